This is an optimization exercise on Yosys and OpenROAD, whose aim is small area, not a production implementation.
RTL that was checked went through simulation tests only; none was proved equivalent to the original.
Runs are listed by start time; runs that overlapped did not see each other's results, and the first one shown may already differ from the original design.
Some runs may be left out. An edit can pass the tests and still lose a function that they never use.
The RTL of runs 4 to 8, 14 and 22 was laid out without a check of its function.
No activity file was given, so power comes from the tool's default toggle rates.

<file path="flow/config.mk">
export PLATFORM = sky130hd
export DESIGN_NAME = PicosOmpSsManager
export DESIGN_NICKNAME = PicosOmpSsManager
export VERILOG_FILES = /design/flow/design.v
export SDC_FILE = /design/flow/constraint.sdc
export NUM_CORES = 4
export LEC_CHECK = 0
export CAP_MARGIN = 20
export CORE_MARGIN = 2
export CORE_UTILIZATION = 40
export PLACE_DENSITY = 0.6
export SLEW_MARGIN = 20
</file>
<file path="flow/constraint.sdc">
create_clock -name core_clock -period 6.0 [get_ports {clk}]
set_input_delay 1.2000 -clock core_clock [delete_from_list [all_inputs] [get_ports {clk}]]
set_output_delay 1.2000 -clock core_clock [all_outputs]
set_load 0.01 [all_outputs]
</file>
<file path="flow/design.v">
package OmpSsManager;
    localparam ENTRY_VALID_OFFSET = 63;
    localparam ENTRY_VALID_BYTE_OFFSET = 56;
    localparam DESTID_L = 40;
    localparam DESTID_H = 47;
    localparam COMPF_L = 32;
    localparam COMPF_H = 39;
    localparam CMD_TYPE_L = 0;
    localparam CMD_TYPE_H = 7;
    localparam NUM_ARGS_OFFSET = 8;
    localparam NUM_DEPS_OFFSET = 16;
    localparam NUM_COPS_OFFSET = 24;
    localparam TASK_SEQ_ID_L = 32;
    localparam TASK_SEQ_ID_H = 63;
    localparam EXEC_TASK_CODE_BYTE = 8'h1;
    localparam EXEC_TASK_CODE = 4'h1;
    localparam SETUP_HW_INST_CODE = 4'h2;
    localparam EXEC_PERI_TASK_CODE = 4'h5;
    localparam CMD_LOCK_CODE = 8'h04;
    localparam CMD_UNLOCK_CODE = 8'h06;
    localparam ARG_FLAG_L = 0;
    localparam ARG_FLAG_H = 7;
    localparam ARG_IDX_L = 32;
    localparam ARG_IDX_H = 35;
    localparam DEFAULT_ARG_FLAGS = 2'b11;
    localparam INSTREAM_COMPONENTS_L = 0;
    localparam INSTREAM_COMPONENTS_H = 31;
    localparam TYPE_B = 32;
    localparam ACK_REJECT_CODE = 8'h00;
    localparam ACK_OK_CODE = 8'h01;
    localparam ACK_FINAL_CODE = 8'h02;
    localparam HWR_CMDOUT_ID_BYTE = 8'h0;
    localparam HWR_CMDOUT_ID = 2'h0;
    localparam HWR_LOCK_ID = 2'h1;
    localparam HWR_NEWTASK_ID = 2'h2;
    localparam HWR_TASKWAIT_ID = 2'h3;
    localparam CMD_NEWTASK_ARCHBITS_FPGA_B = 32;  
    localparam CMD_NEWTASK_ARCHBITS_SMP_B = 33;  
    localparam SCHED_ARCHBITS_BITS = 2;
    localparam CMD_NEWTASK_ARCHBITS_L = 32;  
    localparam CMD_NEWTASK_ARCHBITS_H = 33;  
    localparam SCHED_TASKTYPE_BITS = 32;
    localparam CMD_NEWTASK_TASKTYPE_L = 0;  
    localparam CMD_NEWTASK_TASKTYPE_H = 31;  
    localparam SCHED_INSNUM_BITS = 8;
    localparam SCHED_INSNUM_ANY = 8'hFF;  
    localparam CMD_NEWTASK_INSNUM_L = 40;  
    localparam CMD_NEWTASK_INSNUM_H = 47;  
    localparam LOCK_ID_BITS = 8;
    localparam LOCK_ID_L = 8;
    localparam LOCK_ID_H = 15;
    localparam NDBGREGS = 2;
    typedef struct packed {
        logic [31:0] copy_in_opt;
        logic [31:0] copy_out_opt;
    } DbgRegs_t;
endpackage
module Command_In_copy_opt #(
    parameter SUBQUEUE_BITS = 6
) (
    input  clk,
    input  rstn,
    output logic [SUBQUEUE_BITS-1:0] cmdin_queue_addr,
    output logic cmdin_queue_en,
    output logic [7:0] cmdin_queue_we,
    output logic [63:0] cmdin_queue_din,
    input  [63:0] cmdin_queue_dout,
    output logic [SUBQUEUE_BITS-1:0] intcmdin_queue_addr,
    output logic intCmdInQueue_en,
    output logic intCmdInQueue_we,
    output logic [63:0] intCmdInQueue_din,
    input  [63:0] intCmdInQueue_dout,
    input [3:0] num_args,
    input start,
    output reg finished,
    input [SUBQUEUE_BITS-1:0] first_idx,
    input [SUBQUEUE_BITS-1:0] first_next_idx,
    input queue_select,  
    input [1:0] cmd_type  
);
    localparam COPY_IN_B = 4;
    localparam COPY_OUT_B = 5;
    localparam COPY_IN_CHAIN_B = 7;
    localparam FLAG_COPY_IN_B = 0;
    localparam FLAG_COPY_OUT_B = 1;
    localparam FLAG_COPY_IN_CHAIN_B = 2;
    typedef enum bit [2:0] {
        IDLE,
        READ_ARG_0,
        READ_ARG_1,
        READ_FLAG_0,
        READ_FLAG_1,
        WRITE_FLAG_0,
        WRITE_FLAG_1
    } State_t;
    (* fsm_encoding = "one_hot" *)
    State_t state;
    reg [SUBQUEUE_BITS-1:0] idx;  
    reg [SUBQUEUE_BITS-1:0] cmd_next_idx;  
    wire [SUBQUEUE_BITS-1:0] next_arg_idx;
    reg [63:0] arg;
    reg [2:0] flag;
    reg [2:0] flag_d;
    reg [63:0] intCmdInQueue_buf;
    reg [7:0] cmdin_flags_buf;
    wire copyflag_bit;
    wire [SUBQUEUE_BITS-1:0] idx_prev;
    assign next_arg_idx = idx + 2;
    assign copyflag_bit = flag[FLAG_COPY_IN_B] & !flag_d[FLAG_COPY_IN_CHAIN_B] & !flag_d[FLAG_COPY_IN_B];
    assign idx_prev = idx-1;
    always_comb begin
        cmdin_queue_en = !queue_select;
        cmdin_queue_we = 0;
        cmdin_queue_addr = idx;
        cmdin_queue_din = {56'd0, cmdin_flags_buf};
        cmdin_queue_din[COPY_IN_CHAIN_B] = flag[FLAG_COPY_IN_CHAIN_B];
        cmdin_queue_din[COPY_OUT_B] = flag[FLAG_COPY_OUT_B] & !cmdin_queue_dout[COPY_OUT_B];
        cmdin_queue_din[COPY_IN_B] = flag[FLAG_COPY_IN_B];
        intCmdInQueue_en = queue_select;
        intCmdInQueue_we = 0;
        intcmdin_queue_addr = idx;
        intCmdInQueue_din = intCmdInQueue_buf;
        intCmdInQueue_din[COPY_IN_CHAIN_B] = flag[FLAG_COPY_IN_CHAIN_B];
        intCmdInQueue_din[COPY_OUT_B] = flag[FLAG_COPY_OUT_B] & !intCmdInQueue_dout[COPY_OUT_B];
        intCmdInQueue_din[COPY_IN_B] = flag[FLAG_COPY_IN_B];
        case (state)
            IDLE: begin
                cmdin_queue_en = 0;
                intCmdInQueue_en = 0;
            end
            READ_ARG_1: begin
                cmdin_queue_addr = cmd_next_idx;
                intcmdin_queue_addr = cmd_next_idx;
            end
            READ_FLAG_1: begin
                cmdin_queue_addr = cmd_next_idx;
                intcmdin_queue_addr = cmd_next_idx;
            end
            WRITE_FLAG_0: begin
                cmdin_queue_we = 8'h01;
                intCmdInQueue_we = 1;
            end
            WRITE_FLAG_1: begin
                cmdin_queue_we = 8'h01;
                intCmdInQueue_we = 1;
                cmdin_queue_addr = cmd_next_idx;
                cmdin_queue_din[COPY_IN_CHAIN_B] = !copyflag_bit & flag[FLAG_COPY_IN_B];
                cmdin_queue_din[COPY_OUT_B] = flag[FLAG_COPY_OUT_B];
                cmdin_queue_din[COPY_IN_B] = copyflag_bit;
                intcmdin_queue_addr = cmd_next_idx;
                intCmdInQueue_din[COPY_IN_CHAIN_B] = !copyflag_bit & flag[FLAG_COPY_IN_B];
                intCmdInQueue_din[COPY_OUT_B] = flag[FLAG_COPY_OUT_B];
                intCmdInQueue_din[COPY_IN_B] = copyflag_bit;
            end
            default: begin
            end
        endcase
    end
    always_ff @(posedge clk) begin
        finished <= 0;
        arg <= queue_select ? intCmdInQueue_dout : cmdin_queue_dout;
        flag <= queue_select ? {intCmdInQueue_dout[7], intCmdInQueue_dout[5], intCmdInQueue_dout[4]} : {cmdin_queue_dout[7], cmdin_queue_dout[5], cmdin_queue_dout[4]};
        flag_d <= flag;
        intCmdInQueue_buf <= intCmdInQueue_dout;
        cmdin_flags_buf <= cmdin_queue_dout[7:0];
        case (state)
            IDLE: begin
                idx <= first_idx + (cmd_type == 0 ? 4 : 5);
                cmd_next_idx <= first_next_idx + (cmd_type == 0 ? 4 : 5);
                if (start) begin
                    if (num_args > 0) begin
                        state <= READ_ARG_0;
                    end else begin
                        finished <= 1;
                    end
                end
            end
            READ_ARG_0: begin
                idx <= idx - 1;
                state <= READ_ARG_1;
            end
            READ_ARG_1: begin
                cmd_next_idx <= cmd_next_idx - 1;
                state <= READ_FLAG_0;
            end
            READ_FLAG_0: begin
                if ((queue_select && arg == intCmdInQueue_dout) || (!queue_select && arg == cmdin_queue_dout)) begin
                    state <= READ_FLAG_1;
                end else if (next_arg_idx == first_next_idx) begin
                    state <= IDLE;
                    finished <= 1;
                end else begin
                    state <= READ_ARG_0;
                    idx <= idx + 3;
                    cmd_next_idx <= cmd_next_idx + 3;
                end
            end
            READ_FLAG_1: begin
                state <= WRITE_FLAG_0;
            end
            WRITE_FLAG_0: begin
                idx <= idx + 3;
                state <= WRITE_FLAG_1;
            end
            WRITE_FLAG_1: begin
                cmd_next_idx <= cmd_next_idx + 3;
                if (idx_prev == first_next_idx) begin
                    state <= IDLE;
                    finished <= 1;
                end else begin
                    state <= READ_ARG_0;
                end
            end
        endcase
        if (!rstn) begin
            state <= IDLE;
        end
    end
endmodule
import OmpSsManager::*;
module Command_In #(
    parameter MAX_ACCS = 16,
    parameter ACC_BITS = $clog2(MAX_ACCS),
    parameter SUBQUEUE_BITS = 6
) (
    input clk,
    input rstn,
    output logic [31:0] cmdin_queue_addr,
    output logic cmdin_queue_en,
    output logic [7:0] cmdin_queue_we,
    output logic [63:0] cmdin_queue_din,
    input  [63:0] cmdin_queue_dout,
    output cmdin_queue_clk,
    output cmdin_queue_rst,
    output logic [SUBQUEUE_BITS+ACC_BITS-1:0] intCmdInQueue_addr,
    output logic intCmdInQueue_en,
    output logic intCmdInQueue_we,
    output logic [63:0] intCmdInQueue_din,
    input  [63:0] intCmdInQueue_dout,
    output [63:0] outStream_TDATA,
    output logic outStream_TVALID,
    input  outStream_TREADY,
    output [ACC_BITS-1:0] outStream_TDEST,
    output outStream_TLAST,
    input [ACC_BITS-1:0] sched_queue_nempty_address,
    input sched_queue_nempty_write,
    input [ACC_BITS-1:0] acc_avail_wr_address,
    input acc_avail_wr
);
    typedef enum bit [3:0] {
        IDLE,
        GET_QUEUE_IDX,
        ISSUE_CMD_READ,
        CHECK_CMD_QUEUE,
        READ_NEXT_CMD,
        CHECK_NEXT_CMD,
        WAIT_COPY_OPT,
        SEND_CMD,
        CLEAR_HEADER,
        UPDATE_QUEUE_NEMPTY
    } State_t;
    (* fsm_encoding = "one_hot" *)
    State_t state;
    reg [SUBQUEUE_BITS-1:0] subqueue_idx_cmd_in[MAX_ACCS];
    reg [SUBQUEUE_BITS-1:0] subqueue_idx_int_cmd_in[MAX_ACCS];
    reg [MAX_ACCS-1:0] acc_avail;
    reg [MAX_ACCS-1:0] queue_nempty;
    reg [MAX_ACCS-1:0] front_sent;  
    reg [MAX_ACCS-1:0] copy_optimized;  
    reg [MAX_ACCS-1:0] in_flight_queue_sel;  
    reg acc_avail_reg;
    reg front_sent_reg;
    reg copy_optimized_reg;
    reg [ACC_BITS-1:0] cmd_in_acc_id;
    reg [ACC_BITS-1:0] acc_id;
    reg [3:0] num_args;
    reg [5:0] cmd_length;  
    reg [1:0] cmd_type;  
    reg [SUBQUEUE_BITS-1:0] first_idx;
    reg [SUBQUEUE_BITS-1:0] first_next_idx;
    reg [SUBQUEUE_BITS-1:0] first_cmd_in_idx;
    reg [SUBQUEUE_BITS-1:0] first_int_cmd_in_idx;
    reg [SUBQUEUE_BITS-1:0] cmd_in_idx;
    reg [SUBQUEUE_BITS-1:0] int_cmd_in_idx;
    wire [5:0] cmdin_task_num_slots;
    wire [5:0] intcmdin_task_num_slots;
    reg queue_select;  
    wire [SUBQUEUE_BITS-1:0] copy_opt_intCmdInQueue_addr;
    wire copy_opt_intCmdInQueue_en;
    wire copy_opt_intCmdInQueue_we;
    wire [63:0] copy_opt_intCmdInQueue_din;
    wire [SUBQUEUE_BITS-1:0] copy_opt_cmdin_queue_addr;
    wire copy_opt_cmdin_queue_en;
    wire [7:0] copy_opt_cmdin_queue_we;
    wire [63:0] copy_opt_cmdin_queue_din;
    reg copy_opt_start;
    reg copy_opt_finished;
    Command_In_copy_opt #(
        .SUBQUEUE_BITS(SUBQUEUE_BITS)
    ) copy_opt (
        .clk(clk),
        .rstn(rstn),
        .cmdin_queue_addr(copy_opt_cmdin_queue_addr),
        .cmdin_queue_en(copy_opt_cmdin_queue_en),
        .cmdin_queue_we(copy_opt_cmdin_queue_we),
        .cmdin_queue_din(copy_opt_cmdin_queue_din),
        .cmdin_queue_dout(cmdin_queue_dout),
        .intcmdin_queue_addr(copy_opt_intCmdInQueue_addr),
        .intCmdInQueue_en(copy_opt_intCmdInQueue_en),
        .intCmdInQueue_we(copy_opt_intCmdInQueue_we),
        .intCmdInQueue_dout(intCmdInQueue_dout),
        .intCmdInQueue_din(copy_opt_intCmdInQueue_din),
        .num_args(num_args),
        .start(copy_opt_start),
        .finished(copy_opt_finished),
        .first_idx(first_idx),
        .first_next_idx(first_next_idx),
        .queue_select(queue_select),
        .cmd_type(cmd_type)
    );
    assign cmdin_queue_clk = clk;
    assign cmdin_queue_rst = 0;
    assign cmdin_queue_addr[31:3 + SUBQUEUE_BITS+ACC_BITS] = 0;
    assign cmdin_queue_addr[2:0] = 0;
    assign cmdin_queue_addr[3 + SUBQUEUE_BITS+ACC_BITS-1:3 + SUBQUEUE_BITS] = acc_id;
    assign intCmdInQueue_addr[SUBQUEUE_BITS+ACC_BITS-1:SUBQUEUE_BITS] = acc_id;
    assign outStream_TDEST = acc_id;
    assign outStream_TDATA = queue_select ? intCmdInQueue_dout : cmdin_queue_dout;
    assign outStream_TLAST = cmd_length == 0;
    assign cmdin_task_num_slots = (cmdin_queue_dout[CMD_TYPE_L+3:CMD_TYPE_L] == EXEC_TASK_CODE ? 6'd3 : 6'd4) + {1'b0, cmdin_queue_dout[NUM_ARGS_OFFSET+3:NUM_ARGS_OFFSET], 1'b0};
    assign intcmdin_task_num_slots = (intCmdInQueue_dout[CMD_TYPE_L+3:CMD_TYPE_L] == EXEC_TASK_CODE ? 6'd3 : 6'd4) + {1'b0, intCmdInQueue_dout[NUM_ARGS_OFFSET+3:NUM_ARGS_OFFSET], 1'b0};
    always_comb begin
        cmdin_queue_en = 0;
        cmdin_queue_we = 0;
        cmdin_queue_addr[3 + SUBQUEUE_BITS-1:3] = cmd_in_idx;
        cmdin_queue_din = 64'd0;
        cmdin_queue_din[ENTRY_VALID_BYTE_OFFSET+7:ENTRY_VALID_BYTE_OFFSET] = 0;
        intCmdInQueue_en = 0;
        intCmdInQueue_we = 0;
        intCmdInQueue_addr[SUBQUEUE_BITS-1:0] = int_cmd_in_idx;
        intCmdInQueue_din = 64'dX;
        intCmdInQueue_din[ENTRY_VALID_OFFSET] = 0;
        intCmdInQueue_din[NUM_ARGS_OFFSET+3:NUM_ARGS_OFFSET] = num_args;
        outStream_TVALID = 0;
        case (state)
            ISSUE_CMD_READ: begin
                cmdin_queue_en = 1;
                intCmdInQueue_en = 1;
            end
            SEND_CMD: begin
                outStream_TVALID = 1;
                if (outStream_TREADY) begin
                    cmdin_queue_en = 1;
                    intCmdInQueue_en = 1;
                    if (!outStream_TLAST) begin
                        cmdin_queue_we = !queue_select ? 8'h80 : 0;
                        intCmdInQueue_we = queue_select;
                    end
                end
            end
            READ_NEXT_CMD: begin
                intCmdInQueue_addr[SUBQUEUE_BITS-1:0] = first_next_idx;
                cmdin_queue_addr[3 + SUBQUEUE_BITS-1:3] = first_next_idx;
                intCmdInQueue_en = 1;
                cmdin_queue_en = 1;
            end
            CHECK_NEXT_CMD: begin
                cmdin_queue_en = 1;
                intCmdInQueue_en = 1;
            end
            WAIT_COPY_OPT: begin
                if (copy_opt_finished) begin
                    cmdin_queue_en = 1;
                    intCmdInQueue_en = 1;
                end else begin
                    cmdin_queue_en = copy_opt_cmdin_queue_en;
                    intCmdInQueue_en = copy_opt_intCmdInQueue_en;
                    cmdin_queue_addr[3 + SUBQUEUE_BITS-1:3] = copy_opt_cmdin_queue_addr;
                    intCmdInQueue_addr[SUBQUEUE_BITS-1:0] = copy_opt_intCmdInQueue_addr;
                    cmdin_queue_we = copy_opt_cmdin_queue_we;
                    intCmdInQueue_we = copy_opt_intCmdInQueue_we;
                    cmdin_queue_din = copy_opt_cmdin_queue_din;
                    intCmdInQueue_din = copy_opt_intCmdInQueue_din;
                end
            end
            CLEAR_HEADER: begin
                cmdin_queue_addr[3 + SUBQUEUE_BITS-1:3] = first_cmd_in_idx;
                intCmdInQueue_addr[SUBQUEUE_BITS-1:0] = first_int_cmd_in_idx;
                intCmdInQueue_en = 1;
                cmdin_queue_en = 1;
                if (queue_select) begin
                    intCmdInQueue_we = 1;
                end else begin
                    cmdin_queue_we = 8'h80;
                end
            end
            default: begin
            end
        endcase
    end
    always_ff @(posedge clk) begin
        copy_opt_start <= 0;
        case (state)
            IDLE: begin
                acc_id <= cmd_in_acc_id;
                queue_select <= 0;
                for (int i = MAX_ACCS-1; i >= 0; i = i-1) begin
                    if (((queue_nempty[i] || (front_sent[i] && in_flight_queue_sel[i])) && acc_avail[i]) ||
                        (front_sent[i] && queue_nempty[i] && !copy_optimized[i])) begin
                        queue_select <= 1;
                        acc_id <= i[ACC_BITS-1:0];
                    end
                end
                state <= GET_QUEUE_IDX;
            end
            GET_QUEUE_IDX: begin
                if (MAX_ACCS & (MAX_ACCS-1) == 0) begin  
                    cmd_in_acc_id <= cmd_in_acc_id+1;
                end else begin
                    if (cmd_in_acc_id == MAX_ACCS-1) begin
                        cmd_in_acc_id <= 0;
                    end else begin
                        cmd_in_acc_id <= cmd_in_acc_id+1;
                    end
                end
                front_sent_reg <= front_sent[acc_id];
                copy_optimized_reg <= copy_optimized[acc_id];
                acc_avail_reg <= acc_avail[acc_id];
                cmd_in_idx <= subqueue_idx_cmd_in[acc_id];
                int_cmd_in_idx <= subqueue_idx_int_cmd_in[acc_id];
                if ((!front_sent[acc_id] && !acc_avail[acc_id]) || (!queue_select && copy_optimized[acc_id] && !acc_avail[acc_id])) begin
                    state <= IDLE;
                end else begin
                    state <= ISSUE_CMD_READ;
                end
            end
            ISSUE_CMD_READ: begin
                first_cmd_in_idx <= cmd_in_idx;
                first_int_cmd_in_idx <= int_cmd_in_idx;
                state <= CHECK_CMD_QUEUE;
            end
            CHECK_CMD_QUEUE: begin
                if (cmdin_queue_dout[CMD_TYPE_L+3:CMD_TYPE_L] == SETUP_HW_INST_CODE) begin
                    cmd_length <= 1;
                    cmd_type <= 1;
                end else if (cmdin_queue_dout[CMD_TYPE_L+3:CMD_TYPE_L] == EXEC_TASK_CODE) begin
                    cmd_length <= 6'd2 + {1'b0, cmdin_queue_dout[NUM_ARGS_OFFSET+3:NUM_ARGS_OFFSET], 1'b0};
                    cmd_type <= 0;
                end else begin  
                    cmd_length <= 6'd3 + {1'b0, cmdin_queue_dout[NUM_ARGS_OFFSET+3:NUM_ARGS_OFFSET], 1'b0};
                    cmd_type <= 2;
                end
                num_args <= cmdin_queue_dout[NUM_ARGS_OFFSET+3:NUM_ARGS_OFFSET];
                first_idx <= queue_select ? int_cmd_in_idx : cmd_in_idx;
                first_next_idx <= cmd_in_idx + cmdin_task_num_slots;
                if (queue_select) begin
                    first_next_idx <= int_cmd_in_idx + intcmdin_task_num_slots;
                    num_args <= intCmdInQueue_dout[NUM_ARGS_OFFSET+3:NUM_ARGS_OFFSET];
                    if (intCmdInQueue_dout[CMD_TYPE_L+3:CMD_TYPE_L] == EXEC_TASK_CODE) begin
                        cmd_length <= 6'd2 + {1'b0, intCmdInQueue_dout[NUM_ARGS_OFFSET+3:NUM_ARGS_OFFSET], 1'b0};
                        cmd_type <= 0;
                    end else begin  
                        cmd_length <= 6'd3 + {1'b0, intCmdInQueue_dout[NUM_ARGS_OFFSET+3:NUM_ARGS_OFFSET], 1'b0};
                        cmd_type <= 2;
                    end
                    state <= READ_NEXT_CMD;
                end else if (cmdin_queue_dout[ENTRY_VALID_OFFSET]) begin
                    state <= READ_NEXT_CMD;
                end else begin
                    state <= IDLE;
                end
            end
            READ_NEXT_CMD: begin
                if (front_sent_reg) begin
                    if (queue_select) begin
                        int_cmd_in_idx <= first_next_idx;
                    end else begin
                        cmd_in_idx <= first_next_idx;
                    end
                end
                state <= CHECK_NEXT_CMD;
            end
            CHECK_NEXT_CMD: begin
                if (!copy_optimized_reg && cmd_type != 2'd1 && ((!queue_select && cmdin_queue_dout[ENTRY_VALID_OFFSET] && cmdin_queue_dout[CMD_TYPE_L] != 0)
                                       || (queue_select && intCmdInQueue_dout[ENTRY_VALID_OFFSET] && intCmdInQueue_dout[CMD_TYPE_L] != 0))) begin
                    copy_opt_start <= 1;
                    state <= WAIT_COPY_OPT;
                end else begin
                    if (!front_sent_reg) begin
                        if (queue_select) begin
                            int_cmd_in_idx <= int_cmd_in_idx+1;
                        end else begin
                            cmd_in_idx <= cmd_in_idx+1;
                        end
                    end
                    if (!front_sent_reg) begin
                        state <= SEND_CMD;
                    end else if (acc_avail_reg) begin
                        state <= CLEAR_HEADER;
                    end else begin
                        state <= IDLE;
                    end
                end
            end
            WAIT_COPY_OPT: begin
                copy_optimized[acc_id] <= 1'b1;
                if (copy_opt_finished) begin
                    if (!front_sent_reg) begin
                        if (queue_select) begin
                            int_cmd_in_idx <= int_cmd_in_idx+1;
                        end else begin
                            cmd_in_idx <= cmd_in_idx+1;
                        end
                    end
                    if (!front_sent_reg) begin
                        state <= SEND_CMD;
                    end else if (acc_avail_reg) begin
                        state <= CLEAR_HEADER;
                    end else begin
                        state <= IDLE;
                    end
                end
            end
            SEND_CMD: begin
                if (outStream_TREADY) begin
                    cmd_length <= cmd_length - 1;
                    if (outStream_TLAST) begin
                        if (cmd_type == 2'd1) begin
                            state <= CLEAR_HEADER;
                        end else begin
                            state <= UPDATE_QUEUE_NEMPTY;
                        end
                    end else begin
                        if (queue_select) begin
                            int_cmd_in_idx <= int_cmd_in_idx+1;
                        end else begin
                            cmd_in_idx <= cmd_in_idx+1;
                        end
                    end
                end
            end
            CLEAR_HEADER: begin
                copy_optimized[acc_id] <= 1'b0;
                front_sent[acc_id] <= 1'b0;
                subqueue_idx_cmd_in[acc_id] <= cmd_in_idx;
                subqueue_idx_int_cmd_in[acc_id] <= int_cmd_in_idx;
                state <= IDLE;
            end
            UPDATE_QUEUE_NEMPTY: begin
                front_sent[acc_id] <= 1'b1;
                in_flight_queue_sel[acc_id] <= queue_select;
                acc_avail[acc_id] <= 0;
                if (queue_select && !intCmdInQueue_dout[ENTRY_VALID_OFFSET]) begin
                    queue_nempty[acc_id] <= 0;
                end
                state <= IDLE;
            end
        endcase
        if (sched_queue_nempty_write) begin
            queue_nempty[sched_queue_nempty_address] <= 1;
        end
        if (acc_avail_wr) begin
            acc_avail[acc_avail_wr_address] <= 1;
        end
        if (!rstn) begin
            for (int i = 0; i < MAX_ACCS; i = i+1) begin
                subqueue_idx_cmd_in[i] <= 0;
                subqueue_idx_int_cmd_in[i] <= 0;
            end
            state <= IDLE;
            queue_nempty <= 0;
            acc_avail <= {MAX_ACCS{1'b1}};
            front_sent <= {MAX_ACCS{1'b0}};
            copy_optimized <= {MAX_ACCS{1'b0}};
            cmd_in_acc_id <= 0;
        end
    end
endmodule
import OmpSsManager::*;
module Command_Out #(
    parameter MAX_ACCS = 16,
    parameter ACC_BITS = $clog2(MAX_ACCS),
    parameter SUBQUEUE_BITS = 6,
    parameter PTID_WIDTH = 0
) (
    input clk,
    input rstn,
    output [31:0] cmdout_queue_addr,
    output logic cmdout_queue_en,
    output logic [7:0] cmdout_queue_we,
    output logic [63:0] cmdout_queue_din,
    input  [63:0] cmdout_queue_dout,
    output cmdout_queue_clk,
    output cmdout_queue_rst,
    input  [63:0] inStream_TDATA,
    input  inStream_TVALID,
    output logic inStream_TREADY,
    input  [ACC_BITS-1:0] inStream_TID,
    output logic [63:0] outStream_TDATA,
    output logic outStream_TVALID,
    input  outStream_TREADY,
    output outStream_TLAST,
    output [31:0] picosFinishTask_TDATA,
    output logic picosFinishTask_TVALID,
    input  picosFinishTask_TREADY,
    output reg [ACC_BITS-1:0] acc_avail_wr_address,
    output reg acc_avail_wr
);
    reg r_READ_HEADER;
    reg r_READ_TID;
    reg r_READ_PTID;
    reg r_CMD_OUT_WAIT;
    reg r_WRITE_TID;
    reg r_WRITE_HEADER;
    reg r_NOTIFY_PICOS;
    reg r_NOTIFY_TW_1;
    reg r_NOTIFY_TW_2;
    reg [SUBQUEUE_BITS-1:0] wIdx_mem[MAX_ACCS];
    reg [SUBQUEUE_BITS-1:0] wIdx;
    reg [SUBQUEUE_BITS-1:0] wIdx_first;
    wire [SUBQUEUE_BITS-1:0] next_wIdx;
    reg [ACC_BITS-1:0] acc_id;
    reg [63:0] task_id;
    reg [PTID_WIDTH-1:0] parent_task_id;
    assign cmdout_queue_clk = clk;
    assign cmdout_queue_rst = 0;
    assign cmdout_queue_addr[31:3 + SUBQUEUE_BITS+ACC_BITS] = 0;
    assign cmdout_queue_addr[3 + SUBQUEUE_BITS+ACC_BITS-1:3 + SUBQUEUE_BITS] = acc_id;
    assign cmdout_queue_addr[3 + SUBQUEUE_BITS-1:3] = wIdx;
    assign cmdout_queue_addr[2:0] = 0;
    assign outStream_TLAST = r_NOTIFY_TW_2;
    assign picosFinishTask_TDATA = task_id[31:0];
    assign next_wIdx = wIdx + 1;
    always_comb begin
        cmdout_queue_en = r_READ_PTID | r_CMD_OUT_WAIT | r_WRITE_TID | r_WRITE_HEADER;
        cmdout_queue_we = (r_WRITE_TID | r_WRITE_HEADER) ? 8'hFF : 0;
        cmdout_queue_din = task_id;
        inStream_TREADY = r_READ_HEADER | r_READ_TID | r_READ_PTID;
        outStream_TVALID = r_NOTIFY_TW_1 | r_NOTIFY_TW_2;
        picosFinishTask_TVALID = r_NOTIFY_PICOS && !task_id[62];
        outStream_TDATA = 64'h8000001000000001;
        if (r_WRITE_HEADER) begin
            cmdout_queue_din[ENTRY_VALID_BYTE_OFFSET+7:ENTRY_VALID_BYTE_OFFSET] = 8'h80;
            cmdout_queue_din[7:0] = 8'h03;
        end
        if (r_NOTIFY_TW_2) begin
            outStream_TDATA[PTID_WIDTH-1:0] = parent_task_id;
        end
    end
    always_ff @(posedge clk) begin
        acc_avail_wr_address <= inStream_TID;
        acc_avail_wr <= 0;
        if (r_READ_HEADER) begin
            acc_id <= inStream_TID;
            acc_avail_wr <= inStream_TVALID;
            r_READ_TID <= inStream_TVALID;
            r_READ_HEADER <= !inStream_TVALID;
        end
        if (r_READ_TID) begin
            wIdx <= wIdx_mem[acc_id];
            task_id <= inStream_TDATA;
            r_READ_PTID <= inStream_TVALID;
            r_READ_TID <= !inStream_TVALID;
        end
        if (r_READ_PTID) begin
            wIdx_first <= wIdx;
            parent_task_id <= inStream_TDATA[PTID_WIDTH-1:0];
            if (inStream_TVALID) begin
                if (!task_id[63]) begin
                    r_CMD_OUT_WAIT <= 1;
                    r_READ_PTID <= 0;
                end else begin
                    r_NOTIFY_PICOS <= 1;
                    r_READ_PTID <= 0;
                end
            end
        end
        r_WRITE_TID <= 0;
        if (r_CMD_OUT_WAIT) begin
            if (!cmdout_queue_dout[ENTRY_VALID_OFFSET]) begin
                wIdx <= next_wIdx;
                r_WRITE_TID <= 1;
                r_CMD_OUT_WAIT <= 0;
            end
        end
        if (r_WRITE_TID) begin
            wIdx <= wIdx_first;
            wIdx_first <= next_wIdx;
        end
        r_WRITE_HEADER <= r_WRITE_TID;
        if (r_WRITE_HEADER) begin
            r_READ_HEADER <= 1;
            wIdx_mem[acc_id] <= wIdx_first;
        end
        if (r_NOTIFY_PICOS) begin
            if (task_id[62] || picosFinishTask_TREADY) begin
                r_NOTIFY_TW_1 <= 1;
                r_NOTIFY_PICOS <= 0;
            end
        end
        if (r_NOTIFY_TW_1) begin
            if (outStream_TREADY) begin
                r_NOTIFY_TW_2 <= 1;
                r_NOTIFY_TW_1 <= 0;
            end
        end
        if (r_NOTIFY_TW_2) begin
            if (outStream_TREADY) begin
                r_READ_HEADER <= 1;
                r_NOTIFY_TW_2 <= 0;
            end
        end
        if (!rstn) begin
            for (int i = 0; i < MAX_ACCS; i = i+1) begin
                wIdx_mem[i] <= 0;
            end
            r_READ_HEADER <= 1;
            r_READ_TID <= 0;
            r_READ_PTID <= 0;
            r_CMD_OUT_WAIT <= 0;
            r_WRITE_TID <= 0;
            r_WRITE_HEADER <= 0;
            r_NOTIFY_PICOS <= 0;
            r_NOTIFY_TW_1 <= 0;
            r_NOTIFY_TW_2 <= 0;
        end
    end
endmodule
module PicosOmpSsManager #(
    parameter MAX_ACCS = 16,
    parameter MAX_ACC_CREATORS = 16,
    parameter MAX_ACC_TYPES = 16,
    parameter CMDIN_SUBQUEUE_LEN = 64,
    parameter CMDOUT_SUBQUEUE_LEN = 64,
    parameter SPAWNIN_QUEUE_LEN = 1024,
    parameter SPAWNOUT_QUEUE_LEN = 1024,
    parameter LOCK_SUPPORT = 0,
    parameter ENABLE_SPAWN_QUEUES = 0,
    parameter AXILITE_INTF = 0,
    parameter ENABLE_TASK_CREATION = 0,
    parameter DBG_AVAIL_COUNT_EN = 0,
    parameter DBG_AVAIL_COUNT_W = 1,
    parameter [MAX_ACC_TYPES*8-1:0]  SCHED_COUNT = 0,
    parameter [MAX_ACC_TYPES*8-1:0]  SCHED_ACCID = 0,
    parameter [MAX_ACC_TYPES*32-1:0] SCHED_TTYPE = 0,
    parameter MAX_ARGS_PER_TASK = 15,
    parameter MAX_DEPS_PER_TASK = 8,
    parameter MAX_COPS_PER_TASK = 15,
    localparam ACC_BITS = $clog2(MAX_ACCS)
) (
    input  clk,
    input  rstn,
    input  cmdout_in_tvalid,
    output cmdout_in_tready,
    input  [ACC_BITS-1:0] cmdout_in_tid,
    input  [63:0] cmdout_in_tdata,
    output cmdin_out_tvalid,
    input  cmdin_out_tready,
    output [ACC_BITS-1:0] cmdin_out_tdest,
    output [63:0] cmdin_out_tdata,
    output cmdin_out_tlast,
    output cmdin_queue_en,
    output [7:0] cmdin_queue_we,
    output [31:0] cmdin_queue_addr,
    output [63:0] cmdin_queue_din,
    input  [63:0] cmdin_queue_dout,
    output cmdout_queue_en,
    output [7:0] cmdout_queue_we,
    output [31:0] cmdout_queue_addr,
    output [63:0] cmdout_queue_din,
    input  [63:0] cmdout_queue_dout
);
    localparam TW_MEM_BITS = $clog2(MAX_ACC_CREATORS);
    localparam CMDIN_SUBQUEUE_BITS = $clog2(CMDIN_SUBQUEUE_LEN);
    localparam CMDOUT_SUBQUEUE_BITS = $clog2(CMDOUT_SUBQUEUE_LEN);
    localparam CMDIN_QUEUE_BITS = CMDIN_SUBQUEUE_BITS+ACC_BITS;
    wire Command_Out_acc_avail_wr;
    wire [ACC_BITS-1:0] Command_Out_acc_avail_wr_address;
    wire [63:0] Command_Out_outStream_tdata;
    wire Command_Out_outStream_tlast;
    wire Command_Out_outStream_tready;
    wire Command_Out_outStream_tvalid;
    wire [31:0] Command_out_Picos_finish_task_tdata;
    wire Command_out_Picos_finish_task_tready;
    wire Command_out_Picos_finish_task_tvalid;
    wire [CMDIN_QUEUE_BITS-1:0] Command_In_intCmdInQueue_addr;
    wire [63:0] Command_In_intCmdInQueue_din;
    wire [63:0] Command_In_intCmdInQueue_dout;
    wire Command_In_intCmdInQueue_en;
    wire Command_In_intCmdInQueue_we;
    wire [ACC_BITS-1:0] Scheduler_sched_queue_nempty_address;
    wire Scheduler_sched_queue_nempty_write;
    Command_In #(
        .MAX_ACCS(MAX_ACCS),
        .SUBQUEUE_BITS(CMDIN_SUBQUEUE_BITS)
    ) Command_In_I (
        .acc_avail_wr(Command_Out_acc_avail_wr),
        .acc_avail_wr_address(Command_Out_acc_avail_wr_address),
        .clk(clk),
        .cmdin_queue_addr(cmdin_queue_addr),
        .cmdin_queue_clk(),
        .cmdin_queue_din(cmdin_queue_din),
        .cmdin_queue_dout(cmdin_queue_dout),
        .cmdin_queue_en(cmdin_queue_en),
        .cmdin_queue_rst(),
        .cmdin_queue_we(cmdin_queue_we),
        .intCmdInQueue_addr(Command_In_intCmdInQueue_addr),
        .intCmdInQueue_din(Command_In_intCmdInQueue_din),
        .intCmdInQueue_dout(Command_In_intCmdInQueue_dout),
        .intCmdInQueue_en(Command_In_intCmdInQueue_en),
        .intCmdInQueue_we(Command_In_intCmdInQueue_we),
        .outStream_TDATA(cmdin_out_tdata),
        .outStream_TDEST(cmdin_out_tdest),
        .outStream_TLAST(cmdin_out_tlast),
        .outStream_TREADY(cmdin_out_tready),
        .outStream_TVALID(cmdin_out_tvalid),
        .rstn(rstn),
        .sched_queue_nempty_address(Scheduler_sched_queue_nempty_address),
        .sched_queue_nempty_write(Scheduler_sched_queue_nempty_write)
    );
    Command_Out #(
        .MAX_ACCS(MAX_ACCS),
        .SUBQUEUE_BITS(CMDOUT_SUBQUEUE_BITS),
        .PTID_WIDTH(TW_MEM_BITS)
    ) Command_Out_I (
        .acc_avail_wr(Command_Out_acc_avail_wr),
        .acc_avail_wr_address(Command_Out_acc_avail_wr_address),
        .clk(clk),
        .cmdout_queue_addr(cmdout_queue_addr),
        .cmdout_queue_clk(),
        .cmdout_queue_din(cmdout_queue_din),
        .cmdout_queue_dout(cmdout_queue_dout),
        .cmdout_queue_en(cmdout_queue_en),
        .cmdout_queue_rst(),
        .cmdout_queue_we(cmdout_queue_we),
        .inStream_TDATA(cmdout_in_tdata),
        .inStream_TID(cmdout_in_tid),
        .inStream_TREADY(cmdout_in_tready),
        .inStream_TVALID(cmdout_in_tvalid),
        .outStream_TDATA(Command_Out_outStream_tdata),
        .outStream_TLAST(Command_Out_outStream_tlast),
        .outStream_TREADY(Command_Out_outStream_tready),
        .outStream_TVALID(Command_Out_outStream_tvalid),
        .picosFinishTask_TDATA(Command_out_Picos_finish_task_tdata),
        .picosFinishTask_TREADY(Command_out_Picos_finish_task_tready),
        .picosFinishTask_TVALID(Command_out_Picos_finish_task_tvalid),
        .rstn(rstn)
    );
    assign Command_In_intCmdInQueue_dout = '0;
    assign Scheduler_sched_queue_nempty_address = '0;
    assign Scheduler_sched_queue_nempty_write = 1'b0;
    assign Command_Out_outStream_tready = 1'b0;
    assign Command_out_Picos_finish_task_tready = 1'b0;
endmodule
</file>
<file path="flow/run.sh">
#!/bin/bash
# synth_recipe.tcl (not shown) runs the flow's synth.tcl, then flattens the netlist and writes it again
# the make line also repeats each setting of config.mk as NAME=value (left out here)
make -C /OpenROAD-flow-scripts/flow DESIGN_CONFIG=/design/flow/config.mk WORK_HOME=/design/flow/orfs CLKGATE_MAP_FILE= SYNTH_SCRIPT=/design/flow/synth_recipe.tcl finish
</file>
==> impl_metrics.env, run 1 <==
export IMPL_internal_power_mw=7.45
export IMPL_startpoint="Command_In_I.state[1]"
export IMPL_antenna_found_initial=1
export IMPL_ys_ff_latch=612
export IMPL_tns_ns=0
export IMPL_critPathKind="reg -> out"
export IMPL_diodes=0
export IMPL_clockBufferDepth=3
export IMPL_fin_crit_sh_pct=80.3
export IMPL_ys_warn_count=3
export IMPL_portBuffers=311
export IMPL_final_util_pct=47.2
export IMPL_dieHeight_um=278
export IMPL_clock_skew_final_ns=0.0219
export IMPL_critPathMaxFanout=20
export IMPL_timing_fmax_mhz=208
export IMPL_power_frac_comb_pct=14.1
export IMPL_drc=0
export IMPL_reg_top3="Command_In_I.subqueue_idx_cmd_in: 96 flops, Command_In_I.subqueue_idx_int_cmd_in: 96 flops, Command_Out_I.wIdx_mem: 96 flops"
export IMPL_swShare_pct=27.3
export IMPL_ios=481
export IMPL_powerDensity_mw_per_mm2=292
export IMPL_setup_viol=0
export IMPL_ys_types=78
export IMPL_syn_area_mm2=0.0300
export IMPL_p_clk_share_pct=41.2
export IMPL_cap_violations=0
export IMPL_drt_total_wl_um=83900
export IMPL_worst_pin_slew_ns=1.14
export IMPL_power_switching_mw=2.80
export IMPL_timing_rr_start="Command_In_I.state[3]"
export IMPL_cts_hold_buf=0
export IMPL_drt_first_pass_iters=5
export IMPL_synth_cells=3050
export IMPL_holdWs_ns=0.351
export IMPL_clk_latency_ns=0.62
export IMPL_slew_violations=0
export IMPL_ys_seq_area_share_pct=45.9
export IMPL_min_path_type="reg -> reg"
export IMPL_drive_above_1_share_pct=8.84
export IMPL_post_cts_resized=0
export IMPL_via_per_inst=5.38
export IMPL_dp_hpwl_um=57900
export IMPL_clock_sinks=612
export IMPL_arrival_ns=3.62
export IMPL_die_area_mm2=0.0772
export IMPL_final_cell_mix="459 x dfxtp_1, 392 x nand2_1, 310 x clkdlybuf4s50_1"
export IMPL_peakVddDrop_mv=0.203
export IMPL_slew_headroom_pct=23.5
export IMPL_required_ns=4.80
export IMPL_drt_wirelength_per_cell_um=20.0
export IMPL_status="no timing/DRC/antenna violations"
export IMPL_drt_iter0_drc=1452
export IMPL_vias=22630
export IMPL_fin_nets=3420
export IMPL_synth_ff_type="dfxtp_1"
export IMPL_cts_tree="yes"
export IMPL_post_cts_repair_setup_buffers=0
export IMPL_cts_root_buffer="clkbuf_16"
export IMPL_track_usage_pct=21.1
export IMPL_gp_congestion=0.912
export IMPL_area_delta_synth_final_pct=16.9
export IMPL_antenna_left=0
export IMPL_grt_max_degree=192
export IMPL_synth_edf_count=152
export IMPL_grt_pass1_vias=22538
export IMPL_async_flop_share_pct=0
export IMPL_hold_viol=0
export IMPL_final_cells=4205
export IMPL_grt_pass1_wl_um=130000
export IMPL_clk_pin_slew_ns=0.06
export IMPL_start_util_pct=40.4
export IMPL_power_leakage_nw=12.4
export IMPL_rows=100
export IMPL_grt_ovfl_total=0
export IMPL_layout_min_cycle_time_ns=4.82
export IMPL_coreArea_mm2=0.0743
export IMPL_cp_start_kind="flip-flop"
export IMPL_end_kind="primary output"
export IMPL_final_common_cell="dfxtp_1"
export IMPL_synth_area_per_cell_um2=9.84
export IMPL_dp_cells=4078
export IMPL_die_x_um=278
export IMPL_htree_levels=3
export IMPL_cts_buffers=69
export IMPL_seqPwrFrac_pct=44.8
export IMPL_min_delay_start="Command_In_I.copy_opt.flag[2]"
export IMPL_rsz0062_at_grt="false"
## cells in the mapped netlist, types with 23 or more instances
cell	number	share of area [%]
ha_1	37	1.5
nor2b_1	192	4.0
mux4_2	104	7.8
nand2_1	392	4.9
xnor2_1	70	2.0
xor2_1	30	0.88
a21oi_1	76	1.3
nand2b_1	23	0.48
nor4_1	24	0.50
dfxtp_1	460	31
buf_2	25	0.42
mux2i_1	98	3.3
clkbuf_1	165	2.1
a21boi_0	187	4.7
edfxtp_1	152	15
buf_4	175	4.4
o21ai_0	101	1.7
inv_1	67	0.84
nor2_1	137	1.7
nand3_1	220	3.7
## critical path, stage by stage, from the launching register on
cell	delay [ns]
dfxtp_1	0.73
nand2b_1	0.27
or2_2	0.40
nor2_1	0.60
a222oi_1	0.17
o21ai_0	0.21
clkdlybuf4s50_1	0.62
## power by group through the flow
stage	logic (mW)	registers (mW)	clock network, mW
finish	1.44	4.59	4.22
global route	1.55	4.61	4.46
CTS	1.44	4.59	4.30
detailed placement	1.43	4.68	0
global placement	1.42	4.67	0
floorplan	0.998	4.56	0
## cell type report
cell class,instances,area (um2)
multi-input combinational,2090,14200
fill,6901,39200
timing repair buffer,338,3360
tap,969,1210
clock buffer,104,2120
clock inverter,23,150
sequential,612,13800
inverter,69,259
## cells by family (layout without fill, tap and decap cells)
| logic type | Yosys count | count (layout) | synth area share, % |
|---|---|---|---|
| DFF | 612 | 612 | 45.9 |
| buffers and inverters | 453 | 534 | 8.14 |
| adders and majority gates | 40 | 40 | 1.74 |
| xor gates and xnor gates | 101 | 101 | 2.97 |
| AOI/OAI and AO/OA | 510 | 510 | 11.5 |
| other | 1 | 106 | 0.0125 |
| and+or+nand+nor | 1119 | 1119 | 18.2 |
| muxes | 214 | 214 | 11.5 |
## layer usage
layer | vias up | share of wire [%] | GRT usage [%]
met5 | - | 0 | 0
met4 | 0 | 2.6 | 6.39
met3 | 128 | 6.5 | 4.10
met2 | 798 | 49 | 36.1
met1 | 11050 | 42 | 27.0
li1 | 10654 | - | -
## worst paths after layout
kind                            slack (ns)  cells after the start                                endpoint
worst max-delay path                  1.18                      6                     cmdin_queue_addr[5]
worst max register to register        2.12                      7  Command_In_I.subqueue_idx_cmd_in[9][3]
worst min register to register        0.35                      0         Command_In_I.copy_opt.flag_d[2]
worst min-delay path                  0.35                      0         Command_In_I.copy_opt.flag_d[2]
## metrics by stage
stage / total power, mW / instance area [um2] / worst slack, ns
4_1_cts: 10.3 / 35100 / 1.21
5_1_grt: 10.6 / 35100 / 0.926
6_report: 10.2 / 35100 / 1.18
3_3_place_gp: 6.10 / 32800 / 1.64
3_5_place_dp: 6.11 / 32800 / 1.81
2_1_floorplan: 5.55 / 30400 / 2.23
==> run 2, diff against run 1 <==
==> flow/design.v (replaced) <==
package OmpSsManager;
    localparam ENTRY_VALID_OFFSET = 63;
    localparam ENTRY_VALID_BYTE_OFFSET = 56;
    localparam DESTID_L = 40;
    localparam DESTID_H = 47;
    localparam COMPF_L = 32;
    localparam COMPF_H = 39;
    localparam CMD_TYPE_L = 0;
    localparam CMD_TYPE_H = 7;
    localparam NUM_ARGS_OFFSET = 8;
    localparam NUM_DEPS_OFFSET = 16;
    localparam NUM_COPS_OFFSET = 24;
    localparam TASK_SEQ_ID_L = 32;
    localparam TASK_SEQ_ID_H = 63;
    localparam EXEC_TASK_CODE_BYTE = 8'h1;
    localparam EXEC_TASK_CODE = 4'h1;
    localparam SETUP_HW_INST_CODE = 4'h2;
    localparam EXEC_PERI_TASK_CODE = 4'h5;
    localparam CMD_LOCK_CODE = 8'h04;
    localparam CMD_UNLOCK_CODE = 8'h06;
    localparam ARG_FLAG_L = 0;
    localparam ARG_FLAG_H = 7;
    localparam ARG_IDX_L = 32;
    localparam ARG_IDX_H = 35;
    localparam DEFAULT_ARG_FLAGS = 2'b11;
    localparam INSTREAM_COMPONENTS_L = 0;
    localparam INSTREAM_COMPONENTS_H = 31;
    localparam TYPE_B = 32;
    localparam ACK_REJECT_CODE = 8'h00;
    localparam ACK_OK_CODE = 8'h01;
    localparam ACK_FINAL_CODE = 8'h02;
    localparam HWR_CMDOUT_ID_BYTE = 8'h0;
    localparam HWR_CMDOUT_ID = 2'h0;
    localparam HWR_LOCK_ID = 2'h1;
    localparam HWR_NEWTASK_ID = 2'h2;
    localparam HWR_TASKWAIT_ID = 2'h3;
    localparam CMD_NEWTASK_ARCHBITS_FPGA_B = 32;  
    localparam CMD_NEWTASK_ARCHBITS_SMP_B = 33;  
    localparam SCHED_ARCHBITS_BITS = 2;
    localparam CMD_NEWTASK_ARCHBITS_L = 32;  
    localparam CMD_NEWTASK_ARCHBITS_H = 33;  
    localparam SCHED_TASKTYPE_BITS = 32;
    localparam CMD_NEWTASK_TASKTYPE_L = 0;  
    localparam CMD_NEWTASK_TASKTYPE_H = 31;  
    localparam SCHED_INSNUM_BITS = 8;
    localparam SCHED_INSNUM_ANY = 8'hFF;  
    localparam CMD_NEWTASK_INSNUM_L = 40;  
    localparam CMD_NEWTASK_INSNUM_H = 47;  
    localparam LOCK_ID_BITS = 8;
    localparam LOCK_ID_L = 8;
    localparam LOCK_ID_H = 15;
    localparam NDBGREGS = 2;
    typedef struct packed {
        logic [31:0] copy_in_opt;
        logic [31:0] copy_out_opt;
    } DbgRegs_t;
endpackage
module Command_In_copy_opt #(
    parameter SUBQUEUE_BITS = 6
) (
    input  clk,
    input  rstn,
    output logic [SUBQUEUE_BITS-1:0] cmdin_queue_addr,
    output logic cmdin_queue_en,
    output logic cmdin_queue_we,
    output logic [7:0] cmdin_queue_din,
    input  [63:0] cmdin_queue_dout,
    input  nz_args,
    input  start,
    output reg finished,
    input  [SUBQUEUE_BITS-1:0] first_idx,
    input  [SUBQUEUE_BITS-1:0] first_next_idx,
    input  exec_task
);
    typedef enum bit [2:0] {
        IDLE,
        READ_ARG_0,
        READ_ARG_1,
        READ_FLAG_0,
        READ_FLAG_1,
        WRITE_FLAG_0,
        WRITE_FLAG_1
    } State_t;
    State_t state;
    reg [SUBQUEUE_BITS-1:0] idx;
    reg [SUBQUEUE_BITS-1:0] cmd_next_idx;
    reg [63:0] arg;         
    reg [1:0] flag_d;       
    wire [2:0] flag = {arg[7], arg[5], arg[4]};
    wire copyflag_bit = flag[0] & !flag_d[1] & !flag_d[0];
    always_comb begin
        cmdin_queue_en = state != IDLE;
        cmdin_queue_we = state == WRITE_FLAG_0 || state == WRITE_FLAG_1;
        cmdin_queue_addr = (state == READ_ARG_1 || state == READ_FLAG_1 || state == WRITE_FLAG_1) ? cmd_next_idx : idx;
        cmdin_queue_din = arg[7:0];
        if (state == WRITE_FLAG_1) begin
            cmdin_queue_din[7] = !copyflag_bit & flag[0];
            cmdin_queue_din[5] = flag[1];
            cmdin_queue_din[4] = copyflag_bit;
        end else begin
            cmdin_queue_din[5] = flag[1] & !cmdin_queue_dout[5];
        end
    end
    always_ff @(posedge clk) begin
        finished <= 0;
        arg <= cmdin_queue_dout;
        flag_d <= {flag[2], flag[0]};
        case (state)
            IDLE: begin
                idx <= first_idx + (exec_task ? 6'd4 : 6'd5);
                cmd_next_idx <= first_next_idx + (exec_task ? 6'd4 : 6'd5);
                if (start) begin
                    if (nz_args) begin
                        state <= READ_ARG_0;
                    end else begin
                        finished <= 1;
                    end
                end
            end
            READ_ARG_0: begin
                idx <= idx - 1;
                state <= READ_ARG_1;
            end
            READ_ARG_1: begin
                cmd_next_idx <= cmd_next_idx - 1;
                state <= READ_FLAG_0;
            end
            READ_FLAG_0: begin
                if (arg == cmdin_queue_dout) begin
                    state <= READ_FLAG_1;
                end else if (idx + 6'd2 == first_next_idx) begin
                    state <= IDLE;
                    finished <= 1;
                end else begin
                    state <= READ_ARG_0;
                    idx <= idx + 3;
                    cmd_next_idx <= cmd_next_idx + 3;
                end
            end
            READ_FLAG_1: begin
                state <= WRITE_FLAG_0;
            end
            WRITE_FLAG_0: begin
                idx <= idx + 3;
                state <= WRITE_FLAG_1;
            end
            WRITE_FLAG_1: begin
                cmd_next_idx <= cmd_next_idx + 3;
                if (idx - 6'd1 == first_next_idx) begin
                    state <= IDLE;
                    finished <= 1;
                end else begin
                    state <= READ_ARG_0;
                end
            end
            default: begin
            end
        endcase
        if (!rstn) begin
            state <= IDLE;
        end
    end
endmodule
import OmpSsManager::*;
module Command_In #(
    parameter MAX_ACCS = 16,
    parameter ACC_BITS = $clog2(MAX_ACCS),
    parameter SUBQUEUE_BITS = 6
) (
    input clk,
    input rstn,
    output logic [31:0] cmdin_queue_addr,
    output logic cmdin_queue_en,
    output logic [7:0] cmdin_queue_we,
    output logic [63:0] cmdin_queue_din,
    input  [63:0] cmdin_queue_dout,
    output [63:0] outStream_TDATA,
    output outStream_TVALID,
    input  outStream_TREADY,
    output [ACC_BITS-1:0] outStream_TDEST,
    output outStream_TLAST,
    input [ACC_BITS-1:0] acc_avail_wr_address,
    input acc_avail_wr
);
    typedef enum bit [3:0] {
        IDLE,
        GET_QUEUE_IDX,
        ISSUE_CMD_READ,
        CHECK_CMD_QUEUE,
        READ_NEXT_CMD,
        CHECK_NEXT_CMD,
        WAIT_COPY_OPT,
        SEND_CMD,
        CLEAR_HEADER,
        UPDATE_QUEUE_NEMPTY
    } State_t;
    State_t state;
    reg [SUBQUEUE_BITS-1:0] subqueue_idx_cmd_in[MAX_ACCS];
    reg [MAX_ACCS-1:0] acc_avail;
    reg [MAX_ACCS-1:0] front_sent;  
    reg [MAX_ACCS-1:0] copy_optimized;  
    reg acc_avail_reg;
    reg [ACC_BITS-1:0] acc_id;
    reg nz_args;
    reg exec_task;   
    reg setup_cmd;   
    reg [SUBQUEUE_BITS-1:0] first_idx;
    reg [SUBQUEUE_BITS-1:0] first_next_idx;
    reg [SUBQUEUE_BITS-1:0] cmd_in_idx;
    wire front_sent_cur = front_sent[acc_id];
    wire copy_optimized_cur = copy_optimized[acc_id];
    wire [5:0] cmdin_task_num_slots = (cmdin_queue_dout[3:0] == EXEC_TASK_CODE ? 6'd3 : 6'd4) + {1'b0, cmdin_queue_dout[NUM_ARGS_OFFSET+3:NUM_ARGS_OFFSET], 1'b0};
    wire [SUBQUEUE_BITS-1:0] copy_opt_addr;
    wire copy_opt_en;
    wire copy_opt_we;
    wire [7:0] copy_opt_din;
    reg copy_opt_start;
    wire copy_opt_finished;
    Command_In_copy_opt #(
        .SUBQUEUE_BITS(SUBQUEUE_BITS)
    ) copy_opt (
        .clk(clk),
        .rstn(rstn),
        .cmdin_queue_addr(copy_opt_addr),
        .cmdin_queue_en(copy_opt_en),
        .cmdin_queue_we(copy_opt_we),
        .cmdin_queue_din(copy_opt_din),
        .cmdin_queue_dout(cmdin_queue_dout),
        .nz_args(nz_args),
        .start(copy_opt_start),
        .finished(copy_opt_finished),
        .first_idx(first_idx),
        .first_next_idx(first_next_idx),
        .exec_task(exec_task)
    );
    assign outStream_TDEST = acc_id;
    assign outStream_TDATA = cmdin_queue_dout;
    assign outStream_TLAST = setup_cmd ? (cmd_in_idx[0] == first_idx[0]) : (cmd_in_idx == first_next_idx);
    assign outStream_TVALID = state == SEND_CMD;
    wire wait_opt = state == WAIT_COPY_OPT && !copy_opt_finished;
    always_comb begin
        cmdin_queue_addr = 32'd0;
        cmdin_queue_addr[3 + SUBQUEUE_BITS+ACC_BITS-1:3 + SUBQUEUE_BITS] = acc_id;
        cmdin_queue_addr[3 + SUBQUEUE_BITS-1:3] = cmd_in_idx;
        if (state == READ_NEXT_CMD) cmdin_queue_addr[3 + SUBQUEUE_BITS-1:3] = first_next_idx;
        if (state == CLEAR_HEADER) cmdin_queue_addr[3 + SUBQUEUE_BITS-1:3] = first_idx;
        if (wait_opt) cmdin_queue_addr[3 + SUBQUEUE_BITS-1:3] = copy_opt_addr;
        cmdin_queue_en = state == ISSUE_CMD_READ || state == READ_NEXT_CMD || state == CHECK_NEXT_CMD || state == CLEAR_HEADER
                      || (state == SEND_CMD && outStream_TREADY) || (state == WAIT_COPY_OPT && (copy_opt_finished || copy_opt_en));
        cmdin_queue_we = 8'd0;
        cmdin_queue_we[7] = (state == SEND_CMD && !outStream_TLAST) || state == CLEAR_HEADER;
        cmdin_queue_we[0] = wait_opt && copy_opt_we;
        cmdin_queue_din = {56'd0, copy_opt_din};
    end
    wire next_valid_task = cmdin_queue_dout[ENTRY_VALID_OFFSET] && cmdin_queue_dout[0];
    always_ff @(posedge clk) begin
        copy_opt_start <= 0;
        case (state)
            IDLE: begin
                acc_id <= acc_id + 1'b1;
                state <= GET_QUEUE_IDX;
            end
            GET_QUEUE_IDX: begin
                acc_avail_reg <= acc_avail[acc_id];
                cmd_in_idx <= subqueue_idx_cmd_in[acc_id];
                if (!acc_avail[acc_id] && (!front_sent_cur || copy_optimized_cur)) begin
                    state <= IDLE;
                end else begin
                    state <= ISSUE_CMD_READ;
                end
            end
            ISSUE_CMD_READ: begin
                state <= CHECK_CMD_QUEUE;
            end
            CHECK_CMD_QUEUE: begin
                setup_cmd <= cmdin_queue_dout[3:0] == SETUP_HW_INST_CODE;
                exec_task <= cmdin_queue_dout[3:0] == EXEC_TASK_CODE;
                nz_args <= cmdin_queue_dout[NUM_ARGS_OFFSET+3:NUM_ARGS_OFFSET] != 0;
                first_idx <= cmd_in_idx;
                first_next_idx <= cmd_in_idx + cmdin_task_num_slots;
                if (cmdin_queue_dout[ENTRY_VALID_OFFSET]) begin
                    state <= READ_NEXT_CMD;
                end else begin
                    state <= IDLE;
                end
            end
            READ_NEXT_CMD: begin
                if (front_sent_cur) begin
                    cmd_in_idx <= first_next_idx;
                end
                state <= CHECK_NEXT_CMD;
            end
            CHECK_NEXT_CMD, WAIT_COPY_OPT: begin
                if (state == WAIT_COPY_OPT) begin
                    copy_optimized[acc_id] <= 1'b1;
                end
                if (state == CHECK_NEXT_CMD && !copy_optimized_cur && !setup_cmd && next_valid_task) begin
                    copy_opt_start <= 1;
                    state <= WAIT_COPY_OPT;
                end else if (state == CHECK_NEXT_CMD || copy_opt_finished) begin
                    if (!front_sent_cur) begin
                        cmd_in_idx <= cmd_in_idx + 1'b1;
                        state <= SEND_CMD;
                    end else if (acc_avail_reg) begin
                        state <= CLEAR_HEADER;
                    end else begin
                        state <= IDLE;
                    end
                end
            end
            SEND_CMD: begin
                if (outStream_TREADY) begin
                    if (outStream_TLAST) begin
                        if (setup_cmd) begin
                            state <= CLEAR_HEADER;
                        end else begin
                            state <= UPDATE_QUEUE_NEMPTY;
                        end
                    end else begin
                        cmd_in_idx <= cmd_in_idx + 1'b1;
                    end
                end
            end
            CLEAR_HEADER: begin
                copy_optimized[acc_id] <= 1'b0;
                front_sent[acc_id] <= 1'b0;
                subqueue_idx_cmd_in[acc_id] <= cmd_in_idx;
                state <= IDLE;
            end
            UPDATE_QUEUE_NEMPTY: begin
                front_sent[acc_id] <= 1'b1;
                acc_avail[acc_id] <= 0;
                state <= IDLE;
            end
            default: begin
            end
        endcase
        if (acc_avail_wr) begin
            acc_avail[acc_avail_wr_address] <= 1;
        end
        if (!rstn) begin
            for (int i = 0; i < MAX_ACCS; i = i+1) begin
                subqueue_idx_cmd_in[i] <= 0;
            end
            state <= IDLE;
            acc_avail <= {MAX_ACCS{1'b1}};
            front_sent <= {MAX_ACCS{1'b0}};
            copy_optimized <= {MAX_ACCS{1'b0}};
            acc_id <= {ACC_BITS{1'b1}};
        end
    end
endmodule
import OmpSsManager::*;
module Command_Out #(
    parameter MAX_ACCS = 16,
    parameter ACC_BITS = $clog2(MAX_ACCS),
    parameter SUBQUEUE_BITS = 6
) (
    input clk,
    input rstn,
    output [31:0] cmdout_queue_addr,
    output cmdout_queue_en,
    output [7:0] cmdout_queue_we,
    output [63:0] cmdout_queue_din,
    input  [63:0] cmdout_queue_dout,
    input  [63:0] inStream_TDATA,
    input  inStream_TVALID,
    output inStream_TREADY,
    input  [ACC_BITS-1:0] inStream_TID,
    output reg [ACC_BITS-1:0] acc_id,
    output reg acc_avail_wr
);
    reg r_READ_HEADER;
    reg r_READ_TID;
    reg r_READ_PTID;
    reg r_CMD_OUT_WAIT;
    reg r_WRITE_TID;
    reg r_WRITE_HEADER;
    reg [SUBQUEUE_BITS-2:0] wIdx_mem[MAX_ACCS];
    wire [SUBQUEUE_BITS-2:0] wIdx = wIdx_mem[acc_id];
    reg [62:0] task_id;  
    assign cmdout_queue_addr[31:3 + SUBQUEUE_BITS+ACC_BITS] = 0;
    assign cmdout_queue_addr[3 + SUBQUEUE_BITS+ACC_BITS-1:3 + SUBQUEUE_BITS] = acc_id;
    assign cmdout_queue_addr[3 + SUBQUEUE_BITS-1:4] = wIdx;
    assign cmdout_queue_addr[3] = r_WRITE_TID;
    assign cmdout_queue_addr[2:0] = 0;
    assign cmdout_queue_en = r_READ_PTID | r_CMD_OUT_WAIT | r_WRITE_TID | r_WRITE_HEADER;
    assign cmdout_queue_we = {8{r_WRITE_TID | r_WRITE_HEADER}};
    assign cmdout_queue_din[63] = r_WRITE_HEADER;
    assign cmdout_queue_din[62:56] = r_WRITE_HEADER ? 7'd0 : task_id[62:56];
    assign cmdout_queue_din[55:8] = task_id[55:8];
    assign cmdout_queue_din[7:0] = r_WRITE_HEADER ? 8'h03 : task_id[7:0];
    assign inStream_TREADY = r_READ_HEADER | r_READ_TID | r_READ_PTID;
    always_ff @(posedge clk) begin
        acc_avail_wr <= r_READ_HEADER & inStream_TVALID;
        if (r_READ_HEADER) begin
            acc_id <= inStream_TID;
            r_READ_TID <= inStream_TVALID;
            r_READ_HEADER <= !inStream_TVALID;
        end
        if (r_READ_TID) begin
            task_id <= inStream_TDATA[62:0];
            r_READ_PTID <= inStream_TVALID;
            r_READ_TID <= !inStream_TVALID;
        end
        if (r_READ_PTID) begin
            if (inStream_TVALID) begin
                r_CMD_OUT_WAIT <= 1;
                r_READ_PTID <= 0;
            end
        end
        r_WRITE_TID <= 0;
        if (r_CMD_OUT_WAIT) begin
            if (!cmdout_queue_dout[ENTRY_VALID_OFFSET]) begin
                r_WRITE_TID <= 1;
                r_CMD_OUT_WAIT <= 0;
            end
        end
        r_WRITE_HEADER <= r_WRITE_TID;
        if (r_WRITE_HEADER) begin
            r_READ_HEADER <= 1;
            wIdx_mem[acc_id] <= wIdx + 1'b1;
        end
        if (!rstn) begin
            for (int i = 0; i < MAX_ACCS; i = i+1) begin
                wIdx_mem[i] <= 0;
            end
            r_READ_HEADER <= 1;
            r_READ_TID <= 0;
            r_READ_PTID <= 0;
            r_CMD_OUT_WAIT <= 0;
            r_WRITE_TID <= 0;
            r_WRITE_HEADER <= 0;
        end
    end
endmodule
module PicosOmpSsManager #(
    parameter MAX_ACCS = 16,
    parameter MAX_ACC_CREATORS = 16,
    parameter MAX_ACC_TYPES = 16,
    parameter CMDIN_SUBQUEUE_LEN = 64,
    parameter CMDOUT_SUBQUEUE_LEN = 64,
    parameter SPAWNIN_QUEUE_LEN = 1024,
    parameter SPAWNOUT_QUEUE_LEN = 1024,
    parameter LOCK_SUPPORT = 0,
    parameter ENABLE_SPAWN_QUEUES = 0,
    parameter AXILITE_INTF = 0,
    parameter ENABLE_TASK_CREATION = 0,
    parameter DBG_AVAIL_COUNT_EN = 0,
    parameter DBG_AVAIL_COUNT_W = 1,
    parameter [MAX_ACC_TYPES*8-1:0]  SCHED_COUNT = 0,
    parameter [MAX_ACC_TYPES*8-1:0]  SCHED_ACCID = 0,
    parameter [MAX_ACC_TYPES*32-1:0] SCHED_TTYPE = 0,
    parameter MAX_ARGS_PER_TASK = 15,
    parameter MAX_DEPS_PER_TASK = 8,
    parameter MAX_COPS_PER_TASK = 15,
    localparam ACC_BITS = $clog2(MAX_ACCS)
) (
    input  clk,
    input  rstn,
    input  cmdout_in_tvalid,
    output cmdout_in_tready,
    input  [ACC_BITS-1:0] cmdout_in_tid,
    input  [63:0] cmdout_in_tdata,
    output cmdin_out_tvalid,
    input  cmdin_out_tready,
    output [ACC_BITS-1:0] cmdin_out_tdest,
    output [63:0] cmdin_out_tdata,
    output cmdin_out_tlast,
    output cmdin_queue_en,
    output [7:0] cmdin_queue_we,
    output [31:0] cmdin_queue_addr,
    output [63:0] cmdin_queue_din,
    input  [63:0] cmdin_queue_dout,
    output cmdout_queue_en,
    output [7:0] cmdout_queue_we,
    output [31:0] cmdout_queue_addr,
    output [63:0] cmdout_queue_din,
    input  [63:0] cmdout_queue_dout
);
    localparam CMDIN_SUBQUEUE_BITS = $clog2(CMDIN_SUBQUEUE_LEN);
    localparam CMDOUT_SUBQUEUE_BITS = $clog2(CMDOUT_SUBQUEUE_LEN);
    wire Command_Out_acc_avail_wr;
    wire [ACC_BITS-1:0] Command_Out_acc_id;
    Command_In #(
        .MAX_ACCS(MAX_ACCS),
        .SUBQUEUE_BITS(CMDIN_SUBQUEUE_BITS)
    ) Command_In_I (
        .clk(clk),
        .rstn(rstn),
        .cmdin_queue_addr(cmdin_queue_addr),
        .cmdin_queue_en(cmdin_queue_en),
        .cmdin_queue_we(cmdin_queue_we),
        .cmdin_queue_din(cmdin_queue_din),
        .cmdin_queue_dout(cmdin_queue_dout),
        .outStream_TDATA(cmdin_out_tdata),
        .outStream_TVALID(cmdin_out_tvalid),
        .outStream_TREADY(cmdin_out_tready),
        .outStream_TDEST(cmdin_out_tdest),
        .outStream_TLAST(cmdin_out_tlast),
        .acc_avail_wr_address(Command_Out_acc_id),
        .acc_avail_wr(Command_Out_acc_avail_wr)
    );
    Command_Out #(
        .MAX_ACCS(MAX_ACCS),
        .SUBQUEUE_BITS(CMDOUT_SUBQUEUE_BITS)
    ) Command_Out_I (
        .clk(clk),
        .rstn(rstn),
        .cmdout_queue_addr(cmdout_queue_addr),
        .cmdout_queue_en(cmdout_queue_en),
        .cmdout_queue_we(cmdout_queue_we),
        .cmdout_queue_din(cmdout_queue_din),
        .cmdout_queue_dout(cmdout_queue_dout),
        .inStream_TDATA(cmdout_in_tdata),
        .inStream_TVALID(cmdout_in_tvalid),
        .inStream_TREADY(cmdout_in_tready),
        .inStream_TID(cmdout_in_tid),
        .acc_id(Command_Out_acc_id),
        .acc_avail_wr(Command_Out_acc_avail_wr)
    );
endmodule
==> impl_metrics.env, run 2 <==
export IMPL_antenna_left=0
export IMPL_yosys_top_cells_area="dfxtp_1 32%, edfxtp_1 15%, buf_4 8.8%"
export IMPL_final_common_cell="dfxtp_1"
export IMPL_dp_slack_ns=1.48
export IMPL_critical_path_slowest_cell="edfxtp_1"
export IMPL_synth_top_cell_area_share_pct=31.6
export IMPL_cap_violations=0
export IMPL_track_usage_pct=18.4
export IMPL_post_cts_resized=0
export IMPL_async_flop_share_pct=0
export IMPL_ys_warn_count=3
export IMPL_max_stage_delay_ns=1.00
export IMPL_die_area_mm2=0.0522
export IMPL_synth_ff_type="dfxtp_1"
export IMPL_slew_violations=0
export IMPL_rsz0062_at_grt="false"
export IMPL_rows=82
export IMPL_clock_sinks=419
export IMPL_post_cts_repair_setup_buffers=0
export IMPL_dp_hpwl_um=34600
export IMPL_drive_above_1_share_pct=8.20
export IMPL_critPathKind="reg -> out"
export IMPL_placed_cell_area_mm2=0.0224
export IMPL_fin_crit_sh_pct=79.7
export IMPL_clk_pin_slew_ns=0.06
export IMPL_crit_chain="xnor2_1, nand4_1, o41ai_1, o21ai_0, clkdlybuf4s50_1"
export IMPL_area_delta_synth_final_pct=18.4
export IMPL_largest_reg_flops=96
export IMPL_powerDensity_mw_per_mm2=292
export IMPL_fin_nets=2333
export IMPL_syn_area_mm2=0.0202
export IMPL_drt_total_wl_um=49200
export IMPL_end_kind="primary output"
export IMPL_cts_buffers=46
export IMPL_diodes=0
export IMPL_drt_iter0_drc=1033
export IMPL_status="no timing/DRC/antenna violations"
export IMPL_drt_first_pass_iters=6
export IMPL_coreArea_mm2=0.0500
export IMPL_tns_ns=0
export IMPL_grt_ovfl_total=0
export IMPL_htree_levels=2
export IMPL_arrival_ns=3.58
export IMPL_setup_viol=0
export IMPL_antenna_found_initial=0
export IMPL_vias=14171
export IMPL_gp_congestion=0.845
export IMPL_setup_slack_ns=1.22
export IMPL_regMostFlops="Command_In_I.subqueue_idx_cmd_in"
export IMPL_yosysTopAreaCell="dfxtp_1"
export IMPL_clock_skew_final_ns=0.0350
export IMPL_yosys_top_cells_count="318 x dfxtp_1, 236 x buf_4, 231 x nor2_1, 124 x a21oi_1, 113 x mux2i_1"
export IMPL_drt_wirelength_per_cell_um=17.5
export IMPL_yosysMostFrequentCell="dfxtp_1"
export IMPL_cp_start_kind="flip-flop"
export IMPL_via_per_inst=5.05
export IMPL_synth_edf_count=101
export IMPL_dp_cells=2721
export IMPL_timing_fmax_mhz=209
export IMPL_clk_latency_ns=0.59
export IMPL_grt_pass1_vias=13886
export IMPL_drc=0
export IMPL_hold_viol=0
export IMPL_synth_cells=1955
export IMPL_clockBufferDepth=3
export IMPL_fin_area_mm2=0.0239
export IMPL_final_cell_mix="316 x dfxtp_1, 309 x clkdlybuf4s50_1, 230 x nor2_1"
export IMPL_ys_types=71
export IMPL_fillCellCount=4592
export IMPL_synth_area_per_cell_um2=10.3
export IMPL_min_path_type="reg -> reg"
export IMPL_start_util_pct=40.4
export IMPL_final_util_pct=47.8
export IMPL_portBuffers=310
export IMPL_crit_family="compound AO/OA/AOI/OAI gates"
export IMPL_power_leakage_nw=9.40
export IMPL_cts_hold_buf=0
export IMPL_slew_headroom_pct=24.0
export IMPL_worst_pin_slew_ns=1.13
export IMPL_ys_ff_latch=419
export IMPL_ios=481
export IMPL_reg_top3="Command_In_I.subqueue_idx_cmd_in: 96 flops, Command_Out_I.wIdx_mem: 80 flops, Command_In_I.copy_opt.arg: 64 flops"
export IMPL_layout_min_cycle_time_ns=4.78
export IMPL_final_cells=2807
export IMPL_cts_tree="yes"
export IMPL_peakVddDrop_mv=0.235
export IMPL_critPathMaxFanout=22
export IMPL_cts_root_buffer="clkbuf_16"
export IMPL_required_ns=4.80
export IMPL_holdWs_ns=0.366
export IMPL_power_mw=6.99
export IMPL_die_x_um=229
export IMPL_grt_max_degree=97
export IMPL_ys_seq_area_share_pct=46.6
export IMPL_grt_pass1_wl_um=77500
export IMPL_dieHeight_um=229
export IMPL_worst_path_buf_inv=1
==> run 2: changes by cell type after synthesis, sizes merged, moves of 142 or more <==
cell / change
nand3: -186
nand2: -298
dfxtp: -142
nor2b: -168
a21boi: -209
==> run 2: worst register-to-register path: cells and delay by family (launching register included) <==
kind | cells | cell delay (ns)
compound gates | 2 | 1.03
mux | 2 | 1.15
xor+xnor | 1 | 0.16
buf+inv | 1 | 0.39
flops | 1 | 0.43
==> run 2: routing by layer <==
metal | up-vias | GRT usage, % | wire length, um
met2 | 488 | 30.5 | 23800
met1 | 6806 | 24.2 | 21100
met3 | 63 | 3.82 | 3330
li1 | 6814 | - | -
met5 | - | 0 | 0
met4 | 0 | 5.54 | 974
==> run 2: worst paths after layout <==
| check | from | end | slack (ns) | cells after the start |
|---|---|---|---|---|
| min | Command_In_I.copy_opt.arg[7] | Command_In_I.copy_opt.flag_d[1] | 0.37 | 0 |
| max reg2reg | Command_In_I.acc_id[0] | Command_In_I.cmd_in_idx[0] | 2.40 | 6 |
| min reg2reg | Command_In_I.copy_opt.arg[7] | Command_In_I.copy_opt.flag_d[1] | 0.37 | 0 |
| max | Command_In_I.cmd_in_idx[1] | cmdin_queue_we[7] | 1.22 | 5 |
==> run 2: cell families (layout without fill, tap and decap cells) <==
logic type / after synthesis / after routing / share of synthesized area [%]
XOR/XNOR: 99 / 99 / 4.47
adder cells (fa/ha/maj): 36 / 36 / 2.34
buffers and inverters: 394 / 469 / 12.1
flip-flops: 419 / 419 / 46.6
other: 1 / 106 / 0.0186
AND/OR/NAND/NOR: 484 / 484 / 10.9
multiplexers: 186 / 186 / 13.5
AO/OA/AOI/OAI: 336 / 336 / 10.1
==> run 2: cell type report <==
cell class,instances,area (um2),share of cell area (%)
Tap cell,672,841,3.52
Clock inverter,17,124,0.518
Timing Repair Buffer,326,3220,13.5
Clock buffer,69,1340,5.61
Inverter,57,216,0.906
Sequential cell,419,9400,39.3
Multi-Input combinational cell,1247,8750,36.6
==> run 2: power by group <==
| group | leakage (nW) | internal, mW | total, mW | switching [mW] |
|---|---|---|---|---|
| registers | 3.54 | 3.01 | 3.16 | 0.150 |
| logic | 5.14 | 0.495 | 1.09 | 0.592 |
| clock network | 0.724 | 1.59 | 2.74 | 1.15 |
==> run 3, diff against run 2 <==
--- a/flow/config.mk
+++ b/flow/config.mk
@@ -8,5 +8,5 @@
 export CAP_MARGIN = 20
 export CORE_MARGIN = 2
-export CORE_UTILIZATION = 40
-export PLACE_DENSITY = 0.6
+export CORE_UTILIZATION = 65
+export PLACE_DENSITY = 0.75
 export SLEW_MARGIN = 20
==> impl_metrics.env, run 3 <==
export IMPL_status="no timing/DRC/antenna violations"
export IMPL_start_util_pct=66.0
export IMPL_die_area_mm2=0.0325
export IMPL_cts_tree="yes"
export IMPL_power_frac_comb_pct=15.7
export IMPL_slew_headroom_pct=23.6
export IMPL_rows=64
export IMPL_async_flop_share_pct=0
export IMPL_r2r_end="Command_In_I.cmd_in_idx[3]"
export IMPL_muxShareOfSynthArea_pct=13.5
export IMPL_grt_pass1_vias=14204
export IMPL_antenna_found_initial=0
export IMPL_fin_nets=2333
export IMPL_synth_edf_count=101
export IMPL_layout_min_cycle_time_ns=4.66
export IMPL_clock_sinks=419
export IMPL_critPathKind="reg -> out"
export IMPL_crit_chain="nand2b_1, nor3_2, mux2i_1, nor2_1, a211oi_1, a21oi_1, clkdlybuf4s50_1"
export IMPL_critPathMaxFanout=17
export IMPL_powerDensity_mw_per_mm2=297
export IMPL_dp_hpwl_um=35000
export IMPL_drt_first_pass_iters=8
export IMPL_gp_congestion=0.864
export IMPL_largest_reg_flops=96
export IMPL_min_delay_start="Command_In_I.copy_opt.arg[7]"
export IMPL_timing_rr_start="Command_In_I.acc_id[0]"
export IMPL_yosys_top_cells_area="dfxtp_1 32%, edfxtp_1 15%, buf_4 8.8%"
export IMPL_area_delta_synth_final_pct=16.9
export IMPL_r2r_slack_ns=2.32
export IMPL_fin_crit_sh_pct=77.7
export IMPL_cp_start_kind="flip-flop"
export IMPL_timing_fmax_mhz=215
export IMPL_yosysMostFrequentCell="dfxtp_1"
export IMPL_power_leakage_nw=9.43
export IMPL_ys_types=71
export IMPL_worst_pin_slew_ns=1.14
export IMPL_swShare_pct=27.1
export IMPL_syn_area_mm2=0.0202
export IMPL_yosys_top_cells_count="318 x dfxtp_1, 236 x buf_4, 231 x nor2_1, 124 x a21oi_1, 113 x mux2i_1"
export IMPL_max_stage_delay_ns=0.66
export IMPL_clk_pin_slew_ns=0.06
export IMPL_end_kind="primary output"
export IMPL_synth_compound_gate_area_share_pct=10.1
export IMPL_synth_xor_area_share_pct=4.47
export IMPL_final_common_cell="dfxtp_1"
export IMPL_grt_ovfl_total=0
export IMPL_portBuffers=310
export IMPL_setup_viol=0
export IMPL_dieHeight_um=180
export IMPL_required_ns=4.80
export IMPL_rsz0062_at_grt="false"
export IMPL_hold_end="Command_In_I.copy_opt.flag_d[1]"
export IMPL_synth_ff_type="dfxtp_1"
export IMPL_synth_top_cell_area_share_pct=31.6
export IMPL_vias=14422
export IMPL_grt_max_degree=75
export IMPL_drive_above_1_share_pct=8.77
export IMPL_cap_violations=0
export IMPL_synth_cells=1955
export IMPL_synthAdderAreaFrac_pct=2.34
export IMPL_ys_seq_area_share_pct=46.6
export IMPL_post_cts_repair_setup_buffers=0
export IMPL_rr_worst_depth=5
export IMPL_regMostFlops="Command_In_I.subqueue_idx_cmd_in"
export IMPL_clockBufferDepth=3
export IMPL_drt_iter0_drc=1123
export IMPL_clock_skew_final_ns=0.0225
export IMPL_fillCellCount=2084
export IMPL_drc=0
export IMPL_post_cts_resized=0
export IMPL_synth_area_per_cell_um2=10.3
export IMPL_ys_warn_count=3
export IMPL_ios=481
export IMPL_hold_viol=0
export IMPL_yosysTopAreaCell="dfxtp_1"
export IMPL_internal_power_mw=5.11
export IMPL_min_path_type="reg -> reg"
export IMPL_cts_root_buffer="clkbuf_16"
export IMPL_synth_top_family_by_area="multiplexers"
export IMPL_yosys_area_share_simple_pct=10.9
export IMPL_arrival_ns=3.46
export IMPL_grt_pass1_wl_um=76700
export IMPL_power_switching_mw=1.90
export IMPL_tns_ns=0
export IMPL_seqPwrFrac_pct=45.2
export IMPL_slew_violations=0
export IMPL_htree_levels=2
export IMPL_drt_wirelength_per_cell_um=19.5
export IMPL_critical_path_slowest_cell="nor3_2"
export IMPL_die_x_um=180
export IMPL_cts_buffers=44
export IMPL_clk_latency_ns=0.55
export IMPL_antenna_left=0
export IMPL_hold_depth=0
export IMPL_reg_top3="Command_In_I.subqueue_idx_cmd_in: 96 flops, Command_Out_I.wIdx_mem: 80 flops, Command_In_I.copy_opt.arg: 64 flops"
export IMPL_power_mw=7.01
export IMPL_via_per_inst=5.70
export IMPL_coreArea_mm2=0.0306
export IMPL_cts_hold_buf=0
export IMPL_p_clk_share_pct=39.1
export IMPL_diodes=0
export IMPL_peakVddDrop_mv=0.371
export IMPL_track_usage_pct=29.3
export IMPL_ys_ff_latch=419
export IMPL_final_cell_mix="316 x dfxtp_1, 309 x clkdlybuf4s50_1, 230 x nor2_1"
export IMPL_drt_total_wl_um=49400
## run 3: cell counts after synthesis
No cell type changed its count.
## run 3: area by class of cell
class | instances | area, um2 | share of cell area, %
multi-input combinational | 1247 | 8750 | 37.1
timing repair buffer | 328 | 3230 | 13.7
sequential | 419 | 9400 | 39.9
inverter | 57 | 216 | 0.918
clock buffer | 59 | 1280 | 5.42
tap | 396 | 495 | 2.10
clock inverter | 22 | 205 | 0.870
## run 3: how the worst max path moves through the flow
stage / startpoint / end / slack, ns / depth (start not counted)
CTS: flip-flop / cmdout_queue_addr[4] / 1.06 / 5
floorplan: cmdin_queue_dout[0] / Command_In_I.first_next_idx[5] / 2.43 / 10
detailed placement: cmdin_queue_dout[0] / Command_In_I.first_next_idx[5] / 1.36 / 11
global placement: cmdin_queue_dout[0] / Command_In_I.first_next_idx[5] / 1.51 / 11
finish: Command_In_I.state[2] / cmdin_queue_addr[3] / 1.34 / 7
global route: Command_In_I.state[2] / cmdin_queue_addr[7] / 1.15 / 7
## run 3: power groups by stage
stage | registers [mW] | logic, mW | clock network [mW]
floorplan | 3.14 | 0.831 | 0
global placement | 3.23 | 1.06 | 0
detailed placement | 3.23 | 1.08 | 0
CTS | 3.17 | 1.09 | 2.77
global route | 3.19 | 1.18 | 2.89
finish | 3.17 | 1.10 | 2.74
## run 3: kinds of logic after synthesis
kind of cell,Yosys count
buf+inv,394
compound gates,336
xor+xnor,99
fa+ha+maj,36
flops,419
mux,186
other cells,1
simple gates,484
## run 3: metrics by stage
step | hold WS (ns) | std cells | cell area, um2 | setup WS [ns] | utilization [%]
global route | 0.403 | 2528 | 23600 | 1.15 | 77.1
detailed placement | 0.363 | 2447 | 22100 | 1.36 | 72.2
finish | 0.381 | 2528 | 23600 | 1.34 | 77.1
global placement | 0.361 | 2447 | 22100 | 1.51 | 72.2
floorplan | 0.351 | 2060 | 20600 | 2.43 | -
CTS | 0.385 | 2528 | 23600 | 1.06 | 77.1
## run 3: layer usage
| layer | vias up | wire (um) | track usage, % |
|---|---|---|---|
| li1 | 6801 | - | - |
| met1 | 6932 | 20200 | 38.0 |
| met2 | 604 | 24200 | 49.5 |
| met3 | 85 | 3950 | 7.01 |
| met4 | 0 | 1090 | 7.55 |
| met5 | - | 0 | 0 |
## run 3: worst max-delay path, delay by kind of cell (launching register included)
family | cells | cell delay (ns)
and+or+nand+nor | 3 | 1.21
DFF | 1 | 0.57
buffers and inverters | 1 | 0.49
AOI/OAI and AO/OA | 2 | 0.39
muxes | 1 | 0.26
==> run 4, diff against run 3 <==
--- a/flow/design.v
+++ b/flow/design.v
@@ -253,4 +253,24 @@
         cmdin_queue_din = {56'd0, copy_opt_din};
     end
+    wire [SUBQUEUE_BITS-1:0] subq_wdata = cmd_in_idx & {SUBQUEUE_BITS{rstn}};
+    always_ff @(posedge clk) begin
+        for (int i = 0; i < MAX_ACCS; i = i+1) begin
+            if (!rstn || (state == CLEAR_HEADER && acc_id == i)) begin
+                subqueue_idx_cmd_in[i] <= subq_wdata;
+            end
+        end
+    end
+    wire front_sent_wdata = rstn && state == UPDATE_QUEUE_NEMPTY;
+    wire copy_optimized_wdata = rstn && state == WAIT_COPY_OPT;
+    always_ff @(posedge clk) begin
+        for (int i = 0; i < MAX_ACCS; i = i+1) begin
+            if (!rstn || ((state == UPDATE_QUEUE_NEMPTY || state == CLEAR_HEADER) && acc_id == i)) begin
+                front_sent[i] <= front_sent_wdata;
+            end
+            if (!rstn || ((state == WAIT_COPY_OPT || state == CLEAR_HEADER) && acc_id == i)) begin
+                copy_optimized[i] <= copy_optimized_wdata;
+            end
+        end
+    end
     wire next_valid_task = cmdin_queue_dout[ENTRY_VALID_OFFSET] && cmdin_queue_dout[0];
     always_ff @(posedge clk) begin
@@ -292,7 +312,4 @@
             end
             CHECK_NEXT_CMD, WAIT_COPY_OPT: begin
-                if (state == WAIT_COPY_OPT) begin
-                    copy_optimized[acc_id] <= 1'b1;
-                end
                 if (state == CHECK_NEXT_CMD && !copy_optimized_cur && !setup_cmd && next_valid_task) begin
                     copy_opt_start <= 1;
@@ -323,11 +340,7 @@
             end
             CLEAR_HEADER: begin
-                copy_optimized[acc_id] <= 1'b0;
-                front_sent[acc_id] <= 1'b0;
-                subqueue_idx_cmd_in[acc_id] <= cmd_in_idx;
                 state <= IDLE;
             end
             UPDATE_QUEUE_NEMPTY: begin
-                front_sent[acc_id] <= 1'b1;
                 acc_avail[acc_id] <= 0;
                 state <= IDLE;
@@ -340,11 +353,6 @@
         end
         if (!rstn) begin
-            for (int i = 0; i < MAX_ACCS; i = i+1) begin
-                subqueue_idx_cmd_in[i] <= 0;
-            end
             state <= IDLE;
             acc_avail <= {MAX_ACCS{1'b1}};
-            front_sent <= {MAX_ACCS{1'b0}};
-            copy_optimized <= {MAX_ACCS{1'b0}};
             acc_id <= {ACC_BITS{1'b1}};
         end
@@ -392,4 +400,12 @@
     assign cmdout_queue_din[7:0] = r_WRITE_HEADER ? 8'h03 : task_id[7:0];
     assign inStream_TREADY = r_READ_HEADER | r_READ_TID | r_READ_PTID;
+    wire [SUBQUEUE_BITS-2:0] wIdx_wdata = (wIdx + 1'b1) & {(SUBQUEUE_BITS-1){rstn}};
+    always_ff @(posedge clk) begin
+        for (int i = 0; i < MAX_ACCS; i = i+1) begin
+            if (!rstn || (r_WRITE_HEADER && acc_id == i)) begin
+                wIdx_mem[i] <= wIdx_wdata;
+            end
+        end
+    end
     always_ff @(posedge clk) begin
         acc_avail_wr <= r_READ_HEADER & inStream_TVALID;
@@ -420,10 +436,6 @@
         if (r_WRITE_HEADER) begin
             r_READ_HEADER <= 1;
-            wIdx_mem[acc_id] <= wIdx + 1'b1;
         end
         if (!rstn) begin
-            for (int i = 0; i < MAX_ACCS; i = i+1) begin
-                wIdx_mem[i] <= 0;
-            end
             r_READ_HEADER <= 1;
             r_READ_TID <= 0;
==> flow/flow/run.sh (new file) <==
#!/bin/bash
# Standard ORFS layout, with the port buffers made of the smallest buffer cell.
set -euo pipefail
export BUFFER_PORTS_ARGS="-buffer_cell sky130_fd_sc_hd__buf_1"
bash standard.sh "BUFFER_PORTS_ARGS=$BUFFER_PORTS_ARGS" finish > standard.log 2>&1
==> flow/standard.sh (new file) <==
#!/bin/bash
# synth_recipe.tcl (not shown) runs the flow's synth.tcl, then flattens the netlist and writes it again
# the make line also repeats each setting of config.mk as NAME=value (left out here)
make -C /OpenROAD-flow-scripts/flow DESIGN_CONFIG=/design/flow/config.mk WORK_HOME=/design/flow/orfs CLKGATE_MAP_FILE= SYNTH_SCRIPT=/design/flow/synth_recipe.tcl "${@:-finish}"
--- a/flow/config.mk
+++ b/flow/config.mk
@@ -8,5 +8,5 @@
 export CAP_MARGIN = 20
 export CORE_MARGIN = 2
-export CORE_UTILIZATION = 65
-export PLACE_DENSITY = 0.75
+export CORE_UTILIZATION = 40
+export PLACE_DENSITY = 0.6
 export SLEW_MARGIN = 20
removed: flow/run.sh
==> impl_metrics.env, run 4 <==
export IMPL_status="no timing/DRC/antenna violations"
export IMPL_rsz0062_at_grt="false"
export IMPL_ys_warn_count=5
export IMPL_grt_max_degree=68
export IMPL_die_area_mm2=0.0506
export IMPL_grt_pass1_vias=12467
export IMPL_cp_start_kind="flip-flop"
export IMPL_required_ns=4.80
export IMPL_r2r_end="Command_Out_I.wIdx_mem[5][4]"
export IMPL_via_per_inst=5.21
export IMPL_cts_buffers=45
export IMPL_setup_viol=0
export IMPL_crit_chain="nand2b_1, or2_2, nor2_1, a21oi_1, a211oi_1, a21oi_1, buf_1"
export IMPL_track_usage_pct=18.3
export IMPL_synthAdderAreaFrac_pct=2.42
export IMPL_cts_root_buffer="clkbuf_16"
export IMPL_clock_sinks=411
export IMPL_antenna_left=0
export IMPL_coreArea_mm2=0.0479
export IMPL_hold_end="Command_In_I.copy_opt.flag_d[1]"
export IMPL_clk_latency_ns=0.58
export IMPL_htree_levels=2
export IMPL_dieHeight_um=225
export IMPL_synth_compound_gate_area_share_pct=11.6
export IMPL_timing_fmax_mhz=222
export IMPL_powerDensity_mw_per_mm2=347
export IMPL_seqPwrFrac_pct=46.8
export IMPL_muxShareOfSynthArea_pct=3.81
export IMPL_power_switching_mw=2.02
export IMPL_fin_crit_sh_pct=75.1
export IMPL_reg_top3="Command_In_I.subqueue_idx_cmd_in: 96 flops, Command_Out_I.wIdx_mem: 80 flops, Command_In_I.copy_opt.arg: 64 flops"
export IMPL_power_leakage_nw=7.80
export IMPL_die_x_um=225
export IMPL_max_stage_delay_ns=0.67
export IMPL_drc=0
export IMPL_largest_reg_flops=96
export IMPL_ys_seq_area_share_pct=57.9
export IMPL_r2r_slack_ns=2.18
export IMPL_dp_hpwl_um=32900
export IMPL_syn_area_mm2=0.0195
export IMPL_fin_area_mm2=0.0215
export IMPL_ys_ff_latch=411
export IMPL_placed_cell_area_mm2=0.0200
export IMPL_diodes=0
export IMPL_fin_nets=2036
export IMPL_yosysTopAreaCell="edfxtp_1"
export IMPL_slew_headroom_pct=33.0
export IMPL_final_cell_mix="309 x edfxtp_1, 309 x buf_1, 106 x conb_1"
export IMPL_drive_above_1_share_pct=7.40
export IMPL_post_cts_resized=0
export IMPL_hold_viol=0
export IMPL_drt_first_pass_iters=5
export IMPL_swShare_pct=27.1
export IMPL_drt_total_wl_um=46800
export IMPL_ys_types=71
export IMPL_drt_iter0_drc=936
export IMPL_critPathKind="reg -> out"
export IMPL_area_delta_synth_final_pct=9.93
export IMPL_cpMostUsedCell="a21oi_1"
export IMPL_gp_congestion=0.888
export IMPL_min_path_type="reg -> reg"
export IMPL_peakVddDrop_mv=0.248
export IMPL_yosys_area_share_simple_pct=8.27
export IMPL_timing_rr_start="Command_Out_I.acc_id[0]"
export IMPL_start_util_pct=40.8
export IMPL_vias=12770
export IMPL_regMostFlops="Command_In_I.subqueue_idx_cmd_in"
export IMPL_portBuffers=310
export IMPL_cts_tree="yes"
export IMPL_synth_edf_count=309
export IMPL_cts_hold_buf=0
export IMPL_final_cells=2452
export IMPL_yosys_top_cells_count="309 x edfxtp_1, 237 x buf_4, 104 x o21ai_0, 102 x dfxtp_1, 98 x nand2_1"
export IMPL_dp_cells=2368
export IMPL_grt_pass1_wl_um=71800
export IMPL_antenna_found_initial=0
export IMPL_slew_violations=0
export IMPL_min_delay_start="Command_In_I.copy_opt.arg[7]"
export IMPL_async_flop_share_pct=0
export IMPL_drt_wirelength_per_cell_um=19.1
export IMPL_end_kind="primary output"
export IMPL_clk_pin_slew_ns=0.06
export IMPL_hold_depth=0
export IMPL_critPathMaxFanout=15
export IMPL_layout_min_cycle_time_ns=4.51
export IMPL_power_frac_comb_pct=16.0
export IMPL_synth_top_family_by_area="buffers and inverters"
export IMPL_tns_ns=0
export IMPL_yosysMostFrequentCell="edfxtp_1"
export IMPL_worst_pin_slew_ns=1.01
export IMPL_synth_ff_type="edfxtp_1"
export IMPL_ios=481
export IMPL_grt_ovfl_total=0
export IMPL_rr_worst_depth=8
export IMPL_yosys_top_cells_area="edfxtp_1 47%, dfxtp_1 10%, buf_4 9.1%"
export IMPL_synth_cells=1631
export IMPL_post_cts_repair_setup_buffers=0
export IMPL_rows=80
export IMPL_arrival_ns=3.31
export IMPL_cap_violations=0
export IMPL_p_clk_share_pct=37.2
export IMPL_synth_area_per_cell_um2=12.0
export IMPL_critical_path_slowest_cell="dfxtp_1"
export IMPL_internal_power_mw=5.44
export IMPL_synth_top_cell_area_share_pct=47.5
export IMPL_clockBufferDepth=3
export IMPL_clock_skew_final_ns=0.0197
export IMPL_synth_xor_area_share_pct=4.26
-- run 4: cell count changes after synthesis, sizes merged, moves of 13 or more --
cell	before	now
dfxtp	318	102
edfxtp	101	309
nor2	231	59
mux2i	113	26
a21oi	124	61
mux4	65	15
a22oi	1	39
a211oi	36	15
and2	14	29
nand3	34	19
a222oi	0	13
-- run 4: critical path, delay by kind of cell, from the launching register on --
kind	cells	cell delay, ns
compound gates	3	0.54
buf+inv	1	0.15
simple gates	3	1.37
flops	1	0.67
-- run 4: logic make-up after synthesis --
family                     count (synthesis)
AOI/OAI and AO/OA                        344
xor gates and xnor gates                  95
adders and majority gates                 36
buffers and inverters                    369
DFF                                      411
muxes                                     53
other                                      1
and+or+nand+nor                          322
-- run 4: worst max-delay path by stage --
stage / start / to / depth (start not counted)
after floorplan: cmdin_queue_dout[1] / Command_In_I.first_next_idx[5] / 9
after global placement: cmdin_queue_dout[0] / Command_In_I.first_next_idx[5] / 10
after detailed placement: Command_Out_I.acc_id[1] / Command_Out_I.wIdx_mem[4][4] / 9
after CTS: Command_Out_I.acc_id[1] / cmdout_queue_addr[6] / 8
after global routing: Command_In_I.state[3] / cmdin_queue_addr[7] / 7
final: Command_In_I.state[3] / cmdin_queue_addr[7] / 7
-- run 4: final cells by class --
cell class                 count  area [um2]
tap                          615         769
multi-input combinational    956        6350
clock buffer                  70        1360
timing repair buffer         330        1320
fill                        4405       26500
clock inverter                14         155
inverter                      56         210
sequential                   411       11300
-- run 4: power groups by stage --
| stage | Sequential [mW] | Combinational, mW | Clock, mW |
|---|---|---|---|
| global route | 3.52 | 1.31 | 2.95 |
| detailed placement | 3.56 | 1.18 | 0 |
| floorplan | 3.51 | 0.906 | 0 |
| finish | 3.49 | 1.19 | 2.78 |
| CTS | 3.50 | 1.19 | 2.83 |
| global placement | 3.55 | 1.17 | 0 |
-- run 4: metrics by stage --
| step | utilization, % | hold slack [ns] | power [mW] | setup slack [ns] |
|---|---|---|---|---|
| 6_report | 44.8 | 0.389 | 7.46 | 1.49 |
| 5_1_grt | 44.8 | 0.403 | 7.78 | 1.23 |
| 4_1_cts | 44.8 | 0.390 | 7.52 | 1.46 |
| 3_5_place_dp | 41.6 | 0.377 | 4.74 | 1.70 |
| 3_3_place_gp | 41.6 | 0.375 | 4.72 | 1.80 |
| 2_1_floorplan | - | 0.364 | 4.42 | 2.41 |
-- run 4: routing by layer --
layer | wire, um | vias to the layer above | global-route usage [%] | part of all wire [%]
li1 | - | 5955 | - | -
met1 | 20200 | 6196 | 24.8 | 43
met2 | 22200 | 535 | 29.6 | 47
met3 | 3190 | 84 | 3.08 | 6.8
met4 | 1260 | 0 | 6.52 | 2.7
met5 | 0 | - | 0 | 0
==> run 5, diff against run 4 <==
--- a/flow/config.mk
+++ b/flow/config.mk
@@ -9,4 +9,5 @@
 export CORE_MARGIN = 2
 export CORE_UTILIZATION = 40
+export CTS_BUF_LIST = sky130_fd_sc_hd__clkbuf_8
 export PLACE_DENSITY = 0.6
 export SLEW_MARGIN = 20
==> impl_metrics.env, run 5 <==
export IMPL_status="no timing/DRC/antenna violations"
export IMPL_grt_pass1_wl_um=72500
export IMPL_drt_wirelength_per_cell_um=18.9
export IMPL_multiInputGateArea_mm2=0.00635
export IMPL_ys_warn_count=5
export IMPL_hold_viol=0
export IMPL_grt_ovfl_total=0
export IMPL_synth_edf_count=309
export IMPL_final_cells=2498
export IMPL_cap_violations=0
export IMPL_layout_min_cycle_time_ns=4.70
export IMPL_gp_congestion=0.888
export IMPL_timing_fmax_mhz=213
export IMPL_placed_cell_area_mm2=0.0200
export IMPL_clockBufferDepth=3
export IMPL_drc=0
export IMPL_grt_pass1_vias=12796
export IMPL_ios=481
export IMPL_clock_skew_final_ns=0.0297
export IMPL_drt_total_wl_um=47300
export IMPL_regMostFlops="Command_In_I.subqueue_idx_cmd_in"
export IMPL_coreArea_mm2=0.0479
export IMPL_yosys_top_cells_area="edfxtp_1 47%, dfxtp_1 10%, buf_4 9.1%"
export IMPL_crit_family="compound AO/OA/AOI/OAI gates"
export IMPL_worst_pin_slew_ns=1.06
export IMPL_synth_area_per_cell_um2=12.0
export IMPL_area_delta_synth_final_pct=9.34
export IMPL_drive_above_1_share_pct=8.50
export IMPL_slew_headroom_pct=28.4
export IMPL_fin_area_mm2=0.0214
export IMPL_reg_top3="Command_In_I.subqueue_idx_cmd_in: 96 flops, Command_Out_I.wIdx_mem: 80 flops, Command_In_I.copy_opt.arg: 64 flops"
export IMPL_cts_tree="yes"
export IMPL_power_leakage_nw=7.85
export IMPL_post_cts_repair_setup_buffers=0
export IMPL_track_usage_pct=18.5
export IMPL_dp_hpwl_um=32900
export IMPL_yosys_top_cells_count="309 x edfxtp_1, 237 x buf_4, 104 x o21ai_0, 102 x dfxtp_1, 98 x nand2_1"
export IMPL_synth_top_cell_area_share_pct=47.5
export IMPL_clk_pin_slew_ns=0.06
export IMPL_yosysTopAreaCell="edfxtp_1"
export IMPL_ys_ff_latch=411
export IMPL_vias=12946
export IMPL_peakVddDrop_mv=0.196
export IMPL_rows=80
export IMPL_start_util_pct=40.8
export IMPL_tns_ns=0
export IMPL_largest_reg_flops=96
export IMPL_final_util_pct=44.6
export IMPL_max_stage_delay_ns=0.56
export IMPL_min_delay_start="Command_In_I.copy_opt.arg[7]"
export IMPL_critPathKind="reg -> out"
export IMPL_critical_path_slowest_cell="edfxtp_1"
export IMPL_fin_crit_sh_pct=78.3
export IMPL_antenna_left=0
export IMPL_die_area_mm2=0.0506
export IMPL_setup_slack_ns=1.30
export IMPL_critPathMaxFanout=13
export IMPL_portBuffers=310
export IMPL_startpoint="Command_Out_I.acc_id[1]"
export IMPL_final_cell_mix="309 x edfxtp_1, 309 x buf_1, 106 x conb_1"
export IMPL_worst_path_buf_inv=3
export IMPL_via_per_inst=5.18
export IMPL_die_x_um=225
export IMPL_post_cts_resized=0
export IMPL_min_path_type="reg -> reg"
export IMPL_async_flop_share_pct=0
export IMPL_timing_rr_start="Command_Out_I.acc_id[1]"
export IMPL_rsz0062_at_grt="false"
export IMPL_holdWs_ns=0.389
export IMPL_slew_violations=0
export IMPL_power_mw=7.16
export IMPL_crit_chain="inv_1, ha_1, buf_4, a222oi_1, mux2i_1, a211oi_1, o21ai_1, buf_1"
export IMPL_setup_viol=0
export IMPL_dp_cells=2368
export IMPL_end_kind="primary output"
export IMPL_cp_start_kind="flip-flop"
export IMPL_grt_max_degree=68
export IMPL_required_ns=4.80
export IMPL_cts_hold_buf=0
export IMPL_clk_latency_ns=0.64
export IMPL_fillCellCount=4460
export IMPL_fin_nets=2062
export IMPL_ys_seq_area_share_pct=57.9
export IMPL_cts_buffers=71
export IMPL_powerDensity_mw_per_mm2=335
export IMPL_syn_area_mm2=0.0195
export IMPL_drt_first_pass_iters=6
export IMPL_dp_slack_ns=1.70
export IMPL_seq_area_mm2=0.0113
export IMPL_arrival_ns=3.50
export IMPL_drt_iter0_drc=912
export IMPL_clock_sinks=411
export IMPL_synth_ff_type="edfxtp_1"
export IMPL_antenna_found_initial=0
export IMPL_synth_cells=1631
export IMPL_htree_levels=3
export IMPL_diodes=0
export IMPL_yosysMostFrequentCell="edfxtp_1"
export IMPL_dieHeight_um=225
export IMPL_cts_root_buffer="clkbuf_8"
export IMPL_ys_types=71
[run 5: cell count changes in the layout (fill, tap and decap cells not counted), moves of 2 or more]
cell        change
clkbuf_1       -12
clkbuf_16      -47
clkbuf_8       +72
clkinv_1        +9
inv_1          +25
clkinvlp_4      +3
inv_4           -2
clkbuf_2        -2
[run 5: area by class of cell]
type / count / share of cell area [%]
Clock buffer: 81 / 5.22
Inverter: 56 / 0.984
Timing Repair Buffer: 330 / 6.16
Multi-Input combinational cell: 956 / 29.7
Sequential cell: 411 / 53.0
Tap cell: 615 / 3.60
Clock inverter: 49 / 1.32
[run 5: layer usage]
metal  track usage (%)  vias to the layer above  wire length [um]
li1                  -                     6014                 -
met1              24.6                     6269             20300
met2              29.8                      573             22400
met3              4.11                       90              3320
met4              6.81                        0              1270
met5                 0                        -                 0
[run 5: cell families after synthesis]
family	share of synthesized area (%)
xor gates and xnor gates	4.26
muxes	3.81
AOI/OAI and AO/OA	11.6
DFF	57.9
buffers and inverters	11.7
adders and majority gates	2.42
other	0.0192
and+or+nand+nor	8.27
[run 5: final timing paths]
path / to / slack [ns] / cells past startpoint
hold / removal: Command_In_I.copy_opt.flag_d[1] / 0.39 / 0
setup / recovery: cmdout_queue_addr[6] / 1.30 / 8
setup reg to reg: Command_Out_I.wIdx_mem[10][4] / 2.10 / 9
hold reg to reg: Command_In_I.copy_opt.flag_d[1] / 0.39 / 0
[run 5: report_power, final]
part	internal (mW)	total, mW	switching [mW]
registers	3.37	3.50	0.121
clock network	1.33	2.48	1.15
logic	0.417	1.19	0.772
total	5.12	7.16	2.04
==> run 6, diff against run 5 <==
--- a/flow/config.mk
+++ b/flow/config.mk
@@ -9,5 +9,7 @@
 export CORE_MARGIN = 2
 export CORE_UTILIZATION = 40
-export CTS_BUF_LIST = sky130_fd_sc_hd__clkbuf_8
+export CTS_BUF_LIST = sky130_fd_sc_hd__clkbuf_4
+export CTS_CLUSTER_DIAMETER = 50
+export CTS_CLUSTER_SIZE = 8
 export PLACE_DENSITY = 0.6
 export SLEW_MARGIN = 20
==> impl_metrics.env, run 6 <==
export IMPL_largest_reg_flops=96
export IMPL_slew_headroom_pct=32.2
export IMPL_grt_max_degree=68
export IMPL_drt_first_pass_iters=7
export IMPL_area_delta_synth_final_pct=6.39
export IMPL_via_per_inst=5.18
export IMPL_ys_ff_latch=411
export IMPL_hold_viol=0
export IMPL_final_util_pct=43.4
export IMPL_worst_path_buf_inv=3
export IMPL_cp_start_kind="flip-flop"
export IMPL_power_frac_comb_pct=18.4
export IMPL_critical_path_slowest_cell="edfxtp_1"
export IMPL_tns_ns=0
export IMPL_layout_min_cycle_time_ns=4.85
export IMPL_clock_sinks=411
export IMPL_rsz0062_at_grt="false"
export IMPL_status="no timing/DRC/antenna violations"
export IMPL_powerDensity_mw_per_mm2=310
export IMPL_yosysMostFrequentCell="edfxtp_1"
export IMPL_power_mw=6.44
export IMPL_antenna_left=0
export IMPL_setup_viol=0
export IMPL_clk_latency_ns=0.87
export IMPL_swShare_pct=29.5
export IMPL_dieHeight_um=225
export IMPL_clk_pin_slew_ns=0.09
export IMPL_min_path_type="reg -> reg"
export IMPL_grt_ovfl_total=0
export IMPL_end_kind="primary output"
export IMPL_drive_above_1_share_pct=9.17
export IMPL_cts_root_buffer="clkbuf_4"
export IMPL_synth_cells=1631
export IMPL_critPathMaxFanout=13
export IMPL_regMostFlops="Command_In_I.subqueue_idx_cmd_in"
export IMPL_synth_edf_count=309
export IMPL_async_flop_share_pct=0
export IMPL_worst_pin_slew_ns=1.01
export IMPL_dp_hpwl_um=32900
export IMPL_fillCellCount=4540
export IMPL_cap_violations=0
export IMPL_synth_area_per_cell_um2=12.0
export IMPL_track_usage_pct=18.3
export IMPL_rows=80
export IMPL_die_x_um=225
export IMPL_start_util_pct=40.8
export IMPL_grt_pass1_vias=12581
export IMPL_vias=12843
export IMPL_drt_wirelength_per_cell_um=19.0
export IMPL_seqPwrFrac_pct=54.2
export IMPL_peakVddDrop_mv=0.187
export IMPL_syn_area_mm2=0.0195
export IMPL_portBuffers=310
export IMPL_coreArea_mm2=0.0479
export IMPL_cts_buffers=60
export IMPL_crit_family="compound AO/OA/AOI/OAI gates"
export IMPL_synth_top_cell_area_share_pct=47.5
export IMPL_ys_warn_count=5
export IMPL_power_leakage_nw=7.53
export IMPL_synth_ff_type="edfxtp_1"
export IMPL_grt_pass1_wl_um=72000
export IMPL_clock_skew_final_ns=0.0803
export IMPL_post_cts_resized=0
export IMPL_drt_total_wl_um=47000
export IMPL_drt_iter0_drc=971
export IMPL_reg_top3="Command_In_I.subqueue_idx_cmd_in: 96 flops, Command_Out_I.wIdx_mem: 80 flops, Command_In_I.copy_opt.arg: 64 flops"
export IMPL_yosys_top_cells_count="309 x edfxtp_1, 237 x buf_4, 104 x o21ai_0, 102 x dfxtp_1, 98 x nand2_1"
export IMPL_p_clk_share_pct=27.4
export IMPL_cts_tree="yes"
export IMPL_timing_fmax_mhz=206
export IMPL_htree_levels=2
export IMPL_cts_hold_buf=0
export IMPL_yosysTopAreaCell="edfxtp_1"
export IMPL_clockBufferDepth=3
export IMPL_fin_nets=2051
export IMPL_required_ns=4.80
export IMPL_die_area_mm2=0.0506
export IMPL_gp_congestion=0.888
export IMPL_final_cell_mix="309 x edfxtp_1, 309 x buf_1, 106 x conb_1"
export IMPL_post_cts_repair_setup_buffers=0
export IMPL_slew_violations=0
export IMPL_ys_seq_area_share_pct=57.9
export IMPL_yosys_top_cells_area="edfxtp_1 47%, dfxtp_1 10%, buf_4 9.1%"
export IMPL_antenna_found_initial=1
export IMPL_power_switching_mw=1.90
export IMPL_internal_power_mw=4.54
export IMPL_drc=0
export IMPL_critPathKind="reg -> out"
export IMPL_ys_types=71
export IMPL_fin_crit_sh_pct=80.8
export IMPL_ios=481
export IMPL_max_stage_delay_ns=0.54
export IMPL_arrival_ns=3.65
export IMPL_crit_chain="inv_1, ha_1, buf_4, a222oi_1, mux2i_1, a211oi_1, o21ai_1, buf_1"
-- run 6: cell types whose count changed in the layout (fill, tap and decap cells not counted), sizes merged --
cell    previous run  this run
inv               82        56
bufinv             2         0
clkbuf            82       101
clkinv            18         8
diode              0         1
-- run 6: per-layer routing --
metal  vias up  track usage [%]  routed length (um)
li1       6006                -                   -
met1      6214             24.6               20000
met3        93             3.32                3480
met2       530             29.7               22300
met4         0             6.41                1230
met5         -                0                   0
-- run 6: stage by stage --
step	std cells	hold slack (ns)	setup WS (ns)	cell area, um2
detailed placement	2368	0.377	1.70	20000
finish	2480	0.399	1.15	20800
global placement	2368	0.375	1.80	19900
CTS	2479	0.401	1.12	20800
global route	2480	0.409	0.959	20800
floorplan	1736	0.364	2.41	19900
-- run 6: final timing paths --
check	start	end	slack, ns	cells after the start
worst max register to register	Command_Out_I.acc_id[0]	Command_Out_I.wIdx_mem[4][4]	2.10	8
worst max-delay path	Command_Out_I.acc_id[1]	cmdout_queue_addr[6]	1.15	8
worst min register to register	Command_In_I.copy_opt.arg[4]	Command_In_I.copy_opt.flag_d[0]	0.40	0
worst min-delay path	Command_In_I.copy_opt.arg[4]	Command_In_I.copy_opt.flag_d[0]	0.40	0
-- run 6: cell families after synthesis --
family	after synthesis	share of synthesized area, %
mux	53	3.81
other cells	1	0.0192
xor+xnor	95	4.26
buf+inv	369	11.7
flops	411	57.9
compound gates	344	11.6
simple gates	322	8.27
fa+ha+maj	36	2.42
-- run 6: power groups by stage --
stage	sequential, mW	clock [mW]	combinational (mW)
6_report	3.49	1.77	1.19
5_1_grt	3.52	1.93	1.31
4_1_cts	3.49	1.82	1.19
3_5_place_dp	3.56	0	1.18
3_3_place_gp	3.55	0	1.17
2_1_floorplan	3.51	0	0.906
-- run 6: layout make-up --
cell class	instances	area [um2]	share of cell area, %
Sequential cell	411	11300	54.5
Multi-Input combinational cell	956	6350	30.5
Timing Repair Buffer	330	1320	6.33
Tap cell	615	769	3.70
Clock buffer	100	751	3.61
Inverter	56	210	1.01
Clock inverter	11	66.3	0.319
Antenna cell	1	2.50	0.0120
==> run 7, diff against run 6 <==
--- a/flow/config.mk
+++ b/flow/config.mk
@@ -8,8 +8,8 @@
 export CAP_MARGIN = 20
 export CORE_MARGIN = 2
-export CORE_UTILIZATION = 40
+export CORE_UTILIZATION = 60
 export CTS_BUF_LIST = sky130_fd_sc_hd__clkbuf_4
 export CTS_CLUSTER_DIAMETER = 50
-export CTS_CLUSTER_SIZE = 8
-export PLACE_DENSITY = 0.6
+export CTS_CLUSTER_SIZE = 10
+export PLACE_DENSITY = 0.75
 export SLEW_MARGIN = 20
==> impl_metrics.env, run 7 <==
export IMPL_status="no timing/DRC/antenna violations"
export IMPL_post_cts_repair_setup_buffers=0
export IMPL_rr_worst_depth=8
export IMPL_fin_nets=2035
export IMPL_required_ns=4.80
export IMPL_portBuffers=310
export IMPL_die_x_um=184
export IMPL_worst_pin_slew_ns=0.987
export IMPL_synth_ff_type="edfxtp_1"
export IMPL_power_mw=6.28
export IMPL_end_kind="primary output"
export IMPL_cts_root_buffer="clkbuf_4"
export IMPL_ys_seq_area_share_pct=57.9
export IMPL_drc=0
export IMPL_drt_wirelength_per_cell_um=20.5
export IMPL_min_path_type="reg -> reg"
export IMPL_htree_levels=2
export IMPL_yosysTopAreaCell="edfxtp_1"
export IMPL_dieHeight_um=184
export IMPL_drt_first_pass_iters=7
export IMPL_cts_hold_buf=0
export IMPL_critPathMaxFanout=22
export IMPL_area_delta_synth_final_pct=4.50
export IMPL_synth_edf_count=309
export IMPL_grt_max_degree=84
export IMPL_setup_viol=0
export IMPL_antenna_found_initial=2
export IMPL_hold_depth=0
export IMPL_yosys_top_cells_area="edfxtp_1 47%, dfxtp_1 10%, buf_4 9.1%"
export IMPL_synth_cells=1631
export IMPL_final_cell_mix="309 x edfxtp_1, 309 x buf_1, 106 x conb_1"
export IMPL_ios=481
export IMPL_powerDensity_mw_per_mm2=308
export IMPL_fillCellCount=2505
export IMPL_tns_ns=0
export IMPL_async_flop_share_pct=0
export IMPL_power_leakage_nw=7.45
export IMPL_rsz0062_at_grt="false"
export IMPL_arrival_ns=3.64
export IMPL_drive_above_1_share_pct=8.00
export IMPL_vias=13014
export IMPL_clock_sinks=411
export IMPL_start_util_pct=60.5
export IMPL_cts_tree="yes"
export IMPL_via_per_inst=5.71
export IMPL_dp_hpwl_um=33700
export IMPL_die_area_mm2=0.0340
export IMPL_post_cts_resized=0
export IMPL_critPathKind="reg -> out"
export IMPL_reg_top3="Command_In_I.subqueue_idx_cmd_in: 96 flops, Command_Out_I.wIdx_mem: 80 flops, Command_In_I.copy_opt.arg: 64 flops"
export IMPL_antenna_left=0
export IMPL_layout_min_cycle_time_ns=4.84
export IMPL_synth_top_cell_area_share_pct=47.5
export IMPL_slew_violations=0
export IMPL_rows=66
export IMPL_ys_ff_latch=411
export IMPL_regMostFlops="Command_In_I.subqueue_idx_cmd_in"
export IMPL_coreArea_mm2=0.0323
export IMPL_synth_area_per_cell_um2=12.0
export IMPL_timing_fmax_mhz=207
export IMPL_ys_types=71
export IMPL_fin_crit_sh_pct=80.6
export IMPL_clockBufferDepth=3
export IMPL_drt_total_wl_um=46700
export IMPL_grt_pass1_vias=12138
export IMPL_yosys_top_cells_count="309 x edfxtp_1, 237 x buf_4, 104 x o21ai_0, 102 x dfxtp_1, 98 x nand2_1"
export IMPL_cts_buffers=48
export IMPL_ys_warn_count=5
export IMPL_clk_latency_ns=0.72
export IMPL_peakVddDrop_mv=0.205
export IMPL_grt_pass1_wl_um=70200
export IMPL_clk_pin_slew_ns=0.11
export IMPL_syn_area_mm2=0.0195
export IMPL_largest_reg_flops=96
export IMPL_hold_viol=0
export IMPL_cap_violations=0
export IMPL_clock_skew_final_ns=0.0487
export IMPL_dp_slack_ns=1.61
export IMPL_drt_iter0_drc=1310
export IMPL_yosysMostFrequentCell="edfxtp_1"
export IMPL_slew_headroom_pct=33.6
export IMPL_track_usage_pct=27.3
export IMPL_grt_ovfl_total=0
export IMPL_gp_congestion=0.892
export IMPL_cp_start_kind="flip-flop"
export IMPL_setup_slack_ns=1.16
## run 7: cell types whose count changed in the layout (fill, tap and decap cells not counted), moves of 2 or more
cell and change:
clkinv_1 -3, buf_4 -4, clkinvlp_4 -3, clkbuf_4 -19, bufinv_16 +2
## run 7: final timing paths
check,to,slack (ns),from
min,Command_In_I.copy_opt.flag_d[1],0.39,Command_In_I.copy_opt.arg[7]
min reg2reg,Command_In_I.copy_opt.flag_d[1],0.39,Command_In_I.copy_opt.arg[7]
max,cmdout_queue_addr[7],1.16,Command_Out_I.acc_id[0]
max reg2reg,Command_Out_I.wIdx_mem[6][4],1.98,Command_Out_I.acc_id[0]
## run 7: metal layers
| layer | vias to the layer above | share of wire (%) | GRT usage (%) | wire length [um] |
|---|---|---|---|---|
| li1 | 5949 | - | - | - |
| met1 | 6282 | 40 | 36.2 | 18600 |
| met2 | 694 | 49 | 45.4 | 22700 |
| met3 | 87 | 9.1 | 5.93 | 4260 |
| met4 | 2 | 2.5 | 7.62 | 1170 |
| met5 | - | 0.028 | 0 | 13 |
## run 7: cell families after synthesis
| family | Yosys count | synth area share [%] |
|---|---|---|
| xor gates and xnor gates | 95 | 4.26 |
| buffers and inverters | 369 | 11.7 |
| AOI/OAI and AO/OA | 344 | 11.6 |
| muxes | 53 | 3.81 |
| and+or+nand+nor | 322 | 8.27 |
| adders and majority gates | 36 | 2.42 |
| other | 1 | 0.0192 |
| DFF | 411 | 57.9 |
## run 7: critical path: stages, from the launching register on
cell	delay, ns
edfxtp_1	0.55
inv_1	0.19
ha_1	0.82
a222oi_1	0.24
a311oi_1	0.46
nor2_1	0.12
a31oi_1	0.38
buf_1	0.20
## run 7: stage by stage
step | cell area [um2] | hold WS, ns | cells | utilization [%]
floorplan | 19900 | 0.364 | 1736 | -
global placement | 19700 | 0.372 | 2191 | 61.0
detailed placement | 19700 | 0.377 | 2191 | 61.0
global route | 20400 | 0.399 | 2280 | 63.2
CTS | 20400 | 0.392 | 2279 | 63.2
finish | 20400 | 0.390 | 2280 | 63.2
## run 7: power breakdown
part	total (mW)	leakage (nW)	internal, mW	switching, mW
Sequential	3.49	3.91	3.37	0.123
Combinational	1.19	3.12	0.412	0.776
Clock	1.61	0.419	0.696	0.910
Total	6.28	7.45	4.48	1.81
## run 7: final cells by class
class / instances / area [um2] / area share (%)
Antenna cell: 1 / 2.50 / 0.0123
Clock buffer: 81 / 608 / 2.98
Clock inverter: 7 / 86.3 / 0.423
Inverter: 56 / 210 / 1.03
Multi-Input combinational cell: 956 / 6350 / 31.1
Sequential cell: 411 / 11300 / 55.5
Tap cell: 442 / 553 / 2.71
Timing Repair Buffer: 326 / 1280 / 6.29
==> run 8, diff against run 7 <==
--- a/flow/design.v
+++ b/flow/design.v
@@ -83,14 +83,17 @@
     } State_t;
     State_t state;
-    reg [SUBQUEUE_BITS-1:0] idx;
-    reg [SUBQUEUE_BITS-1:0] cmd_next_idx;
+    reg [SUBQUEUE_BITS-1:0] val_idx;
+    reg [SUBQUEUE_BITS-1:0] nval_idx;
     reg [63:0] arg;         
     reg [1:0] flag_d;       
     wire [2:0] flag = {arg[7], arg[5], arg[4]};
     wire copyflag_bit = flag[0] & !flag_d[1] & !flag_d[0];
+    wire next_side = state == READ_ARG_1 || state == READ_FLAG_1 || state == WRITE_FLAG_1;
+    wire [SUBQUEUE_BITS-1:0] base_idx = next_side ? nval_idx : val_idx;
+    wire last_arg = val_idx + 1'b1 == first_next_idx;
     always_comb begin
         cmdin_queue_en = state != IDLE;
         cmdin_queue_we = state == WRITE_FLAG_0 || state == WRITE_FLAG_1;
-        cmdin_queue_addr = (state == READ_ARG_1 || state == READ_FLAG_1 || state == WRITE_FLAG_1) ? cmd_next_idx : idx;
+        cmdin_queue_addr = base_idx - (state != READ_ARG_0 && state != READ_ARG_1);
         cmdin_queue_din = arg[7:0];
         if (state == WRITE_FLAG_1) begin
@@ -108,6 +111,6 @@
         case (state)
             IDLE: begin
-                idx <= first_idx + (exec_task ? 6'd4 : 6'd5);
-                cmd_next_idx <= first_next_idx + (exec_task ? 6'd4 : 6'd5);
+                val_idx <= first_idx + (exec_task ? 6'd4 : 6'd5);
+                nval_idx <= first_next_idx + (exec_task ? 6'd4 : 6'd5);
                 if (start) begin
                     if (nz_args) begin
@@ -119,9 +122,7 @@
             end
             READ_ARG_0: begin
-                idx <= idx - 1;
                 state <= READ_ARG_1;
             end
             READ_ARG_1: begin
-                cmd_next_idx <= cmd_next_idx - 1;
                 state <= READ_FLAG_0;
             end
@@ -129,11 +130,11 @@
                 if (arg == cmdin_queue_dout) begin
                     state <= READ_FLAG_1;
-                end else if (idx + 6'd2 == first_next_idx) begin
+                end else if (last_arg) begin
                     state <= IDLE;
                     finished <= 1;
                 end else begin
                     state <= READ_ARG_0;
-                    idx <= idx + 3;
-                    cmd_next_idx <= cmd_next_idx + 3;
+                    val_idx <= val_idx + 6'd2;
+                    nval_idx <= nval_idx + 6'd2;
                 end
             end
@@ -142,10 +143,10 @@
             end
             WRITE_FLAG_0: begin
-                idx <= idx + 3;
                 state <= WRITE_FLAG_1;
             end
             WRITE_FLAG_1: begin
-                cmd_next_idx <= cmd_next_idx + 3;
-                if (idx - 6'd1 == first_next_idx) begin
+                val_idx <= val_idx + 6'd2;
+                nval_idx <= nval_idx + 6'd2;
+                if (last_arg) begin
                     state <= IDLE;
                     finished <= 1;
==> flow/flow/run.sh (replaced) <==
#!/bin/bash
# Standard ORFS layout, with the port buffers made of the smallest buffer cell
# and one tie cell shared by the constant outputs.
set -euo pipefail
export BUFFER_PORTS_ARGS="-buffer_cell sky130_fd_sc_hd__buf_1"
export SKIP_REPAIR_TIE_FANOUT=1
bash standard.sh "BUFFER_PORTS_ARGS=$BUFFER_PORTS_ARGS" SKIP_REPAIR_TIE_FANOUT=1 finish > standard.log 2>&1
--- a/flow/config.mk
+++ b/flow/config.mk
@@ -8,8 +8,8 @@
 export CAP_MARGIN = 20
 export CORE_MARGIN = 2
-export CORE_UTILIZATION = 60
+export CORE_UTILIZATION = 40
 export CTS_BUF_LIST = sky130_fd_sc_hd__clkbuf_4
 export CTS_CLUSTER_DIAMETER = 50
-export CTS_CLUSTER_SIZE = 10
-export PLACE_DENSITY = 0.75
+export CTS_CLUSTER_SIZE = 8
+export PLACE_DENSITY = 0.6
 export SLEW_MARGIN = 20
==> impl_metrics.env, run 8 <==
export IMPL_status="no timing/DRC/antenna violations"
export IMPL_critPathKind="reg -> out"
export IMPL_synth_edf_count=309
export IMPL_ys_seq_area_share_pct=58.8
export IMPL_required_ns=4.80
export IMPL_yosys_top_cells_count="309 x edfxtp_1, 237 x buf_4, 139 x nand2_1, 102 x dfxtp_1, 84 x xnor2_1"
export IMPL_cap_violations=0
export IMPL_clk_pin_slew_ns=0.09
export IMPL_synth_top_cell_area_share_pct=48.2
export IMPL_antenna_found_initial=2
export IMPL_grt_pass1_vias=12114
export IMPL_min_delay_start="Command_In_I.copy_opt.arg[7]"
export IMPL_clock_sinks=411
export IMPL_cts_tree="yes"
export IMPL_vias=12343
export IMPL_fin_nets=1917
export IMPL_hold_viol=0
export IMPL_drt_total_wl_um=45100
export IMPL_cp_start_kind="flip-flop"
export IMPL_yosysTopAreaCell="edfxtp_1"
export IMPL_peakVddDrop_mv=0.202
export IMPL_fin_crit_sh_pct=80.7
export IMPL_post_cts_resized=0
export IMPL_yosys_top_cells_area="edfxtp_1 48%, dfxtp_1 11%, buf_4 9.2%"
export IMPL_ios=481
export IMPL_drt_first_pass_iters=8
export IMPL_reg_top3="Command_In_I.subqueue_idx_cmd_in: 96 flops, Command_Out_I.wIdx_mem: 80 flops, Command_In_I.copy_opt.arg: 64 flops"
export IMPL_powerDensity_mw_per_mm2=334
export IMPL_die_x_um=223
export IMPL_setup_slack_ns=1.16
export IMPL_slew_headroom_pct=22.6
export IMPL_critical_path_slowest_cell="ha_1"
export IMPL_regMostFlops="Command_In_I.subqueue_idx_cmd_in"
export IMPL_drt_iter0_drc=965
export IMPL_timing_fmax_mhz=207
export IMPL_dp_hpwl_um=31500
export IMPL_synth_ff_type="edfxtp_1"
export IMPL_r2r_end="Command_Out_I.wIdx_mem[7][4]"
export IMPL_rr_worst_depth=11
export IMPL_ys_warn_count=5
export IMPL_cts_root_buffer="clkbuf_4"
export IMPL_max_stage_delay_ns=0.85
export IMPL_rows=80
export IMPL_coreArea_mm2=0.0476
export IMPL_power_leakage_nw=7.03
export IMPL_setup_viol=0
export IMPL_end_kind="primary output"
export IMPL_async_flop_share_pct=0
export IMPL_synth_cells=1611
export IMPL_area_delta_synth_final_pct=4.41
export IMPL_drive_above_1_share_pct=9.31
export IMPL_hold_end="Command_In_I.copy_opt.flag_d[1]"
export IMPL_antenna_left=0
export IMPL_die_area_mm2=0.0499
export IMPL_final_util_pct=42.2
export IMPL_critPathMaxFanout=23
export IMPL_gp_congestion=0.827
export IMPL_synth_area_per_cell_um2=12.0
export IMPL_grt_max_degree=107
export IMPL_cts_hold_buf=0
export IMPL_crit_chain="inv_1, ha_1, a222oi_1, mux4_2, nand4_1, buf_1"
export IMPL_slew_violations=0
export IMPL_hold_depth=0
export IMPL_ys_types=77
export IMPL_dieHeight_um=223
export IMPL_arrival_ns=3.64
export IMPL_final_cell_mix="309 x edfxtp_1, 309 x buf_1, 139 x nand2_1"
export IMPL_grt_pass1_wl_um=69200
export IMPL_start_util_pct=40.4
export IMPL_clockBufferDepth=3
export IMPL_ys_ff_latch=411
export IMPL_portBuffers=310
export IMPL_syn_area_mm2=0.0193
export IMPL_min_path_type="reg -> reg"
export IMPL_cts_buffers=58
export IMPL_clock_skew_final_ns=0.0505
export IMPL_clk_latency_ns=0.77
export IMPL_holdWs_ns=0.389
export IMPL_yosysMostFrequentCell="edfxtp_1"
export IMPL_track_usage_pct=17.6
export IMPL_post_cts_repair_setup_buffers=0
export IMPL_drt_wirelength_per_cell_um=19.2
export IMPL_via_per_inst=5.26
export IMPL_htree_levels=2
export IMPL_layout_min_cycle_time_ns=4.84
export IMPL_timing_rr_start="Command_Out_I.acc_id[1]"
export IMPL_drc=0
export IMPL_rsz0062_at_grt="false"
export IMPL_worst_pin_slew_ns=1.15
export IMPL_dp_slack_ns=1.88
export IMPL_largest_reg_flops=96
export IMPL_grt_ovfl_total=0
export IMPL_tns_ns=0
export IMPL_r2r_slack_ns=2.20
[run 8: cell types whose count changed after synthesis, sizes merged, moves of 9 or more]
cell,delta
a211oi,-11
nand2,+41
nor2,-9
nor3,+10
and2,-17
a21oi,-19
xnor2,+37
inv,-10
nand3,+26
xor2,-34
a22oi,-23
nand4,+13
[run 8: routing by layer]
layer  vias to the layer above  global-route usage [%]  routed length (um)
met3                        82                    3.20                2910
met1                      6040                    23.7               19400
met4                         0                    5.55                1140
li1                       5777                       -                   -
met2                       444                    29.0               21600
met5                         -                       0                   0
[run 8: worst max-delay path, delay by kind of cell (launching register included)]
family | cells | cell delay, ns
fa+ha+maj | 1 | 0.85
mux | 1 | 0.57
flops | 1 | 0.56
buf+inv | 2 | 0.35
compound gates | 1 | 0.35
simple gates | 1 | 0.19
[run 8: cell families after synthesis]
family	synth area share [%]
compound gates	10.1
mux	3.17
fa+ha+maj	2.26
flops	58.8
other cells	0.0195
xor+xnor	4.46
simple gates	9.34
buf+inv	11.8
[run 8: area by class of cell]
cell class / instances / area [um2]
inverters: 47 / 176
multi-input cells: 837 / 5670
well taps: 615 / 769
diodes: 2 / 5.00
repair buffers: 329 / 1320
clock buffers: 98 / 736
clock inverters: 7 / 113
fillers: 4559 / 27500
flip-flops and latches: 411 / 11300
[run 8: worst max-delay path by stage]
stage / start / to / slack, ns
after floorplan: cmdin_queue_dout[1] / Command_In_I.first_next_idx[5] / 2.41
after detailed placement: cmdin_queue_dout[0] / Command_In_I.first_next_idx[5] / 1.88
after global routing: Command_Out_I.acc_id[0] / cmdout_queue_addr[4] / 0.93
final: Command_Out_I.acc_id[1] / cmdout_queue_addr[6] / 1.16
after global placement: cmdin_queue_dout[0] / Command_In_I.first_next_idx[5] / 1.85
after CTS: Command_Out_I.acc_id[1] / cmdout_queue_addr[6] / 1.14
[run 8: power breakdown]
group | switching (mW) | internal (mW) | leakage [nW]
logic | 0.849 | 0.466 | 2.61
clock network | 0.970 | 0.859 | 0.497
registers | 0.169 | 3.40 | 3.92
total | 1.99 | 4.73 | 7.03
[run 8: through the flow]
step / power (mW) / instances / area [um2]
6_report: 6.71 / 2346 / 20100
5_1_grt: 7.04 / 2346 / 20100
4_1_cts: 6.77 / 2343 / 20100
3_5_place_dp: 4.94 / 2238 / 19200
3_3_place_gp: 4.92 / 2238 / 19200
2_1_floorplan: 4.58 / 1611 / 19300
==> run 9, diff against run 8 <==
--- a/flow/design.v
+++ b/flow/design.v
@@ -197,8 +197,8 @@
     } State_t;
     State_t state;
-    reg [SUBQUEUE_BITS-1:0] subqueue_idx_cmd_in[MAX_ACCS];
+    localparam ENTRY_BITS = SUBQUEUE_BITS+2;
+    reg [MAX_ACCS-1:0][ENTRY_BITS-1:0] ring;
+    reg first_lap;  
     reg [MAX_ACCS-1:0] acc_avail;
-    reg [MAX_ACCS-1:0] front_sent;  
-    reg [MAX_ACCS-1:0] copy_optimized;  
     reg acc_avail_reg;
     reg [ACC_BITS-1:0] acc_id;
@@ -209,6 +209,7 @@
     reg [SUBQUEUE_BITS-1:0] first_next_idx;
     reg [SUBQUEUE_BITS-1:0] cmd_in_idx;
-    wire front_sent_cur = front_sent[acc_id];
-    wire copy_optimized_cur = copy_optimized[acc_id];
+    wire [SUBQUEUE_BITS-1:0] subqueue_idx_cur = ring[0][SUBQUEUE_BITS-1:0];
+    wire front_sent_cur = ring[0][SUBQUEUE_BITS];  
+    wire copy_optimized_cur = ring[0][SUBQUEUE_BITS+1];  
     wire [5:0] cmdin_task_num_slots = (cmdin_queue_dout[3:0] == EXEC_TASK_CODE ? 6'd3 : 6'd4) + {1'b0, cmdin_queue_dout[NUM_ARGS_OFFSET+3:NUM_ARGS_OFFSET], 1'b0};
     wire [SUBQUEUE_BITS-1:0] copy_opt_addr;
@@ -254,23 +255,27 @@
         cmdin_queue_din = {56'd0, copy_opt_din};
     end
-    wire [SUBQUEUE_BITS-1:0] subq_wdata = cmd_in_idx & {SUBQUEUE_BITS{rstn}};
     always_ff @(posedge clk) begin
-        for (int i = 0; i < MAX_ACCS; i = i+1) begin
-            if (!rstn || (state == CLEAR_HEADER && acc_id == i)) begin
-                subqueue_idx_cmd_in[i] <= subq_wdata;
+        if (state == IDLE) begin
+            for (int i = 1; i < MAX_ACCS-1; i = i+1) begin
+                ring[i] <= ring[i+1];
             end
-        end
-    end
-    wire front_sent_wdata = rstn && state == UPDATE_QUEUE_NEMPTY;
-    wire copy_optimized_wdata = rstn && state == WAIT_COPY_OPT;
-    always_ff @(posedge clk) begin
-        for (int i = 0; i < MAX_ACCS; i = i+1) begin
-            if (!rstn || ((state == UPDATE_QUEUE_NEMPTY || state == CLEAR_HEADER) && acc_id == i)) begin
-                front_sent[i] <= front_sent_wdata;
-            end
-            if (!rstn || ((state == WAIT_COPY_OPT || state == CLEAR_HEADER) && acc_id == i)) begin
-                copy_optimized[i] <= copy_optimized_wdata;
+            ring[MAX_ACCS-1] <= ring[0];
+            ring[0] <= first_lap ? {ENTRY_BITS{1'b0}} : ring[1];
+            if (acc_id == MAX_ACCS-2) begin
+                first_lap <= 1'b0;
             end
         end
+        if (state == CLEAR_HEADER) begin
+            ring[0] <= {2'b00, cmd_in_idx};
+        end
+        if (state == UPDATE_QUEUE_NEMPTY) begin
+            ring[0][SUBQUEUE_BITS] <= 1'b1;
+        end
+        if (state == WAIT_COPY_OPT) begin
+            ring[0][SUBQUEUE_BITS+1] <= 1'b1;
+        end
+        if (!rstn) begin
+            first_lap <= 1'b1;
+        end
     end
     wire next_valid_task = cmdin_queue_dout[ENTRY_VALID_OFFSET] && cmdin_queue_dout[0];
@@ -284,5 +289,5 @@
             GET_QUEUE_IDX: begin
                 acc_avail_reg <= acc_avail[acc_id];
-                cmd_in_idx <= subqueue_idx_cmd_in[acc_id];
+                cmd_in_idx <= subqueue_idx_cur;
                 if (!acc_avail[acc_id] && (!front_sent_cur || copy_optimized_cur)) begin
                     state <= IDLE;
==> flow/flow/run.sh (replaced) <==
#!/bin/bash
# Standard ORFS layout, with the port buffers made of the smallest buffer cell.
set -euo pipefail
export BUFFER_PORTS_ARGS="-buffer_cell sky130_fd_sc_hd__buf_1"
bash standard.sh "BUFFER_PORTS_ARGS=$BUFFER_PORTS_ARGS" finish > standard.log 2>&1
==> impl_metrics.env, run 9 <==
export IMPL_layout_min_cycle_time_ns=4.91
export IMPL_ys_types=76
export IMPL_cts_root_buffer="clkbuf_4"
export IMPL_ys_ff_latch=412
export IMPL_gp_congestion=0.836
export IMPL_vias=10915
export IMPL_largest_reg_flops=128
export IMPL_rsz0062_at_grt="false"
export IMPL_ios=481
export IMPL_cp_start_kind="flip-flop"
export IMPL_portBuffers=310
export IMPL_ys_seq_area_share_pct=62.6
export IMPL_syn_area_mm2=0.0181
export IMPL_fin_area_mm2=0.0193
export IMPL_clock_sinks=412
export IMPL_clk_pin_slew_ns=0.09
export IMPL_synth_cells=1435
export IMPL_grt_pass1_vias=10415
export IMPL_min_path_type="reg -> reg"
export IMPL_hold_viol=0
export IMPL_clock_skew_final_ns=0.0937
export IMPL_dieHeight_um=217
export IMPL_slew_violations=0
export IMPL_coreArea_mm2=0.0444
export IMPL_worst_pin_slew_ns=1.07
export IMPL_yosysMostFrequentCell="edfxtp_1"
export IMPL_arrival_ns=3.71
export IMPL_grt_ovfl_total=0
export IMPL_peakVddDrop_mv=0.201
export IMPL_drt_iter0_drc=810
export IMPL_drt_total_wl_um=39100
export IMPL_drt_wirelength_per_cell_um=17.3
export IMPL_critPathMaxFanout=22
export IMPL_fin_crit_sh_pct=81.8
export IMPL_die_area_mm2=0.0470
export IMPL_cts_tree="yes"
export IMPL_cts_buffers=61
export IMPL_clk_latency_ns=0.87
export IMPL_placed_cell_area_mm2=0.0185
export IMPL_post_cts_resized=0
export IMPL_setup_viol=0
export IMPL_yosys_top_cells_count="307 x edfxtp_1, 236 x buf_4, 105 x dfxtp_1, 100 x nand2_1, 80 x o21ai_0"
export IMPL_powerDensity_mw_per_mm2=319
export IMPL_drt_first_pass_iters=5
export IMPL_grt_pass1_wl_um=58800
export IMPL_drive_above_1_share_pct=8.32
export IMPL_timing_fmax_mhz=204
export IMPL_die_x_um=217
export IMPL_area_delta_synth_final_pct=6.66
export IMPL_grt_max_degree=129
export IMPL_synth_top_cell_area_share_pct=50.9
export IMPL_status="no timing/DRC/antenna violations"
export IMPL_regMostFlops="Command_In_I.ring"
export IMPL_cap_violations=0
export IMPL_dp_hpwl_um=27500
export IMPL_yosys_top_cells_area="edfxtp_1 51%, dfxtp_1 12%, buf_4 9.8%"
export IMPL_power_leakage_nw=6.89
export IMPL_fin_nets=1861
export IMPL_final_common_cell="buf_1"
export IMPL_ys_warn_count=4
export IMPL_tns_ns=0
export IMPL_end_kind="primary output"
export IMPL_rows=77
export IMPL_required_ns=4.80
export IMPL_synth_edf_count=307
export IMPL_antenna_left=0
export IMPL_final_cell_mix="309 x buf_1, 307 x edfxtp_1, 106 x conb_1"
export IMPL_async_flop_share_pct=0
export IMPL_start_util_pct=40.7
export IMPL_reg_top3="Command_In_I.ring: 128 flops, Command_Out_I.wIdx_mem: 80 flops, Command_In_I.copy_opt.arg: 64 flops"
export IMPL_cts_hold_buf=0
export IMPL_yosysTopAreaCell="edfxtp_1"
export IMPL_track_usage_pct=16.3
export IMPL_synth_ff_type="edfxtp_1"
export IMPL_drc=0
export IMPL_antenna_found_initial=2
export IMPL_post_cts_repair_setup_buffers=0
export IMPL_critPathKind="reg -> out"
export IMPL_synth_area_per_cell_um2=12.6
export IMPL_slew_headroom_pct=28.2
export IMPL_htree_levels=2
export IMPL_via_per_inst=4.82
export IMPL_clockBufferDepth=3
==> run 9: cell type report <==
type | instances | area (um2)
Multi-Input combinational cell | 798 | 5040
Clock buffer | 94 | 706
Timing Repair Buffer | 321 | 1260
Antenna cell | 2 | 5.00
Inverter | 34 | 128
Clock inverter | 11 | 98.8
Sequential cell | 412 | 11300
Fill cell | 4161 | 25100
Tap cell | 592 | 741
==> run 9: final timing paths <==
check                           from                            to  slack (ns)  cells after the start
max reg2reg  Command_Out_I.acc_id[1]  Command_Out_I.wIdx_mem[9][2]        2.24                      9
min            Command_In_I.ring[94]         Command_In_I.ring[86]        0.37                      0
max          Command_Out_I.acc_id[1]          cmdout_queue_addr[7]        1.09                      7
min reg2reg    Command_In_I.ring[94]         Command_In_I.ring[86]        0.37                      0
==> run 9: critical path, stage by stage, from the launching register on <==
cell	delay (ns)
edfxtp_1	0.50
inv_1	0.14
ha_1	0.83
a22oi_1	0.20
a21boi_0	0.23
o311ai_0	0.26
a31oi_1	0.48
buf_1	0.20
==> run 9: per-layer routing <==
layer	GRT usage (%)	part of all wire [%]	wire length (um)
met4	5.96	2.6	1010
met3	3.47	6.4	2500
met2	26.8	49	19100
met1	21.2	42	16500
met5	0	0	0
==> run 9: logic make-up after synthesis <==
kind of cell | after synthesis | synth area share, %
buf+inv | 330 | 11.9
xor+xnor | 98 | 4.74
simple gates | 317 | 8.68
fa+ha+maj | 33 | 2.41
flops | 412 | 62.6
other cells | 1 | 0.0207
mux | 18 | 1.34
compound gates | 226 | 8.35
==> run 9: stage by stage <==
stage                     util (%)  std cells  hold WS, ns  total power [mW]  worst slack (ns)
after detailed placement      41.6       2157        0.384              4.47              1.94
after global routing          43.5       2264        0.375              6.48             0.805
after floorplan                  -       1540        0.364              4.28              1.57
after CTS                     43.4       2262        0.369              6.25             0.921
final                         43.5       2264        0.373              6.15              1.09
after global placement        41.6       2157        0.377              4.45              1.97
==> run 9: power by group <==
part,internal [mW],switching [mW]
sequential,3.45,0.184
combinational,0.278,0.493
clock,0.762,0.987
total,4.49,1.66
==> run 10, diff against run 9 <==
==> flow/flow/run.sh (replaced) <==
#!/bin/bash
# Standard ORFS layout with three changes:
#  - port buffers use the smallest buffer cell (buf_1);
#  - one tie cell drives all constant outputs (no tie fan-out repair);
#  - clock tree from clkbuf_4 in small sink clusters, without dummy loads.
set -euo pipefail
export BUFFER_PORTS_ARGS="-buffer_cell sky130_fd_sc_hd__buf_1"
export SKIP_REPAIR_TIE_FANOUT=1
export CTS_ARGS="-sink_clustering_enable -repair_clock_nets -buf_list sky130_fd_sc_hd__clkbuf_4 -sink_clustering_size 8 -sink_clustering_max_diameter 50 -dont_use_dummy_load"
bash standard.sh "BUFFER_PORTS_ARGS=$BUFFER_PORTS_ARGS" SKIP_REPAIR_TIE_FANOUT=1 "CTS_ARGS=$CTS_ARGS" finish > standard.log 2>&1
--- a/flow/config.mk
+++ b/flow/config.mk
@@ -9,7 +9,4 @@
 export CORE_MARGIN = 2
 export CORE_UTILIZATION = 40
-export CTS_BUF_LIST = sky130_fd_sc_hd__clkbuf_4
-export CTS_CLUSTER_DIAMETER = 50
-export CTS_CLUSTER_SIZE = 8
 export PLACE_DENSITY = 0.6
 export SLEW_MARGIN = 20
==> impl_metrics.env, run 10 <==
export IMPL_status="no timing/DRC/antenna violations"
export IMPL_ys_types=76
export IMPL_grt_pass1_vias=10448
export IMPL_clk_latency_ns=0.84
export IMPL_track_usage_pct=16.3
export IMPL_fin_crit_sh_pct=79.2
export IMPL_drt_wirelength_per_cell_um=18.5
export IMPL_powerDensity_mw_per_mm2=309
export IMPL_grt_ovfl_total=0
export IMPL_reg_top3="Command_In_I.ring: 128 flops, Command_Out_I.wIdx_mem: 80 flops, Command_In_I.copy_opt.arg: 64 flops"
export IMPL_critPathMaxFanout=22
export IMPL_layout_min_cycle_time_ns=4.75
export IMPL_hold_end="Command_In_I.ring[87]"
export IMPL_largest_reg_flops=128
export IMPL_clockBufferDepth=3
export IMPL_drt_total_wl_um=39100
export IMPL_async_flop_share_pct=0
export IMPL_slew_violations=0
export IMPL_cts_root_buffer="clkbuf_4"
export IMPL_power_mw=5.74
export IMPL_rr_worst_depth=9
export IMPL_r2r_end="Command_Out_I.wIdx_mem[4][2]"
export IMPL_post_cts_repair_setup_buffers=0
export IMPL_rows=77
export IMPL_arrival_ns=3.55
export IMPL_syn_area_mm2=0.0181
export IMPL_hold_depth=0
export IMPL_r2r_slack_ns=2.23
export IMPL_wl_met1_um=16800
export IMPL_timing_fmax_mhz=210
export IMPL_setup_viol=0
export IMPL_peakVddDrop_mv=0.190
export IMPL_grt_max_degree=107
export IMPL_clock_skew_final_ns=0.134
export IMPL_critPathKind="reg -> out"
export IMPL_multiInputGateArea_mm2=0.00465
export IMPL_tns_ns=0
export IMPL_cp_start_kind="flip-flop"
export IMPL_htree_levels=2
export IMPL_fin_nets=1756
export IMPL_antenna_left=0
export IMPL_clk_pin_slew_ns=0.09
export IMPL_vias=10665
export IMPL_seq_area_mm2=0.0113
export IMPL_hold_viol=0
export IMPL_start_util_pct=40.7
export IMPL_cap_violations=0
export IMPL_drt_iter0_drc=688
export IMPL_placed_cell_area_mm2=0.0181
export IMPL_yosysMostFrequentCell="edfxtp_1"
export IMPL_final_common_cell="buf_1"
export IMPL_yosys_top_cells_count="307 x edfxtp_1, 236 x buf_4, 105 x dfxtp_1, 100 x nand2_1, 80 x o21ai_0"
export IMPL_power_leakage_nw=6.35
export IMPL_clock_sinks=412
export IMPL_ios=481
export IMPL_min_path_type="reg -> reg"
export IMPL_dp_hpwl_um=27400
export IMPL_post_cts_resized=0
export IMPL_slew_headroom_pct=28.5
export IMPL_area_delta_synth_final_pct=2.57
export IMPL_grt_pass1_wl_um=58900
export IMPL_synth_area_per_cell_um2=12.6
export IMPL_startpoint="Command_Out_I.acc_id[1]"
export IMPL_fillCellCount=4180
export IMPL_final_util_pct=41.8
export IMPL_fin_area_mm2=0.0186
export IMPL_rsz0062_at_grt="false"
export IMPL_synth_ff_type="edfxtp_1"
export IMPL_ys_warn_count=4
export IMPL_yosysTopAreaCell="edfxtp_1"
export IMPL_end_kind="primary output"
export IMPL_wl_met2_um=18100
export IMPL_wl_met3_um=2780
export IMPL_yosys_top_cells_area="edfxtp_1 51%, dfxtp_1 12%, buf_4 9.8%"
export IMPL_coreArea_mm2=0.0444
export IMPL_highest_layer="met5"
export IMPL_antenna_found_initial=3
export IMPL_die_area_mm2=0.0470
export IMPL_drc=0
export IMPL_synth_cells=1435
export IMPL_gp_congestion=0.832
export IMPL_synth_top_cell_area_share_pct=50.9
export IMPL_worst_pin_slew_ns=1.07
export IMPL_cts_tree="yes"
export IMPL_ys_ff_latch=412
export IMPL_drt_first_pass_iters=6
export IMPL_synth_edf_count=307
export IMPL_timing_rr_start="Command_Out_I.acc_id[0]"
export IMPL_drive_above_1_share_pct=6.38
export IMPL_regMostFlops="Command_In_I.ring"
export IMPL_dieHeight_um=217
export IMPL_die_x_um=217
export IMPL_final_cell_mix="309 x buf_1, 307 x edfxtp_1, 104 x dfxtp_1"
export IMPL_ys_seq_area_share_pct=62.6
export IMPL_cts_buffers=59
export IMPL_portBuffers=310
export IMPL_cts_hold_buf=0
export IMPL_required_ns=4.80
export IMPL_via_per_inst=5.04
export IMPL_min_delay_start="Command_In_I.ring[95]"
run 10: cell counts after synthesis:
Identical to the previous run, type by type.
run 10: area by class of cell:
class	count	share of cell area [%]
sequential	412	61.0
multi-input combinational	693	25.0
timing repair buffer	323	6.87
tap	592	3.99
clock buffer	59	2.39
inverter	34	0.688
antenna	1	0.0135
run 10: per-layer routing:
metal / track usage [%] / vias to the layer above
met4: 6.94 / 2
li1: - / 5065
met1: 21.5 / 5123
met3: 3.69 / 80
met2: 25.9 / 395
met5: 0 / -
run 10: how the worst max path moves through the flow:
stage | to | slack (ns)
after floorplan | Command_In_I.acc_id[3] | 1.57
after global placement | cmdout_queue_addr[7] | 2.04
after detailed placement | cmdout_queue_addr[7] | 1.98
after CTS | cmdout_queue_addr[7] | 1.07
after global routing | cmdout_queue_addr[7] | 0.86
final | cmdout_queue_addr[7] | 1.25
run 10: cell families (layout without fill, tap and decap cells):
group           count (synthesis)  in the layout  synth area share [%]
flops                         412            412                  62.6
fa+ha+maj                      33             33                  2.41
buf+inv                       330            416                  11.9
simple gates                  317            317                  8.68
other cells                     1              2                0.0207
mux                            18             18                  1.34
compound gates                226            226                  8.35
xor+xnor                       98             98                  4.74
run 10: worst max-delay path: stages (launching register included):
cell and delay [ns]:
edfxtp_1 0.51, inv_1 0.14, ha_1 0.83, a22oi_1 0.20, a21boi_0 0.33, o311ai_0 0.18
a31oi_1 0.41, buf_1 0.20
run 10: power by group:
part           internal, mW  switching [mW]  leakage (nW)
registers              3.45           0.195          3.89
clock network         0.448           0.894         0.271
logic                 0.279           0.484          2.18
run 10: metrics by stage:
step,hold slack [ns],instances,setup WS [ns]
floorplan,0.364,1435,1.57
global placement,0.375,2053,2.04
detailed placement,0.382,2053,1.98
global route,0.357,2114,0.864
CTS,0.355,2112,1.07
finish,0.334,2114,1.25
==> run 11, diff against run 10 <==
--- a/flow/config.mk
+++ b/flow/config.mk
@@ -6,4 +6,5 @@
 export NUM_CORES = 4
 export LEC_CHECK = 0
+export ABC_AREA = 1
 export CAP_MARGIN = 20
 export CORE_MARGIN = 2
==> impl_metrics.env, run 11 <==
export IMPL_coreArea_mm2=0.0464
export IMPL_antenna_found_initial=3
export IMPL_synth_top_cell_area_share_pct=49.2
export IMPL_yosys_top_cells_count="398 x nand2_1, 307 x edfxtp_1, 236 x buf_4, 196 x inv_1, 176 x nor2_1"
export IMPL_r2r_end="Command_Out_I.wIdx_mem[8][2]"
export IMPL_fin_nets=2179
export IMPL_end_kind="primary output"
export IMPL_drt_iter0_drc=680
export IMPL_status="no timing/DRC/antenna violations"
export IMPL_worst_pin_slew_ns=1.04
export IMPL_dieHeight_um=220
export IMPL_async_flop_share_pct=0
export IMPL_min_delay_start="Command_In_I.ring[50]"
export IMPL_hold_viol=0
export IMPL_grt_max_degree=107
export IMPL_dp_cells=2490
export IMPL_synth_edf_count=307
export IMPL_synth_ff_type="edfxtp_1"
export IMPL_ys_seq_area_share_pct=60.4
export IMPL_cap_violations=0
export IMPL_rr_worst_depth=13
export IMPL_drive_above_1_share_pct=6.53
export IMPL_drt_first_pass_iters=5
export IMPL_htree_levels=2
export IMPL_gp_congestion=0.887
export IMPL_post_cts_repair_setup_buffers=0
export IMPL_vias=12001
export IMPL_cts_hold_buf=0
export IMPL_syn_area_mm2=0.0187
export IMPL_timing_fmax_mhz=232
export IMPL_cp_start_kind="flip-flop"
export IMPL_yosysTopAreaCell="edfxtp_1"
export IMPL_track_usage_pct=16.0
export IMPL_timing_rr_start="Command_Out_I.acc_id[3]"
export IMPL_largest_reg_flops=128
export IMPL_synth_cells=1829
export IMPL_slew_violations=0
export IMPL_clk_latency_ns=0.81
export IMPL_setup_viol=0
export IMPL_area_delta_synth_final_pct=2.88
export IMPL_fin_crit_sh_pct=71.7
export IMPL_regMostFlops="Command_In_I.ring"
export IMPL_tns_ns=0
export IMPL_layout_min_cycle_time_ns=4.30
export IMPL_peakVddDrop_mv=0.162
export IMPL_powerDensity_mw_per_mm2=320
export IMPL_portBuffers=310
export IMPL_yosysMostFrequentCell="nand2_1"
export IMPL_r2r_slack_ns=2.50
export IMPL_rows=79
export IMPL_clock_sinks=412
export IMPL_clock_skew_final_ns=0.0611
export IMPL_final_cells=2554
export IMPL_via_per_inst=4.70
export IMPL_cts_buffers=61
export IMPL_grt_ovfl_total=0
export IMPL_drt_wirelength_per_cell_um=15.3
export IMPL_clk_pin_slew_ns=0.09
export IMPL_ys_types=50
export IMPL_drt_total_wl_um=39100
export IMPL_min_path_type="reg -> reg"
export IMPL_reg_top3="Command_In_I.ring: 128 flops, Command_Out_I.wIdx_mem: 80 flops, Command_In_I.copy_opt.arg: 64 flops"
export IMPL_rsz0062_at_grt="false"
export IMPL_critPathKind="reg -> out"
export IMPL_cts_root_buffer="clkbuf_4"
export IMPL_yosys_top_cells_area="edfxtp_1 49%, dfxtp_1 11%, buf_4 9.5%"
export IMPL_holdWs_ns=0.392
export IMPL_grt_pass1_vias=11582
export IMPL_drc=0
export IMPL_arrival_ns=3.10
export IMPL_power_leakage_nw=7.95
export IMPL_final_cell_mix="398 x nand2_1, 310 x buf_1, 307 x edfxtp_1"
export IMPL_clockBufferDepth=3
export IMPL_cts_tree="yes"
export IMPL_grt_pass1_wl_um=60200
export IMPL_ys_warn_count=4
export IMPL_required_ns=4.80
export IMPL_slew_headroom_pct=30.7
export IMPL_die_area_mm2=0.0486
export IMPL_start_util_pct=40.4
export IMPL_critPathMaxFanout=9
export IMPL_dp_hpwl_um=28600
export IMPL_antenna_left=0
export IMPL_hold_depth=0
export IMPL_final_common_cell="nand2_1"
export IMPL_post_cts_resized=0
export IMPL_ys_ff_latch=412
export IMPL_ios=481
export IMPL_fillCellCount=4466
export IMPL_synth_area_per_cell_um2=10.2
export IMPL_die_x_um=220
export IMPL_hold_end="Command_In_I.ring[42]"
## run 11: cell count changes after synthesis, sizes merged, moves of 33 or more
cell	previous run	this run
inv	33	208
nand2	100	408
nand3	37	82
nor2	55	199
xnor2	79	12
nor2b	33	0
## run 11: power breakdown
group	leakage, nW	switching (mW)	internal (mW)
Clock	0.281	0.895	0.462
Sequential	3.92	0.211	3.71
Combinational	3.75	0.628	0.255
Total	7.95	1.73	4.42
## run 11: layout make-up
cell class | instances | area (um2) | share of cell area (%)
antenna | 3 | 7.51 | 0.0390
sequential | 412 | 11300 | 58.8
inverter | 210 | 803 | 4.17
clock buffer | 61 | 458 | 2.38
timing repair buffer | 314 | 1210 | 6.26
tap | 607 | 759 | 3.94
multi-input combinational | 947 | 4710 | 24.5
## run 11: kinds of logic after synthesis
group | after synthesis | share of synthesized area (%)
AND/OR/NAND/NOR | 719 | 16.5
buffers and inverters | 470 | 14.5
flip-flops | 412 | 60.4
AO/OA/AOI/OAI | 158 | 4.56
XOR/XNOR | 36 | 1.72
adder cells (fa/ha/maj) | 33 | 2.32
other | 1 | 0.0200
## run 11: worst max-delay path by stage
stage	from	endpoint	slack (ns)	cells after the start
after floorplan	Command_In_I.state[1]	Command_In_I.first_lap	1.35	7
after global placement	cmdin_queue_dout[0]	Command_In_I.first_next_idx[5]	1.92	10
after detailed placement	cmdin_queue_dout[0]	Command_In_I.first_next_idx[5]	1.87	10
after CTS	Command_Out_I.acc_id[1]	cmdout_queue_addr[8]	1.61	11
after global routing	Command_Out_I.acc_id[1]	cmdout_queue_addr[8]	1.48	11
final	Command_Out_I.acc_id[1]	cmdout_queue_addr[8]	1.70	11
## run 11: per-stage QoR
| step | util (%) | setup slack (ns) | cell area, um2 | total power, mW |
|---|---|---|---|---|
| after detailed placement | 40.6 | 1.87 | 18800 | 4.88 |
| after global routing | 41.6 | 1.48 | 19300 | 6.51 |
| final | 41.6 | 1.70 | 19300 | 6.16 |
| after CTS | 41.5 | 1.61 | 19300 | 6.26 |
| after floorplan | - | 1.35 | 18700 | 4.62 |
| after global placement | 40.5 | 1.92 | 18800 | 4.84 |
## run 11: worst max-delay path, cell delays in order (launching register included)
cell and delay [ns]:
edfxtp_1 0.51, inv_1 0.15, ha_1 0.45, inv_2 0.20, nor2_1 0.23, nand2_1 0.09
nand2_1 0.07, nor2_1 0.06, nand2_1 0.10, nor2_1 0.07, a21oi_2 0.18, buf_1 0.20
## run 11: layer usage
layer	vias up	wire length, um	GRT usage, %	part of all wire (%)
met2	394	18700	27.1	48
met1	5575	16400	19.6	42
met5	-	0	0	0
met4	0	1400	6.78	3.6
li1	5954	-	-	-
met3	78	2570	3.59	6.6
==> run 12, diff against run 11 <==
--- a/flow/flow/run.sh
+++ b/flow/flow/run.sh
@@ -7,4 +7,4 @@
 export BUFFER_PORTS_ARGS="-buffer_cell sky130_fd_sc_hd__buf_1"
 export SKIP_REPAIR_TIE_FANOUT=1
-export CTS_ARGS="-sink_clustering_enable -repair_clock_nets -buf_list sky130_fd_sc_hd__clkbuf_4 -sink_clustering_size 8 -sink_clustering_max_diameter 50 -dont_use_dummy_load"
+export CTS_ARGS="-sink_clustering_enable -repair_clock_nets -buf_list sky130_fd_sc_hd__clkbuf_4 -sink_clustering_size 10 -sink_clustering_max_diameter 50 -dont_use_dummy_load"
 bash standard.sh "BUFFER_PORTS_ARGS=$BUFFER_PORTS_ARGS" SKIP_REPAIR_TIE_FANOUT=1 "CTS_ARGS=$CTS_ARGS" finish > standard.log 2>&1
--- a/flow/config.mk
+++ b/flow/config.mk
@@ -6,5 +6,4 @@
 export NUM_CORES = 4
 export LEC_CHECK = 0
-export ABC_AREA = 1
 export CAP_MARGIN = 20
 export CORE_MARGIN = 2
==> impl_metrics.env, run 12 <==
export IMPL_power_leakage_nw=6.31
export IMPL_final_cell_mix="309 x buf_1, 307 x edfxtp_1, 104 x dfxtp_1"
export IMPL_cts_tree="yes"
export IMPL_cts_hold_buf=0
export IMPL_post_cts_resized=0
export IMPL_ys_ff_latch=412
export IMPL_setup_viol=0
export IMPL_synth_top_cell_area_share_pct=50.9
export IMPL_hold_viol=0
export IMPL_via_per_inst=5.04
export IMPL_fin_nets=1747
export IMPL_swShare_pct=27.2
export IMPL_cts_buffers=50
export IMPL_timing_fmax_mhz=212
export IMPL_start_util_pct=40.7
export IMPL_cp_start_kind="flip-flop"
export IMPL_clk_latency_ns=0.81
export IMPL_yosysMostFrequentCell="edfxtp_1"
export IMPL_dieHeight_um=217
export IMPL_drt_first_pass_iters=5
export IMPL_final_util_pct=41.6
export IMPL_fin_crit_sh_pct=78.5
export IMPL_fin_area_mm2=0.0185
export IMPL_clock_sinks=412
export IMPL_grt_pass1_vias=10367
export IMPL_final_cells=2105
export IMPL_layout_min_cycle_time_ns=4.71
export IMPL_grt_max_degree=107
export IMPL_synth_cells=1435
export IMPL_ys_types=76
export IMPL_async_flop_share_pct=0
export IMPL_synth_ff_type="edfxtp_1"
export IMPL_drc=0
export IMPL_grt_ovfl_total=0
export IMPL_crit_family="compound AO/OA/AOI/OAI gates"
export IMPL_peakVddDrop_mv=0.183
export IMPL_syn_area_mm2=0.0181
export IMPL_area_delta_synth_final_pct=2.20
export IMPL_portBuffers=310
export IMPL_dp_hpwl_um=27400
export IMPL_cap_violations=0
export IMPL_drt_wirelength_per_cell_um=18.4
export IMPL_die_area_mm2=0.0470
export IMPL_ys_seq_area_share_pct=62.6
export IMPL_antenna_found_initial=2
export IMPL_critPathMaxFanout=22
export IMPL_antenna_left=0
export IMPL_drive_above_1_share_pct=5.82
export IMPL_grt_pass1_wl_um=58500
export IMPL_yosysTopAreaCell="edfxtp_1"
export IMPL_largest_reg_flops=128
export IMPL_tns_ns=0
export IMPL_p_clk_share_pct=22.0
export IMPL_power_mw=5.64
export IMPL_end_kind="primary output"
export IMPL_dp_cells=2053
export IMPL_power_frac_comb_pct=13.5
export IMPL_clock_skew_final_ns=0.140
export IMPL_critPathKind="reg -> out"
export IMPL_yosys_top_cells_area="edfxtp_1 51%, dfxtp_1 12%, buf_4 9.8%"
export IMPL_yosys_top_cells_count="307 x edfxtp_1, 236 x buf_4, 105 x dfxtp_1, 100 x nand2_1, 80 x o21ai_0"
export IMPL_rows=77
export IMPL_drt_total_wl_um=38700
export IMPL_regMostFlops="Command_In_I.ring"
export IMPL_drt_iter0_drc=704
export IMPL_seqPwrFrac_pct=64.5
export IMPL_clockBufferDepth=3
export IMPL_vias=10609
export IMPL_crit_chain="inv_1, ha_1, a22oi_1, a21boi_0, o311ai_0, a31oi_1, buf_1"
export IMPL_internal_power_mw=4.11
export IMPL_slew_headroom_pct=28.8
export IMPL_worst_path_buf_inv=2
export IMPL_status="no timing/DRC/antenna violations"
export IMPL_synth_edf_count=307
export IMPL_rsz0062_at_grt="false"
export IMPL_critical_path_slowest_cell="ha_1"
export IMPL_ios=481
export IMPL_placed_cell_area_mm2=0.0181
export IMPL_slew_violations=0
export IMPL_worst_pin_slew_ns=1.07
export IMPL_cts_root_buffer="clkbuf_4"
export IMPL_max_stage_delay_ns=0.83
export IMPL_reg_top3="Command_In_I.ring: 128 flops, Command_Out_I.wIdx_mem: 80 flops, Command_In_I.copy_opt.arg: 64 flops"
export IMPL_powerDensity_mw_per_mm2=305
export IMPL_die_x_um=217
export IMPL_synth_area_per_cell_um2=12.6
export IMPL_gp_congestion=0.832
export IMPL_track_usage_pct=16.2
export IMPL_power_switching_mw=1.54
export IMPL_arrival_ns=3.51
export IMPL_min_path_type="reg -> reg"
export IMPL_required_ns=4.80
export IMPL_post_cts_repair_setup_buffers=0
export IMPL_htree_levels=2
export IMPL_ys_warn_count=4
export IMPL_coreArea_mm2=0.0444
export IMPL_clk_pin_slew_ns=0.10
export IMPL_final_common_cell="buf_1"
## run 12: worst paths after layout
check	start	end	slack, ns	depth (start not counted)
worst max register to register	Command_Out_I.acc_id[1]	Command_Out_I.wIdx_mem[8][2]	2.31	8
worst max-delay path	Command_Out_I.acc_id[1]	cmdout_queue_addr[7]	1.29	7
worst min register to register	Command_In_I.ring[35]	Command_In_I.ring[27]	0.38	0
worst min-delay path	Command_In_I.ring[35]	Command_In_I.ring[27]	0.38	0
## run 12: per-stage QoR
step / worst slack, ns / hold slack, ns
global route: 0.945 / 0.392
global placement: 2.04 / 0.375
finish: 1.29 / 0.376
floorplan: 1.57 / 0.364
detailed placement: 1.98 / 0.382
CTS: 1.16 / 0.365
## run 12: layout make-up
class                   count  area, um2
fillers                  4180      25900
repair buffers            323       1270
multi-input cells         693       4650
clock buffers              50        375
inverters                  34        128
diodes                      1       2.50
flip-flops and latches    412      11300
well taps                 592        741
## run 12: routing by layer
metal | global-route usage (%) | wire, um
met5 | 0 | 0
met4 | 6.87 | 1280
met3 | 3.59 | 2770
met2 | 25.8 | 18100
met1 | 21.4 | 16600
## run 12: logic make-up after synthesis
group | after synthesis | synth area share [%]
AO/OA/AOI/OAI | 226 | 8.35
XOR/XNOR | 98 | 4.74
adder cells (fa/ha/maj) | 33 | 2.41
buffers and inverters | 330 | 11.9
flip-flops | 412 | 62.6
multiplexers | 18 | 1.34
other | 1 | 0.0207
AND/OR/NAND/NOR | 317 | 8.68
## run 12: power by group through the flow
stage / clock network [mW] / logic (mW) / registers [mW]
detailed placement: 0 / 0.761 / 3.71
floorplan: 0 / 0.671 / 3.61
finish: 1.24 / 0.763 / 3.64
global placement: 0 / 0.752 / 3.70
global route: 1.41 / 0.850 / 3.68
CTS: 1.31 / 0.765 / 3.65
## run 12: worst register-to-register path: stages (launching register included)
cell	delay [ns]
edfxtp_1	0.51
inv_1	0.14
ha_1	0.83
nor3_1	0.26
a31oi_1	0.30
nand3_1	0.23
ha_1	0.30
xnor2_1	0.14
nor2_1	0.77
==> run 13, diff against run 12 <==
--- a/flow/flow/run.sh
+++ b/flow/flow/run.sh
@@ -7,4 +7,4 @@
 export BUFFER_PORTS_ARGS="-buffer_cell sky130_fd_sc_hd__buf_1"
 export SKIP_REPAIR_TIE_FANOUT=1
-export CTS_ARGS="-sink_clustering_enable -repair_clock_nets -buf_list sky130_fd_sc_hd__clkbuf_4 -sink_clustering_size 10 -sink_clustering_max_diameter 50 -dont_use_dummy_load"
+export CTS_ARGS="-sink_clustering_enable -repair_clock_nets -buf_list sky130_fd_sc_hd__clkbuf_8 -sink_clustering_size 16 -sink_clustering_max_diameter 60 -dont_use_dummy_load"
 bash standard.sh "BUFFER_PORTS_ARGS=$BUFFER_PORTS_ARGS" SKIP_REPAIR_TIE_FANOUT=1 "CTS_ARGS=$CTS_ARGS" finish > standard.log 2>&1
==> impl_metrics.env, run 13 <==
export IMPL_final_common_cell="buf_1"
export IMPL_slew_violations=0
export IMPL_antenna_found_initial=1
export IMPL_cap_violations=0
export IMPL_layout_min_cycle_time_ns=4.58
export IMPL_power_leakage_nw=6.34
export IMPL_synth_top_family_by_area="buffers and inverters"
export IMPL_die_x_um=217
export IMPL_clk_latency_ns=0.63
export IMPL_final_util_pct=41.9
export IMPL_critical_path_slowest_cell="ha_1"
export IMPL_arrival_ns=3.38
export IMPL_post_cts_repair_setup_buffers=0
export IMPL_htree_levels=2
export IMPL_ys_seq_area_share_pct=62.6
export IMPL_ios=481
export IMPL_critPathKind="reg -> out"
export IMPL_portBuffers=310
export IMPL_ys_ff_latch=412
export IMPL_ys_warn_count=4
export IMPL_cts_tree="yes"
export IMPL_fin_crit_sh_pct=76.4
export IMPL_grt_pass1_vias=10293
export IMPL_die_area_mm2=0.0470
export IMPL_max_stage_delay_ns=0.82
export IMPL_via_per_inst=5.03
export IMPL_grt_pass1_wl_um=58400
export IMPL_gp_congestion=0.832
export IMPL_async_flop_share_pct=0
export IMPL_wl_met1_um=16800
export IMPL_ys_types=76
export IMPL_status="no timing/DRC/antenna violations"
export IMPL_power_frac_comb_pct=13.1
export IMPL_yosys_top_cells_count="307 x edfxtp_1, 236 x buf_4, 105 x dfxtp_1, 100 x nand2_1, 80 x o21ai_0"
export IMPL_largest_reg_flops=128
export IMPL_end_kind="primary output"
export IMPL_clock_sinks=412
export IMPL_drt_wirelength_per_cell_um=18.5
export IMPL_cts_buffers=37
export IMPL_synth_area_per_cell_um2=12.6
export IMPL_timing_fmax_mhz=218
export IMPL_power_switching_mw=1.55
export IMPL_muxShareOfSynthArea_pct=1.34
export IMPL_holdWs_ns=0.362
export IMPL_antenna_left=0
export IMPL_rsz0062_at_grt="false"
export IMPL_area_delta_synth_final_pct=2.92
export IMPL_wl_met2_um=18000
export IMPL_synth_edf_count=307
export IMPL_drt_first_pass_iters=6
export IMPL_power_mw=5.82
export IMPL_min_path_type="reg -> reg"
export IMPL_diodes=0
export IMPL_track_usage_pct=16.2
export IMPL_clockBufferDepth=3
export IMPL_final_cell_mix="309 x buf_1, 307 x edfxtp_1, 104 x dfxtp_1"
export IMPL_multiInputGateArea_mm2=0.00465
export IMPL_start_util_pct=40.7
export IMPL_seq_area_mm2=0.0113
export IMPL_slew_headroom_pct=29.3
export IMPL_cts_hold_buf=0
export IMPL_tns_ns=0
export IMPL_post_cts_resized=0
export IMPL_synth_xor_area_share_pct=4.74
export IMPL_internal_power_mw=4.28
export IMPL_worst_pin_slew_ns=1.05
export IMPL_required_ns=4.80
export IMPL_p_clk_share_pct=24.4
export IMPL_drive_above_1_share_pct=5.00
export IMPL_yosysMostFrequentCell="edfxtp_1"
export IMPL_synth_top_cell_area_share_pct=50.9
export IMPL_swShare_pct=26.6
export IMPL_clock_skew_final_ns=0.0807
export IMPL_powerDensity_mw_per_mm2=313
export IMPL_crit_chain="inv_1, ha_1, a22oi_1, a21boi_0, o311ai_0, a31oi_1, buf_1"
export IMPL_syn_area_mm2=0.0181
export IMPL_drc=0
export IMPL_regMostFlops="Command_In_I.ring"
export IMPL_seqPwrFrac_pct=62.5
export IMPL_fin_nets=1734
export IMPL_reg_top3="Command_In_I.ring: 128 flops, Command_Out_I.wIdx_mem: 80 flops, Command_In_I.copy_opt.arg: 64 flops"
export IMPL_coreArea_mm2=0.0444
export IMPL_yosys_area_share_simple_pct=8.68
export IMPL_rows=77
export IMPL_yosysTopAreaCell="edfxtp_1"
export IMPL_drt_total_wl_um=38700
export IMPL_cp_start_kind="flip-flop"
export IMPL_synth_ff_type="edfxtp_1"
export IMPL_fillCellCount=4154
export IMPL_synth_compound_gate_area_share_pct=8.34
export IMPL_yosys_top_cells_area="edfxtp_1 51%, dfxtp_1 12%, buf_4 9.8%"
export IMPL_highest_layer="met4"
export IMPL_cts_root_buffer="clkbuf_8"
export IMPL_dieHeight_um=217
export IMPL_drt_iter0_drc=690
export IMPL_synthAdderAreaFrac_pct=2.41
export IMPL_grt_ovfl_total=0
export IMPL_critPathMaxFanout=22
export IMPL_synth_cells=1435
export IMPL_vias=10525
export IMPL_wl_met3_um=2540
export IMPL_setup_viol=0
export IMPL_dp_hpwl_um=27400
export IMPL_grt_max_degree=107
export IMPL_peakVddDrop_mv=0.214
export IMPL_hold_viol=0
export IMPL_clk_pin_slew_ns=0.09
run 13: changes by cell type in the layout (fill, tap and decap cells not counted), sizes merged:
cell and delta:
diode -1, clkbuf -13
run 13: cells by family (layout without fill, tap and decap cells):
| group | count (synthesis) | after routing |
|---|---|---|
| fa+ha+maj | 33 | 33 |
| compound gates | 226 | 226 |
| mux | 18 | 18 |
| other cells | 1 | 1 |
| buf+inv | 330 | 394 |
| simple gates | 317 | 317 |
| xor+xnor | 98 | 98 |
| flops | 412 | 412 |
run 13: final timing paths:
check / end / from / cells after the start / slack (ns)
hold reg to reg: Command_In_I.ring[87] / Command_In_I.ring[95] / 0 / 0.36
hold / removal: Command_In_I.ring[87] / Command_In_I.ring[95] / 0 / 0.36
setup / recovery: cmdout_queue_addr[7] / Command_Out_I.acc_id[1] / 7 / 1.42
setup reg to reg: Command_Out_I.wIdx_mem[11][2] / Command_Out_I.acc_id[0] / 9 / 2.28
run 13: through the flow:
stage	area [um2]	worst slack, ns	std cells
after global placement	18100	2.04	2053
after global routing	18600	1.10	2091
after floorplan	18100	1.57	1435
final	18600	1.42	2091
after detailed placement	18100	1.98	2053
after CTS	18600	1.33	2090
run 13: per-layer routing:
layer | GRT usage (%) | vias to the layer above
li1 | - | 5007
met1 | 21.4 | 5075
met2 | 25.8 | 378
met3 | 3.33 | 65
met4 | 6.94 | 0
met5 | 0 | -
run 13: layout make-up:
class / instances / share of cell area, %
clock buffer: 37 / 2.73
multi-input combinational: 693 / 25.0
timing repair buffer: 323 / 6.84
sequential: 412 / 60.8
tap: 592 / 3.98
inverter: 34 / 0.685
run 13: worst max-delay path, delay by kind of cell (launching register included):
family                     cells  cell delay [ns]
AOI/OAI and AO/OA              4             1.16
adders and majority gates      1             0.82
buffers and inverters          2             0.34
DFF                            1             0.51
run 13: power groups by stage:
stage / Combinational [mW] / Clock (mW) / Sequential, mW
floorplan: 0.671 / 0 / 3.61
global placement: 0.752 / 0 / 3.70
detailed placement: 0.761 / 0 / 3.71
CTS: 0.765 / 1.49 / 3.65
global route: 0.850 / 1.58 / 3.68
finish: 0.762 / 1.42 / 3.64
==> run 14, diff against run 13 <==
--- a/flow/design.v
+++ b/flow/design.v
@@ -385,10 +385,11 @@
     output reg acc_avail_wr
 );
-    reg r_READ_HEADER;
-    reg r_READ_TID;
-    reg r_READ_PTID;
-    reg r_CMD_OUT_WAIT;
-    reg r_WRITE_TID;
-    reg r_WRITE_HEADER;
+    reg [2:0] st;
+    wire r_READ_HEADER = st == 3'b000;
+    wire r_READ_TID = st == 3'b001;
+    wire r_READ_PTID = st == 3'b011;
+    wire r_CMD_OUT_WAIT = st == 3'b010;
+    wire r_WRITE_TID = st == 3'b110;
+    wire r_WRITE_HEADER = st == 3'b100;
     reg [SUBQUEUE_BITS-2:0] wIdx_mem[MAX_ACCS];
     wire [SUBQUEUE_BITS-2:0] wIdx = wIdx_mem[acc_id];
@@ -397,13 +398,13 @@
     assign cmdout_queue_addr[3 + SUBQUEUE_BITS+ACC_BITS-1:3 + SUBQUEUE_BITS] = acc_id;
     assign cmdout_queue_addr[3 + SUBQUEUE_BITS-1:4] = wIdx;
-    assign cmdout_queue_addr[3] = r_WRITE_TID;
+    assign cmdout_queue_addr[3] = st[2] & st[1];  
     assign cmdout_queue_addr[2:0] = 0;
-    assign cmdout_queue_en = r_READ_PTID | r_CMD_OUT_WAIT | r_WRITE_TID | r_WRITE_HEADER;
-    assign cmdout_queue_we = {8{r_WRITE_TID | r_WRITE_HEADER}};
-    assign cmdout_queue_din[63] = r_WRITE_HEADER;
-    assign cmdout_queue_din[62:56] = r_WRITE_HEADER ? 7'd0 : task_id[62:56];
+    assign cmdout_queue_en = st[1] | st[2];
+    assign cmdout_queue_we = {8{st[2]}};
+    assign cmdout_queue_din[63] = !st[1];
+    assign cmdout_queue_din[62:56] = st[1] ? task_id[62:56] : 7'd0;
     assign cmdout_queue_din[55:8] = task_id[55:8];
-    assign cmdout_queue_din[7:0] = r_WRITE_HEADER ? 8'h03 : task_id[7:0];
-    assign inStream_TREADY = r_READ_HEADER | r_READ_TID | r_READ_PTID;
+    assign cmdout_queue_din[7:0] = st[1] ? task_id[7:0] : 8'h03;
+    assign inStream_TREADY = !st[2] & (st[0] | !st[1]);
     wire [SUBQUEUE_BITS-2:0] wIdx_wdata = (wIdx + 1'b1) & {(SUBQUEUE_BITS-1){rstn}};
     always_ff @(posedge clk) begin
@@ -418,36 +419,19 @@
         if (r_READ_HEADER) begin
             acc_id <= inStream_TID;
-            r_READ_TID <= inStream_TVALID;
-            r_READ_HEADER <= !inStream_TVALID;
         end
         if (r_READ_TID) begin
             task_id <= inStream_TDATA[62:0];
-            r_READ_PTID <= inStream_TVALID;
-            r_READ_TID <= !inStream_TVALID;
-        end
-        if (r_READ_PTID) begin
-            if (inStream_TVALID) begin
-                r_CMD_OUT_WAIT <= 1;
-                r_READ_PTID <= 0;
-            end
-        end
-        r_WRITE_TID <= 0;
-        if (r_CMD_OUT_WAIT) begin
-            if (!cmdout_queue_dout[ENTRY_VALID_OFFSET]) begin
-                r_WRITE_TID <= 1;
-                r_CMD_OUT_WAIT <= 0;
-            end
-        end
-        r_WRITE_HEADER <= r_WRITE_TID;
-        if (r_WRITE_HEADER) begin
-            r_READ_HEADER <= 1;
         end
+        case (st)
+            3'b000: if (inStream_TVALID) st <= 3'b001;
+            3'b001: if (inStream_TVALID) st <= 3'b011;
+            3'b011: if (inStream_TVALID) st <= 3'b010;
+            3'b010: if (!cmdout_queue_dout[ENTRY_VALID_OFFSET]) st <= 3'b110;
+            3'b110: st <= 3'b100;
+            3'b100: st <= 3'b000;
+            default: st <= 3'b000;
+        endcase
         if (!rstn) begin
-            r_READ_HEADER <= 1;
-            r_READ_TID <= 0;
-            r_READ_PTID <= 0;
-            r_CMD_OUT_WAIT <= 0;
-            r_WRITE_TID <= 0;
-            r_WRITE_HEADER <= 0;
+            st <= 3'b000;
         end
     end
--- a/flow/flow/run.sh
+++ b/flow/flow/run.sh
@@ -7,4 +7,4 @@
 export BUFFER_PORTS_ARGS="-buffer_cell sky130_fd_sc_hd__buf_1"
 export SKIP_REPAIR_TIE_FANOUT=1
-export CTS_ARGS="-sink_clustering_enable -repair_clock_nets -buf_list sky130_fd_sc_hd__clkbuf_8 -sink_clustering_size 16 -sink_clustering_max_diameter 60 -dont_use_dummy_load"
+export CTS_ARGS="-sink_clustering_enable -repair_clock_nets -buf_list sky130_fd_sc_hd__clkbuf_4 -sink_clustering_size 10 -sink_clustering_max_diameter 50 -dont_use_dummy_load"
 bash standard.sh "BUFFER_PORTS_ARGS=$BUFFER_PORTS_ARGS" SKIP_REPAIR_TIE_FANOUT=1 "CTS_ARGS=$CTS_ARGS" finish > standard.log 2>&1
==> impl_metrics.env, run 14 <==
export IMPL_track_usage_pct=16.9
export IMPL_cp_start_kind="flip-flop"
export IMPL_critPathMaxFanout=25
export IMPL_drc=0
export IMPL_yosysMostFrequentCell="edfxtp_1"
export IMPL_dp_slack_ns=1.74
export IMPL_grt_max_degree=107
export IMPL_cts_tree="yes"
export IMPL_clock_skew_final_ns=0.183
export IMPL_timing_rr_start="Command_Out_I.acc_id[0]"
export IMPL_powerDensity_mw_per_mm2=317
export IMPL_synthAdderAreaFrac_pct=2.41
export IMPL_ios=481
export IMPL_reg_top3="Command_In_I.ring: 128 flops, Command_Out_I.wIdx_mem: 80 flops, Command_In_I.copy_opt.arg: 64 flops"
export IMPL_fin_area_mm2=0.0184
export IMPL_cap_violations=0
export IMPL_start_util_pct=40.6
export IMPL_synth_xor_area_share_pct=4.93
export IMPL_cts_hold_buf=0
export IMPL_multiInputGateArea_mm2=0.00465
export IMPL_die_x_um=216
export IMPL_ys_types=73
export IMPL_drive_above_1_share_pct=5.64
export IMPL_dieHeight_um=216
export IMPL_rr_worst_depth=10
export IMPL_grt_ovfl_total=0
export IMPL_area_delta_synth_final_pct=2.16
export IMPL_drt_first_pass_iters=5
export IMPL_crit_chain="inv_1, ha_1, o21ai_1, and2_1, a221oi_1, and2_1, inv_1, buf_1"
export IMPL_synth_ff_type="edfxtp_1"
export IMPL_power_leakage_nw=6.30
export IMPL_post_cts_resized=0
export IMPL_yosys_top_cells_count="307 x edfxtp_1, 237 x buf_4, 102 x dfxtp_1, 70 x o21ai_0, 66 x xnor2_1"
export IMPL_post_cts_repair_setup_buffers=0
export IMPL_largest_reg_flops=128
export IMPL_clock_sinks=409
export IMPL_startpoint="Command_Out_I.acc_id[0]"
export IMPL_required_ns=4.80
export IMPL_clk_pin_slew_ns=0.10
export IMPL_placed_cell_area_mm2=0.0180
export IMPL_antenna_left=0
export IMPL_fin_nets=1724
export IMPL_end_kind="primary output"
export IMPL_muxShareOfSynthArea_pct=1.77
export IMPL_final_cells=2084
export IMPL_rows=77
export IMPL_synth_cells=1410
export IMPL_arrival_ns=3.91
export IMPL_hold_viol=0
export IMPL_worst_path_buf_inv=3
export IMPL_r2r_slack_ns=1.62
export IMPL_critPathKind="reg -> out"
export IMPL_dp_hpwl_um=28400
export IMPL_r2r_end="Command_Out_I.wIdx_mem[4][2]"
export IMPL_dp_cells=2030
export IMPL_power_mw=5.85
export IMPL_via_per_inst=5.09
export IMPL_gp_congestion=0.958
export IMPL_ys_seq_area_share_pct=62.4
export IMPL_setup_viol=0
export IMPL_synth_top_family_by_area="buffers and inverters"
export IMPL_tns_ns=0
export IMPL_async_flop_share_pct=0
export IMPL_portBuffers=310
export IMPL_die_area_mm2=0.0468
export IMPL_yosysTopAreaCell="edfxtp_1"
export IMPL_vias=10598
export IMPL_clk_latency_ns=0.86
export IMPL_cts_root_buffer="clkbuf_4"
export IMPL_timing_fmax_mhz=196
export IMPL_max_stage_delay_ns=0.87
export IMPL_clockBufferDepth=3
export IMPL_drt_iter0_drc=852
export IMPL_crit_family="adder cells"
export IMPL_fillCellCount=4171
export IMPL_layout_min_cycle_time_ns=5.11
export IMPL_regMostFlops="Command_In_I.ring"
export IMPL_final_cell_mix="309 x buf_1, 307 x edfxtp_1, 102 x dfxtp_1"
export IMPL_synth_area_per_cell_um2=12.8
export IMPL_rsz0062_at_grt="false"
export IMPL_min_path_type="reg -> reg"
export IMPL_htree_levels=2
export IMPL_drt_total_wl_um=40200
export IMPL_grt_pass1_wl_um=60900
export IMPL_slew_violations=0
export IMPL_status="no timing/DRC/antenna violations"
export IMPL_setup_slack_ns=0.887
export IMPL_coreArea_mm2=0.0444
export IMPL_synth_compound_gate_area_share_pct=8.47
export IMPL_ys_warn_count=4
export IMPL_fin_crit_sh_pct=85.2
export IMPL_drt_wirelength_per_cell_um=19.3
export IMPL_synth_edf_count=307
export IMPL_antenna_found_initial=3
export IMPL_peakVddDrop_mv=0.180
export IMPL_yosys_area_share_simple_pct=7.99
export IMPL_path_depth=8
export IMPL_crit_path_end="cmdout_queue_addr[6]"
export IMPL_yosys_top_cells_area="edfxtp_1 51%, dfxtp_1 11%, buf_4 9.9%"
export IMPL_worst_pin_slew_ns=1.04
export IMPL_seq_area_mm2=0.0113
export IMPL_cts_buffers=50
export IMPL_final_common_cell="buf_1"
export IMPL_ys_ff_latch=409
export IMPL_synth_top_cell_area_share_pct=51.1
export IMPL_syn_area_mm2=0.0181
export IMPL_grt_pass1_vias=10564
export IMPL_slew_headroom_pct=30.2
export IMPL_critical_path_slowest_cell="ha_1"
run 14: logic make-up (layout without fill, tap and decap cells):
group / Yosys count / after routing
xor+xnor: 100 / 100
flops: 409 / 409
fa+ha+maj: 33 / 33
compound gates: 233 / 233
buf+inv: 334 / 413
other cells: 1 / 4
mux: 23 / 23
simple gates: 277 / 277
run 14: worst min-delay path by stage:
| stage | start | to | depth (start not counted) |
|---|---|---|---|
| after floorplan | Command_In_I.copy_opt.arg[7] | Command_In_I.copy_opt.flag_d[1] | 0 |
| after CTS | Command_In_I.ring[57] | Command_In_I.ring[49] | 0 |
| after global placement | Command_In_I.copy_opt.arg[7] | Command_In_I.copy_opt.flag_d[1] | 0 |
| after detailed placement | Command_In_I.copy_opt.arg[7] | Command_In_I.copy_opt.flag_d[1] | 0 |
| after global routing | Command_In_I.ring[57] | Command_In_I.ring[49] | 0 |
| final | Command_In_I.ring[57] | Command_In_I.ring[49] | 0 |
run 14: stage by stage:
step / utilization, % / hold slack (ns)
floorplan: - / 0.362
global placement: 40.6 / 0.371
detailed placement: 40.6 / 0.372
CTS: 41.5 / 0.315
global route: 41.5 / 0.347
finish: 41.5 / 0.302
run 14: routing by layer:
metal / up-vias / routed length (um) / track usage [%]
met1: 5117 / 16300 / 21.1
li1: 4995 / - / -
met4: 0 / 1550 / 7.58
met5: - / 0 / 0
met2: 413 / 19500 / 28.0
met3: 73 / 2830 / 3.75
run 14: cell type report:
cell class / count / area share (%)
Sequential cell: 409 / 61.1
Multi-Input combinational cell: 667 / 25.2
Timing Repair Buffer: 322 / 6.80
Tap cell: 592 / 4.02
Clock buffer: 50 / 2.04
Inverter: 41 / 0.834
Antenna cell: 3 / 0.0407
run 14: power breakdown:
part / switching [mW] / leakage [nW] / internal (mW)
logic: 0.567 / 2.21 / 0.284
clock network: 0.875 / 0.230 / 0.382
registers: 0.202 / 3.87 / 3.54
total: 1.64 / 6.30 / 4.21
==> run 15, diff against run 14 <==
--- a/flow/design.v
+++ b/flow/design.v
@@ -206,5 +206,4 @@
     reg exec_task;   
     reg setup_cmd;   
-    reg [SUBQUEUE_BITS-1:0] first_idx;
     reg [SUBQUEUE_BITS-1:0] first_next_idx;
     reg [SUBQUEUE_BITS-1:0] cmd_in_idx;
@@ -232,5 +231,5 @@
         .start(copy_opt_start),
         .finished(copy_opt_finished),
-        .first_idx(first_idx),
+        .first_idx(subqueue_idx_cur),
         .first_next_idx(first_next_idx),
         .exec_task(exec_task)
@@ -238,5 +237,5 @@
     assign outStream_TDEST = acc_id;
     assign outStream_TDATA = cmdin_queue_dout;
-    assign outStream_TLAST = setup_cmd ? (cmd_in_idx[0] == first_idx[0]) : (cmd_in_idx == first_next_idx);
+    assign outStream_TLAST = setup_cmd ? (cmd_in_idx[0] == subqueue_idx_cur[0]) : (cmd_in_idx == first_next_idx);
     assign outStream_TVALID = state == SEND_CMD;
     wire wait_opt = state == WAIT_COPY_OPT && !copy_opt_finished;
@@ -246,5 +245,5 @@
         cmdin_queue_addr[3 + SUBQUEUE_BITS-1:3] = cmd_in_idx;
         if (state == READ_NEXT_CMD) cmdin_queue_addr[3 + SUBQUEUE_BITS-1:3] = first_next_idx;
-        if (state == CLEAR_HEADER) cmdin_queue_addr[3 + SUBQUEUE_BITS-1:3] = first_idx;
+        if (state == CLEAR_HEADER) cmdin_queue_addr[3 + SUBQUEUE_BITS-1:3] = subqueue_idx_cur;
         if (wait_opt) cmdin_queue_addr[3 + SUBQUEUE_BITS-1:3] = copy_opt_addr;
         cmdin_queue_en = state == ISSUE_CMD_READ || state == READ_NEXT_CMD || state == CHECK_NEXT_CMD || state == CLEAR_HEADER
@@ -303,5 +302,4 @@
                 exec_task <= cmdin_queue_dout[3:0] == EXEC_TASK_CODE;
                 nz_args <= cmdin_queue_dout[NUM_ARGS_OFFSET+3:NUM_ARGS_OFFSET] != 0;
-                first_idx <= cmd_in_idx;
                 first_next_idx <= cmd_in_idx + cmdin_task_num_slots;
                 if (cmdin_queue_dout[ENTRY_VALID_OFFSET]) begin
==> impl_metrics.env, run 15 <==
export IMPL_via_per_inst=5.07
export IMPL_cts_tree="yes"
export IMPL_cts_root_buffer="clkbuf_4"
export IMPL_powerDensity_mw_per_mm2=382
export IMPL_ys_ff_latch=403
export IMPL_fin_crit_sh_pct=79.0
export IMPL_yosys_top_cells_count="301 x edfxtp_1, 238 x buf_4, 102 x dfxtp_1, 83 x nand2_1, 71 x nor2_1"
export IMPL_post_cts_resized=0
export IMPL_seq_area_mm2=0.0111
export IMPL_ios=481
export IMPL_synth_edf_count=301
export IMPL_gp_congestion=0.865
export IMPL_synth_cells=1451
export IMPL_setup_slack_ns=1.26
export IMPL_synth_ff_type="edfxtp_1"
export IMPL_worst_pin_slew_ns=1.17
export IMPL_drt_iter0_drc=938
export IMPL_min_delay_start="Command_In_I.ring[95]"
export IMPL_dp_slack_ns=1.66
export IMPL_area_delta_synth_final_pct=2.08
export IMPL_grt_pass1_vias=10563
export IMPL_timing_fmax_mhz=211
export IMPL_die_area_mm2=0.0469
export IMPL_syn_area_mm2=0.0181
export IMPL_yosysMostFrequentCell="edfxtp_1"
export IMPL_yosys_top_cells_area="edfxtp_1 50%, dfxtp_1 11%, buf_4 9.9%"
export IMPL_hold_end="Command_In_I.ring[87]"
export IMPL_regMostFlops="Command_In_I.ring"
export IMPL_reg_top3="Command_In_I.ring: 128 flops, Command_Out_I.wIdx_mem: 80 flops, Command_In_I.copy_opt.arg: 64 flops"
export IMPL_drt_first_pass_iters=6
export IMPL_ys_seq_area_share_pct=61.3
export IMPL_ys_types=72
export IMPL_cts_buffers=48
export IMPL_dieHeight_um=217
export IMPL_dp_hpwl_um=26900
export IMPL_start_util_pct=40.7
export IMPL_end_kind="primary output"
export IMPL_largest_reg_flops=128
export IMPL_status="no timing/DRC/antenna violations"
export IMPL_clk_pin_slew_ns=0.10
export IMPL_final_cell_mix="309 x buf_1, 301 x edfxtp_1, 102 x dfxtp_1"
export IMPL_slew_headroom_pct=21.1
export IMPL_antenna_found_initial=2
export IMPL_drt_total_wl_um=38500
export IMPL_drive_above_1_share_pct=4.91
export IMPL_clk_latency_ns=0.75
export IMPL_yosysTopAreaCell="edfxtp_1"
export IMPL_post_cts_repair_setup_buffers=0
export IMPL_critPathMaxFanout=20
export IMPL_required_ns=4.80
export IMPL_drc=0
export IMPL_vias=10762
export IMPL_grt_ovfl_total=0
export IMPL_synth_top_cell_area_share_pct=50.0
export IMPL_r2r_end="Command_Out_I.wIdx_mem[3][2]"
export IMPL_tns_ns=0
export IMPL_timing_rr_start="Command_Out_I.acc_id[0]"
export IMPL_dp_cells=2072
export IMPL_hold_viol=0
export IMPL_final_common_cell="buf_1"
export IMPL_ys_warn_count=4
export IMPL_arrival_ns=3.54
export IMPL_htree_levels=2
export IMPL_antenna_left=0
export IMPL_multiInputGateArea_mm2=0.00486
export IMPL_r2r_slack_ns=1.91
export IMPL_fin_nets=1764
export IMPL_rows=77
export IMPL_clock_sinks=403
export IMPL_synth_area_per_cell_um2=12.5
export IMPL_slew_violations=0
export IMPL_portBuffers=310
export IMPL_layout_min_cycle_time_ns=4.74
export IMPL_cap_violations=0
export IMPL_peakVddDrop_mv=0.416
export IMPL_die_x_um=217
export IMPL_clockBufferDepth=3
export IMPL_power_leakage_nw=6.31
export IMPL_hold_depth=0
export IMPL_rr_worst_depth=10
export IMPL_fillCellCount=4171
export IMPL_critPathKind="reg -> out"
export IMPL_setup_viol=0
export IMPL_rsz0062_at_grt="false"
export IMPL_grt_pass1_wl_um=58800
export IMPL_cts_hold_buf=0
export IMPL_drt_wirelength_per_cell_um=18.1
export IMPL_grt_max_degree=128
export IMPL_coreArea_mm2=0.0444
export IMPL_min_path_type="reg -> reg"
export IMPL_final_cells=2123
export IMPL_cp_start_kind="flip-flop"
export IMPL_track_usage_pct=15.9
export IMPL_clock_skew_final_ns=0.0694
export IMPL_async_flop_share_pct=0
-- run 15: through the flow --
stage / cell area (um2) / utilization [%] / hold slack (ns) / power [mW]
CTS: 18400 / 41.5 / 0.386 / 7.15
floorplan: 18100 / - / 0.362 / 5.49
global route: 18500 / 41.5 / 0.402 / 7.48
global placement: 18100 / 40.7 / 0.368 / 5.86
detailed placement: 18100 / 40.7 / 0.372 / 5.90
finish: 18500 / 41.5 / 0.393 / 7.05
-- run 15: area by class of cell --
cell class,count,share of cell area (%)
clock buffer,48,1.95
timing repair buffer,321,6.83
inverter,39,0.793
multi-input combinational,718,26.3
antenna,2,0.0271
sequential,403,60.1
tap,592,4.01
-- run 15: how the worst max path moves through the flow --
stage                             from                        endpoint  slack [ns]  cells past startpoint
6_report       Command_Out_I.acc_id[0]            cmdout_queue_addr[4]        1.26                      8
5_1_grt        Command_Out_I.acc_id[0]            cmdout_queue_addr[4]        1.03                      8
4_1_cts        Command_Out_I.acc_id[0]            cmdout_queue_addr[7]        1.24                      7
3_5_place_dp       cmdin_queue_dout[0]  Command_In_I.first_next_idx[5]        1.66                     10
3_3_place_gp       cmdin_queue_dout[0]  Command_In_I.first_next_idx[5]        1.83                     10
2_1_floorplan    Command_In_I.state[0]          Command_In_I.acc_id[3]        1.58                      7
-- run 15: cells by family after synthesis --
| group | Yosys count | share of synthesized area, % |
|---|---|---|
| AND/OR/NAND/NOR | 325 | 9.12 |
| multiplexers | 22 | 1.61 |
| flip-flops | 403 | 61.3 |
| buffers and inverters | 330 | 11.9 |
| AO/OA/AOI/OAI | 235 | 8.65 |
| adder cells (fa/ha/maj) | 33 | 2.41 |
| XOR/XNOR | 102 | 4.94 |
| other | 1 | 0.0207 |
-- run 15: report_power, final --
| part | switching [mW] | internal, mW |
|---|---|---|
| logic | 0.926 | 0.529 |
| clock network | 0.845 | 0.368 |
| registers | 0.413 | 3.97 |
-- run 15: worst max-delay path, stage by stage, from the launching register on --
cell and delay, ns:
edfxtp_1 0.51, inv_1 0.17, ha_1 0.74, a31oi_1 0.16, o21ai_0 0.22, o22ai_1 0.17
o221ai_1 0.40, o21a_1 0.25, buf_1 0.17
-- run 15: metal layers --
| layer | global-route usage, % | part of all wire [%] | up-vias |
|---|---|---|---|
| met1 | 22.0 | 45 | 5199 |
| met5 | 0 | 0 | - |
| li1 | - | - | 5138 |
| met4 | 5.64 | 2.6 | 0 |
| met2 | 25.0 | 46 | 339 |
| met3 | 3.28 | 6.3 | 86 |
==> run 16, diff against run 15 <==
==> flow/flow/run.sh (replaced) <==
#!/bin/bash
# Standard ORFS layout with four changes:
#  - synthesis maps with an area-oriented abc script (flow/synth.tcl, flow/abc_area_nf.script);
#    everything else in it is synth_recipe.tcl, so the registers are the standard synthesis's;
#  - port buffers use the smallest buffer cell (buf_1);
#  - one tie cell drives all constant outputs (no tie fan-out repair);
#  - clock tree from clkbuf_4 in small sink clusters, without dummy loads.
set -euo pipefail
here=$(pwd)
export MY_ABC_SCRIPT="$here/flow/abc_area_nf.script"
export BUFFER_PORTS_ARGS="-buffer_cell sky130_fd_sc_hd__buf_1"
export SKIP_REPAIR_TIE_FANOUT=1
export CTS_ARGS="-sink_clustering_enable -repair_clock_nets -buf_list sky130_fd_sc_hd__clkbuf_4 -sink_clustering_size 10 -sink_clustering_max_diameter 50 -dont_use_dummy_load"
bash standard.sh "SYNTH_SCRIPT=$here/flow/synth.tcl" "BUFFER_PORTS_ARGS=$BUFFER_PORTS_ARGS" SKIP_REPAIR_TIE_FANOUT=1 "CTS_ARGS=$CTS_ARGS" finish > standard.log 2>&1
==> flow/flow/abc_area_nf.script (new file) <==
&get -n
&st
&dch -f
&nf -a
&st
&syn2
&dch -f
&nf -a
&st
&synch2
&nf -a
&put
==> flow/flow/synth.tcl (new file) <==
# The standard flow's synthesis script (synth_recipe.tcl) with one change: abc maps with
# flow/abc_area_nf.script (area-oriented mapping, no buffering or upsizing).
proc synth {args} { yosys synth -nofsm -noshare {*}$args }
proc abc {args} {
  set i [lsearch $args -script]
  if { $i >= 0 } { lset args [expr {$i + 1}] $::env(MY_ABC_SCRIPT) }
  yosys abc {*}$args
}
source $::env(SCRIPTS_DIR)/synth.tcl
# left out here: clear keep_hierarchy, flatten, clean up, hide names made inside functions, write 1_2_yosys.v
==> impl_metrics.env, run 16 <==
export IMPL_clockBufferDepth=3
export IMPL_use_met2_pct=26.2
export IMPL_largest_reg_flops=128
export IMPL_slew_violations=0
export IMPL_min_path_type="reg -> reg"
export IMPL_clk_pin_slew_ns=0.10
export IMPL_rows=76
export IMPL_grt_max_degree=107
export IMPL_crit_family="compound AO/OA/AOI/OAI gates"
export IMPL_clk_latency_ns=0.79
export IMPL_slew_headroom_pct=27.2
export IMPL_yosysTopAreaCell="edfxtp_1"
export IMPL_worst_path_buf_inv=2
export IMPL_synthAdderAreaFrac_pct=2.50
export IMPL_layout_min_cycle_time_ns=4.95
export IMPL_area_delta_synth_final_pct=3.59
export IMPL_grt_pass1_wl_um=59100
export IMPL_required_ns=4.80
export IMPL_yosysMostFrequentCell="edfxtp_1"
export IMPL_setup_viol=0
export IMPL_grt_pass1_vias=10322
export IMPL_drive_above_1_share_pct=4.96
export IMPL_gp_congestion=0.870
export IMPL_gr_usage_met3_pct=3.19
export IMPL_use_met1_pct=24.3
export IMPL_cts_tree="yes"
export IMPL_setup_slack_ns=1.05
export IMPL_dieHeight_um=213
export IMPL_final_cell_mix="309 x buf_1, 301 x edfxtp_1, 102 x dfxtp_1"
export IMPL_synth_xor_area_share_pct=2.86
export IMPL_powerDensity_mw_per_mm2=315
export IMPL_final_common_cell="buf_1"
export IMPL_htree_levels=2
export IMPL_yosys_top_cells_count="301 x edfxtp_1, 235 x buf_4, 102 x dfxtp_1, 85 x nand2_1, 74 x clkinv_1"
export IMPL_post_cts_resized=0
export IMPL_drc=0
export IMPL_critPathKind="reg -> out"
export IMPL_ys_types=60
export IMPL_portBuffers=310
export IMPL_critPathMaxFanout=17
export IMPL_status="no timing/DRC/antenna violations"
export IMPL_synth_ff_type="edfxtp_1"
export IMPL_die_x_um=213
export IMPL_peakVddDrop_mv=0.205
export IMPL_cap_violations=0
export IMPL_clock_skew_final_ns=0.111
export IMPL_cts_root_buffer="clkbuf_4"
export IMPL_vias=10545
export IMPL_tns_ns=0
export IMPL_antenna_found_initial=1
export IMPL_timing_fmax_mhz=202
export IMPL_grt_ovfl_total=0
export IMPL_arrival_ns=3.75
export IMPL_max_stage_delay_ns=0.71
export IMPL_fin_nets=1727
export IMPL_post_cts_repair_setup_buffers=0
export IMPL_coreArea_mm2=0.0431
export IMPL_grt_busiest_layer="met2"
export IMPL_antenna_left=0
export IMPL_dp_slack_ns=1.71
export IMPL_ios=481
export IMPL_clock_sinks=403
export IMPL_cts_buffers=49
export IMPL_track_usage_pct=17.1
export IMPL_critical_path_slowest_cell="a2111oi_0"
export IMPL_via_per_inst=5.07
export IMPL_muxShareOfSynthArea_pct=1.31
export IMPL_syn_area_mm2=0.0174
export IMPL_synth_compound_gate_area_share_pct=9.22
export IMPL_rsz0062_at_grt="false"
export IMPL_async_flop_share_pct=0
export IMPL_die_area_mm2=0.0453
export IMPL_drt_iter0_drc=788
export IMPL_dp_hpwl_um=27500
export IMPL_cts_hold_buf=0
export IMPL_drt_total_wl_um=38900
export IMPL_cp_start_kind="flip-flop"
export IMPL_drt_first_pass_iters=5
export IMPL_synth_top_cell_area_share_pct=51.8
export IMPL_ys_seq_area_share_pct=63.5
export IMPL_synth_edf_count=301
export IMPL_ys_ff_latch=403
export IMPL_fin_crit_sh_pct=82.6
export IMPL_synth_top_family_by_area="buffers and inverters"
export IMPL_yosys_area_share_simple_pct=8.84
export IMPL_crit_chain="clkinv_1, ha_1, and4_1, a2111oi_0, nand4_1, o32a_1, buf_1"
export IMPL_end_kind="primary output"
export IMPL_ys_warn_count=4
export IMPL_synth_cells=1354
export IMPL_reg_top3="Command_In_I.ring: 128 flops, Command_Out_I.wIdx_mem: 80 flops, Command_In_I.copy_opt.arg: 64 flops"
export IMPL_worst_pin_slew_ns=1.08
export IMPL_drt_wirelength_per_cell_um=18.7
export IMPL_power_leakage_nw=6.13
export IMPL_synth_area_per_cell_um2=12.9
export IMPL_regMostFlops="Command_In_I.ring"
export IMPL_start_util_pct=40.5
export IMPL_hold_viol=0
export IMPL_yosys_top_cells_area="edfxtp_1 52%, dfxtp_1 12%, buf_4 10%"
## run 16: changes by cell type after synthesis, sizes merged, moves of 14 or more
cell and delta:
xnor2 -39, buf -24, inv -38, clkinv +73
clkbuf -32, nor2 -25, o22ai +14
## run 16: cell type report
cell class / instances / area [um2]
Tap cell: 585 / 732
Timing Repair Buffer: 324 / 1270
Fill cell: 4045 / 25000
Multi-Input combinational cell: 642 / 4330
Antenna cell: 2 / 5.00
Clock buffer: 49 / 368
Sequential cell: 403 / 11100
Inverter: 74 / 278
## run 16: through the flow
stage                     hold WS (ns)  total power, mW  cells  util [%]  cell area (um2)
after floorplan                  0.364             4.27   1354         -            17400
after detailed placement         0.396             4.52   2027      41.0            17700
after global routing             0.377             5.96   2078      41.9            18100
after CTS                        0.343             5.75   2076      41.9            18000
final                            0.339             5.68   2079      41.9            18100
after global placement           0.382             4.49   2027      41.0            17700
## run 16: final timing paths
path | startpoint | end | slack [ns] | cells past startpoint
max | Command_Out_I.acc_id[0] | cmdout_queue_addr[6] | 1.05 | 7
min | Command_In_I.ring[46] | Command_In_I.ring[38] | 0.34 | 0
max reg2reg | Command_Out_I.acc_id[0] | Command_Out_I.wIdx_mem[7][3] | 2.11 | 9
min reg2reg | Command_In_I.ring[46] | Command_In_I.ring[38] | 0.34 | 0
## run 16: kinds of logic after synthesis
kind of cell | Yosys count
buf+inv | 309
fa+ha+maj | 33
simple gates | 299
xor+xnor | 57
flops | 403
compound gates | 237
other cells | 1
mux | 15
## run 16: where the power goes
part	total [mW]	internal [mW]	leakage (nW)	switching [mW]
clock	1.23	0.375	0.225	0.855
combinational	0.786	0.261	2.06	0.525
sequential	3.67	3.47	3.85	0.195
## run 16: worst reg2reg max path, delay by kind of cell, from the launching register on
kind	cells	cell delay [ns]
and+or+nand+nor	4	1.23
AOI/OAI and AO/OA	2	1.12
adders and majority gates	1	0.52
DFF	1	0.46
buffers and inverters	1	0.18
xor gates and xnor gates	1	0.08
## run 16: routing by layer
| metal | vias to the layer above | wire length, um | part of all wire (%) |
|---|---|---|---|
| li1 | 4992 | - | - |
| met1 | 5136 | 17800 | 46 |
| met2 | 350 | 17600 | 45 |
| met3 | 67 | 2500 | 6.4 |
| met4 | 0 | 971 | 2.5 |
| met5 | - | 0 | 0 |
==> run 17, diff against run 16 <==
--- a/flow/config.mk
+++ b/flow/config.mk
@@ -8,5 +8,5 @@
 export CAP_MARGIN = 20
 export CORE_MARGIN = 2
-export CORE_UTILIZATION = 40
-export PLACE_DENSITY = 0.6
+export CORE_UTILIZATION = 60
+export PLACE_DENSITY = 0.75
 export SLEW_MARGIN = 20
==> impl_metrics.env, run 17 <==
export IMPL_synth_top_family_by_area="buffers and inverters"
export IMPL_yosys_top_cells_count="301 x edfxtp_1, 235 x buf_4, 102 x dfxtp_1, 85 x nand2_1, 74 x clkinv_1"
export IMPL_cts_tree="yes"
export IMPL_post_cts_repair_setup_buffers=0
export IMPL_syn_area_mm2=0.0174
export IMPL_area_delta_synth_final_pct=2.27
export IMPL_regMostFlops="Command_In_I.ring"
export IMPL_coreArea_mm2=0.0286
export IMPL_clk_pin_slew_ns=0.10
export IMPL_layout_min_cycle_time_ns=4.65
export IMPL_worst_pin_slew_ns=1.13
export IMPL_drt_first_pass_iters=7
export IMPL_post_cts_resized=0
export IMPL_drive_above_1_share_pct=5.03
export IMPL_timing_fmax_mhz=215
export IMPL_synth_ff_type="edfxtp_1"
export IMPL_final_common_cell="buf_1"
export IMPL_antenna_found_initial=1
export IMPL_dieHeight_um=174
export IMPL_dp_hpwl_um=28400
export IMPL_peakVddDrop_mv=0.189
export IMPL_yosys_area_share_simple_pct=8.84
export IMPL_vias=10831
export IMPL_ios=481
export IMPL_async_flop_share_pct=0
export IMPL_synth_xor_area_share_pct=2.86
export IMPL_muxShareOfSynthArea_pct=1.31
export IMPL_critPathKind="reg -> out"
export IMPL_yosys_top_cells_area="edfxtp_1 52%, dfxtp_1 12%, buf_4 10%"
export IMPL_clock_sinks=403
export IMPL_status="no timing/DRC/antenna violations"
export IMPL_start_util_pct=60.9
export IMPL_power_switching_mw=1.54
export IMPL_clk_latency_ns=0.70
export IMPL_yosysTopAreaCell="edfxtp_1"
export IMPL_clockBufferDepth=3
export IMPL_rows=62
export IMPL_clock_skew_final_ns=0.102
export IMPL_powerDensity_mw_per_mm2=316
export IMPL_ys_warn_count=4
export IMPL_cts_buffers=48
export IMPL_cts_hold_buf=0
export IMPL_grt_max_degree=107
export IMPL_setup_viol=0
export IMPL_largest_reg_flops=128
export IMPL_tns_ns=0
export IMPL_track_usage_pct=25.6
export IMPL_cap_violations=0
export IMPL_cp_start_kind="flip-flop"
export IMPL_gp_congestion=0.913
export IMPL_power_frac_comb_pct=14.0
export IMPL_drt_wirelength_per_cell_um=21.0
export IMPL_fin_nets=1726
export IMPL_ys_ff_latch=403
export IMPL_die_area_mm2=0.0304
export IMPL_slew_headroom_pct=23.9
export IMPL_seqPwrFrac_pct=65.0
export IMPL_die_x_um=174
export IMPL_rsz0062_at_grt="false"
export IMPL_reg_top3="Command_In_I.ring: 128 flops, Command_Out_I.wIdx_mem: 80 flops, Command_In_I.copy_opt.arg: 64 flops"
export IMPL_critPathMaxFanout=18
export IMPL_synthAdderAreaFrac_pct=2.50
export IMPL_drc=0
export IMPL_ys_seq_area_share_pct=63.5
export IMPL_swShare_pct=27.3
export IMPL_grt_pass1_vias=10526
export IMPL_grt_pass1_wl_um=59500
export IMPL_synth_compound_gate_area_share_pct=9.22
export IMPL_synth_top_cell_area_share_pct=51.8
export IMPL_drt_total_wl_um=39400
export IMPL_synth_area_per_cell_um2=12.9
export IMPL_required_ns=4.80
export IMPL_portBuffers=310
export IMPL_via_per_inst=5.77
export IMPL_arrival_ns=3.45
export IMPL_htree_levels=2
export IMPL_ys_types=60
export IMPL_hold_viol=0
export IMPL_final_cell_mix="309 x buf_1, 301 x edfxtp_1, 102 x dfxtp_1"
export IMPL_min_path_type="reg -> reg"
export IMPL_grt_ovfl_total=0
export IMPL_cts_root_buffer="clkbuf_4"
export IMPL_p_clk_share_pct=21.0
export IMPL_slew_violations=0
export IMPL_power_leakage_nw=6.13
export IMPL_fin_crit_sh_pct=77.6
export IMPL_drt_iter0_drc=1103
export IMPL_fillCellCount=2220
export IMPL_yosysMostFrequentCell="edfxtp_1"
export IMPL_end_kind="primary output"
export IMPL_synth_cells=1354
export IMPL_antenna_left=0
export IMPL_synth_edf_count=301
export IMPL_power_mw=5.64
export IMPL_internal_power_mw=4.10
## run 17: cell counts after synthesis
No cell type changed its count.
## run 17: critical path, stage by stage (launching register included)
cell and delay, ns:
edfxtp_1 0.51, clkinv_1 0.10, ha_1 0.67, nor3b_1 0.62
a22oi_1 0.24, nand4_1 0.22, o32a_1 0.22, buf_1 0.17
## run 17: metrics by stage
stage	hold WS [ns]	setup WS (ns)	utilization [%]	cell area, um2	instances
CTS	0.375	1.33	62.2	17800	1873
global placement	0.379	1.74	60.9	17400	1825
detailed placement	0.385	1.59	60.9	17400	1825
floorplan	0.364	1.72	-	17400	1354
finish	0.387	1.35	62.3	17800	1876
global route	0.389	1.08	62.3	17800	1876
## run 17: area by class of cell
| cell class | instances | area, um2 | share of cell area (%) |
|---|---|---|---|
| Antenna cell | 1 | 2.50 | 0.0140 |
| Sequential cell | 403 | 11100 | 62.1 |
| Clock buffer | 48 | 360 | 2.02 |
| Multi-Input combinational cell | 642 | 4340 | 24.4 |
| Timing Repair Buffer | 324 | 1290 | 7.23 |
| Tap cell | 384 | 480 | 2.69 |
| Inverter | 74 | 278 | 1.56 |
## run 17: final timing paths
path	from	to	slack (ns)	depth (start not counted)
worst max register to register	Command_Out_I.acc_id[1]	Command_Out_I.wIdx_mem[7][4]	2.06	10
worst min-delay path	Command_In_I.ring[104]	Command_In_I.ring[96]	0.39	0
worst max-delay path	Command_Out_I.acc_id[1]	cmdout_queue_addr[5]	1.35	7
worst min register to register	Command_In_I.ring[104]	Command_In_I.ring[96]	0.39	0
## run 17: cells by family after synthesis
logic type | count (synthesis)
mux | 15
flops | 403
other cells | 1
fa+ha+maj | 33
xor+xnor | 57
buf+inv | 309
simple gates | 299
compound gates | 237
## run 17: power groups by stage
| stage | Combinational [mW] | Clock (mW) | Sequential, mW |
|---|---|---|---|
| floorplan | 0.605 | 0 | 3.67 |
| global placement | 0.760 | 0 | 3.72 |
| detailed placement | 0.778 | 0 | 3.73 |
| CTS | 0.781 | 1.22 | 3.67 |
| global route | 0.871 | 1.32 | 3.71 |
| finish | 0.790 | 1.18 | 3.67 |
## run 17: metal layers
layer  up-vias  share of wire (%)  global-route usage (%)
met5         -                  0                       0
met4         0                2.6                    7.70
met3        88                8.9                    5.21
met2       538                 47                    40.7
met1      5202                 42                    35.9
li1       5003                  -                       -
==> run 18, diff against run 17 <==
--- a/flow/flow/run.sh
+++ b/flow/flow/run.sh
@@ -11,4 +11,4 @@
 export BUFFER_PORTS_ARGS="-buffer_cell sky130_fd_sc_hd__buf_1"
 export SKIP_REPAIR_TIE_FANOUT=1
-export CTS_ARGS="-sink_clustering_enable -repair_clock_nets -buf_list sky130_fd_sc_hd__clkbuf_4 -sink_clustering_size 10 -sink_clustering_max_diameter 50 -dont_use_dummy_load"
+export CTS_ARGS="-sink_clustering_enable -repair_clock_nets -buf_list sky130_fd_sc_hd__clkbuf_4 -sink_clustering_size 8 -sink_clustering_max_diameter 50 -dont_use_dummy_load"
 bash standard.sh "SYNTH_SCRIPT=$here/flow/synth.tcl" "BUFFER_PORTS_ARGS=$BUFFER_PORTS_ARGS" SKIP_REPAIR_TIE_FANOUT=1 "CTS_ARGS=$CTS_ARGS" finish > standard.log 2>&1
==> flow/flow/abc_area_nf.script (replaced) <==
&get -n
&st
&fraig -x
&st
&dch -f
&nf -a -R 1000
&put
--- a/flow/config.mk
+++ b/flow/config.mk
@@ -8,5 +8,5 @@
 export CAP_MARGIN = 20
 export CORE_MARGIN = 2
-export CORE_UTILIZATION = 60
-export PLACE_DENSITY = 0.75
+export CORE_UTILIZATION = 40
+export PLACE_DENSITY = 0.6
 export SLEW_MARGIN = 20
==> impl_metrics.env, run 18 <==
export IMPL_min_path_type="reg -> reg"
export IMPL_setup_viol=0
export IMPL_final_cell_mix="309 x buf_1, 301 x edfxtp_1, 102 x dfxtp_1"
export IMPL_vias=9982
export IMPL_yosysTopAreaCell="edfxtp_1"
export IMPL_drt_first_pass_iters=5
export IMPL_drt_wirelength_per_cell_um=17.8
export IMPL_peakVddDrop_mv=0.404
export IMPL_hold_viol=0
export IMPL_ios=481
export IMPL_tns_ns=0
export IMPL_power_leakage_nw=5.95
export IMPL_final_common_cell="buf_1"
export IMPL_use_met2_pct=26.1
export IMPL_fin_nets=1668
export IMPL_drc=0
export IMPL_grt_pass1_vias=9837
export IMPL_clockBufferDepth=3
export IMPL_cp_start_kind="flip-flop"
export IMPL_cts_hold_buf=0
export IMPL_syn_area_mm2=0.0171
export IMPL_hold_depth=0
export IMPL_holdWs_ns=0.345
export IMPL_layout_min_cycle_time_ns=4.41
export IMPL_ys_seq_area_share_pct=64.9
export IMPL_rsz0062_at_grt="false"
export IMPL_via_per_inst=5.04
export IMPL_arrival_ns=3.21
export IMPL_timing_fmax_mhz=227
export IMPL_async_flop_share_pct=0
export IMPL_yosys_top_cells_count="301 x edfxtp_1, 235 x buf_4, 102 x dfxtp_1, 97 x xnor2_1, 82 x nand2_1"
export IMPL_r2r_end="Command_Out_I.wIdx_mem[2][1]"
export IMPL_die_x_um=211
export IMPL_antenna_found_initial=6
export IMPL_cts_buffers=59
export IMPL_end_kind="primary output"
export IMPL_portBuffers=310
export IMPL_synth_ff_type="edfxtp_1"
export IMPL_placed_cell_area_mm2=0.0172
export IMPL_largest_reg_flops=128
export IMPL_clock_skew_final_ns=0.0838
export IMPL_yosysMostFrequentCell="edfxtp_1"
export IMPL_worst_pin_slew_ns=0.997
export IMPL_dp_slack_ns=2.13
export IMPL_clk_pin_slew_ns=0.09
export IMPL_fillCellCount=3949
export IMPL_ys_types=48
export IMPL_r2r_slack_ns=2.35
export IMPL_area_delta_synth_final_pct=3.77
export IMPL_clock_sinks=403
export IMPL_cap_violations=0
export IMPL_post_cts_repair_setup_buffers=0
export IMPL_die_area_mm2=0.0443
export IMPL_yosys_top_cells_area="edfxtp_1 53%, dfxtp_1 12%, buf_4 10%"
export IMPL_grt_busiest_layer="met2"
export IMPL_ys_warn_count=4
export IMPL_rr_worst_depth=9
export IMPL_dieHeight_um=211
export IMPL_clk_latency_ns=0.79
export IMPL_timing_rr_start="Command_Out_I.acc_id[1]"
export IMPL_synth_area_per_cell_um2=13.2
export IMPL_fin_area_mm2=0.0177
export IMPL_fin_crit_sh_pct=73.5
export IMPL_hold_end="Command_In_I.ring[70]"
export IMPL_htree_levels=2
export IMPL_powerDensity_mw_per_mm2=441
export IMPL_antenna_left=0
export IMPL_cts_root_buffer="clkbuf_4"
export IMPL_cts_tree="yes"
export IMPL_drive_above_1_share_pct=5.58
export IMPL_critPathKind="reg -> out"
export IMPL_slew_violations=0
export IMPL_slew_headroom_pct=33.3
export IMPL_setup_slack_ns=1.59
export IMPL_reg_top3="Command_In_I.ring: 128 flops, Command_Out_I.wIdx_mem: 80 flops, Command_In_I.copy_opt.arg: 64 flops"
export IMPL_regMostFlops="Command_In_I.ring"
export IMPL_grt_pass1_wl_um=54100
export IMPL_drt_iter0_drc=709
export IMPL_grt_ovfl_total=0
export IMPL_gp_congestion=0.864
export IMPL_ys_ff_latch=403
export IMPL_status="no timing/DRC/antenna violations"
export IMPL_synth_edf_count=301
export IMPL_synth_cells=1290
export IMPL_critPathMaxFanout=12
export IMPL_required_ns=4.80
export IMPL_synth_top_cell_area_share_pct=52.9
export IMPL_grt_max_degree=107
export IMPL_gr_usage_met3_pct=4.05
export IMPL_coreArea_mm2=0.0420
export IMPL_dp_hpwl_um=25300
export IMPL_min_delay_start="Command_In_I.ring[78]"
export IMPL_rows=75
export IMPL_start_util_pct=40.6
export IMPL_use_met1_pct=20.4
export IMPL_drt_total_wl_um=35300
export IMPL_track_usage_pct=15.9
export IMPL_post_cts_resized=0
-- run 18: cell types whose count changed after synthesis, sizes merged, moves of 18 or more --
cell    before  now
a22oi        4   22
clkinv      74   26
nand4       13   39
nor2b       26    6
o211ai      26    7
xnor2       29   97
-- run 18: metrics by stage --
| stage | util (%) | cells | power, mW |
|---|---|---|---|
| 6_report | 42.1 | 1979 | 7.82 |
| 5_1_grt | 42.1 | 1975 | 8.33 |
| 4_1_cts | 42.1 | 1972 | 7.92 |
| 3_5_place_dp | 41.0 | 1913 | 6.59 |
| 3_3_place_gp | 41.0 | 1913 | 6.53 |
| 2_1_floorplan | - | 1290 | 6.06 |
-- run 18: cells by family after synthesis --
family | synth area share [%]
simple gates | 8.69
fa+ha+maj | 2.55
other cells | 0.0220
buf+inv | 10.9
flops | 64.9
xor+xnor | 5.95
compound gates | 5.97
mux | 1.00
-- run 18: routing by layer --
metal,vias to the layer above,part of all wire (%)
li1,4750,-
met1,4744,42
met2,403,48
met3,81,7.6
met4,4,2.8
met5,-,0.077
-- run 18: layout make-up --
| class | count | area, um2 | area share, % |
|---|---|---|---|
| flip-flops and latches | 403 | 11100 | 62.5 |
| multi-input cells | 626 | 4170 | 23.5 |
| repair buffers | 319 | 1230 | 6.96 |
| well taps | 539 | 674 | 3.81 |
| clock buffers | 59 | 443 | 2.50 |
| inverters | 26 | 97.6 | 0.551 |
| diodes | 7 | 17.5 | 0.0989 |
-- run 18: how the worst max path moves through the flow --
stage / startpoint / end / slack, ns / cells after the start
4_1_cts: Command_In_I.state[2] / cmdin_queue_addr[3] / 1.35 / 7
5_1_grt: Command_In_I.copy_opt.state[2] / cmdin_queue_addr[7] / 1.30 / 10
3_5_place_dp: Command_Out_I.acc_id[1] / Command_Out_I.wIdx_mem[13][4] / 2.13 / 11
6_report: Command_Out_I.acc_id[1] / cmdout_queue_addr[8] / 1.59 / 9
3_3_place_gp: Command_In_I.state[2] / cmdin_queue_addr[3] / 2.20 / 7
2_1_floorplan: Command_In_I.state[3] / Command_In_I.ring[0] / 0.64 / 3
-- run 18: worst max-delay path: stages (launching register included) --
cell and delay [ns]:
edfxtp_1 0.51, clkinv_1 0.15, ha_1 0.38, and2_0 0.31, a22oi_1 0.19, nand2_1 0.07
a221oi_1 0.26, nand4_1 0.17, o22a_1 0.24, buf_1 0.15
-- run 18: power breakdown --
part           internal, mW  leakage [nW]  switching (mW)
clock                 0.448         0.271           0.854
sequential             4.24          3.82           0.470
combinational         0.592          1.86            1.21
total                  5.28          5.95            2.54
==> run 19, diff against run 18 <==
==> flow/flow/abc_area_nf.script (replaced) <==
&get -n
&st
&dch -f
&nf -a -R 1000
&put
==> impl_metrics.env, run 19 <==
export IMPL_status="no timing/DRC/antenna violations"
export IMPL_yosysMostFrequentCell="edfxtp_1"
export IMPL_worst_pin_slew_ns=1.06
export IMPL_setup_viol=0
export IMPL_synth_cells=1293
export IMPL_synth_area_per_cell_um2=13.2
export IMPL_portBuffers=310
export IMPL_hold_depth=0
export IMPL_antenna_left=0
export IMPL_fillCellCount=3943
export IMPL_async_flop_share_pct=0
export IMPL_rr_worst_depth=9
export IMPL_yosys_top_cells_count="301 x edfxtp_1, 235 x buf_4, 102 x dfxtp_1, 94 x xnor2_1, 84 x nand2_1"
export IMPL_hold_viol=0
export IMPL_drc=0
export IMPL_via_per_inst=5.06
export IMPL_placed_cell_area_mm2=0.0172
export IMPL_drt_iter0_drc=601
export IMPL_gp_congestion=0.855
export IMPL_min_path_type="reg -> reg"
export IMPL_final_util_pct=42.1
export IMPL_clockBufferDepth=3
export IMPL_drt_total_wl_um=36100
export IMPL_timing_rr_start="Command_Out_I.acc_id[0]"
export IMPL_synth_top_cell_area_share_pct=52.8
export IMPL_yosysTopAreaCell="edfxtp_1"
export IMPL_arrival_ns=3.50
export IMPL_grt_ovfl_total=0
export IMPL_ys_types=46
export IMPL_fin_area_mm2=0.0177
export IMPL_final_cells=1973
export IMPL_coreArea_mm2=0.0420
export IMPL_fin_nets=1668
export IMPL_fin_crit_sh_pct=78.3
export IMPL_reg_top3="Command_In_I.ring: 128 flops, Command_Out_I.wIdx_mem: 80 flops, Command_In_I.copy_opt.arg: 64 flops"
export IMPL_syn_area_mm2=0.0171
export IMPL_cts_buffers=58
export IMPL_timing_fmax_mhz=213
export IMPL_ios=481
export IMPL_final_common_cell="buf_1"
export IMPL_clock_sinks=403
export IMPL_grt_max_degree=107
export IMPL_rsz0062_at_grt="false"
export IMPL_cts_tree="yes"
export IMPL_ys_seq_area_share_pct=64.8
export IMPL_post_cts_repair_setup_buffers=0
export IMPL_start_util_pct=40.7
export IMPL_htree_levels=2
export IMPL_holdWs_ns=0.361
export IMPL_post_cts_resized=0
export IMPL_antenna_found_initial=1
export IMPL_dp_hpwl_um=26400
export IMPL_drt_wirelength_per_cell_um=18.3
export IMPL_cts_root_buffer="clkbuf_4"
export IMPL_synth_ff_type="edfxtp_1"
export IMPL_largest_reg_flops=128
export IMPL_yosys_top_cells_area="edfxtp_1 53%, dfxtp_1 12%, buf_4 10%"
export IMPL_rows=75
export IMPL_ys_warn_count=4
export IMPL_cap_violations=0
export IMPL_synth_edf_count=301
export IMPL_startpoint="Command_Out_I.acc_id[0]"
export IMPL_track_usage_pct=16.1
export IMPL_layout_min_cycle_time_ns=4.70
export IMPL_clk_pin_slew_ns=0.09
export IMPL_hold_end="Command_In_I.ring[15]"
export IMPL_slew_violations=0
export IMPL_regMostFlops="Command_In_I.ring"
export IMPL_min_delay_start="Command_In_I.ring[23]"
export IMPL_clock_skew_final_ns=0.136
export IMPL_final_cell_mix="309 x buf_1, 301 x edfxtp_1, 102 x dfxtp_1"
export IMPL_vias=9990
export IMPL_power_leakage_nw=5.94
export IMPL_r2r_slack_ns=2.00
export IMPL_end_kind="primary output"
export IMPL_drive_above_1_share_pct=5.23
export IMPL_peakVddDrop_mv=0.236
export IMPL_dieHeight_um=211
export IMPL_drt_first_pass_iters=4
export IMPL_area_delta_synth_final_pct=3.46
export IMPL_ys_ff_latch=403
export IMPL_r2r_end="Command_Out_I.wIdx_mem[1][1]"
export IMPL_clk_latency_ns=0.80
export IMPL_grt_pass1_vias=9889
export IMPL_cp_start_kind="flip-flop"
export IMPL_critPathMaxFanout=8
export IMPL_powerDensity_mw_per_mm2=423
export IMPL_cts_hold_buf=0
export IMPL_die_x_um=211
export IMPL_die_area_mm2=0.0444
export IMPL_required_ns=4.80
export IMPL_critPathKind="reg -> out"
export IMPL_dp_cells=1913
export IMPL_tns_ns=0
export IMPL_grt_pass1_wl_um=55000
export IMPL_slew_headroom_pct=29.3
==> run 19: cell count changes after synthesis, moves of 4 or more <==
| cell | delta |
|---|---|
| o21ai_0 | -7 |
| a21oi_1 | -5 |
| clkinv_1 | -5 |
| nor2b_1 | +5 |
| and3_1 | +4 |
==> run 19: layer usage <==
metal  part of all wire, %  up-vias  wire (um)  track usage [%]
met1                    43     4825      15500             20.8
met2                    47      342      16900             25.8
met4                   3.2        0       1170             6.73
met3                   7.1       79       2550             4.07
met5                     0        -          0                0
li1                      -     4744          -                -
==> run 19: critical path: stages (launching register included) <==
cell	delay, ns
edfxtp_1	0.52
clkinv_1	0.19
ha_1	0.34
and2_0	0.29
a222oi_1	0.38
and3_1	0.22
nand4_1	0.13
a221oi_1	0.29
a31oi_1	0.18
buf_1	0.16
==> run 19: worst max-delay path by stage <==
| stage | endpoint | slack (ns) |
|---|---|---|
| after floorplan | Command_In_I.acc_id[3] | 0.76 |
| after global placement | Command_In_I.first_next_idx[5] | 2.13 |
| after detailed placement | Command_In_I.first_next_idx[5] | 2.12 |
| after CTS | cmdout_queue_addr[8] | 1.19 |
| after global routing | cmdout_queue_addr[8] | 1.03 |
| final | cmdout_queue_addr[8] | 1.30 |
==> run 19: cells by family (layout without fill, tap and decap cells) <==
family,after synthesis,count (layout),synth area share [%]
muxes,13,13,1.05
adders and majority gates,33,33,2.55
buffers and inverters,256,396,10.8
xor gates and xnor gates,115,115,5.89
DFF,403,403,64.8
and+or+nand+nor,316,316,9.32
AOI/OAI and AO/OA,156,156,5.62
other,1,2,0.0219
==> run 19: metrics by stage <==
stage               setup WS, ns  power (mW)
floorplan                  0.765        5.79
global placement            2.13        6.20
detailed placement          2.12        6.27
CTS                         1.19        7.60
global route                1.03        7.94
finish                      1.30        7.48
==> run 19: report_power, final <==
part | total (mW) | switching (mW) | internal [mW]
sequential | 4.59 | 0.445 | 4.14
combinational | 1.60 | 1.06 | 0.543
clock | 1.29 | 0.852 | 0.441
total | 7.48 | 2.35 | 5.13
==> run 19: layout make-up <==
cell class | count | area, um2 | share of cell area [%]
antenna | 1 | 2.50 | 0.0141
timing repair buffer | 317 | 1220 | 6.88
inverter | 21 | 78.8 | 0.445
tap | 539 | 674 | 3.81
sequential | 403 | 11100 | 62.6
clock buffer | 58 | 435 | 2.46
multi-input combinational | 634 | 4210 | 23.8
==> run 20, diff against run 19 <==
==> flow/flow/abc_area_nf.script (replaced) <==
&get -n
&st
&fraig -x
&st
&dch -f
&nf -a -p -R 1000 -F 8 -A 8 -C 32
&put
==> impl_metrics.env, run 20 <==
export IMPL_peakVddDrop_mv=0.302
export IMPL_critPathMaxFanout=8
export IMPL_yosys_top_cells_area="edfxtp_1 53%, dfxtp_1 12%, buf_4 10%"
export IMPL_end_kind="primary output"
export IMPL_ys_warn_count=4
export IMPL_synth_top_cell_area_share_pct=53.0
export IMPL_fin_nets=1656
export IMPL_dp_slack_ns=2.02
export IMPL_post_cts_repair_setup_buffers=0
export IMPL_status="no timing/DRC/antenna violations"
export IMPL_die_area_mm2=0.0443
export IMPL_synth_cells=1278
export IMPL_dieHeight_um=211
export IMPL_critical_path_slowest_cell="a222oi_1"
export IMPL_dp_hpwl_um=26500
export IMPL_drt_wirelength_per_cell_um=18.8
export IMPL_hold_viol=0
export IMPL_clock_skew_final_ns=0.118
export IMPL_ys_types=51
export IMPL_cts_tree="yes"
export IMPL_drc=0
export IMPL_final_cell_mix="309 x buf_1, 301 x edfxtp_1, 102 x dfxtp_1"
export IMPL_antenna_found_initial=4
export IMPL_grt_max_degree=107
export IMPL_fillCellCount=3969
export IMPL_regMostFlops="Command_In_I.ring"
export IMPL_ios=481
export IMPL_required_ns=4.80
export IMPL_yosysTopAreaCell="edfxtp_1"
export IMPL_htree_levels=2
export IMPL_synth_edf_count=301
export IMPL_arrival_ns=3.30
export IMPL_synth_area_per_cell_um2=13.4
export IMPL_critPathKind="reg -> out"
export IMPL_start_util_pct=40.6
export IMPL_placed_cell_area_mm2=0.0172
export IMPL_yosys_top_cells_count="301 x edfxtp_1, 235 x buf_4, 102 x dfxtp_1, 96 x xnor2_1, 93 x nand2_1"
export IMPL_synth_ff_type="edfxtp_1"
export IMPL_yosysMostFrequentCell="edfxtp_1"
export IMPL_cts_buffers=58
export IMPL_drt_first_pass_iters=6
export IMPL_holdWs_ns=0.311
export IMPL_cts_hold_buf=0
export IMPL_syn_area_mm2=0.0171
export IMPL_area_delta_synth_final_pct=3.74
export IMPL_worst_path_buf_inv=2
export IMPL_async_flop_share_pct=0
export IMPL_tns_ns=0
export IMPL_fin_area_mm2=0.0177
export IMPL_crit_chain="clkinv_1, ha_1, and2_0, a222oi_1, nand4_1, o22a_1, buf_1"
export IMPL_fin_crit_sh_pct=75.0
export IMPL_drt_iter0_drc=681
export IMPL_rows=75
export IMPL_reg_top3="Command_In_I.ring: 128 flops, Command_Out_I.wIdx_mem: 80 flops, Command_In_I.copy_opt.arg: 64 flops"
export IMPL_gp_congestion=0.849
export IMPL_grt_pass1_vias=9829
export IMPL_clockBufferDepth=3
export IMPL_power_mw=7.75
export IMPL_slew_violations=0
export IMPL_via_per_inst=5.07
export IMPL_drive_above_1_share_pct=5.70
export IMPL_cts_root_buffer="clkbuf_4"
export IMPL_layout_min_cycle_time_ns=4.50
export IMPL_cp_start_kind="flip-flop"
export IMPL_setup_viol=0
export IMPL_ys_ff_latch=403
export IMPL_powerDensity_mw_per_mm2=438
export IMPL_r2r_slack_ns=2.24
export IMPL_coreArea_mm2=0.0420
export IMPL_final_common_cell="buf_1"
export IMPL_grt_ovfl_total=0
export IMPL_max_stage_delay_ns=0.55
export IMPL_track_usage_pct=16.5
export IMPL_antenna_left=0
export IMPL_worst_pin_slew_ns=1.03
export IMPL_timing_fmax_mhz=222
export IMPL_largest_reg_flops=128
export IMPL_clk_pin_slew_ns=0.10
export IMPL_post_cts_resized=0
export IMPL_crit_family="compound AO/OA/AOI/OAI gates"
export IMPL_cap_violations=0
export IMPL_die_x_um=211
export IMPL_grt_pass1_wl_um=56200
export IMPL_drt_total_wl_um=36900
export IMPL_slew_headroom_pct=31.2
export IMPL_power_leakage_nw=5.92
export IMPL_clk_latency_ns=0.80
export IMPL_portBuffers=310
export IMPL_vias=9946
export IMPL_rsz0062_at_grt="false"
export IMPL_ys_seq_area_share_pct=64.9
export IMPL_min_path_type="reg -> reg"
export IMPL_setup_slack_ns=1.50
export IMPL_clock_sinks=403
## run 20: changes by cell type after synthesis, moves of 4 or more
| cell | before | now |
|---|---|---|
| a222oi_1 | 8 | 19 |
| nand2_1 | 84 | 93 |
| a22oi_1 | 22 | 8 |
| nand3_1 | 49 | 45 |
| nor2_1 | 47 | 30 |
| o21ai_0 | 60 | 66 |
| o22ai_1 | 5 | 0 |
| o211ai_1 | 9 | 4 |
| a211oi_1 | 2 | 6 |
| clkinv_1 | 21 | 27 |
## run 20: kinds of logic (layout without fill, tap and decap cells)
group                      Yosys count  in the layout  share of synthesized area, %
xor gates and xnor gates           114            114                          5.85
buffers and inverters              262            405                          10.9
and+or+nand+nor                    291            291                          8.58
adders and majority gates           33             33                          2.55
AOI/OAI and AO/OA                  162            162                          6.04
other                                1              3                        0.0220
muxes                               12             12                          1.08
DFF                                403            403                          64.9
## run 20: routing by layer
metal | vias to the layer above | track usage (%) | routed length (um)
met2 | 342 | 26.9 | 17400
li1 | 4704 | - | -
met5 | - | 0 | 12
met3 | 76 | 4.10 | 2610
met1 | 4822 | 21.7 | 15900
met4 | 2 | 5.61 | 931
## run 20: final cells by class
type	count	area, um2	area share (%)
timing repair buffer	320	1240	7.01
inverter	27	101	0.573
antenna	2	5.00	0.0283
sequential	403	11100	62.6
clock buffer	58	435	2.46
multi-input combinational	613	4160	23.5
tap	539	674	3.81
## run 20: per-stage QoR
| stage | instances | util (%) |
|---|---|---|
| after floorplan | 1278 | - |
| after global placement | 1901 | 41.0 |
| after detailed placement | 1901 | 41.0 |
| after CTS | 1959 | 42.1 |
| after global routing | 1962 | 42.1 |
| final | 1962 | 42.1 |
## run 20: worst register-to-register path, stage by stage, from the launching register on
cell      delay, ns
edfxtp_1       0.52
clkinv_1       0.18
ha_1           0.36
and2_0         0.27
a222oi_1       0.38
o21ai_0        0.14
or3_1          0.46
ha_1           0.27
and3_1         0.18
a21oi_2        0.59
## run 20: path summary, 6_finish.rpt
| check | start | endpoint | cells after the start |
|---|---|---|---|
| worst max-delay path | Command_Out_I.acc_id[0] | cmdout_queue_addr[8] | 7 |
| worst min register to register | Command_In_I.ring[18] | Command_In_I.ring[10] | 0 |
| worst max register to register | Command_Out_I.acc_id[0] | Command_Out_I.wIdx_mem[4][4] | 9 |
| worst min-delay path | Command_In_I.ring[18] | Command_In_I.ring[10] | 0 |
## run 20: power by group
part           switching [mW]  internal, mW
logic                    1.17         0.585
clock network           0.870         0.440
registers               0.476          4.21
==> run 21, diff against run 20 <==
--- a/flow/flow/run.sh
+++ b/flow/flow/run.sh
@@ -11,4 +11,4 @@
 export BUFFER_PORTS_ARGS="-buffer_cell sky130_fd_sc_hd__buf_1"
 export SKIP_REPAIR_TIE_FANOUT=1
-export CTS_ARGS="-sink_clustering_enable -repair_clock_nets -buf_list sky130_fd_sc_hd__clkbuf_4 -sink_clustering_size 8 -sink_clustering_max_diameter 50 -dont_use_dummy_load"
+export CTS_ARGS="-sink_clustering_enable -repair_clock_nets -buf_list sky130_fd_sc_hd__clkbuf_4 -sink_clustering_size 9 -sink_clustering_max_diameter 50 -dont_use_dummy_load"
 bash standard.sh "SYNTH_SCRIPT=$here/flow/synth.tcl" "BUFFER_PORTS_ARGS=$BUFFER_PORTS_ARGS" SKIP_REPAIR_TIE_FANOUT=1 "CTS_ARGS=$CTS_ARGS" finish > standard.log 2>&1
==> flow/flow/abc_area_nf.script (replaced) <==
&get -n
&st
&fraig -x
&st
&dch -f
&nf -a -R 1000
&put
==> impl_metrics.env, run 21 <==
export IMPL_status="no timing/DRC/antenna violations"
export IMPL_htree_levels=2
export IMPL_area_delta_synth_final_pct=3.45
export IMPL_ys_ff_latch=403
export IMPL_max_stage_delay_ns=0.52
export IMPL_fillCellCount=3957
export IMPL_critPathMaxFanout=10
export IMPL_post_cts_resized=0
export IMPL_yosys_top_cells_area="edfxtp_1 53%, dfxtp_1 12%, buf_4 10%"
export IMPL_cts_tree="yes"
export IMPL_synth_cells=1290
export IMPL_yosysTopAreaCell="edfxtp_1"
export IMPL_drc=0
export IMPL_regMostFlops="Command_In_I.ring"
export IMPL_cts_buffers=53
export IMPL_vias=9928
export IMPL_clk_latency_ns=0.77
export IMPL_via_per_inst=5.04
export IMPL_drt_first_pass_iters=5
export IMPL_clockBufferDepth=3
export IMPL_holdWs_ns=0.380
export IMPL_highest_layer="met5"
export IMPL_min_path_type="reg -> reg"
export IMPL_drt_wirelength_per_cell_um=17.8
export IMPL_synth_area_per_cell_um2=13.2
export IMPL_ys_types=48
export IMPL_gp_congestion=0.864
export IMPL_cts_root_buffer="clkbuf_4"
export IMPL_grt_ovfl_total=0
export IMPL_portBuffers=310
export IMPL_grt_pass1_wl_um=53800
export IMPL_cap_violations=0
export IMPL_dieHeight_um=211
export IMPL_final_util_pct=42.0
export IMPL_powerDensity_mw_per_mm2=439
export IMPL_fin_crit_sh_pct=73.9
export IMPL_yosysMostFrequentCell="edfxtp_1"
export IMPL_hold_viol=0
export IMPL_worst_pin_slew_ns=0.991
export IMPL_async_flop_share_pct=0
export IMPL_worst_path_buf_inv=2
export IMPL_cp_start_kind="flip-flop"
export IMPL_coreArea_mm2=0.0420
export IMPL_grt_max_degree=107
export IMPL_ys_warn_count=4
export IMPL_critPathKind="reg -> out"
export IMPL_synth_top_cell_area_share_pct=52.9
export IMPL_rsz0062_at_grt="false"
export IMPL_antenna_found_initial=5
export IMPL_multiInputGateArea_mm2=0.00417
export IMPL_wl_met3_um=2500
export IMPL_clk_pin_slew_ns=0.12
export IMPL_peakVddDrop_mv=0.433
export IMPL_start_util_pct=40.6
export IMPL_tns_ns=0
export IMPL_placed_cell_area_mm2=0.0172
export IMPL_final_cell_mix="309 x buf_1, 301 x edfxtp_1, 102 x dfxtp_1"
export IMPL_rows=75
export IMPL_cts_hold_buf=0
export IMPL_antenna_left=0
export IMPL_drt_iter0_drc=611
export IMPL_ios=481
export IMPL_track_usage_pct=15.8
export IMPL_clock_sinks=403
export IMPL_crit_family="simple AND/OR/NAND/NOR gates"
export IMPL_die_x_um=211
export IMPL_wl_met2_um=16800
export IMPL_ys_seq_area_share_pct=64.9
export IMPL_syn_area_mm2=0.0171
export IMPL_reg_top3="Command_In_I.ring: 128 flops, Command_Out_I.wIdx_mem: 80 flops, Command_In_I.copy_opt.arg: 64 flops"
export IMPL_slew_violations=0
export IMPL_final_common_cell="buf_1"
export IMPL_largest_reg_flops=128
export IMPL_grt_pass1_vias=9756
export IMPL_arrival_ns=3.24
export IMPL_post_cts_repair_setup_buffers=0
export IMPL_crit_chain="clkinv_1, nor3_1, nor2_1, mux2i_1, ha_1, nand3_1, nand3b_1, xnor2_1, o22ai_1, buf_1"
export IMPL_setup_viol=0
export IMPL_synth_ff_type="edfxtp_1"
export IMPL_power_leakage_nw=5.92
export IMPL_power_mw=7.76
export IMPL_die_area_mm2=0.0443
export IMPL_drt_total_wl_um=35100
export IMPL_clock_skew_final_ns=0.0712
export IMPL_wl_met1_um=14700
export IMPL_timing_fmax_mhz=225
export IMPL_end_kind="primary output"
export IMPL_dp_hpwl_um=25300
export IMPL_fin_nets=1662
export IMPL_required_ns=4.80
export IMPL_critical_path_slowest_cell="dfxtp_1"
export IMPL_yosys_top_cells_count="301 x edfxtp_1, 235 x buf_4, 102 x dfxtp_1, 97 x xnor2_1, 82 x nand2_1"
export IMPL_fin_area_mm2=0.0177
export IMPL_layout_min_cycle_time_ns=4.44
export IMPL_drive_above_1_share_pct=5.19
export IMPL_seq_area_mm2=0.0111
export IMPL_synth_edf_count=301
export IMPL_slew_headroom_pct=33.7
## run 21: changes by cell type in the layout (fill, tap and decap cells not counted), moves of 4 or more
cell      change
clkbuf_4      -5
a22oi_1      +14
nor2_1       +12
nand3_1       +4
a222oi_1     -10
nand2_1      -11
a21oi_1       +5
## run 21: per-stage QoR
stage	cells	worst slack, ns
detailed placement	1913	2.13
CTS	1966	1.34
global placement	1913	2.20
floorplan	1290	0.642
finish	1969	1.56
global route	1968	1.30
## run 21: layout make-up
type	instances	area share, %
Inverter	26	0.553
Timing Repair Buffer	319	6.98
Antenna cell	3	0.0425
Multi-Input combinational cell	626	23.6
Tap cell	539	3.82
Sequential cell	403	62.7
Clock buffer	53	2.25
## run 21: report_power, final
group | internal, mW | total, mW | switching, mW
Sequential | 4.24 | 4.71 | 0.471
Clock | 0.404 | 1.24 | 0.839
Combinational | 0.593 | 1.80 | 1.21
## run 21: worst paths after layout
check | from | endpoint | slack [ns] | depth (start not counted)
max | Command_In_I.copy_opt.state[2] | cmdin_queue_addr[8] | 1.56 | 10
min | Command_In_I.ring[46] | Command_In_I.ring[38] | 0.38 | 0
min reg2reg | Command_In_I.ring[46] | Command_In_I.ring[38] | 0.38 | 0
max reg2reg | Command_Out_I.acc_id[1] | Command_Out_I.wIdx_mem[2][1] | 2.32 | 9
## run 21: logic make-up after synthesis
group	Yosys count	share of synthesized area, %
multiplexers	12	1.00
buffers and inverters	261	10.9
XOR/XNOR	116	5.95
adder cells (fa/ha/maj)	33	2.55
flip-flops	403	64.9
AND/OR/NAND/NOR	297	8.69
AO/OA/AOI/OAI	167	5.97
other	1	0.0220
## run 21: layer usage
metal | track usage (%) | up-vias
met5 | 0 | -
met4 | 5.93 | 4
met3 | 3.75 | 74
met2 | 26.2 | 395
met1 | 20.2 | 4718
li1 | - | 4737
==> run 22, diff against run 21 <==
--- a/flow/design.v
+++ b/flow/design.v
@@ -383,11 +383,10 @@
     output reg acc_avail_wr
 );
-    reg [2:0] st;
-    wire r_READ_HEADER = st == 3'b000;
-    wire r_READ_TID = st == 3'b001;
-    wire r_READ_PTID = st == 3'b011;
-    wire r_CMD_OUT_WAIT = st == 3'b010;
-    wire r_WRITE_TID = st == 3'b110;
-    wire r_WRITE_HEADER = st == 3'b100;
+    reg r_READ_HEADER;
+    reg r_READ_TID;
+    reg r_READ_PTID;
+    reg r_CMD_OUT_WAIT;
+    reg r_WRITE_TID;
+    reg r_WRITE_HEADER;
     reg [SUBQUEUE_BITS-2:0] wIdx_mem[MAX_ACCS];
     wire [SUBQUEUE_BITS-2:0] wIdx = wIdx_mem[acc_id];
@@ -396,13 +395,13 @@
     assign cmdout_queue_addr[3 + SUBQUEUE_BITS+ACC_BITS-1:3 + SUBQUEUE_BITS] = acc_id;
     assign cmdout_queue_addr[3 + SUBQUEUE_BITS-1:4] = wIdx;
-    assign cmdout_queue_addr[3] = st[2] & st[1];  
+    assign cmdout_queue_addr[3] = r_WRITE_TID;
     assign cmdout_queue_addr[2:0] = 0;
-    assign cmdout_queue_en = st[1] | st[2];
-    assign cmdout_queue_we = {8{st[2]}};
-    assign cmdout_queue_din[63] = !st[1];
-    assign cmdout_queue_din[62:56] = st[1] ? task_id[62:56] : 7'd0;
+    assign cmdout_queue_en = r_READ_PTID | r_CMD_OUT_WAIT | r_WRITE_TID | r_WRITE_HEADER;
+    assign cmdout_queue_we = {8{r_WRITE_TID | r_WRITE_HEADER}};
+    assign cmdout_queue_din[63] = r_WRITE_HEADER;
+    assign cmdout_queue_din[62:56] = r_WRITE_HEADER ? 7'd0 : task_id[62:56];
     assign cmdout_queue_din[55:8] = task_id[55:8];
-    assign cmdout_queue_din[7:0] = st[1] ? task_id[7:0] : 8'h03;
-    assign inStream_TREADY = !st[2] & (st[0] | !st[1]);
+    assign cmdout_queue_din[7:0] = r_WRITE_HEADER ? 8'h03 : task_id[7:0];
+    assign inStream_TREADY = r_READ_HEADER | r_READ_TID | r_READ_PTID;
     wire [SUBQUEUE_BITS-2:0] wIdx_wdata = (wIdx + 1'b1) & {(SUBQUEUE_BITS-1){rstn}};
     always_ff @(posedge clk) begin
@@ -417,19 +416,36 @@
         if (r_READ_HEADER) begin
             acc_id <= inStream_TID;
+            r_READ_TID <= inStream_TVALID;
+            r_READ_HEADER <= !inStream_TVALID;
         end
         if (r_READ_TID) begin
             task_id <= inStream_TDATA[62:0];
+            r_READ_PTID <= inStream_TVALID;
+            r_READ_TID <= !inStream_TVALID;
+        end
+        if (r_READ_PTID) begin
+            if (inStream_TVALID) begin
+                r_CMD_OUT_WAIT <= 1;
+                r_READ_PTID <= 0;
+            end
+        end
+        r_WRITE_TID <= 0;
+        if (r_CMD_OUT_WAIT) begin
+            if (!cmdout_queue_dout[ENTRY_VALID_OFFSET]) begin
+                r_WRITE_TID <= 1;
+                r_CMD_OUT_WAIT <= 0;
+            end
+        end
+        r_WRITE_HEADER <= r_WRITE_TID;
+        if (r_WRITE_HEADER) begin
+            r_READ_HEADER <= 1;
         end
-        case (st)
-            3'b000: if (inStream_TVALID) st <= 3'b001;
-            3'b001: if (inStream_TVALID) st <= 3'b011;
-            3'b011: if (inStream_TVALID) st <= 3'b010;
-            3'b010: if (!cmdout_queue_dout[ENTRY_VALID_OFFSET]) st <= 3'b110;
-            3'b110: st <= 3'b100;
-            3'b100: st <= 3'b000;
-            default: st <= 3'b000;
-        endcase
         if (!rstn) begin
-            st <= 3'b000;
+            r_READ_HEADER <= 1;
+            r_READ_TID <= 0;
+            r_READ_PTID <= 0;
+            r_CMD_OUT_WAIT <= 0;
+            r_WRITE_TID <= 0;
+            r_WRITE_HEADER <= 0;
         end
     end
==> impl_metrics.env, run 22 <==
export IMPL_worst_path_buf_inv=2
export IMPL_htree_levels=2
export IMPL_drc=0
export IMPL_rsz0062_at_grt="false"
export IMPL_grt_pass1_vias=9605
export IMPL_dp_hpwl_um=26900
export IMPL_cp_start_kind="flip-flop"
export IMPL_max_stage_delay_ns=0.52
export IMPL_fin_nets=1666
export IMPL_fin_crit_sh_pct=81.7
export IMPL_seqPwrFrac_pct=61.9
export IMPL_cts_buffers=54
export IMPL_powerDensity_mw_per_mm2=410
export IMPL_startpoint="Command_Out_I.acc_id[0]"
export IMPL_post_cts_repair_setup_buffers=0
export IMPL_swShare_pct=31.1
export IMPL_gp_congestion=0.853
export IMPL_dieHeight_um=211
export IMPL_cts_root_buffer="clkbuf_4"
export IMPL_ys_types=43
export IMPL_coreArea_mm2=0.0421
export IMPL_path_depth=7
export IMPL_synth_cells=1293
export IMPL_ys_ff_latch=406
export IMPL_required_ns=4.80
export IMPL_power_mw=7.26
export IMPL_drt_total_wl_um=37400
export IMPL_min_path_type="reg -> reg"
export IMPL_tns_ns=0
export IMPL_antenna_left=0
export IMPL_layout_min_cycle_time_ns=4.90
export IMPL_timing_fmax_mhz=204
export IMPL_crit_chain="clkinv_1, ha_1, and2_0, a2111oi_0, nand3_1, o21ai_0, buf_1"
export IMPL_critPathMaxFanout=8
export IMPL_ys_warn_count=4
export IMPL_die_x_um=211
export IMPL_status="no timing/DRC/antenna violations"
export IMPL_vias=9856
export IMPL_yosysMostFrequentCell="edfxtp_1"
export IMPL_slew_headroom_pct=40.7
export IMPL_drt_wirelength_per_cell_um=19.0
export IMPL_setup_viol=0
export IMPL_synth_top_cell_area_share_pct=52.8
export IMPL_track_usage_pct=16.7
export IMPL_clockBufferDepth=3
export IMPL_synth_edf_count=301
export IMPL_clock_sinks=406
export IMPL_peakVddDrop_mv=0.260
export IMPL_min_delay_start="Command_In_I.ring[72]"
export IMPL_regMostFlops="Command_In_I.ring"
export IMPL_critical_path_slowest_cell="o21ai_0"
export IMPL_grt_pass1_wl_um=56200
export IMPL_p_clk_share_pct=17.7
export IMPL_drt_iter0_drc=682
export IMPL_reg_top3="Command_In_I.ring: 128 flops, Command_Out_I.wIdx_mem: 80 flops, Command_In_I.copy_opt.arg: 64 flops"
export IMPL_start_util_pct=40.6
export IMPL_power_switching_mw=2.26
export IMPL_portBuffers=310
export IMPL_die_area_mm2=0.0445
export IMPL_drive_above_1_share_pct=5.31
export IMPL_wl_met1_um=15700
export IMPL_rows=75
export IMPL_clk_pin_slew_ns=0.10
export IMPL_synth_area_per_cell_um2=13.2
export IMPL_hold_depth=0
export IMPL_syn_area_mm2=0.0171
export IMPL_grt_max_degree=107
export IMPL_highest_layer="met5"
export IMPL_end_kind="primary output"
export IMPL_antenna_found_initial=8
export IMPL_wl_met3_um=2520
export IMPL_via_per_inst=5.00
export IMPL_final_util_pct=42.0
export IMPL_cts_hold_buf=0
export IMPL_hold_viol=0
export IMPL_internal_power_mw=5.00
export IMPL_wl_met2_um=18100
export IMPL_yosys_top_cells_area="edfxtp_1 53%, dfxtp_1 12%, buf_4 10%"
export IMPL_final_common_cell="buf_1"
export IMPL_arrival_ns=3.70
export IMPL_ys_seq_area_share_pct=65.0
export IMPL_ios=481
export IMPL_synth_ff_type="edfxtp_1"
export IMPL_cts_tree="yes"
export IMPL_timing_rr_start="Command_Out_I.acc_id[0]"
export IMPL_largest_reg_flops=128
export IMPL_worst_pin_slew_ns=0.889
export IMPL_clock_skew_final_ns=0.0918
export IMPL_area_delta_synth_final_pct=3.38
export IMPL_grt_ovfl_total=0
export IMPL_power_leakage_nw=6.02
export IMPL_rr_worst_depth=10
export IMPL_yosysTopAreaCell="edfxtp_1"
export IMPL_fillCellCount=3957
export IMPL_cap_violations=0
export IMPL_clk_latency_ns=0.79
export IMPL_critPathKind="reg -> out"
export IMPL_slew_violations=0
export IMPL_drt_first_pass_iters=5
export IMPL_async_flop_share_pct=0
export IMPL_final_cell_mix="309 x buf_1, 301 x edfxtp_1, 104 x dfxtp_1"
export IMPL_power_frac_comb_pct=20.4
export IMPL_post_cts_resized=0
export IMPL_yosys_top_cells_count="301 x edfxtp_1, 236 x buf_4, 105 x dfxtp_1, 95 x xnor2_1, 86 x nand2_1"
export IMPL_crit_family="compound AO/OA/AOI/OAI gates"
## run 22: cell count changes after synthesis, moves of 3 or more
cell	change
nor2b_1	+15
o21ai_0	-15
and2_0	-11
nand2b_1	+7
or3_1	+5
nand2_1	+4
a2111oi_0	+3
a22oi_1	-3
clkinv_1	-3
dfxtp_1	+3
nor3_1	-3
o22ai_1	+3
or2_0	+3
## run 22: final cells by class
cell class | instances | area, um2 | area share, %
Timing Repair Buffer | 320 | 1240 | 7.00
Tap cell | 539 | 674 | 3.81
Inverter | 23 | 86.3 | 0.488
Sequential cell | 406 | 11100 | 62.9
Multi-Input combinational cell | 628 | 4150 | 23.4
Antenna cell | 3 | 7.51 | 0.0424
Clock buffer | 54 | 405 | 2.29
## run 22: path summary, 6_finish.rpt
path                                                       to  slack [ns]
worst min-delay path                    Command_In_I.ring[64]        0.37
worst min register to register          Command_In_I.ring[64]        0.37
worst max-delay path                     cmdout_queue_addr[4]        1.10
worst max register to register  Command_Out_I.wIdx_mem[13][4]        1.90
## run 22: kinds of logic after synthesis
family / share of synthesized area, %
DFF: 65.0
AOI/OAI and AO/OA: 5.46
xor gates and xnor gates: 5.83
and+or+nand+nor: 9.31
muxes: 0.935
adders and majority gates: 2.54
other: 0.0219
buffers and inverters: 10.8
## run 22: layer usage
layer / track usage [%] / up-vias
met5: 0 / -
met4: 5.39 / 8
met3: 4.48 / 78
met2: 27.9 / 321
met1: 21.1 / 4729
li1: - / 4720
## run 22: power groups by stage
stage          combinational (mW)  sequential, mW  clock [mW]
2_1_floorplan                1.15            4.45           0
3_3_place_gp                 1.46            4.55           0
3_5_place_dp                 1.49            4.56           0
4_1_cts                      1.50            4.51        1.35
5_1_grt                      1.67            4.59        1.44
6_report                     1.48            4.49        1.29
## run 22: through the flow
step           hold WS [ns]  std cells  worst slack (ns)  instance area [um2]
6_report              0.373       1973              1.10                17700
5_1_grt               0.370       1973             0.755                17700
4_1_cts               0.355       1970              1.09                17700
3_5_place_dp          0.389       1916              1.69                17300
3_3_place_gp          0.385       1916              1.86                17300
2_1_floorplan         0.364       1293              1.21                17100
==> run 23, diff against run 22 <==
==> flow/design.v: back to that of run 15 <==
--- a/flow/flow/run.sh
+++ b/flow/flow/run.sh
@@ -11,4 +11,4 @@
 export BUFFER_PORTS_ARGS="-buffer_cell sky130_fd_sc_hd__buf_1"
 export SKIP_REPAIR_TIE_FANOUT=1
-export CTS_ARGS="-sink_clustering_enable -repair_clock_nets -buf_list sky130_fd_sc_hd__clkbuf_4 -sink_clustering_size 9 -sink_clustering_max_diameter 50 -dont_use_dummy_load"
+export CTS_ARGS="-sink_clustering_enable -repair_clock_nets -buf_list sky130_fd_sc_hd__clkbuf_4 -sink_clustering_size 9 -sink_clustering_max_diameter 70 -dont_use_dummy_load"
 bash standard.sh "SYNTH_SCRIPT=$here/flow/synth.tcl" "BUFFER_PORTS_ARGS=$BUFFER_PORTS_ARGS" SKIP_REPAIR_TIE_FANOUT=1 "CTS_ARGS=$CTS_ARGS" finish > standard.log 2>&1
==> impl_metrics.env, run 23 <==
export IMPL_syn_area_mm2=0.0171
export IMPL_start_util_pct=40.6
export IMPL_ios=481
export IMPL_placed_cell_area_mm2=0.0172
export IMPL_layout_min_cycle_time_ns=4.47
export IMPL_synth_compound_gate_area_share_pct=5.97
export IMPL_critPathMaxFanout=10
export IMPL_drc=0
export IMPL_grt_pass1_wl_um=54000
export IMPL_r2r_slack_ns=2.34
export IMPL_powerDensity_mw_per_mm2=439
export IMPL_tns_ns=0
export IMPL_fin_nets=1659
export IMPL_track_usage_pct=15.9
export IMPL_min_path_type="reg -> reg"
export IMPL_critPathKind="reg -> out"
export IMPL_post_cts_repair_setup_buffers=0
export IMPL_synth_top_cell_area_share_pct=52.9
export IMPL_grt_max_degree=107
export IMPL_dp_hpwl_um=25300
export IMPL_yosysMostFrequentCell="edfxtp_1"
export IMPL_cpMostUsedCell="ha_1"
export IMPL_ys_ff_latch=403
export IMPL_drt_first_pass_iters=5
export IMPL_dieHeight_um=211
export IMPL_rr_worst_depth=9
export IMPL_grt_pass1_vias=9824
export IMPL_synthAdderAreaFrac_pct=2.55
export IMPL_synth_area_per_cell_um2=13.2
export IMPL_critical_path_slowest_cell="dfxtp_1"
export IMPL_regMostFlops="Command_In_I.ring"
export IMPL_cts_tree="yes"
export IMPL_fin_crit_sh_pct=74.5
export IMPL_ys_seq_area_share_pct=64.9
export IMPL_coreArea_mm2=0.0420
export IMPL_crit_family="simple AND/OR/NAND/NOR gates"
export IMPL_ys_warn_count=4
export IMPL_largest_reg_flops=128
export IMPL_synth_cells=1290
export IMPL_drt_iter0_drc=675
export IMPL_status="no timing/DRC/antenna violations"
export IMPL_synth_xor_area_share_pct=5.95
export IMPL_reg_top3="Command_In_I.ring: 128 flops, Command_Out_I.wIdx_mem: 80 flops, Command_In_I.copy_opt.arg: 64 flops"
export IMPL_die_x_um=211
export IMPL_antenna_left=0
export IMPL_grt_ovfl_total=0
export IMPL_yosys_area_share_simple_pct=8.69
export IMPL_cts_buffers=50
export IMPL_r2r_end="Command_Out_I.wIdx_mem[6][1]"
export IMPL_timing_fmax_mhz=224
export IMPL_muxShareOfSynthArea_pct=1.00
export IMPL_gp_congestion=0.864
export IMPL_arrival_ns=3.27
export IMPL_yosys_top_cells_count="301 x edfxtp_1, 235 x buf_4, 102 x dfxtp_1, 97 x xnor2_1, 82 x nand2_1"
export IMPL_required_ns=4.80
export IMPL_htree_levels=2
export IMPL_via_per_inst=5.04
export IMPL_slew_violations=0
export IMPL_portBuffers=310
export IMPL_hold_depth=0
export IMPL_rows=75
export IMPL_drive_above_1_share_pct=4.99
export IMPL_die_area_mm2=0.0443
export IMPL_vias=9923
export IMPL_post_cts_resized=0
export IMPL_clock_sinks=403
export IMPL_yosys_top_cells_area="edfxtp_1 53%, dfxtp_1 12%, buf_4 10%"
export IMPL_cts_hold_buf=0
export IMPL_final_cell_mix="309 x buf_1, 301 x edfxtp_1, 102 x dfxtp_1"
export IMPL_crit_chain="clkinv_1, nor3_1, nor2_1, mux2i_1, ha_1, ha_1, xor2_1, o21ai_0, buf_1"
export IMPL_clk_latency_ns=0.80
export IMPL_clock_skew_final_ns=0.0680
export IMPL_power_leakage_nw=5.91
export IMPL_clockBufferDepth=3
export IMPL_hold_end="Command_In_I.ring[70]"
export IMPL_setup_viol=0
export IMPL_final_common_cell="buf_1"
export IMPL_cts_root_buffer="clkbuf_4"
export IMPL_antenna_found_initial=6
export IMPL_hold_viol=0
export IMPL_worst_pin_slew_ns=1.00
export IMPL_max_stage_delay_ns=0.51
export IMPL_timing_rr_start="Command_Out_I.acc_id[1]"
export IMPL_final_util_pct=42.0
export IMPL_worst_path_buf_inv=2
export IMPL_fin_area_mm2=0.0176
export IMPL_ys_types=48
export IMPL_synth_ff_type="edfxtp_1"
export IMPL_cp_start_kind="flip-flop"
export IMPL_synth_top_family_by_area="buffers and inverters"
export IMPL_slew_headroom_pct=32.9
export IMPL_clk_pin_slew_ns=0.12
export IMPL_peakVddDrop_mv=0.431
export IMPL_cap_violations=0
export IMPL_drt_total_wl_um=35500
export IMPL_min_delay_start="Command_In_I.ring[78]"
export IMPL_rsz0062_at_grt="false"
export IMPL_end_kind="primary output"
export IMPL_yosysTopAreaCell="edfxtp_1"
export IMPL_synth_edf_count=301
export IMPL_area_delta_synth_final_pct=3.35
export IMPL_async_flop_share_pct=0
export IMPL_drt_wirelength_per_cell_um=18.0
export IMPL_startpoint="Command_In_I.copy_opt.state[2]"
==> run 23: logic make-up after synthesis <==
| kind of cell | after synthesis |
|---|---|
| AOI/OAI and AO/OA | 167 |
| DFF | 403 |
| xor gates and xnor gates | 116 |
| and+or+nand+nor | 297 |
| other | 1 |
| buffers and inverters | 261 |
| adders and majority gates | 33 |
| muxes | 12 |
==> run 23: power breakdown <==
| group | leakage (nW) | switching, mW | internal, mW |
|---|---|---|---|
| Clock | 0.230 | 0.849 | 0.382 |
| Combinational | 1.86 | 1.21 | 0.593 |
| Sequential | 3.82 | 0.473 | 4.24 |
==> run 23: worst max path at each step <==
stage	endpoint	slack [ns]	cells past startpoint
floorplan	Command_In_I.ring[0]	0.64	3
global placement	cmdin_queue_addr[3]	2.20	7
detailed placement	Command_Out_I.wIdx_mem[13][4]	2.13	11
CTS	cmdin_queue_addr[3]	1.34	7
global route	cmdin_queue_addr[7]	1.29	10
finish	cmdin_queue_addr[5]	1.53	9
==> run 23: stage by stage <==
step | hold slack (ns) | setup WS [ns] | power (mW) | cells
after CTS | 0.338 | 1.34 | 7.85 | 1963
after global routing | 0.367 | 1.29 | 8.24 | 1966
final | 0.358 | 1.53 | 7.75 | 1968
after floorplan | 0.364 | 0.642 | 6.06 | 1290
after detailed placement | 0.378 | 2.13 | 6.59 | 1913
after global placement | 0.373 | 2.20 | 6.53 | 1913
==> run 23: routing by layer <==
layer | up-vias | global-route usage, % | wire length [um]
met5 | - | 0 | 21
met4 | 4 | 6.17 | 1140
met3 | 85 | 3.83 | 2410
met2 | 372 | 26.2 | 17000
met1 | 4747 | 20.2 | 14900
li1 | 4715 | - | -
==> run 23: area by class of cell <==
type / count / area, um2
flip-flops and latches: 403 / 11100
multi-input cells: 626 / 4170
repair buffers: 319 / 1230
well taps: 539 / 674
fillers: 3946 / 24400
clock buffers: 50 / 375
inverters: 26 / 97.6
diodes: 5 / 12.5
==> run 24, diff against run 23 <==
--- a/flow/config.mk
+++ b/flow/config.mk
@@ -6,7 +6,7 @@
 export NUM_CORES = 4
 export LEC_CHECK = 0
-export CAP_MARGIN = 20
+export CAP_MARGIN = 5
 export CORE_MARGIN = 2
 export CORE_UTILIZATION = 40
 export PLACE_DENSITY = 0.6
-export SLEW_MARGIN = 20
+export SLEW_MARGIN = 5
==> impl_metrics.env, run 24 <==
export IMPL_status="no timing/DRC/antenna violations"
export IMPL_dp_hpwl_um=25300
export IMPL_seqPwrFrac_pct=60.9
export IMPL_power_leakage_nw=5.91
export IMPL_regMostFlops="Command_In_I.ring"
export IMPL_worst_pin_slew_ns=1.13
export IMPL_yosys_top_cells_count="301 x edfxtp_1, 235 x buf_4, 102 x dfxtp_1, 97 x xnor2_1, 82 x nand2_1"
export IMPL_p_clk_share_pct=15.9
export IMPL_dp_slack_ns=2.13
export IMPL_min_path_type="reg -> reg"
export IMPL_critPathKind="reg -> out"
export IMPL_synth_ff_type="edfxtp_1"
export IMPL_largest_reg_flops=128
export IMPL_drt_wirelength_per_cell_um=18.0
export IMPL_synth_cells=1290
export IMPL_via_per_inst=5.04
export IMPL_setup_viol=0
export IMPL_crit_chain="nand2b_1, nor3_1, nand2_1, a21oi_1, a211oi_1, a21oi_1, buf_1"
export IMPL_async_flop_share_pct=0
export IMPL_syn_area_mm2=0.0171
export IMPL_yosys_top_cells_area="edfxtp_1 53%, dfxtp_1 12%, buf_4 10%"
export IMPL_synthAdderAreaFrac_pct=2.55
export IMPL_synth_compound_gate_area_share_pct=5.97
export IMPL_portBuffers=310
export IMPL_coreArea_mm2=0.0420
export IMPL_antenna_left=0
export IMPL_hold_viol=0
export IMPL_grt_pass1_vias=9824
export IMPL_start_util_pct=40.6
export IMPL_clk_latency_ns=0.80
export IMPL_power_switching_mw=2.53
export IMPL_synth_top_cell_area_share_pct=52.9
export IMPL_max_stage_delay_ns=0.92
export IMPL_dieHeight_um=211
export IMPL_drc=0
export IMPL_yosys_area_share_simple_pct=8.69
export IMPL_drive_above_1_share_pct=4.71
export IMPL_holdWs_ns=0.353
export IMPL_fin_crit_sh_pct=77.5
export IMPL_die_area_mm2=0.0443
export IMPL_ys_warn_count=4
export IMPL_reg_top3="Command_In_I.ring: 128 flops, Command_Out_I.wIdx_mem: 80 flops, Command_In_I.copy_opt.arg: 64 flops"
export IMPL_cap_violations=0
export IMPL_drt_total_wl_um=35500
export IMPL_post_cts_resized=0
export IMPL_die_x_um=211
export IMPL_timing_fmax_mhz=215
export IMPL_ys_types=48
export IMPL_ys_ff_latch=403
export IMPL_power_frac_comb_pct=23.3
export IMPL_gp_congestion=0.864
export IMPL_rsz0062_at_grt="false"
export IMPL_synth_top_family_by_area="buffers and inverters"
export IMPL_track_usage_pct=15.9
export IMPL_swShare_pct=32.7
export IMPL_yosysTopAreaCell="edfxtp_1"
export IMPL_internal_power_mw=5.22
export IMPL_slew_headroom_pct=24.1
export IMPL_ys_seq_area_share_pct=64.9
export IMPL_synth_edf_count=301
export IMPL_clockBufferDepth=3
export IMPL_required_ns=4.80
export IMPL_cts_root_buffer="clkbuf_4"
export IMPL_cts_buffers=50
export IMPL_final_common_cell="buf_1"
export IMPL_htree_levels=2
export IMPL_critical_path_slowest_cell="nor3_1"
export IMPL_post_cts_repair_setup_buffers=0
export IMPL_yosysMostFrequentCell="edfxtp_1"
export IMPL_slew_violations=0
export IMPL_powerDensity_mw_per_mm2=439
export IMPL_antenna_found_initial=6
export IMPL_cts_hold_buf=0
export IMPL_drt_first_pass_iters=5
export IMPL_end_kind="primary output"
export IMPL_critPathMaxFanout=11
export IMPL_tns_ns=0
export IMPL_clock_sinks=403
export IMPL_setup_slack_ns=1.35
export IMPL_fillCellCount=3945
export IMPL_grt_ovfl_total=0
export IMPL_cp_start_kind="flip-flop"
export IMPL_vias=9912
export IMPL_cpMostUsedCell="a21oi_1"
export IMPL_rows=75
export IMPL_drt_iter0_drc=597
export IMPL_placed_cell_area_mm2=0.0172
export IMPL_final_cell_mix="309 x buf_1, 301 x edfxtp_1, 102 x dfxtp_1"
export IMPL_area_delta_synth_final_pct=3.28
export IMPL_clock_skew_final_ns=0.0734
export IMPL_fin_nets=1659
export IMPL_fin_area_mm2=0.0176
export IMPL_grt_max_degree=107
export IMPL_muxShareOfSynthArea_pct=1.00
export IMPL_grt_pass1_wl_um=54000
export IMPL_ios=481
export IMPL_cts_tree="yes"
export IMPL_layout_min_cycle_time_ns=4.65
export IMPL_peakVddDrop_mv=0.431
export IMPL_clk_pin_slew_ns=0.12
export IMPL_arrival_ns=3.45
export IMPL_synth_xor_area_share_pct=5.95
export IMPL_synth_area_per_cell_um2=13.2
[run 24: cell counts after synthesis]
Identical to the previous run, type by type.
[run 24: worst max-delay path, delay by kind of cell (launching register included)]
kind	cells	cell delay (ns)
simple gates	3	1.46
flops	1	0.59
compound gates	3	0.49
buf+inv	1	0.18
[run 24: kinds of logic (layout without fill, tap and decap cells)]
family	after synthesis	count (layout)
other	1	6
adders and majority gates	33	33
AOI/OAI and AO/OA	167	167
DFF	403	403
muxes	12	12
buffers and inverters	261	395
xor gates and xnor gates	116	116
and+or+nand+nor	297	297
[run 24: metal layers]
layer	track usage (%)	wire length, um
met4	6.17	1240
met5	0	21
met2	26.2	16900
met3	3.83	2430
met1	20.2	14800
[run 24: metrics by stage]
step                cells  util (%)  total power [mW]
floorplan            1290         -              6.06
global placement     1913      41.0              6.53
detailed placement   1913      41.0              6.59
CTS                  1963      41.9              7.85
global route         1966      41.9              8.23
finish               1968      41.9              7.75
[run 24: worst paths after layout]
| path | startpoint | endpoint | slack (ns) | cells after the start |
|---|---|---|---|---|
| worst min register to register | Command_In_I.ring[78] | Command_In_I.ring[70] | 0.35 | 0 |
| worst min-delay path | Command_In_I.ring[78] | Command_In_I.ring[70] | 0.35 | 0 |
| worst max register to register | Command_Out_I.acc_id[1] | Command_Out_I.wIdx_mem[6][4] | 2.17 | 11 |
| worst max-delay path | Command_In_I.state[2] | cmdin_queue_addr[3] | 1.35 | 7 |
[run 24: layout make-up]
type	count	area [um2]	area share, %
timing repair buffer	319	1230	6.99
sequential	403	11100	62.8
inverter	26	97.6	0.554
multi-input combinational	626	4160	23.6
tap	539	674	3.83
clock buffer	50	375	2.13
antenna	5	12.5	0.0710
[run 24: power by group through the flow]
stage / Sequential (mW) / Clock, mW / Combinational (mW)
6_report: 4.72 / 1.23 / 1.80
5_1_grt: 4.83 / 1.38 / 2.02
4_1_cts: 4.73 / 1.30 / 1.82
3_5_place_dp: 4.78 / 0 / 1.81
3_3_place_gp: 4.76 / 0 / 1.78
2_1_floorplan: 4.65 / 0 / 1.40

==> separate check: timing with driven ports <==
The results above use ideal ports. As a check the final layouts listed here were re-extracted and re-timed, cells and wires unchanged. Step 1, drivers: a clkbuf_16 drives clk and a buf_2 each remaining input, both assumed. Step 2, shift: input delay + t, output delay - t, t = (earliest + latest rising clock arrival at the registers) / 2. This alone moves slack from input paths to output paths. a / b / c = ideal / step 1 / step 2; a / b = the first two.
| run | t (ns) | setup WS [ns] | worst hold slack (ns) | clock arrival spread, ns | worst data-port slew with drivers (ns) |
|---|---|---|---|---|---|
| run 1 | 0.669 | 1.182 / 1.118 / 1.751 | 0.351 / 0.351 / 0.351 | 0.024 / 0.024 | 0.07 |
| run 2 | 0.631 | 1.217 / 1.164 / 1.567 | 0.366 / 0.366 / 0.366 | 0.036 / 0.037 | 0.07 |
| run 3 | 0.595 | 1.340 / 1.287 / 1.311 | 0.381 / 0.381 / 0.381 | 0.025 / 0.025 | 0.10 |
| run 4 | 0.625 | 1.493 / 1.436 / 1.837 | 0.389 / 0.389 / 0.389 | 0.022 / 0.023 | 0.09 |
| run 5 | 0.671 | 1.305 / 1.256 / 1.830 | 0.389 / 0.389 / 0.389 | 0.032 / 0.032 | 0.11 |
| run 6 | 0.876 | 1.150 / 1.101 / 1.839 | 0.399 / 0.399 / 0.399 | 0.096 / 0.096 | 0.09 |
| run 7 | 0.742 | 1.162 / 1.114 / 1.793 | 0.390 / 0.390 / 0.390 | 0.054 / 0.053 | 0.10 |
| run 8 | 0.808 | 1.160 / 1.111 / 1.895 | 0.389 / 0.389 / 0.389 | 0.085 / 0.085 | 0.08 |
| run 9 | 0.871 | 1.091 / 1.041 / 1.912 | 0.373 / 0.373 / 0.373 | 0.104 / 0.104 | 0.10 |
| run 10 | 0.829 | 1.247 / 1.195 / 2.024 | 0.334 / 0.334 / 0.334 | 0.140 / 0.140 | 0.07 |
| run 11 | 0.828 | 1.698 / 1.648 / 1.885 | 0.392 / 0.392 / 0.392 | 0.064 / 0.064 | 0.06 |
| run 12 | 0.796 | 1.288 / 1.235 / 2.031 | 0.376 / 0.376 / 0.376 | 0.140 / 0.140 | 0.07 |
| run 13 | 0.633 | 1.416 / 1.365 / 1.997 | 0.362 / 0.362 / 0.362 | 0.088 / 0.089 | 0.07 |
| run 14 | 0.823 | 0.887 / 0.834 / 1.618 | 0.302 / 0.302 / 0.302 | 0.194 / 0.194 | 0.10 |
| run 15 | 0.762 | 1.258 / 1.207 / 1.912 | 0.393 / 0.393 / 0.393 | 0.086 / 0.086 | 0.10 |
| run 16 | 0.780 | 1.046 / 0.995 / 1.775 | 0.339 / 0.339 / 0.339 | 0.128 / 0.128 | 0.10 |
| run 17 | 0.710 | 1.345 / 1.294 / 1.868 | 0.387 / 0.387 / 0.387 | 0.131 / 0.130 | 0.11 |
| run 18 | 0.800 | 1.588 / 1.541 / 2.282 | 0.345 / 0.345 / 0.345 | 0.095 / 0.096 | 0.09 |
| run 19 | 0.784 | 1.302 / 1.248 / 2.002 | 0.361 / 0.361 / 0.361 | 0.136 / 0.136 | 0.06 |
| run 20 | 0.795 | 1.502 / 1.452 / 2.134 | 0.311 / 0.311 / 0.311 | 0.123 / 0.122 | 0.08 |
| run 21 | 0.791 | 1.564 / 1.515 / 2.293 | 0.380 / 0.380 / 0.380 | 0.077 / 0.077 | 0.10 |
| run 22 | 0.797 | 1.100 / 1.046 / 1.844 | 0.373 / 0.373 / 0.373 | 0.093 / 0.093 | 0.12 |
| run 23 | 0.815 | 1.533 / 1.480 / 2.295 | 0.358 / 0.358 / 0.358 | 0.070 / 0.070 | 0.09 |
| run 24 | 0.810 | 1.351 / 1.299 / 2.109 | 0.353 / 0.353 / 0.353 | 0.076 / 0.075 | 0.10 |
After both steps every run listed still meets setup and hold. The setup slack of run 3, which loses most, moves by -0.053 ns with the drivers and by -0.029 ns with both steps.
